What follows belongs to an exercise in optimizing a design on an open flow for a short achievable clock period and few clock cycles; a production flow would make more cautious choices. At most, simulation tests tie the RTL to the original design; equivalence was not proved. The runs stand in the order in which they began. Some may have run side by side, so a run need not build on the results above it, and the first need not be the original design. The series may have gaps, and a smaller design here may also do less where the tests do not look. Function not checked in runs 2 to 4 and 7: the RTL went through the layout flow alone. No activity file was given, so power comes from the tool's default toggle rates.

==> design/flow/design.v <==
`timescale 1ns / 1ps
module PC(input clk,input rst, 
	input [31:0]jump_address,
	input[31:0] alu_ou_result,
	input [31:0]alu_result,
	input [1:0]pc_source,
	input zero,
	input pcwrite ,
	input pcwrite_cond,
	output reg [31:0] pc_out
    );
	 wire pc_in;
	 assign pc_in=pcwrite||(zero&&pcwrite_cond);
	always@(posedge clk or posedge rst)begin
		if(rst)begin
			pc_out<=0;
		end
		else begin
			if(pc_in)begin
				case(pc_source)
					2'b00:pc_out<=pc_out+1;
					2'b01:pc_out<=alu_ou_result;
					2'b10:pc_out<=jump_address;
					default:pc_out<=alu_result;
				endcase
			end
		end
	end
endmodule
`timescale 1ns / 1ps
module Instruction_reg(input [31:0]instruction,
input IRwrite,
input clk,
input rst,
output reg[5:0]opcode,
output reg[5:0]func,
output reg[31:0]jump_address,
output reg[4:0]rs,
output reg[4:0]rt,
output reg[4:0]rd,
output reg[31:0]signextend
    );
always@(posedge clk or posedge rst)begin
	if(rst)begin
		opcode<=0;
		rs<=0;
		rt<=0;
		rd<=0;
		func<=0;
		jump_address<=0;
		signextend<=0;
	end	
	else begin
		if(IRwrite)begin
			opcode<=instruction[31:26];
			rs<=instruction[25:21];
			rt<=instruction[20:16];
			rd<=instruction[15:11];
			func<=instruction[5:0];
			jump_address<={16'b0, instruction[15:0]};
			signextend<= {{16{instruction[15]}}, instruction[15:0]};
		end	
	end 
end
endmodule
`timescale 1ns / 1ps
module memory_data_register(input [31:0]data_in,
	input clk,input rst,
	output reg [31:0]mdr_result
    );
	always@(posedge clk or posedge rst)begin
		if(rst)begin
			mdr_result<=0;
		end
		else
			mdr_result<=data_in;
	end
endmodule
`timescale 1ns / 1ps
module controlunit (
    input clk,
    input rst,
    input [5:0] opcode,
    output PCWrite,
    output IorD,
    output MemWrite,
    output IRWrite,
    output ALUSrcA,
    output [1:0] ALUSrcB,
    output [1:0] ALUOp,
    output MemtoReg,
    output RegWrite,
    output RegDst,
    output PCWriteCond,
    output MemRead,
    output [1:0] PCSource,
    output Branch
    );
  reg PCWrite_reg, IorD_reg, MemWrite_reg, IRWrite_reg, ALUSrcA_reg, MemtoReg_reg, RegWrite_reg, RegDst_reg, PCWriteCond_reg, MemRead_reg, Branch_reg;
  reg [1:0] PCSource_reg;
  reg [1:0] ALUSrcB_reg;
  reg [1:0] ALUOp_reg;
    reg [3:0] next_state, current_state;
    parameter IDLE = 4'b0000, FETCH = 4'b0001, DECODE = 4'b0010, RTYP1 = 4'b0011, RTYP2 = 4'b0100, LW = 4'b0101,
    LW1 = 4'b0110, LW2 = 4'b0111, SW = 4'b1000, SW1 = 4'b1001, BEQ = 4'b1010, JUMP = 4'b1011;
    always@(posedge clk or posedge rst)
    begin 
        if(rst)
            current_state <= IDLE;
        else
            current_state <= next_state;
    end
    always@(current_state or opcode) begin
        case(current_state)
            IDLE: next_state = FETCH;
            FETCH: next_state= DECODE;
            DECODE: 
                case(opcode)
                    6'b000000: next_state = RTYP1;
                    6'b100011: next_state = LW;
                    6'b101011: next_state = SW;
                    6'b000100: next_state = BEQ;
                    6'b001000: next_state = JUMP;
                    default: next_state = IDLE;
                endcase
            RTYP1: next_state = RTYP2;
            LW: next_state = LW1;
            LW1: next_state = LW2;
            SW: next_state = SW1;
            SW1: next_state = IDLE;
            LW2: next_state = IDLE;
            RTYP2: next_state = IDLE;
            BEQ: next_state = IDLE;
            JUMP: next_state = IDLE;
            default: next_state = IDLE;
        endcase
    end
    always@(current_state)
    begin
            PCWrite_reg = 0;
            IorD_reg = 0;
            MemWrite_reg = 0;
            IRWrite_reg = 0;
            ALUSrcA_reg = 0;
            ALUSrcB_reg = 0;
            ALUOp_reg = 0;
            MemtoReg_reg = 0;
            RegWrite_reg = 0;
            RegDst_reg = 0;
            PCWriteCond_reg = 0;
            MemRead_reg = 0;
            PCSource_reg = 0;
            Branch_reg = 0;
        case(current_state)
            FETCH: begin
                PCWrite_reg = 1;
                IRWrite_reg = 1;
                ALUSrcB_reg = 2'b01;
					 MemRead_reg=1;
            end
            DECODE: begin
                ALUSrcB_reg = 2'b11;
            end
            RTYP1: begin
                ALUSrcA_reg = 1;
                ALUOp_reg = 2'b10;
            end
            RTYP2: begin
                RegDst_reg = 1;
                RegWrite_reg = 1;
            end
            LW, SW: begin
                ALUSrcA_reg = 1;
                ALUSrcB_reg = 2'b10;
            end
            LW1: begin
                IorD_reg = 1;
                MemRead_reg = 1;
            end
            LW2: begin
                MemtoReg_reg = 1;
                RegWrite_reg = 1;
            end
            SW1: begin
                IorD_reg = 1;
                MemWrite_reg = 1;
            end
            BEQ: begin
                ALUSrcA_reg = 1;
                ALUOp_reg = 2'b01;
                PCSource_reg = 2'b01;
                PCWriteCond_reg = 1;
                Branch_reg = 1;
            end
            JUMP: begin
                PCSource_reg = 2'b10;
                PCWrite_reg = 1;
            end
        endcase
    end
    assign PCWrite = PCWrite_reg;
    assign IorD = IorD_reg;
    assign MemWrite = MemWrite_reg;
    assign IRWrite = IRWrite_reg;
    assign ALUSrcA = ALUSrcA_reg;
    assign ALUSrcB = ALUSrcB_reg;
    assign ALUOp = ALUOp_reg;
    assign MemtoReg = MemtoReg_reg;
    assign RegWrite = RegWrite_reg;
    assign RegDst = RegDst_reg;
    assign PCWriteCond = PCWriteCond_reg;
    assign MemRead = MemRead_reg;
    assign PCSource = PCSource_reg;
    assign Branch = Branch_reg;
endmodule
module Registers( input clk,input rst,
	input [4:0]rs,
	input [4:0]rt,
	input [4:0]rd,	
	input regdst,
	input regwrite,
	input memtoreg,
	input[31:0] alu_ou_result,
	input[31:0]mdr_result,
	output reg[31:0]rs_data,
	output reg[31:0]rt_data
    );
	reg [31:0] register [9:0];
	wire [4:0] wa = regdst ? rd : rt;
	always@(*)begin
		if(rst)begin
			rs_data=0;
			rt_data=0;
		end
		else begin
			rs_data=(rs<5'd10)?register[rs]:32'b0;
			rt_data=(rt<5'd10)?register[rt]:32'b0;
		end
	end
	always@(posedge clk)begin
		if(regwrite && wa<5'd10)begin
			if(memtoreg)begin
				register[wa]<=mdr_result;
			end
			else
				register[wa]<=alu_ou_result;
		end
	end
endmodule
module registerA(input clk,input rst, input [31:0]rs_data,
	output reg[31:0]A_out
    );
	always@(posedge clk or posedge rst)begin
		if(rst)
			A_out<=0;
		else
			A_out<=rs_data;
	end
endmodule
module registerB(input clk,input rst, input [31:0]rt_data,
	output reg[31:0]B_out
    );
	always@(posedge clk or posedge rst)begin
		if(rst)
			B_out<=0;
		else
			B_out<=rt_data;
	end
endmodule
module Alu_Control(input clk,input rst,
	input [5:0]func,
	input[1:0]alu_op,
	output reg[3:0] alu_control
    );
	always @(*) begin
    if (rst) begin
        alu_control = 4'b0000;
    end
    else begin
        case (alu_op)
            2'b10: case (func)
                6'b000000: alu_control = 4'b0010;
                6'b000001: alu_control = 4'b0110;
                6'b000010: alu_control = 4'b0000;
                default: alu_control = 4'b0010;
            endcase
            2'b01: alu_control = 4'b0110;
            2'b11: alu_control = 4'b0010;
            default: alu_control = 4'b0010;
        endcase
    end
end
endmodule
module ALU(alu_result,zero,clk,inputA,inputB,signextend,pc,alu_control,alu_src_A,alu_src_B);
  output reg [31:0] alu_result;
  output reg zero;
  input clk;
  input wire [31:0] inputA,inputB;
  input wire [31:0] signextend;
  input wire [31:0]pc;
  input wire [3:0] alu_control;
  input wire alu_src_A;
  input wire [1:0]alu_src_B;
 reg [31:0] input1,input2;
  always@(*)begin
	if(alu_src_A)
		input1=inputA;
	else
		input1=pc;
  end
  always@(*)begin
	case(alu_src_B)
		2'b00:input2=inputB;
		2'b01:input2=1;
		default:input2=signextend;
	endcase	
  end
  always @(*)
      begin
          case (alu_control)
          4'b0010: alu_result = input1 + input2; 
          4'b0110: alu_result = input1 - input2; 
          4'b0000: alu_result = input1 & input2; 
          4'b0001: alu_result = input1 | input2; 
          4'b1100: alu_result = ~(input1 | input2); 
          4'b1001: alu_result = input2 << input1 ; 
          default: alu_result = input1 + input2;
       endcase
      end
  always@(alu_result)       
    begin
      if(alu_result == 32'h0000_0000)
            zero = 1'b1;
        else
            zero = 1'b0;
    end
endmodule
`timescale 1ns / 1ps
module ALUreg(input[31:0]alu_result,
	input clk,input rst,
	output reg[31:0]alu_ou_result
    );
	always@(posedge clk or posedge rst)begin
		if(rst)
			alu_ou_result<=0;
		else
			alu_ou_result<=alu_result;
	end
endmodule
`timescale 1ns / 1ps
module Integration(input clk,
	 input rst,
	 output [31:0]mem_addr,
	 output [31:0]mem_wdata,
	 output mem_we,
	 input [31:0]mem_rdata
 );
 	wire [5:0]func;
	wire [31:0]signextend;
	wire [31:0]rs_data;
	wire [31:0]rt_data;
	 wire [31:0]mdr_result;
	 wire [31:0]A_out;
	  wire [31:0]B_out;
	  wire [31:0]alu_ou_result;
	   wire[3:0]alu_control;
	 wire zero;
	 wire [31:0]instruction;
	 wire [31:0]pc_out;
	 wire [31:0]jump_address;
	 wire [31:0]alu_result;
	 wire [5:0] opcode;
	 wire [4:0] rs;
	 wire [4:0] rt;
	 wire [4:0] rd;
	 wire PCWrite;
	 wire IorD;
	 wire MemWrite;
	 wire IRWrite;
	 wire ALUSrcA;
	 wire [1:0] ALUSrcB;
	 wire [1:0] ALUOp;
	 wire MemtoReg;
	 wire RegWrite;
	 wire RegDst;
	 wire PCWriteCond;
	 wire MemRead;
	 wire [1:0] PCSource;
	 wire Branch;
	assign instruction = mem_rdata;
	assign mem_addr = IorD ? alu_ou_result : pc_out;
	assign mem_wdata = B_out;
	assign mem_we = MemWrite;
PC pc (
    .clk(clk), 
    .rst(rst), 
    .jump_address(jump_address),
    .alu_ou_result(alu_ou_result),
    .alu_result(alu_result),
    .pc_source(PCSource), 
    .zero(zero),
    .pcwrite(PCWrite), 
    .pcwrite_cond(PCWriteCond),
    .pc_out(pc_out)
    );
	Instruction_reg IR (
    .instruction(instruction), 
    .IRwrite(IRWrite), 
    .clk(clk), 
    .rst(rst), 
    .opcode(opcode), 
    .func(func), 
    .jump_address(jump_address), 
    .rs(rs), 
    .rt(rt), 
    .rd(rd), 
    .signextend(signextend)
    );
	 memory_data_register mdr (
    .data_in(mem_rdata), 
    .clk(clk), 
    .rst(rst), 
    .mdr_result(mdr_result)
    );
	 controlunit control (
    .clk(clk), 
    .rst(rst), 
    .opcode(opcode), 
    .PCWrite(PCWrite), 
    .IorD(IorD), 
    .MemWrite(MemWrite), 
    .IRWrite(IRWrite), 
    .ALUSrcA(ALUSrcA), 
    .ALUSrcB(ALUSrcB), 
    .ALUOp(ALUOp), 
    .MemtoReg(MemtoReg), 
    .RegWrite(RegWrite), 
    .RegDst(RegDst), 
    .PCWriteCond(PCWriteCond), 
    .MemRead(MemRead), 
    .PCSource(PCSource), 
    .Branch(Branch)
    );
	Registers registermem (
    .clk(clk), 
    .rst(rst), 
    .rs(rs), 
    .rt(rt), 
    .rd(rd), 
    .regdst(RegDst), 
    .regwrite(RegWrite), 
    .memtoreg(MemtoReg), 
    .alu_ou_result(alu_ou_result), 
    .mdr_result(mdr_result), 
    .rs_data(rs_data), 
    .rt_data(rt_data)
    );
	 registerA Areg (
    .clk(clk), 
    .rst(rst), 
    .rs_data(rs_data), 
    .A_out(A_out)
    );
	 registerB Breg (
    .clk(clk), 
    .rst(rst), 
    .rt_data(rt_data), 
    .B_out(B_out)
    );
	Alu_Control alu_cont(
    .clk(clk), 
    .rst(rst), 
    .func(func), 
    .alu_op(ALUOp), 
    .alu_control(alu_control)
    );
	ALU alu (
    .alu_result(alu_result), 
    .zero(zero), 
	 .clk(clk),
    .inputA(A_out), 
    .inputB(B_out), 
    .signextend(signextend), 
    .pc(pc_out), 
    .alu_control(alu_control), 
    .alu_src_A(ALUSrcA), 
    .alu_src_B(ALUSrcB)
    );
	 ALUreg alureg (
    .alu_result(alu_result), 
    .clk(clk), 
    .rst(rst), 
    .alu_ou_result(alu_ou_result)
    );
endmodule
==> design/flow/run.sh <==
#!/bin/bash
# synth_recipe.tcl (not shown) runs the flow's synth.tcl, then flattens the netlist and writes it again
# the make line also repeats each setting of config.mk as NAME=value (left out here)
make -C /OpenROAD-flow-scripts/flow DESIGN_CONFIG=/design/flow/config.mk WORK_HOME=/design/flow/orfs CLKGATE_MAP_FILE= SYNTH_SCRIPT=/design/flow/synth_recipe.tcl finish
==> design/flow/config.mk <==
export PLATFORM = sky130hd
export DESIGN_NAME = Integration
export DESIGN_NICKNAME = Integration
export VERILOG_FILES = /design/flow/design.v
export SDC_FILE = /design/flow/constraint.sdc
export NUM_CORES = 4
export LEC_CHECK = 0
export CAP_MARGIN = 20
export CORE_MARGIN = 2
export CORE_UTILIZATION = 40
export SLEW_MARGIN = 20
==> design/flow/constraint.sdc <==
create_clock -name core_clock -period 8.0 [get_ports {clk}]
set_input_delay 1.6000 -clock core_clock [delete_from_list [all_inputs] [get_ports {clk}]]
set_output_delay 1.6000 -clock core_clock [all_outputs]
set_load 0.01 [all_outputs]
==> impl_metrics.csv, run 1 <==
group,metric,value,unit
route,drt_drc_violations_left,0,
grt,number_of_global_route_vias_before_repair,19460,
floorplan,io_pins,99,
final_layout,layout-area-overhead-vs-synth,14.5,%
run_status,run_status,"no timing/DRC/antenna violations",
synth,synth_area_leaders,"edfxtp_1 35%, dfrtp_1 18%, mux4_2 11%",
floorplan,chipWidth,266,um
timing,timing.clock.skew,0.0165,ns
synth,yosysUniqueCellTypes,86,
worst_hold_path,worst_hold_startpoint,"IR.opcode[5]",
worst_setup_path,cp.required,8.50,ns
synth,syn-instance-count,2150,
synth,synth.ff_latch_count,516,
cts,postCtsSetupBuffers,0,
route,drt-total-wl,86.8,mm
synth,yosys.area_share.adder,1.81,%
worst_setup_path,r2r_setup_slack,0.58,ns
timing,hold_slack,0.554,ns
timing,grt_setup_unrepaired,"false",
cts,cts_hold_buffers,0,
synth,synth_top_family_by_area,"multiplexers",
synth,cell_with_the_most_instances_after_synthesis,"edfxtp_1",
worst_setup_path,critical_path.reg2reg.endpoint,"pc.pc_out[18]",
final_layout,finalNetCount,2293,
grt,overflow,0,
route,num_vias,19398,
synth,syn_nets,2223,
grt,grt_use_total,24.5,%
worst_setup_path,worstRegToRegCells,28,
timing,drv_slew,0,
worst_setup_path,r2r_start,"control.current_state[0]",
timing,period_utilisation_layout,92.8,%
floorplan,design.core.area,67500,um^2
route,routed_wirelength_normalized_by_instance_count,27.7,um
worst_setup_path,crit_path_start_kind,"flip-flop",
grt,global_route_wire_length_before_repair,129,mm
synth,sequential_share_of_the_synthesized_area,53.0,%
worst_setup_path,critical_path.slowest_cell,"ha_1",
synth,async_sr_flop_fraction,38.0,%
floorplan,die_ar,70600,um^2
grt,grt_antenna_before_repair,0,
placed_design,placedCellCount,3040,
cts,clock_tree.htree_level_count,2,
worst_setup_path,setup.worst_path.end_class,"flip-flop",
synth,number_of_synthesized_flops_with_an_enable_pin,320,
cts,cts_tree,"yes",
synth,yosysWarnings,10,
final_layout,non_filler_instance_count_after_layout,3135,
final_layout,antennaDiodeCount,0,
floorplan,placement_rows,95,
route,number_of_drc_markers_in_iteration_0,1880,
synth,synth_top_cells_by_count,"320 x edfxtp_1, 196 x dfrtp_1, 137 x a211oi_1",
synth,synth_xor_area_share,1.69,%
cts,clock_sink_count,516,
synth,avgSynthCellArea,12.7,um^2
worst_setup_path,max_stage_delay,0.45,ns
final_layout,drive_above_1_share,19.1,%
worst_setup_path,worst_path_most_repeated_cell,"o21ai_0",
timing,final-setup-viol-count,0,
timing,slew_headroom,33.8,%
timing,timing_hold_violations_final,0,
cts,ctsRootBufferMaster,"clkbuf_16",
cts,number_of_buffers_created_by_cts,51,
timing,time_the_worst_path_needs_with_i_o_delays_and_setup,7.42,ns
cts,clock_latency,0.62,ns
synth,portion_of_netlist_area_occupied_by_mux_cells,18.4,%
worst_setup_path,worstSetupPathType,"flip-flop to flip-flop",
placed_design,weighted_congestion_reported_at_the_end_of_routability_driven_placement,0.941,
synth,synth_area_leader_cell,"edfxtp_1",
timing,tightestPinTransition,0.983,ns
worst_setup_path,timing.critical_path.arrival,7.92,ns
cts,clock_tree.buffer_depth,3,
flow_run,cap_viol_max_count,0,
floorplan,initial_utilization,40.6,%
placed_design,hpwlAfterDp,60.2,mm
synth,synth_top_flop_cell,"edfxtp_1",
route,routed_via_density,6.19,
synth,syn-cell-area,27400,um^2
worst_setup_path,critPathMaxFanout,14,
route,drt-pass1-iter-count,5,
synth,synthSimpleGateAreaFrac,8.71,%
synth,post-synth-top-area-fraction,35.1,%
floorplan,die_height,266,um
route,ant_nets,0,
grt,grt_start_max_net_pins,77,
placed_design,numPortBuffers,98,
worst_hold_path,hold_path_end,"IR.opcode[5]",
cts,clkSlewWorstSetupHoldPaths,0.07,ns
cts,quantity_of_gates_resized_following_cts,0,
synth,synth_compound_area_share,13.7,%
worst_hold_path,min_path_type,"flip-flop to flip-flop",
timing,maximum_frequency_from_static_timing_analysis,135,MHz
worst_hold_path,hold_depth,1,
final_layout,postLayoutCoreUtil,46.5,%
## flip-flops by register name (all words and copies together) (netlist names)
| name | flops |
|---|---|
| pc.pc_out | 32 |
| IR.opcode | 6 |
| mdr.mdr_result | 32 |
| alureg.alu_ou_result | 32 |
| control.current_state | 4 |
| Areg.A_out | 32 |
| IR.signextend | 11 |
| IR.rt | 5 |
| IR.rd | 5 |
| registermem.register | 320 |
| IR.rs | 5 |
| Breg.B_out | 32 |
## final cells by class
cell class              count  area (um^2)
flip-flops and latches    516        14500
clock buffers              70         1480
clock inverters            25          317
inverters                  46          176
well taps                 873         1090
fillers                  5972        36200
multi-input cells        1445        12300
repair buffers            160         1470
## worst max path at each step
stage                                to  slack [ns]                     start  cells past startpoint
after detailed placement  pc.pc_out[18]        0.72  control.current_state[0]                     28
after global placement    pc.pc_out[18]        0.59  control.current_state[0]                     28
final                     pc.pc_out[18]        0.58  control.current_state[0]                     28
after global routing      pc.pc_out[18]        0.16  control.current_state[0]                     28
after floorplan            pc.pc_out[6]       -0.71                       rst                     18
after CTS                 pc.pc_out[18]        0.64  control.current_state[0]                     28
## metal layers
metal	share of wire [%]	GRT usage, %	vias to the layer above	wire length [um]
met2	47	39.4	722	41000
met5	0	0	-	0
li1	-	-	8571	-
met1	43	34.4	9972	37600
met3	6.6	3.57	133	5730
met4	2.8	7.39	0	2470
## layout by cell type (no fill, tap or decap), types with 13 or more instances in the layout
cell type / n
clkdlybuf4s50_1: 98
nand2_1: 124
clkbuf_8: 13
mux2i_1: 100
nand4_1: 14
xnor2_1: 32
mux4_2: 128
nor3_1: 32
o22ai_1: 24
dfrtp_1: 188
a211oi_1: 137
mux2_2: 102
inv_1: 44
nand2b_1: 13
a21o_1: 17
o31ai_1: 15
xor2_1: 21
ha_1: 37
edfxtp_1: 320
o21ai_0: 118
nor2_1: 88
nand3_1: 25
nor2b_1: 74
and3_1: 20
a21oi_1: 100
clkbuf_16: 51
nor4_1: 15
buf_4: 60
## worst max-delay path: cells and delay by family (launching register included)
| kind | cells | cell delay, ns |
|---|---|---|
| buffers and inverters | 3 | 0.55 |
| adder cells (fa/ha/maj) | 3 | 1.11 |
| multiplexers | 1 | 0.22 |
| AND/OR/NAND/NOR | 3 | 0.68 |
| AO/OA/AOI/OAI | 18 | 4.34 |
| flip-flops | 1 | 0.40 |
## stage by stage
stage | instance area (um^2) | setup TNS, ns | setup slack [ns]
after detailed placement | 29600 | 0 | 0.722
after global placement | 29600 | 0 | 0.589
final | 31400 | 0 | 0.579
after global routing | 31400 | 0 | 0.155
after floorplan | 27400 | -20.09 | -0.706
after CTS | 31400 | 0 | 0.642
## kinds of logic (layout without fill, tap and decap cells)
kind of cell               Yosys count  in the layout
AOI/OAI and AO/OA                  553            553
DFF                                516            516
and+or+nand+nor                    469            469
muxes                              331            331
buffers and inverters              189            301
xor gates and xnor gates            53             53
adders and majority gates           39             39
Testbench counts, summed over its fixed seeds: cycles 33,587.
Power of run 1 is not shown: the default activity estimate is doubtful for this run.
==> run 2: changes to the inputs <==
==> design/flow/design.v (replaced) <==
`timescale 1ns / 1ps
module Integration(input clk,
	 input rst,
	 output [31:0]mem_addr,
	 output [31:0]mem_wdata,
	 output mem_we,
	 input [31:0]mem_rdata
 );
	localparam OP_R = 6'b000000, OP_LW = 6'b100011, OP_SW = 6'b101011,
	           OP_BEQ = 6'b000100, OP_J = 6'b001000;
	reg [31:0] rf [0:9];
	reg [9:0] pc_f;
	reg d_valid;
	reg [31:0] d_ir;
	reg [9:0] d_pc;
	reg e_valid;
	reg [9:0] e_pc;
	reg e_rwe;           
	reg [3:0] e_wa;
	reg e_ld, e_st, e_beq;
	reg [4:0] e_rs, e_rt;
	reg [31:0] e_a, e_b, e_opb;
	reg e_opb_b;         
	reg e_cin, e_and;
	reg [9:0] e_tgt;
	reg e_tgt_nz;        
	reg m_active, m_st, m_ldwe;
	reg [3:0] m_wa;
	reg [31:0] m_addr, m_data;
	wire stall = m_active;
	wire [31:0] sum = e_a + e_opb + {31'b0, e_cin};
	wire [31:0] res = e_and ? (e_a & e_b) : sum;
	wire e_exec = e_valid & ~stall;
	wire e_wr = e_exec & e_rwe;
	wire e_redirect = e_exec & e_beq & e_tgt_nz & (e_a == e_b);
	wire [5:0] d_op = d_ir[31:26];
	wire [4:0] d_rs = d_ir[25:21];
	wire [4:0] d_rt = d_ir[20:16];
	wire [4:0] d_rd = d_ir[15:11];
	wire [5:0] d_fn = d_ir[5:0];
	wire [31:0] d_sext = {{16{d_ir[15]}}, d_ir[15:0]};
	wire [9:0] d_tgt = d_pc + 10'd1 + d_ir[9:0];
	wire d_tgt_nz = |d_ir[9:0];
	wire d_isr = (d_op == OP_R);
	wire d_isld = (d_op == OP_LW);
	wire d_isst = (d_op == OP_SW);
	wire d_isbeq = (d_op == OP_BEQ);
	wire d_same = (d_rs == d_rt);
	wire d_sub = d_isr & (d_fn == 6'd1);
	wire d_and = d_isr & (d_fn == 6'd2);
	wire d_redirect = ~stall & ~e_redirect & d_valid & d_isbeq & d_same & d_tgt_nz;
	wire [31:0] rf_a = (d_rs < 5'd10) ? rf[d_rs[3:0]] : 32'b0;
	wire [31:0] rf_b = (d_rt < 5'd10) ? rf[d_rt[3:0]] : 32'b0;
	wire byp_a = e_wr & (d_rs == {1'b0, e_wa});
	wire byp_b = e_wr & (d_rt == {1'b0, e_wa});
	wire [31:0] a_val = byp_a ? res : rf_a;
	wire [31:0] b_val = byp_b ? res : rf_b;
	wire f_isj = (mem_rdata[31:26] == OP_J);
	wire fetch_ok = ~stall & ~e_redirect & ~d_redirect;
	wire smc_hit = m_st & ((e_valid & (m_addr[9:0] == e_pc)) |
	                       (d_valid & (m_addr[9:0] == d_pc)));
	wire [9:0] smc_pc = e_valid ? e_pc : d_pc;
	wire ld_a = m_ldwe & (e_rs == {1'b0, m_wa});
	wire ld_b = m_ldwe & (e_rt == {1'b0, m_wa});
	assign mem_addr = {m_addr[31:10], stall ? m_addr[9:0] : pc_f};
	assign mem_wdata = m_data;
	assign mem_we = m_st;
	always @(posedge clk) begin
		if (e_wr)
			rf[e_wa] <= res;
		else if (m_ldwe)
			rf[m_wa] <= mem_rdata;
	end
	always @(posedge clk or posedge rst) begin
		if (rst) begin
			pc_f <= 0;
			d_valid <= 0;
			d_ir <= 0;
			d_pc <= 0;
			e_valid <= 0;
			e_pc <= 0;
			e_rwe <= 0;
			e_wa <= 0;
			e_ld <= 0;
			e_st <= 0;
			e_beq <= 0;
			e_rs <= 0;
			e_rt <= 0;
			e_a <= 0;
			e_b <= 0;
			e_opb <= 0;
			e_opb_b <= 0;
			e_cin <= 0;
			e_and <= 0;
			e_tgt <= 0;
			e_tgt_nz <= 0;
			m_active <= 0;
			m_st <= 0;
			m_ldwe <= 0;
			m_wa <= 0;
			m_addr <= 0;
			m_data <= 0;
		end else begin
			m_active <= e_exec & (e_ld | e_st);
			m_st <= e_exec & e_st;
			m_ldwe <= e_exec & e_ld & (e_rt < 5'd10);
			if (e_exec) begin
				m_wa <= e_rt[3:0];
				m_addr <= sum;
				m_data <= e_b;
			end
			if (stall) begin
				if (ld_a)
					e_a <= mem_rdata;
				if (ld_b) begin
					e_b <= mem_rdata;
					if (e_opb_b)
						e_opb <= e_cin ? ~mem_rdata : mem_rdata;
				end
				if (smc_hit) begin
					e_valid <= 0;
					d_valid <= 0;
					pc_f <= smc_pc;
				end
			end else begin
				if (e_redirect) begin
					e_valid <= 0;
				end else begin
					e_valid <= d_valid;
				end
				e_pc <= d_pc;
				e_rwe <= d_valid & d_isr & (d_rd < 5'd10);
				e_wa <= d_isr ? d_rd[3:0] : d_rt[3:0];
				e_ld <= d_valid & d_isld;
				e_st <= d_valid & d_isst;
				e_beq <= d_valid & d_isbeq & ~d_same;
				e_rs <= d_rs;
				e_rt <= d_rt;
				e_a <= a_val;
				e_b <= b_val;
				e_opb <= (d_isld | d_isst) ? d_sext : (d_sub ? ~b_val : b_val);
				e_opb_b <= d_isr;
				e_cin <= d_sub;
				e_and <= d_and;
				e_tgt <= d_tgt;
				e_tgt_nz <= d_tgt_nz;
				d_valid <= fetch_ok;
				d_ir <= mem_rdata;
				d_pc <= pc_f;
				if (e_redirect)
					pc_f <= e_tgt;
				else if (d_redirect)
					pc_f <= d_tgt;
				else if (f_isj)
					pc_f <= mem_rdata[9:0];
				else
					pc_f <= pc_f + 10'd1;
			end
		end
	end
endmodule
==> impl_metrics.csv, run 2 <==
group,metric,value,unit
run_status,run_status,"no timing/DRC/antenna violations",
route,drt-total-wl,95.5,mm
floorplan,chipWidth,286,um
cts,cts_hold_buffers,0,
final_layout,most_frequent_cells_in_the_layout,"320 x edfxtp_1, 252 x dfrtp_1, 207 x nand2_1",
route,ant_nets,0,
final_layout,finalNetCount,2694,
synth,cell_with_the_most_instances_after_synthesis,"edfxtp_1",
worst_setup_path,setup.worst_path.end_class,"flip-flop",
timing,tightestPinTransition,0.995,ns
power_and_ir_drop,ir_worst_vdd,200,uV
cts,clock_tree.buffer_depth,3,
route,num_vias,21965,
worst_setup_path,crit_family,"compound AO/OA/AOI/OAI gates",
worst_setup_path,timing.critical_path.arrival,4.53,ns
final_layout,fillers,7067,
cts,postCtsSetupBuffers,0,
grt,overflow,0,
worst_setup_path,path_cells,"fa_1 -> fa_1 -> a21o_1 -> and4_1 -> o2111ai_2 -> a21o_2 -> a21oi_1 -> xor2_1 -> a21boi_0 -> a21oi_1",
grt,grt_antenna_before_repair,0,
worst_setup_path,worstSetupPathType,"flip-flop to flip-flop",
floorplan,die_ar,81600,um^2
final_layout,largest_register_ff_count,320,
worst_hold_path,hold_depth,2,
route,routed_via_density,5.96,
cts,clock_tree.htree_level_count,2,
synth,async_sr_flop_fraction,45.1,%
worst_setup_path,max_stage_delay,0.79,ns
floorplan,initial_utilization,40.3,%
synth,synth_top_cells_by_count,"320 x edfxtp_1, 263 x dfrtp_1, 207 x nand2_1",
worst_setup_path,cp.required,8.32,ns
timing,timing.clock.skew,0.0241,ns
placed_design,numPortBuffers,98,
synth,synth_area_leaders,"edfxtp_1 30%, dfrtp_1 21%, mux4_2 9.1%",
route,drt_drc_violations_left,0,
worst_hold_path,hold_path_end,"m_addr[23]",
cts,clock_sink_count,583,
grt,global_route_wire_length_before_repair,142,mm
worst_setup_path,r2r_setup_slack,3.79,ns
placed_design,hpwlAfterDp,62.6,mm
final_layout,layout-area-overhead-vs-synth,12.3,%
timing,period_utilisation_layout,52.7,%
placed_design,weighted_congestion_reported_at_the_end_of_routability_driven_placement,0.976,
synth,yosysUniqueCellTypes,84,
cts,cts_tree,"yes",
synth,avgSynthCellArea,12.3,um^2
synth,synth_top_flop_cell,"edfxtp_1",
synth,syn_nets,2690,
placed_design,pre_cts_ws,3.60,ns
timing,time_the_worst_path_needs_with_i_o_delays_and_setup,4.21,ns
synth,syn-instance-count,2581,
power_and_ir_drop,p_leak,13.1,nW
synth,synth_area_leader_cell,"edfxtp_1",
synth,number_of_synthesized_flops_with_an_enable_pin,320,
final_layout,drive_above_1_share,16.7,%
route,number_of_drc_markers_in_iteration_0,2132,
route,drt-pass1-iter-count,5,
grt,grt_start_max_net_pins,160,
final_layout,postLayoutCoreUtil,45.2,%
flow_run,cap_viol_max_count,0,
timing,final-setup-viol-count,0,
timing,hold_slack,0.479,ns
worst_setup_path,critPathMaxFanout,10,
worst_setup_path,r2r_start,"e_a[0]",
floorplan,placement_rows,103,
synth,sequential_share_of_the_synthesized_area,51.0,%
worst_hold_path,min_path_type,"flip-flop to flip-flop",
floorplan,design.core.area,78700,um^2
worst_setup_path,crit_path_start_kind,"flip-flop",
grt,number_of_global_route_vias_before_repair,21722,
synth,synth.ff_latch_count,583,
worst_setup_path,worstRegToRegCells,10,
cts,clock_latency,0.65,ns
cts,number_of_buffers_created_by_cts,60,
worst_setup_path,cp_bufs_invs,0,
power_and_ir_drop,p_per_area,241,nW/um^2
timing,maximum_frequency_from_static_timing_analysis,237,MHz
cts,quantity_of_gates_resized_following_cts,0,
synth,yosysWarnings,1,
timing,worst_slack,3.79,ns
worst_hold_path,worst_hold_startpoint,"m_addr[23]",
timing,grt_setup_unrepaired,"false",
cts,clkSlewWorstSetupHoldPaths,0.06,ns
worst_setup_path,critical_path.reg2reg.endpoint,"rf[4][24]",
grt,grt_use_total,23.1,%
timing,drv_slew,0,
worst_setup_path,critical_path.slowest_cell,"a21oi_1",
synth,post-synth-top-area-fraction,30.3,%
route,routed_wirelength_normalized_by_instance_count,25.9,um
timing,timing_hold_violations_final,0,
floorplan,io_pins,99,
cts,ctsRootBufferMaster,"clkbuf_16",
final_layout,layout.cells.most_common,"edfxtp_1",
power_and_ir_drop,power,8.57,mW
floorplan,die_height,286,um
timing,fin_setup_tns,0,ns
synth,syn-cell-area,31700,um^2
timing,slew_headroom,32.8,%
-- run 2: changes by cell type after synthesis, moves of 49 or more --
cell      before  now
dfrtp_1      196  263
nor2_1        97  146
a211oi_1     137   71
nand2_1      125  207
a21oi_1      101  176
xnor2_1       32   87
mux2i_1      100  177
-- run 2: worst max path at each step --
stage	slack (ns)	start	endpoint	cells past startpoint
2_1_floorplan	2.93	rst	d_ir[0]	1
3_3_place_gp	3.72	e_valid	e_opb[23]	10
3_5_place_dp	3.60	e_valid	e_opb[23]	10
4_1_cts	3.61	e_valid	e_opb[23]	10
5_1_grt	3.56	m_active	pc_f[0]	12
6_report	3.79	e_a[0]	rf[4][24]	10
-- run 2: report_power, final --
part,internal (mW),switching [mW]
combinational,0.765,1.03
clock,1.71,1.22
sequential,3.54,0.300
total,6.02,2.55
-- run 2: routing by layer --
metal / part of all wire, % / track usage, %
met5: 0 / 0
met4: 3.0 / 6.95
met1: 44 / 32.5
met2: 46 / 37.0
met3: 6.8 / 3.59
-- run 2: cell families after synthesis --
kind of cell	share of synthesized area, %
DFF	51.0
and+or+nand+nor	8.39
AOI/OAI and AO/OA	11.4
muxes	19.0
buffers and inverters	3.51
xor gates and xnor gates	3.70
adders and majority gates	3.03
-- run 2: worst register-to-register path, cell delays in order (launching register included) --
cell and delay [ns]:
dfrtp_1 0.41, fa_1 0.50, fa_1 0.42, a21o_1 0.22
and4_1 0.23, o2111ai_2 0.53, a21o_2 0.26, a21oi_1 0.09
xor2_1 0.21, a21boi_0 0.22, a21oi_1 0.79
-- run 2: per-stage QoR --
stage / instance area, um^2 / cells
after CTS: 35600 / 3684
after global placement: 33500 / 3571
final: 35600 / 3687
after detailed placement: 33500 / 3571
after floorplan: 31700 / 2581
after global routing: 35600 / 3686
-- run 2: cell type report --
type / count / area, um^2 / share of cell area, %
Antenna cell: 1 / 2.50 / 0.00703
Clock inverter: 29 / 344 / 0.966
Sequential cell: 583 / 16200 / 45.5
Inverter: 37 / 143 / 0.400
Tap cell: 1050 / 1310 / 3.69
Clock buffer: 84 / 1710 / 4.81
Multi-Input combinational cell: 1757 / 14500 / 40.8
Timing Repair Buffer: 146 / 1360 / 3.82
==> run 3: changes to the inputs <==
--- a/design/flow/config.mk
+++ b/design/flow/config.mk
@@ -5,7 +5,9 @@
 export SDC_FILE = /design/flow/constraint.sdc
 export NUM_CORES = 4
 export LEC_CHECK = 0
+export ABC_CLOCK_PERIOD_IN_PS = 2000
 export CAP_MARGIN = 20
 export CORE_MARGIN = 2
 export CORE_UTILIZATION = 40
+export SETUP_SLACK_MARGIN = 5
 export SLEW_MARGIN = 20
==> impl_metrics.csv, run 3 <==
group,metric,value,unit
run_status,run_status,"no timing/DRC/antenna violations",
timing,tightestPinTransition,1.15,ns
worst_setup_path,timing.critical_path.arrival,4.00,ns
synth,yosysUniqueCellTypes,84,
worst_setup_path,critPathMaxFanout,5,
route,num_vias,23432,
flow_run,cap_viol_max_count,0,
synth,syn_nets,2690,
synth,yosys.area_share.adder,3.03,%
worst_hold_path,worst_hold_startpoint,"m_addr[11]",
floorplan,io_pins,99,
timing,maximum_frequency_from_static_timing_analysis,290,MHz
synth,syn-cell-area,31700,um^2
power_and_ir_drop,p_per_area,232,nW/um^2
floorplan,initial_utilization,40.3,%
grt,number_of_global_route_vias_before_repair,23483,
cts,ctsRootBufferMaster,"clkbuf_16",
synth,synthSimpleGateAreaFrac,8.39,%
placed_design,weighted_congestion_reported_at_the_end_of_routability_driven_placement,0.974,
floorplan,die_height,286,um
synth,synth_compound_area_share,11.4,%
synth,synth_top_flop_cell,"edfxtp_1",
floorplan,design.core.area,78700,um^2
synth,number_of_synthesized_flops_with_an_enable_pin,320,
worst_setup_path,setup.worst_path.end_class,"flip-flop",
final_layout,finalNetCount,2850,
final_layout,largest_register_ff_count,320,
floorplan,die_ar,81600,um^2
power_and_ir_drop,power,9.11,mW
floorplan,chipWidth,286,um
synth,synth_xor_area_share,3.70,%
synth,synth_area_leader_cell,"edfxtp_1",
route,routed_via_density,6.10,
final_layout,most_frequent_cells_in_the_layout,"320 x edfxtp_1, 247 x dfrtp_1, 177 x mux2i_1",
timing,timing_hold_violations_final,0,
grt,grt_use_total,25.0,%
synth,sequential_share_of_the_synthesized_area,51.0,%
power_and_ir_drop,p_leak,14.8,nW
worst_hold_path,min_path_type,"flip-flop to flip-flop",
worst_hold_path,hold_path_end,"m_addr[11]",
synth,cell_with_the_most_instances_after_synthesis,"edfxtp_1",
route,ant_nets,0,
timing,fin_setup_tns,0,ns
worst_setup_path,crit_path_start_kind,"flip-flop",
cts,clock_sink_count,583,
timing,final-setup-viol-count,0,
final_layout,layout-area-overhead-vs-synth,23.8,%
route,drt_drc_violations_left,0,
synth,synth_top_cells_by_count,"320 x edfxtp_1, 263 x dfrtp_1, 207 x nand2_1",
synth,synth_top_family_by_area,"multiplexers",
worst_setup_path,worstSetupPathType,"flip-flop to flip-flop",
synth,async_sr_flop_fraction,45.1,%
cts,clkSlewWorstSetupHoldPaths,0.06,ns
route,drt-total-wl,104,mm
cts,clock_tree.buffer_depth,3,
timing,time_the_worst_path_needs_with_i_o_delays_and_setup,3.44,ns
worst_setup_path,r2r_start,"e_cin",
timing,period_utilisation_layout,43.0,%
cts,number_of_buffers_created_by_cts,59,
grt,overflow,0,
cts,clock_latency,0.64,ns
route,drt-pass1-iter-count,8,
route,routed_wirelength_normalized_by_instance_count,27.2,um
placed_design,numPortBuffers,98,
worst_hold_path,hold_depth,2,
floorplan,placement_rows,103,
worst_setup_path,cp.required,8.56,ns
grt,global_route_wire_length_before_repair,154,mm
synth,synth_area_leaders,"edfxtp_1 30%, dfrtp_1 21%, mux4_2 9.1%",
timing,drv_slew,0,
cts,cts_hold_buffers,0,
synth,synth.ff_latch_count,583,
worst_setup_path,critical_path.reg2reg.endpoint,"e_b[16]",
timing,timing.clock.skew,0.0235,ns
timing,slew_headroom,23.0,%
synth,portion_of_netlist_area_occupied_by_mux_cells,19.0,%
timing,grt_setup_unrepaired,"true",
final_layout,layout.cells.most_common,"edfxtp_1",
synth,yosysWarnings,1,
route,number_of_drc_markers_in_iteration_0,2481,
placed_design,hpwlAfterDp,62.1,mm
synth,avgSynthCellArea,12.3,um^2
synth,post-synth-top-area-fraction,30.3,%
timing,hold_slack,0.475,ns
final_layout,drive_above_1_share,30.3,%
worst_setup_path,r2r_setup_slack,4.56,ns
grt,grt_antenna_before_repair,4,
cts,clock_tree.htree_level_count,2,
power_and_ir_drop,ir_worst_vdd,163,uV
synth,syn-instance-count,2581,
worst_setup_path,worstRegToRegCells,15,
grt,grt_start_max_net_pins,88,
cts,cts_tree,"yes",
run 3: cell counts after synthesis:
Identical to the previous run, type by type.
run 3: cell families after synthesis:
| kind of cell | after synthesis |
|---|---|
| compound gates | 558 |
| xor+xnor | 134 |
| fa+ha+maj | 75 |
| buf+inv | 241 |
| flops | 583 |
| mux | 426 |
| simple gates | 564 |
run 3: power breakdown:
group / internal (mW) / switching (mW) / total (mW) / leakage [nW]
Clock: 1.69 / 1.24 / 2.93 / 0.997
Sequential: 3.53 / 0.301 / 3.84 / 6.19
Combinational: 1.06 / 1.28 / 2.34 / 7.59
Total: 6.29 / 2.82 / 9.11 / 14.8
run 3: worst max-delay path by stage:
stage             startpoint           to  slack (ns)  depth (start not counted)
2_1_floorplan            rst      d_ir[0]        2.93                          1
3_3_place_gp   mem_rdata[26]      pc_f[2]        3.71                         10
3_5_place_dp         e_valid    e_opb[14]        3.69                         12
4_1_cts             m_active  mem_addr[5]        4.61                          4
5_1_grt                e_cin    e_opb[16]        4.45                         14
6_report               e_cin      e_b[16]        4.56                         15
run 3: layout make-up:
type | count | area (um^2)
sequential | 583 | 16200
tap | 1050 | 1310
timing repair buffer | 289 | 3090
antenna | 1 | 2.50
clock inverter | 32 | 365
clock buffer | 79 | 1670
multi-input combinational | 1771 | 16500
inverter | 37 | 146
fill | 6716 | 39500
run 3: timing repair:
action                     in CTS  in global routing
hold endpoints to repair        0                  0
cloned                         22                  4
setup endpoints to repair     861                450
pin swaps                      95                 90
resized for setup             390                186
buffers inserted               82                 49
run 3: layer usage:
| metal | vias to the layer above | track usage (%) | share of wire (%) |
|---|---|---|---|
| met3 | 224 | 4.11 | 8.1 |
| met2 | 1072 | 40.4 | 47 |
| met4 | 2 | 8.12 | 3.7 |
| met5 | - | 0 | 0.0077 |
| met1 | 12026 | 34.6 | 41 |
| li1 | 10108 | - | - |
run 3: worst max-delay path, cell delays in order, from the launching register on:
cell	delay, ns
dfrtp_2	0.42
buf_12	0.13
fa_2	0.37
fa_2	0.35
a21o_1	0.21
and4_4	0.19
o2111ai_4	0.21
buf_12	0.17
a21boi_4	0.06
o21ai_2	0.16
a21boi_2	0.11
o31ai_4	0.41
a22o_1	0.25
buf_4	0.12
nor2_1	0.03
a21oi_1	0.16
run 3: per-stage QoR:
stage,cells,util (%),area [um^2],setup slack [ns]
finish,3842,49.9,39300,4.56
global route,3841,49.9,39300,4.45
CTS,3788,48.2,38000,4.61
detailed placement,3573,42.7,33600,3.69
global placement,3573,42.7,33600,3.71
floorplan,2581,-,31800,2.93
==> run 4: changes to the inputs <==
==> design/flow/design.v (replaced) <==
`timescale 1ns / 1ps
module Integration(input clk,
	 input rst,
	 output [31:0]mem_addr,
	 output [31:0]mem_wdata,
	 output mem_we,
	 input [31:0]mem_rdata
 );
	localparam OP_R = 6'b000000, OP_LW = 6'b100011, OP_SW = 6'b101011,
	           OP_BEQ = 6'b000100, OP_J = 6'b001000;
	reg [31:0] rf [0:9];
	reg [9:0] pc_f;      
	reg [9:0] a_lo;      
	reg d_valid;
	reg [31:0] d_ir;
	reg [9:0] d_pc;
	reg e_valid;
	reg [9:0] e_pc;
	reg e_rwe;           
	reg e_ldwe;          
	reg [3:0] e_wa;      
	reg e_mem, e_st, e_beq;
	reg [31:0] e_a, e_b, e_imm;
	reg e_byp_a, e_byp_b;    
	reg e_sub, e_and;
	reg [9:0] e_tgt;
	reg e_tgt_nz;        
	reg m_active, m_st, m_ldwe;
	reg [3:0] m_wa;
	reg [31:0] m_addr, m_data;
	reg w_we;
	reg [3:0] w_wa;
	reg [31:0] w_res;
	wire stall = m_active;
	wire [31:0] a_in = e_byp_a ? w_res : e_a;
	wire [31:0] b_in = e_byp_b ? w_res : e_b;
	wire [31:0] opb = e_mem ? e_imm : (b_in ^ {32{e_sub}});
	wire [31:0] sum = a_in + opb + {31'b0, e_sub};
	wire [31:0] res = e_and ? (a_in & b_in) : sum;
	wire e_exec = e_valid & ~stall;
	wire e_redirect = e_exec & e_beq & e_tgt_nz & (a_in == b_in);
	wire m_next = e_exec & e_mem;
	wire [5:0] d_op = d_ir[31:26];
	wire [4:0] d_rs = d_ir[25:21];
	wire [4:0] d_rt = d_ir[20:16];
	wire [4:0] d_rd = d_ir[15:11];
	wire [5:0] d_fn = d_ir[5:0];
	wire [9:0] d_tgt = d_pc + 10'd1 + d_ir[9:0];
	wire d_tgt_nz = |d_ir[9:0];
	wire d_isr = (d_op == OP_R);
	wire d_isld = (d_op == OP_LW);
	wire d_isst = (d_op == OP_SW);
	wire d_isbeq = (d_op == OP_BEQ);
	wire d_same = (d_rs == d_rt);
	wire d_redirect = ~e_redirect & d_valid & d_isbeq & d_same & d_tgt_nz;
	wire [31:0] rf_a = (d_rs < 5'd10) ? rf[d_rs[3:0]] : 32'b0;
	wire [31:0] rf_b = (d_rt < 5'd10) ? rf[d_rt[3:0]] : 32'b0;
	wire [31:0] a_val = (w_we & (d_rs == {1'b0, w_wa})) ? w_res : rf_a;
	wire [31:0] b_val = (w_we & (d_rt == {1'b0, w_wa})) ? w_res : rf_b;
	wire e_wr = e_exec & (e_rwe | e_ldwe);
	wire j_take = (mem_rdata[31:26] == OP_J) & ~e_redirect & ~d_redirect;
	wire [9:0] pc_other = e_redirect ? e_tgt : (d_redirect ? d_tgt : pc_f + 10'd1);
	wire smc_hit = m_st & ((e_valid & (m_addr[9:0] == e_pc)) |
	                       (d_valid & (m_addr[9:0] == d_pc)));
	wire [9:0] smc_pc = e_valid ? e_pc : d_pc;
	assign mem_addr = {m_addr[31:10], a_lo};
	assign mem_wdata = m_data;
	assign mem_we = m_st;
	always @(posedge clk) begin
		if (w_we)
			rf[w_wa] <= w_res;
	end
	always @(posedge clk) begin
		if (stall) begin
			w_wa <= m_wa;
			w_res <= mem_rdata;
		end else begin
			w_wa <= e_wa;
			w_res <= res;
			m_wa <= e_wa;
			m_addr <= sum;
			m_data <= b_in;
			e_pc <= d_pc;
			e_rwe <= d_isr & (d_rd < 5'd10);
			e_ldwe <= d_isld & (d_rt < 5'd10);
			e_wa <= d_isr ? d_rd[3:0] : d_rt[3:0];
			e_mem <= d_valid & (d_isld | d_isst);
			e_st <= d_isst;
			e_beq <= d_isbeq & ~d_same;
			e_a <= a_val;
			e_b <= b_val;
			e_imm <= {{16{d_ir[15]}}, d_ir[15:0]};
			e_byp_a <= e_wr & (d_rs == {1'b0, e_wa});
			e_byp_b <= e_wr & (d_rt == {1'b0, e_wa});
			e_sub <= d_isr & (d_fn == 6'd1);
			e_and <= d_isr & (d_fn == 6'd2);
			e_tgt <= d_tgt;
			e_tgt_nz <= d_tgt_nz;
			d_ir <= mem_rdata;
			d_pc <= pc_f;
		end
	end
	always @(posedge clk or posedge rst) begin
		if (rst) begin
			pc_f <= 0;
			a_lo <= 0;
			d_valid <= 0;
			e_valid <= 0;
			m_active <= 0;
			m_st <= 0;
			m_ldwe <= 0;
			w_we <= 0;
		end else if (stall) begin
			m_active <= 0;
			m_st <= 0;
			m_ldwe <= 0;
			w_we <= m_ldwe;
			if (smc_hit) begin
				e_valid <= 0;
				d_valid <= 0;
				pc_f <= smc_pc;
				a_lo <= smc_pc;
			end else
				a_lo <= pc_f;
		end else begin
			m_active <= m_next;
			m_st <= e_exec & e_st;
			m_ldwe <= e_exec & e_ldwe;
			w_we <= e_exec & e_rwe;
			e_valid <= d_valid & ~e_redirect;
			d_valid <= ~e_redirect & ~d_redirect;
			pc_f <= j_take ? mem_rdata[9:0] : pc_other;
			a_lo <= m_next ? sum[9:0] : (j_take ? mem_rdata[9:0] : pc_other);
		end
	end
endmodule
==> impl_metrics.csv, run 4 <==
group,metric,value,unit
final_layout,regArea,17800,um^2
floorplan,die_ar,77400,um^2
grt,overflow,0,
run_status,run_status,"no timing/DRC/antenna violations",
route,number_of_drc_markers_in_iteration_0,1687,
final_layout,drive_above_1_share,27.1,%
timing,slew_headroom,27.5,%
final_layout,largest_register_ff_count,320,
final_layout,finalNetCount,2307,
floorplan,design.core.area,74400,um^2
cts,ctsRootBufferMaster,"clkbuf_16",
final_layout,layout-area-overhead-vs-synth,19.4,%
cts,cts_tree,"yes",
synth,number_of_synthesized_flops_with_an_enable_pin,544,
timing,timing_hold_violations_final,0,
worst_setup_path,cp_bufs_invs,2,
synth,synth_top_cells_by_count,"544 x edfxtp_1, 128 x mux4_2, 104 x a21oi_1",
placed_design,placedCellCount,3008,
synth,syn_nets,2171,
floorplan,initial_utilization,40.4,%
cts,clock_tree.htree_level_count,2,
synth,syn-instance-count,2062,
worst_hold_path,hold_depth,0,
worst_setup_path,r2r_start,"e_byp_b",
grt,grt_start_max_net_pins,107,
worst_setup_path,setup.worst_path.end_class,"flip-flop",
power_and_ir_drop,ir_worst_vdd,231,uV
timing,drv_slew,0,
worst_setup_path,worstSetupPathType,"flip-flop to flip-flop",
synth,yosysWarnings,1,
final_layout,fillers,6275,
synth,synth.ff_latch_count,610,
route,ant_nets,0,
final_layout,layout.cells.most_common,"edfxtp_1",
placed_design,hpwlAfterDp,52.2,mm
worst_setup_path,timing.critical_path.arrival,4.31,ns
timing,fin_setup_tns,0,ns
cts,clock_tree.buffer_depth,3,
worst_setup_path,max_stage_delay,0.46,ns
timing,grt_setup_unrepaired,"true",
synth,avgSynthCellArea,14.6,um^2
final_layout,non_filler_instance_count_after_layout,3219,
placed_design,numPortBuffers,98,
timing,maximum_frequency_from_static_timing_analysis,267,MHz
placed_design,weighted_congestion_reported_at_the_end_of_routability_driven_placement,0.899,
floorplan,chipWidth,278,um
grt,number_of_global_route_vias_before_repair,19108,
route,drt-total-wl,84.7,mm
timing,period_utilisation_layout,46.8,%
worst_setup_path,r2r_setup_slack,4.26,ns
worst_setup_path,worstRegToRegCells,15,
synth,yosysUniqueCellTypes,78,
floorplan,die_height,278,um
route,num_vias,18922,
grt,grt_use_total,21.7,%
worst_setup_path,crit_family,"compound AO/OA/AOI/OAI gates",
floorplan,placement_rows,100,
final_layout,multi_input_area,12600,um^2
route,drt-pass1-iter-count,5,
timing,timing.clock.skew,0.0265,ns
synth,syn-cell-area,30100,um^2
cts,clock_latency,0.65,ns
grt,grt_antenna_before_repair,0,
synth,async_sr_flop_fraction,4.26,%
worst_setup_path,path_cells,"buf_12 -> buf_4 -> mux2_2 -> xnor2_1 -> o21ai_1 -> ha_2 -> nand4_1 -> o221ai_2 -> or4_1 -> o21ai_4 -> o21bai_2 -> a31o_4 -> a221oi_4 -> nor4b_2 -> nor3b_2",
worst_setup_path,critical_path.reg2reg.endpoint,"w_res[28]",
final_layout,most_frequent_cells_in_the_layout,"544 x edfxtp_1, 128 x mux4_2, 100 x buf_4",
worst_hold_path,min_path_type,"flip-flop to flip-flop",
worst_hold_path,hold_path_end,"e_imm[10]",
power_and_ir_drop,p_per_area,444,nW/um^2
route,routed_via_density,5.88,
power_and_ir_drop,p_leak,12.9,nW
grt,global_route_wire_length_before_repair,126,mm
timing,time_the_worst_path_needs_with_i_o_delays_and_setup,3.74,ns
cts,clkSlewWorstSetupHoldPaths,0.07,ns
synth,synth_area_leaders,"edfxtp_1 54%, mux4_2 9.6%, mux2_2 3.1%",
cts,number_of_buffers_created_by_cts,59,
worst_setup_path,crit_path_start_kind,"flip-flop",
worst_setup_path,critPathMaxFanout,6,
synth,post-synth-top-area-fraction,54.3,%
worst_setup_path,critical_path.slowest_cell,"or4_1",
synth,cell_with_the_most_instances_after_synthesis,"edfxtp_1",
cts,clock_sink_count,610,
route,drt_drc_violations_left,0,
floorplan,io_pins,99,
worst_setup_path,cp.required,8.56,ns
synth,synth_top_flop_cell,"edfxtp_1",
timing,tightestPinTransition,1.08,ns
flow_run,cap_viol_max_count,0,
synth,synth_area_leader_cell,"edfxtp_1",
synth,sequential_share_of_the_synthesized_area,59.2,%
worst_hold_path,worst_hold_startpoint,"d_ir[10]",
timing,final-setup-viol-count,0,
route,routed_wirelength_normalized_by_instance_count,26.3,um
[run 4: through the flow]
step | cell area (um^2) | setup WS, ns | hold WS (ns) | total power [mW] | util [%]
floorplan | 30200 | 4.47 | 0.400 | 9.43 | -
global placement | 32100 | 3.63 | 0.409 | 11.4 | 43.1
detailed placement | 32100 | 3.56 | 0.409 | 11.5 | 43.1
CTS | 35400 | 4.30 | 0.437 | 15.4 | 47.5
global route | 35900 | 4.14 | 0.455 | 16.7 | 48.2
finish | 35900 | 4.26 | 0.430 | 15.9 | 48.2
[run 4: cell type report]
type	instances	share of cell area (%)
clock inverters	42	1.33
diodes	1	0.00697
well taps	969	3.38
flip-flops and latches	610	49.6
repair buffers	229	5.81
multi-input cells	1264	35.2
clock buffers	70	4.28
inverters	34	0.376
[run 4: worst max path at each step]
stage	start	endpoint	slack (ns)	cells past startpoint
floorplan	e_byp_b	w_res[28]	4.47	17
global placement	e_byp_b	w_res[30]	3.63	16
detailed placement	e_byp_b	w_res[28]	3.56	16
CTS	e_byp_b	w_res[28]	4.30	15
global route	e_byp_b	w_res[30]	4.14	16
finish	e_byp_b	w_res[28]	4.26	15
[run 4: metal layers]
layer | part of all wire, % | global-route usage, % | up-vias
met5 | 0 | 0 | -
li1 | - | - | 8399
met2 | 48 | 36.1 | 618
met1 | 44 | 30.2 | 9792
met4 | 2.6 | 5.43 | 0
met3 | 5.8 | 3.02 | 113
[run 4: cells by family after synthesis]
kind of cell               after synthesis  synth area share, %
adders and majority gates               75                 3.20
buffers and inverters                  188                 2.71
muxes                                  303                 15.8
DFF                                    610                 59.2
xor gates and xnor gates               112                 3.26
and+or+nand+nor                        331                 5.84
AOI/OAI and AO/OA                      443                 10.1
[run 4: what timing repair did]
| action | CTS | global route |
|---|---|---|
| hold buffers | 0 | 0 |
| pin swaps | 51 | 33 |
| setup buffers | 68 | 28 |
| hold endpoints to repair | 0 | 0 |
| endpoints found under the setup margin | 187 | 120 |
| resized for setup | 255 | 74 |
| cloned | 2 | 0 |
[run 4: power by group]
part / switching (mW) / leakage [nW] / internal, mW
clock: 1.25 / 0.974 / 1.67
sequential: 0.977 / 6.03 / 4.75
combinational: 3.94 / 5.92 / 3.34
total: 6.17 / 12.9 / 9.76
[run 4: worst register-to-register path, cell delays in order, from the launching register on]
cell	delay (ns)
edfxtp_1	0.45
buf_12	0.18
buf_4	0.14
mux2_2	0.30
xnor2_1	0.13
o21ai_1	0.16
ha_2	0.40
nand4_1	0.18
o221ai_2	0.12
or4_1	0.46
o21ai_4	0.21
o21bai_2	0.09
a31o_4	0.25
a221oi_4	0.30
nor4b_2	0.09
nor3b_2	0.19
==> run 5: changes to the inputs <==
==> design/flow/design.v (replaced) <==
`timescale 1ns / 1ps
module Integration(input clk,
	 input rst,
	 output [31:0]mem_addr,
	 output [31:0]mem_wdata,
	 output mem_we,
	 input [31:0]mem_rdata
 );
	localparam OP_R = 6'b000000, OP_LW = 6'b100011, OP_SW = 6'b101011,
	           OP_BEQ = 6'b000100, OP_J = 6'b001000;
	reg [31:0] rf [0:9];
	reg [9:0] pc_f;      
	reg [9:0] a_lo;      
	reg d_valid;
	reg [31:0] d_ir;
	reg [9:0] d_pc;
	reg [9:0] d_rs_oh, d_rt_oh;    
	reg e_valid;
	reg [9:0] e_pc;
	reg e_rwe;           
	reg e_ldwe;          
	reg [3:0] e_wa;      
	reg e_mem, e_st, e_beq;
	reg [31:0] e_a, e_b, e_opb;
	reg [31:0] e_g, e_p, e_gc, e_pp;
	reg e_opb_b;         
	reg e_sub, e_and;
	reg [9:0] e_tgt;
	reg e_tgt_nz;        
	reg m_active, m_st, m_ldwe;
	reg [3:0] m_wa;
	reg [31:0] m_addr, m_data;
	reg w_we;
	reg [3:0] w_wa;
	reg [31:0] w_res;
	wire stall = m_active;
	wire [31:0] kg [0:5];
	wire [31:0] kp [0:5];
	assign kg[0] = e_gc;     
	assign kp[0] = e_pp;
	genvar gl, gi;
	generate
		for (gl = 0; gl < 5; gl = gl + 1) begin : ks
			for (gi = 0; gi < 32; gi = gi + 1) begin : b
				if (gi >= (1 << gl)) begin : c
					assign kg[gl + 1][gi] = kg[gl][gi] | (kp[gl][gi] & kg[gl][gi - (1 << gl)]);
					assign kp[gl + 1][gi] = kp[gl][gi] & kp[gl][gi - (1 << gl)];
				end else begin : n
					assign kg[gl + 1][gi] = kg[gl][gi];
					assign kp[gl + 1][gi] = kp[gl][gi];
				end
			end
		end
	endgenerate
	wire [31:0] e_x = e_and ? e_g : (e_p & ~e_g);
	wire [31:0] sum = e_x ^ {kg[5][30:0], e_sub};
	wire [31:0] res = sum;
	reg br_pend;
	reg [9:0] br_tgt;
	wire e_exec = e_valid & ~stall & ~br_pend;
	wire e_taken = e_exec & e_beq & e_tgt_nz & ~|e_x;
	wire m_next = e_exec & e_mem;
	wire [5:0] d_op = d_ir[31:26];
	wire [4:0] d_rs = d_ir[25:21];
	wire [4:0] d_rt = d_ir[20:16];
	wire [4:0] d_rd = d_ir[15:11];
	wire [5:0] d_fn = d_ir[5:0];
	wire [9:0] d_tgt = d_pc + 10'd1 + d_ir[9:0];
	wire d_tgt_nz = |d_ir[9:0];
	wire d_isr = (d_op == OP_R);
	wire d_isld = (d_op == OP_LW);
	wire d_isst = (d_op == OP_SW);
	wire d_isbeq = (d_op == OP_BEQ);
	wire d_same = (d_rs == d_rt);
	wire d_sub = d_isr & (d_fn == 6'd1);
	wire d_and = d_isr & (d_fn == 6'd2);
	wire d_redirect = ~br_pend & d_valid & d_isbeq & d_same & d_tgt_nz;
	reg [31:0] rf_a, rf_b;
	integer k;
	always @(*) begin
		rf_a = 32'b0;
		rf_b = 32'b0;
		for (k = 0; k < 10; k = k + 1) begin
			rf_a = rf_a | (rf[k] & {32{d_rs_oh[k]}});
			rf_b = rf_b | (rf[k] & {32{d_rt_oh[k]}});
		end
	end
	wire e_byp_a = e_exec & e_rwe & (d_rs == {1'b0, e_wa});
	wire e_byp_b = e_exec & e_rwe & (d_rt == {1'b0, e_wa});
	wire e_ldb_a = e_exec & e_ldwe & (d_rs == {1'b0, e_wa});
	wire e_ldb_b = e_exec & e_ldwe & (d_rt == {1'b0, e_wa});
	wire w_byp_a = w_we & (d_rs == {1'b0, w_wa});
	wire w_byp_b = w_we & (d_rt == {1'b0, w_wa});
	wire [31:0] aw = w_byp_a ? w_res : rf_a;
	wire [31:0] bw = w_byp_b ? w_res : rf_b;
	wire d_mem = d_isld | d_isst;
	wire [31:0] d_imm = {{16{d_ir[15]}}, d_ir[15:0]};
	wire f_isj = ~mem_rdata[31] & ~mem_rdata[30] & mem_rdata[29] &
	             ~mem_rdata[28] & ~mem_rdata[27] & ~mem_rdata[26];
	wire j_take = f_isj & ~br_pend & ~d_redirect;
	wire [9:0] pc_other = br_pend ? br_tgt : (d_redirect ? d_tgt : pc_f + 10'd1);
	reg [9:0] f_rs_oh, f_rt_oh;
	always @(*) begin
		for (k = 0; k < 10; k = k + 1) begin
			f_rs_oh[k] = (mem_rdata[25:21] == k);
			f_rt_oh[k] = (mem_rdata[20:16] == k);
		end
	end
	wire smc_hit = m_st & ((e_valid & (m_addr[9:0] == e_pc)) |
	                       (d_valid & (m_addr[9:0] == d_pc)));
	wire [9:0] smc_pc = e_valid ? e_pc : d_pc;
	reg ld_a, ld_b;      
	wire [31:0] ld_a_val = ld_a ? mem_rdata : e_a;
	wire [31:0] ld_b_val = ld_b ? mem_rdata : e_b;
	wire [31:0] ld_opb_val = (ld_b & e_opb_b) ? (mem_rdata ^ {32{e_sub}}) : e_opb;
	wire [31:0] carry = {kg[5][30:0], e_sub};
	wire [31:0] a_c0 = e_byp_a ? e_x : aw;
	wire [31:0] a_c1 = e_byp_a ? ~e_x : aw;
	wire [31:0] b_c0 = e_byp_b ? e_x : bw;
	wire [31:0] b_c1 = e_byp_b ? ~e_x : bw;
	wire [31:0] o_c0 = d_mem ? d_imm : (b_c0 ^ {32{d_sub}});
	wire [31:0] o_c1 = d_mem ? d_imm : (b_c1 ^ {32{d_sub}});
	wire [31:0] na_0 = stall ? ld_a_val : a_c0;
	wire [31:0] na_1 = stall ? ld_a_val : a_c1;
	wire [31:0] nb_0 = stall ? ld_b_val : b_c0;
	wire [31:0] nb_1 = stall ? ld_b_val : b_c1;
	wire [31:0] no_0 = stall ? ld_opb_val : o_c0;
	wire [31:0] no_1 = stall ? ld_opb_val : o_c1;
	wire nand_ = stall ? ~e_and : ~d_and;
	wire ncin = stall ? e_sub : d_sub;
	wire [31:0] ng_0 = na_0 & no_0;
	wire [31:0] ng_1 = na_1 & no_1;
	wire [31:0] np_0 = na_0 | no_0;
	wire [31:0] np_1 = na_1 | no_1;
	function [31:0] csel(input [31:0] c, input [31:0] v1, input [31:0] v0);
		csel = (c & v1) | (~c & v0);
	endfunction
	assign mem_addr = {m_addr[31:10], a_lo};
	assign mem_wdata = m_data;
	assign mem_we = m_st;
	always @(posedge clk) begin
		if (w_we)
			rf[w_wa] <= w_res;
	end
	always @(posedge clk) begin
		e_a <= csel(carry, na_1, na_0);
		e_b <= csel(carry, nb_1, nb_0);
		e_opb <= csel(carry, no_1, no_0);
		e_g <= csel(carry, ng_1, ng_0);
		e_p <= csel(carry, np_1, np_0);
		e_gc <= csel(carry, ng_1 | {31'b0, np_1[0] & ncin}, ng_0 | {31'b0, np_0[0] & ncin}) & {32{nand_}};
		e_pp <= csel(carry, np_1, np_0) & {32{nand_}};
	end
	always @(posedge clk) begin
		if (stall) begin
			w_wa <= m_wa;
			w_res <= mem_rdata;
		end else begin
			w_wa <= e_wa;
			w_res <= res;
			m_wa <= e_wa;
			m_addr <= sum;
			m_data <= e_b;
			e_pc <= d_pc;
			e_rwe <= d_isr & (d_rd < 5'd10);
			e_ldwe <= d_isld & (d_rt < 5'd10);
			e_wa <= d_isr ? d_rd[3:0] : d_rt[3:0];
			ld_a <= e_ldb_a;
			ld_b <= e_ldb_b;
			e_mem <= d_valid & (d_isld | d_isst);
			e_st <= d_isst;
			e_beq <= d_isbeq & ~d_same;
			e_opb_b <= ~(d_isld | d_isst);
			e_sub <= d_sub;
			e_and <= d_and;
			br_tgt <= e_tgt;
			e_tgt <= d_tgt;
			e_tgt_nz <= d_tgt_nz;
			d_ir <= mem_rdata;
			d_pc <= pc_f;
			d_rs_oh <= f_rs_oh;
			d_rt_oh <= f_rt_oh;
		end
	end
	always @(posedge clk or posedge rst) begin
		if (rst) begin
			pc_f <= 0;
			a_lo <= 0;
			d_valid <= 0;
			e_valid <= 0;
			m_active <= 0;
			m_st <= 0;
			m_ldwe <= 0;
			w_we <= 0;
			br_pend <= 0;
		end else if (stall) begin
			m_active <= 0;
			m_st <= 0;
			m_ldwe <= 0;
			w_we <= m_ldwe;
			br_pend <= 0;
			if (smc_hit) begin
				e_valid <= 0;
				d_valid <= 0;
				pc_f <= smc_pc;
				a_lo <= smc_pc;
			end else
				a_lo <= pc_f;
		end else begin
			m_active <= m_next;
			m_st <= e_exec & e_st;
			m_ldwe <= e_exec & e_ldwe;
			w_we <= e_exec & e_rwe;
			br_pend <= e_taken;
			e_valid <= d_valid & ~br_pend;
			d_valid <= ~br_pend & ~d_redirect;
			pc_f <= j_take ? mem_rdata[9:0] : pc_other;
			a_lo <= m_next ? sum[9:0] : (j_take ? mem_rdata[9:0] : pc_other);
		end
	end
endmodule
==> impl_metrics.csv, run 5 <==
group,metric,value,unit
synth,number_of_synthesized_flops_with_an_enable_pin,494,
route,routed_via_density,6.40,
synth,synth_top_flop_cell,"edfxtp_1",
placed_design,hpwlAfterDp,80.6,mm
route,number_of_drc_markers_in_iteration_0,4025,
worst_setup_path,crit_path_start_kind,"flip-flop",
floorplan,die_ar,93800,um^2
timing,maximum_frequency_from_static_timing_analysis,318,MHz
final_layout,fin_area,43400,um^2
timing,slew_headroom,42.4,%
flow_run,cap_viol_max_count,0,
worst_setup_path,cp.required,8.54,ns
synth,cell_with_the_most_instances_after_synthesis,"edfxtp_1",
floorplan,io_pins,99,
placed_design,numPortBuffers,98,
worst_setup_path,max_stage_delay,0.49,ns
worst_setup_path,critical_path.slowest_cell,"edfxtp_1",
timing,tightestPinTransition,0.864,ns
placed_design,placedCellCount,4386,
floorplan,die_height,306,um
grt,grt_start_max_net_pins,134,
route,num_vias,29710,
worst_setup_path,r2r_start,"d_ir[20]",
worst_setup_path,crit_family,"simple AND/OR/NAND/NOR gates",
worst_setup_path,timing.critical_path.arrival,3.69,ns
final_layout,largest_register_ff_count,320,
worst_setup_path,setup.worst_path.end_class,"flip-flop",
final_layout,layout-area-overhead-vs-synth,18.8,%
timing,grt_setup_unrepaired,"true",
timing,worst_slack,4.86,ns
synth,post-synth-top-area-fraction,40.6,%
cts,cts_hold_buffers,0,
grt,grt_use_total,27.7,%
worst_setup_path,worst_path_most_repeated_cell,"mux2_4",
synth,syn-instance-count,3265,
cts,clock_sink_count,775,
worst_setup_path,worstSetupPathType,"flip-flop to flip-flop",
worst_hold_path,worst_hold_startpoint,"e_b[19]",
cts,number_of_buffers_created_by_cts,84,
cts,cts_tree,"yes",
placed_design,placedInstanceArea,38800,um^2
placed_design,weighted_congestion_reported_at_the_end_of_routability_driven_placement,0.925,
timing,final-setup-viol-count,0,
timing,timing.clock.skew,0.0378,ns
grt,number_of_global_route_vias_before_repair,28367,
floorplan,initial_utilization,40.5,%
synth,yosysUniqueCellTypes,102,
route,drt_drc_violations_left,0,
cts,clock_tree.buffer_depth,3,
timing,fin_setup_tns,0,ns
timing,period_utilisation_layout,39.3,%
synth,synth.ff_latch_count,775,
route,ant_nets,0,
synth,syn-cell-area,36500,um^2
floorplan,chipWidth,306,um
synth,synth_top_cells_by_count,"494 x edfxtp_1, 254 x dfxtp_1, 234 x nand2_1",
synth,synth_area_leader_cell,"edfxtp_1",
final_layout,most_frequent_cells_in_the_layout,"494 x edfxtp_1, 253 x dfxtp_1, 228 x nand2_1",
route,drt-pass1-iter-count,6,
synth,async_sr_flop_fraction,3.48,%
cts,clock_latency,0.67,ns
grt,global_route_wire_length_before_repair,192,mm
placed_design,pre_cts_ws,3.76,ns
final_layout,finalNetCount,3437,
timing,drv_slew,0,
worst_setup_path,critPathMaxFanout,6,
worst_hold_path,min_path_type,"flip-flop to flip-flop",
cts,clkSlewWorstSetupHoldPaths,0.07,ns
final_layout,drive_above_1_share,17.3,%
worst_setup_path,path_cells,"nor2b_2 -> o2111ai_4 -> or3_4 -> buf_4 -> clkbuf_16 -> mux2_4 -> and4_4 -> nor3_4 -> a21oi_1 -> mux2_4 -> and2_1",
timing,time_the_worst_path_needs_with_i_o_delays_and_setup,3.14,ns
synth,synth_area_leaders,"edfxtp_1 41%, dfxtp_1 14%, a22oi_1 3.4%",
worst_setup_path,cp_bufs_invs,2,
synth,syn_nets,3310,
final_layout,fillers,8144,
grt,overflow,0,
route,routed_wirelength_normalized_by_instance_count,29.0,um
final_layout,non_filler_instance_count_after_layout,4640,
grt,grt_antenna_before_repair,9,
floorplan,design.core.area,90300,um^2
route,drt-total-wl,134,mm
cts,ctsRootBufferMaster,"clkbuf_16",
cts,clock_tree.htree_level_count,3,
worst_setup_path,startpoint,"d_ir[20]",
synth,avgSynthCellArea,11.2,um^2
final_layout,layout.cells.most_common,"edfxtp_1",
floorplan,placement_rows,110,
synth,yosysWarnings,1,
run_status,run_status,"no timing/DRC/antenna violations",
synth,sequential_share_of_the_synthesized_area,56.4,%
timing,timing_hold_violations_final,0,
-- run 5: changes by cell type in the layout (fill, tap and decap cells not counted), sizes merged, moves of 43 or more --
| cell | previous run | this run |
|---|---|---|
| mux4 | 128 | 0 |
| ha | 72 | 10 |
| a221oi | 3 | 91 |
| a22oi | 1 | 167 |
| edfxtp | 544 | 494 |
| dfxtp | 40 | 254 |
| nand3 | 20 | 63 |
| nor2 | 46 | 212 |
| nand2 | 83 | 234 |
| a21oi | 107 | 225 |
| o21ai | 90 | 141 |
| clkbuf | 70 | 129 |
| nand4 | 16 | 64 |
-- run 5: final timing paths --
kind / end / slack, ns / cells after the start
max in group asynchronous: e_valid / 6.26 / 3
max reg2reg: e_gc[17] / 4.86 / 11
max: e_gc[17] / 4.86 / 11
min: m_data[19] / 0.41 / 0
min reg2reg: m_data[19] / 0.41 / 0
min in group asynchronous: pc_f[2] / 1.36 / 3
-- run 5: timing repair --
action / CTS / global route
gates resized for setup: 209 / 170
pin swaps: 18 / 34
gates cloned: 5 / 3
setup endpoints to repair: 332 / 147
endpoints found under the hold margin: 0 / 0
buffers inserted: 51 / 37
-- run 5: metal layers --
| layer | up-vias | routed length [um] | global-route usage, % |
|---|---|---|---|
| li1 | 12849 | - | - |
| met1 | 14702 | 54100 | 37.6 |
| met2 | 1788 | 59400 | 42.7 |
| met3 | 361 | 13100 | 4.98 |
| met4 | 10 | 7850 | 14.0 |
| met5 | - | 68 | 0 |
-- run 5: cell type report --
type                       instances  area, um^2  area share [%]
inverter                          49         196           0.452
sequential                       775       20600            47.5
antenna                            1        2.50         0.00576
clock buffer                     120        2360            5.43
clock inverter                    37         377           0.867
multi-input combinational       2220       16000            36.8
timing repair buffer             262        2450            5.64
tap                             1176        1470            3.39
-- run 5: cells by family after synthesis --
family / after synthesis / synth area share, %
flops: 775 / 56.4
fa+ha+maj: 11 / 0.397
compound gates: 1025 / 19.7
mux: 189 / 5.44
xor+xnor: 114 / 2.73
simple gates: 878 / 12.1
buf+inv: 273 / 3.24
-- run 5: metrics by stage --
stage / util [%] / hold WS (ns)
after detailed placement: 42.9 / 0.406
final: 48.1 / 0.413
after global routing: 48.1 / 0.427
after floorplan: - / 0.400
after global placement: 42.9 / 0.401
after CTS: 47.0 / 0.418
Testbench counts for the RTL of run 5, summed over its fixed seeds: cycles 10,252.
Power of run 5 is not shown: the default activity estimate is doubtful for this run.
==> run 6: changes to the inputs <==
--- a/design/flow/design.v
+++ b/design/flow/design.v
@@ -19,7 +19,7 @@
 	reg [9:0] e_pc;
 	reg e_rwe;           
 	reg e_ldwe;          
-	reg [3:0] e_wa;      
+	reg [4:0] e_wa;      
 	reg e_mem, e_st, e_beq;
 	reg [31:0] e_a, e_b, e_opb;
 	reg [31:0] e_g, e_p, e_gc, e_pp;
@@ -60,21 +60,12 @@
 	wire e_exec = e_valid & ~stall & ~br_pend;
 	wire e_taken = e_exec & e_beq & e_tgt_nz & ~|e_x;
 	wire m_next = e_exec & e_mem;
-	wire [5:0] d_op = d_ir[31:26];
 	wire [4:0] d_rs = d_ir[25:21];
 	wire [4:0] d_rt = d_ir[20:16];
 	wire [4:0] d_rd = d_ir[15:11];
-	wire [5:0] d_fn = d_ir[5:0];
 	wire [9:0] d_tgt = d_pc + 10'd1 + d_ir[9:0];
 	wire d_tgt_nz = |d_ir[9:0];
-	wire d_isr = (d_op == OP_R);
-	wire d_isld = (d_op == OP_LW);
-	wire d_isst = (d_op == OP_SW);
-	wire d_isbeq = (d_op == OP_BEQ);
-	wire d_same = (d_rs == d_rt);
-	wire d_sub = d_isr & (d_fn == 6'd1);
-	wire d_and = d_isr & (d_fn == 6'd2);
-	wire d_redirect = ~br_pend & d_valid & d_isbeq & d_same & d_tgt_nz;
+	reg d_isr, d_isld, d_isst, d_isbeq, d_same, d_sub, d_and, d_rwe, d_ldwe;
 	reg [31:0] rf_a, rf_b;
 	integer k;
 	always @(*) begin
@@ -85,20 +76,31 @@
 			rf_b = rf_b | (rf[k] & {32{d_rt_oh[k]}});
 		end
 	end
-	wire e_byp_a = e_exec & e_rwe & (d_rs == {1'b0, e_wa});
-	wire e_byp_b = e_exec & e_rwe & (d_rt == {1'b0, e_wa});
-	wire e_ldb_a = e_exec & e_ldwe & (d_rs == {1'b0, e_wa});
-	wire e_ldb_b = e_exec & e_ldwe & (d_rt == {1'b0, e_wa});
-	wire w_byp_a = w_we & (d_rs == {1'b0, w_wa});
-	wire w_byp_b = w_we & (d_rt == {1'b0, w_wa});
+	reg c_ea, c_eb, c_wa, c_wb;
+	wire e_byp_a = e_exec & e_rwe & c_ea;
+	wire e_byp_b = e_exec & e_rwe & c_eb;
+	wire e_ldb_a = e_exec & e_ldwe & c_ea;
+	wire e_ldb_b = e_exec & e_ldwe & c_eb;
+	wire w_byp_a = w_we & c_wa;
+	wire w_byp_b = w_we & c_wb;
+	wire [4:0] d_wa = d_isr ? d_rd : d_rt;
 	wire [31:0] aw = w_byp_a ? w_res : rf_a;
 	wire [31:0] bw = w_byp_b ? w_res : rf_b;
 	wire d_mem = d_isld | d_isst;
 	wire [31:0] d_imm = {{16{d_ir[15]}}, d_ir[15:0]};
 	wire f_isj = ~mem_rdata[31] & ~mem_rdata[30] & mem_rdata[29] &
 	             ~mem_rdata[28] & ~mem_rdata[27] & ~mem_rdata[26];
-	wire j_take = f_isj & ~br_pend & ~d_redirect;
-	wire [9:0] pc_other = br_pend ? br_tgt : (d_redirect ? d_tgt : pc_f + 10'd1);
+	wire [4:0] f_rs = mem_rdata[25:21];
+	wire [4:0] f_rt = mem_rdata[20:16];
+	wire f_isbeq = ~mem_rdata[31] & ~mem_rdata[30] & ~mem_rdata[29] &
+	               mem_rdata[28] & ~mem_rdata[27] & ~mem_rdata[26];
+	wire f_same = (f_rs == f_rt) | (f_rs >= 5'd10 & f_rt >= 5'd10);
+	wire [9:0] pc_inc = pc_f + 10'd1;
+	wire f_isr = (mem_rdata[31:26] == OP_R);
+	wire f_isld = (mem_rdata[31:26] == OP_LW);
+	wire d_redirect = ~br_pend & d_valid & d_isbeq & d_same & d_tgt_nz;
+	wire take_j = f_isj & ~br_pend & ~d_redirect;
+	wire [9:0] pc_other = br_pend ? br_tgt : (d_redirect ? d_tgt : pc_inc);
 	reg [9:0] f_rs_oh, f_rt_oh;
 	always @(*) begin
 		for (k = 0; k < 10; k = k + 1) begin
@@ -140,7 +142,7 @@
 	assign mem_we = m_st;
 	always @(posedge clk) begin
 		if (w_we)
-			rf[w_wa] <= w_res;
+			rf[w_wa[3:0]] <= w_res;
 	end
 	always @(posedge clk) begin
 		e_a <= csel(carry, na_1, na_0);
@@ -154,17 +156,23 @@
 	always @(posedge clk) begin
 		if (stall) begin
 			w_wa <= m_wa;
+			c_wa <= (d_rs == {1'b0, m_wa});
+			c_wb <= (d_rt == {1'b0, m_wa});
 			w_res <= mem_rdata;
 		end else begin
-			w_wa <= e_wa;
+			w_wa <= e_wa[3:0];
+			c_wa <= (f_rs == e_wa);
+			c_wb <= (f_rt == e_wa);
+			c_ea <= (f_rs == d_wa);
+			c_eb <= (f_rt == d_wa);
 			w_res <= res;
-			m_wa <= e_wa;
+			m_wa <= e_wa[3:0];
 			m_addr <= sum;
 			m_data <= e_b;
 			e_pc <= d_pc;
-			e_rwe <= d_isr & (d_rd < 5'd10);
-			e_ldwe <= d_isld & (d_rt < 5'd10);
-			e_wa <= d_isr ? d_rd[3:0] : d_rt[3:0];
+			e_rwe <= d_rwe;
+			e_ldwe <= d_ldwe;
+			e_wa <= d_wa;
 			ld_a <= e_ldb_a;
 			ld_b <= e_ldb_b;
 			e_mem <= d_valid & (d_isld | d_isst);
@@ -177,6 +185,15 @@
 			e_tgt <= d_tgt;
 			e_tgt_nz <= d_tgt_nz;
 			d_ir <= mem_rdata;
+			d_isr <= f_isr;
+			d_isld <= f_isld;
+			d_isst <= (mem_rdata[31:26] == OP_SW);
+			d_isbeq <= f_isbeq;
+			d_same <= f_same;
+			d_sub <= f_isr & (mem_rdata[5:0] == 6'd1);
+			d_and <= f_isr & (mem_rdata[5:0] == 6'd2);
+			d_rwe <= f_isr & (mem_rdata[15:11] < 5'd10);
+			d_ldwe <= f_isld & (f_rt < 5'd10);
 			d_pc <= pc_f;
 			d_rs_oh <= f_rs_oh;
 			d_rt_oh <= f_rt_oh;
@@ -214,8 +231,8 @@
 			br_pend <= e_taken;
 			e_valid <= d_valid & ~br_pend;
 			d_valid <= ~br_pend & ~d_redirect;
-			pc_f <= j_take ? mem_rdata[9:0] : pc_other;
-			a_lo <= m_next ? sum[9:0] : (j_take ? mem_rdata[9:0] : pc_other);
+			pc_f <= take_j ? mem_rdata[9:0] : pc_other;
+			a_lo <= (take_j & ~m_next) ? mem_rdata[9:0] : (m_next ? sum[9:0] : pc_other);
 		end
 	end
 endmodule
==> impl_metrics.csv, run 6 <==
group,metric,value,unit
cts,cts_tree,"yes",
cts,clock_tree.htree_level_count,3,
grt,grt.met2_usage,41.7,%
synth,synth_area_leader_cell,"edfxtp_1",
synth,yosysWarnings,1,
timing,maximum_frequency_from_static_timing_analysis,328,MHz
route,drt-total-wl,137,mm
worst_hold_path,worst_hold_startpoint,"e_tgt[0]",
cts,clkSlewWorstSetupHoldPaths,0.06,ns
timing,tightestPinTransition,0.910,ns
worst_setup_path,critical_path.reg2reg.endpoint,"e_p[31]",
final_layout,drive_above_1_share,14.1,%
final_layout,finalNetCount,3482,
synth,syn_nets,3384,
final_layout,fillers,8084,
timing,time_the_worst_path_needs_with_i_o_delays_and_setup,3.05,ns
synth,cell_with_the_most_instances_after_synthesis,"edfxtp_1",
floorplan,io_pins,99,
final_layout,layout-area-overhead-vs-synth,17.5,%
grt,grt_use_total,28.2,%
cts,clock_latency,0.66,ns
cts,ctsRootBufferMaster,"clkbuf_16",
grt,grt_antenna_before_repair,7,
synth,avgSynthCellArea,10.9,um^2
synth,synth_top_cells_by_count,"500 x edfxtp_1, 314 x nand2_1, 256 x dfxtp_1",
worst_setup_path,crit_path_start_kind,"flip-flop",
route,number_of_drc_markers_in_iteration_0,4296,
grt,met3_usage,6.30,%
grt,grt_start_max_net_pins,149,
final_layout,largest_register_ff_count,320,
floorplan,placement_rows,110,
flow_run,cap_viol_max_count,0,
grt,global_route_wire_length_before_repair,193,mm
floorplan,initial_utilization,40.5,%
placed_design,numPortBuffers,98,
route,routed_via_density,6.34,
worst_setup_path,cp.required,8.50,ns
final_layout,regArea,20800,um^2
synth,yosysUniqueCellTypes,99,
worst_setup_path,path_cells,"nand3_1 -> nor2_1 -> o2111ai_2 -> a21oi_2 -> or3_1 -> a21oi_1 -> o31ai_1 -> nand4_1",
worst_setup_path,critical_path.slowest_cell,"a21oi_2",
synth,number_of_synthesized_flops_with_an_enable_pin,500,
grt,busiest_layer,"met2",
worst_hold_path,min_path_type,"flip-flop to flip-flop",
timing,slew_headroom,39.3,%
route,routed_wirelength_normalized_by_instance_count,29.3,um
worst_hold_path,hold_depth,0,
synth,post-synth-top-area-fraction,41.1,%
run_status,run_status,"no timing/DRC/antenna violations",
worst_setup_path,worstSetupPathType,"flip-flop to flip-flop",
worst_setup_path,setup.worst_path.end_class,"flip-flop",
cts,clock_sink_count,783,
floorplan,die_height,306,um
worst_setup_path,critPathMaxFanout,9,
floorplan,chipWidth,306,um
synth,syn-instance-count,3339,
synth,async_sr_flop_fraction,3.45,%
route,drt_drc_violations_left,0,
floorplan,design.core.area,90100,um^2
worst_setup_path,r2r_setup_slack,4.95,ns
timing,grt_setup_unrepaired,"true",
synth,synth_area_leaders,"edfxtp_1 41%, dfxtp_1 14%, a22oi_1 4.0%",
grt,grtUsageMet1,39.4,%
worst_setup_path,r2r_start,"e_pp[15]",
grt,overflow,0,
grt,number_of_global_route_vias_before_repair,27578,
cts,number_of_buffers_created_by_cts,85,
timing,timing_hold_violations_final,0,
synth,syn-cell-area,36500,um^2
worst_setup_path,worstRegToRegCells,8,
route,ant_nets,0,
worst_setup_path,timing.critical_path.arrival,3.55,ns
placed_design,hpwlAfterDp,80.9,mm
cts,clock_tree.buffer_depth,3,
floorplan,die_ar,93700,um^2
synth,synth_top_flop_cell,"edfxtp_1",
timing,timing.clock.skew,0.0456,ns
timing,fin_setup_tns,0,ns
final_layout,layout.cells.most_common,"edfxtp_1",
route,num_vias,29710,
synth,sequential_share_of_the_synthesized_area,57.0,%
timing,final-setup-viol-count,0,
worst_setup_path,max_stage_delay,0.54,ns
final_layout,multi_input_area,15100,um^2
route,drt-pass1-iter-count,9,
timing,period_utilisation_layout,38.1,%
final_layout,most_frequent_cells_in_the_layout,"500 x edfxtp_1, 310 x nand2_1, 255 x dfxtp_1",
timing,drv_slew,0,
synth,synth.ff_latch_count,783,
placed_design,weighted_congestion_reported_at_the_end_of_routability_driven_placement,0.957,
worst_hold_path,hold_path_end,"br_tgt[0]",
## run 6: cell types whose count changed in the layout (fill, tap and decap cells not counted), moves of 38 or more
cell / change
nand3_1: +113
nand2_1: +82
a22o_1: -74
inv_1: +38
a221oi_1: -80
a222oi_1: +61
nand4_1: -40
## run 6: area by class of cell
class | count | area share, %
Timing Repair Buffer | 233 | 5.18
Inverter | 91 | 0.834
Antenna cell | 2 | 0.0117
Clock buffer | 112 | 5.49
Tap cell | 1176 | 3.43
Clock inverter | 47 | 1.24
Sequential cell | 783 | 48.6
Multi-Input combinational cell | 2243 | 35.3
## run 6: kinds of logic (layout without fill, tap and decap cells)
| logic type | after synthesis | after routing | synth area share (%) |
|---|---|---|---|
| adders and majority gates | 12 | 12 | 0.425 |
| DFF | 783 | 783 | 57.0 |
| xor gates and xnor gates | 140 | 140 | 3.36 |
| other | 0 | 2 | 0 |
| AOI/OAI and AO/OA | 980 | 980 | 18.8 |
| buffers and inverters | 316 | 483 | 3.71 |
| muxes | 132 | 132 | 3.77 |
| and+or+nand+nor | 976 | 979 | 12.9 |
## run 6: critical path, delay by kind of cell, from the launching register on
family / cells / cell delay (ns)
and+or+nand+nor: 4 / 0.88
DFF: 1 / 0.50
AOI/OAI and AO/OA: 4 / 1.49
## run 6: timing repair
| action | in CTS | in global routing |
|---|---|---|
| pin swaps | 8 | 35 |
| setup endpoints to repair | 313 | 135 |
| gates cloned | 4 | 4 |
| setup buffers | 13 | 54 |
| resized for setup | 146 | 122 |
| hold buffers | 0 | 0 |
## run 6: layer usage
layer	wire, um	vias up
met3	16600	327
li1	-	12925
met1	56100	14483
met4	6300	4
met5	33	-
met2	58400	1971
## run 6: how the worst max path moves through the flow
| stage | startpoint | endpoint | slack (ns) | cells after the start |
|---|---|---|---|---|
| floorplan | m_wa[0] | rf[0][0] | 3.78 | 2 |
| global placement | e_valid | e_pp[30] | 3.80 | 9 |
| detailed placement | e_valid | e_pp[30] | 3.85 | 9 |
| CTS | mem_rdata[24] | e_pp[24] | 4.84 | 10 |
| global route | mem_rdata[5] | e_gc[5] | 4.92 | 7 |
| finish | e_pp[15] | e_p[31] | 4.95 | 8 |
## run 6: per-stage QoR
step           area, um^2  cells  worst slack (ns)  hold WS [ns]  util (%)
6_report            42900   4687              4.95         0.419      47.6
4_1_cts             41900   4627              4.84         0.410      46.5
3_5_place_dp        38600   4451              3.85         0.405      42.8
3_3_place_gp        38600   4451              3.80         0.401      42.8
5_1_grt             42900   4686              4.92         0.413      47.6
2_1_floorplan       36600   3339              3.78         0.400         -
Testbench counts for the RTL of run 6, summed over its fixed seeds: cycles 10,250.
Power of run 6 is not shown: the default activity estimate is doubtful for this run.
==> run 7: changes to the inputs <==
--- a/design/flow/design.v
+++ b/design/flow/design.v
@@ -58,7 +58,7 @@
 	reg br_pend;
 	reg [9:0] br_tgt;
 	wire e_exec = e_valid & ~stall & ~br_pend;
-	wire e_taken = e_exec & e_beq & e_tgt_nz & ~|e_x;
+	wire e_taken = e_exec & e_beq & e_tgt_nz & ~|(e_p & ~e_g);    
 	wire m_next = e_exec & e_mem;
 	wire [4:0] d_rs = d_ir[25:21];
 	wire [4:0] d_rt = d_ir[20:16];
@@ -154,6 +154,10 @@
 		e_pp <= csel(carry, np_1, np_0) & {32{nand_}};
 	end
 	always @(posedge clk) begin
+		m_addr <= sum;
+		m_data <= e_b;
+	end
+	always @(posedge clk) begin
 		if (stall) begin
 			w_wa <= m_wa;
 			c_wa <= (d_rs == {1'b0, m_wa});
@@ -167,8 +171,6 @@
 			c_eb <= (f_rt == d_wa);
 			w_res <= res;
 			m_wa <= e_wa[3:0];
-			m_addr <= sum;
-			m_data <= e_b;
 			e_pc <= d_pc;
 			e_rwe <= d_rwe;
 			e_ldwe <= d_ldwe;
==> design/flow/flow/run.sh (new file) <==
#!/bin/bash
set -euo pipefail
export BUFFER_PORTS_ARGS="-inputs -outputs -buffer_cell sky130_fd_sc_hd__buf_8"
bash standard.sh SETUP_SLACK_MARGIN=6 MATCH_CELL_FOOTPRINT=0 finish > run_make.log 2>&1
==> design/flow/standard.sh (new file) <==
#!/bin/bash
# synth_recipe.tcl (not shown) runs the flow's synth.tcl, then flattens the netlist and writes it again
# the make line also repeats each setting of config.mk as NAME=value (left out here)
make -C /OpenROAD-flow-scripts/flow DESIGN_CONFIG=/design/flow/config.mk WORK_HOME=/design/flow/orfs CLKGATE_MAP_FILE= SYNTH_SCRIPT=/design/flow/synth_recipe.tcl "${@:-finish}"
==> design/flow/config.mk (replaced) <==
export PLATFORM = sky130hd
export DESIGN_NAME = Integration
export DESIGN_NICKNAME = Integration
export VERILOG_FILES = /design/flow/design.v
export SDC_FILE = /design/flow/constraint.sdc
export NUM_CORES = 4
export LEC_CHECK = 0
export CAP_MARGIN = 20
export CORE_MARGIN = 2
export CORE_UTILIZATION = 40
export SLEW_MARGIN = 20
removed: design/flow/run.sh
==> impl_metrics.csv, run 7 <==
group,metric,value,unit
run_status,run_status,"no timing/DRC/antenna violations",
timing,slew_headroom,34.9,%
floorplan,die_ar,92300,um^2
placed_design,hpwlAfterDp,82.1,mm
worst_setup_path,cp_bufs_invs,4,
grt,grt_start_max_net_pins,73,
timing,timing_hold_violations_final,0,
worst_setup_path,timing.critical_path.arrival,3.46,ns
floorplan,placement_rows,109,
route,routed_via_density,6.51,
timing,timing.clock.skew,0.0373,ns
floorplan,io_pins,99,
grt,grt_use_total,32.1,%
route,number_of_drc_markers_in_iteration_0,5186,
placed_design,weighted_congestion_reported_at_the_end_of_routability_driven_placement,0.923,
final_layout,fillers,6800,
route,num_vias,32872,
synth,syn-cell-area,36000,um^2
worst_setup_path,worst_path_most_repeated_cell,"buf_12",
worst_setup_path,critPathMaxFanout,4,
route,drt-total-wl,158,mm
route,routed_wirelength_normalized_by_instance_count,31.3,um
cts,cts_tree,"yes",
synth,post-synth-top-area-fraction,36.4,%
timing,final-setup-viol-count,0,
grt,grt_antenna_before_repair,5,
floorplan,die_height,304,um
synth,syn_nets,3380,
synth,avgSynthCellArea,10.8,um^2
cts,clock_latency,0.70,ns
timing,drv_slew,0,
worst_setup_path,max_stage_delay,0.44,ns
floorplan,chipWidth,304,um
grt,global_route_wire_length_before_repair,216,mm
floorplan,design.core.area,88800,um^2
final_layout,largest_register_ff_count,320,
synth,yosysWarnings,1,
cts,clkSlewWorstSetupHoldPaths,0.07,ns
worst_setup_path,cp.required,8.53,ns
worst_setup_path,setup.worst_path.end_class,"flip-flop",
synth,synth_top_flop_cell,"edfxtp_1",
worst_hold_path,hold_depth,0,
floorplan,initial_utilization,40.5,%
grt,number_of_global_route_vias_before_repair,30691,
cts,clock_tree.htree_level_count,3,
worst_setup_path,crit_path_start_kind,"flip-flop",
synth,synth_area_leaders,"edfxtp_1 36%, dfxtp_1 18%, a22oi_1 4.0%",
worst_setup_path,critical_path.reg2reg.endpoint,"e_pp[7]",
placed_design,placedCellCount,4424,
worst_setup_path,worstSetupPathType,"flip-flop to flip-flop",
synth,syn-instance-count,3335,
timing,maximum_frequency_from_static_timing_analysis,342,MHz
worst_setup_path,worstRegToRegCells,11,
synth,synth.ff_latch_count,783,
placed_design,numPortBuffers,98,
worst_hold_path,hold_path_end,"m_data[29]",
worst_hold_path,min_path_type,"flip-flop to flip-flop",
cts,clock_tree.buffer_depth,3,
final_layout,non_filler_instance_count_after_layout,5049,
timing,worst_slack,5.08,ns
timing,fin_setup_tns,0,ns
flow_run,cap_viol_max_count,0,
timing,tightestPinTransition,0.967,ns
route,drt_drc_violations_left,0,
worst_setup_path,path_cells,"buf_12 -> buf_12 -> buf_8 -> a222oi_1 -> nand4_1 -> a21oi_2 -> o32a_1 -> nor3_2 -> a211oi_2 -> buf_4 -> a21oi_1",
final_layout,layout.cells.most_common,"edfxtp_1",
worst_setup_path,crit_family,"compound AO/OA/AOI/OAI gates",
timing,period_utilisation_layout,36.5,%
synth,synth_area_leader_cell,"edfxtp_1",
timing,grt_setup_unrepaired,"true",
synth,sequential_share_of_the_synthesized_area,56.1,%
worst_setup_path,r2r_start,"d_rt_oh[0]",
final_layout,drive_above_1_share,40.6,%
final_layout,regArea,20300,um^2
worst_setup_path,r2r_setup_slack,5.08,ns
worst_hold_path,worst_hold_startpoint,"e_b[29]",
final_layout,most_frequent_cells_in_the_layout,"436 x edfxtp_1, 248 x dfxtp_1, 244 x buf_4",
timing,time_the_worst_path_needs_with_i_o_delays_and_setup,2.92,ns
synth,cell_with_the_most_instances_after_synthesis,"edfxtp_1",
cts,clock_sink_count,783,
final_layout,finalNetCount,3856,
route,ant_nets,0,
synth,yosysUniqueCellTypes,109,
synth,number_of_synthesized_flops_with_an_enable_pin,436,
final_layout,layout-area-overhead-vs-synth,43.8,%
final_layout,multi_input_area,19300,um^2
grt,overflow,0,
cts,number_of_buffers_created_by_cts,85,
placed_design,pre_cts_ws,3.72,ns
synth,synth_top_cells_by_count,"436 x edfxtp_1, 320 x dfxtp_1, 295 x nand2_1",
synth,async_sr_flop_fraction,3.45,%
cts,ctsRootBufferMaster,"clkbuf_16",
worst_setup_path,critical_path.slowest_cell,"edfxtp_1",
route,drt-pass1-iter-count,10,
-- run 7: layer usage --
| layer | track usage, % | vias up | share of wire [%] |
|---|---|---|---|
| met5 | 0 | - | 0.016 |
| met4 | 21.4 | 4 | 8.4 |
| met3 | 8.02 | 696 | 13 |
| met2 | 47.5 | 2685 | 42 |
| met1 | 41.6 | 15959 | 37 |
| li1 | - | 13528 | - |
-- run 7: cell type report --
type	instances	area share, %
multi-input combinational	2227	37.4
clock buffer	116	4.60
antenna	1	0.00484
tap	1165	2.82
sequential	783	39.3
timing repair inverter	1	0.0218
clock inverter	43	0.813
inverter	103	0.820
timing repair buffer	610	14.2
-- run 7: worst reg2reg max path: stages (launching register included) --
cell and delay (ns):
edfxtp_1 0.44, buf_12 0.17, buf_12 0.14, buf_8 0.13
a222oi_1 0.33, nand4_1 0.31, a21oi_2 0.38, o32a_1 0.31
nor3_2 0.07, a211oi_2 0.23, buf_4 0.18, a21oi_1 0.07
-- run 7: worst max-delay path by stage --
stage / depth (start not counted) / slack [ns] / end / startpoint
after CTS: 9 / 5.13 / e_gc[0] / d_rt_oh[0]
after global routing: 14 / 5.02 / e_gc[14] / d_rt_oh[0]
after detailed placement: 10 / 3.72 / e_pp[28] / m_active
final: 11 / 5.08 / e_pp[7] / d_rt_oh[0]
after floorplan: 8 / 5.01 / a_lo[8] / mem_rdata[27]
after global placement: 10 / 3.76 / e_pp[28] / m_active
-- run 7: metrics by stage --
stage | utilization, % | hold WS (ns) | cell area [um^2]
finish | 58.2 | 0.345 | 51700
global route | 58.2 | 0.349 | 51700
CTS | 55.3 | 0.345 | 49100
detailed placement | 44.0 | 0.335 | 39100
global placement | 44.0 | 0.334 | 39100
floorplan | - | 0.324 | 37100
-- run 7: cells by family after synthesis --
kind of cell	count (synthesis)	share of synthesized area [%]
buffers and inverters	333	4.07
AO/OA/AOI/OAI	968	19.0
adder cells (fa/ha/maj)	13	0.463
XOR/XNOR	147	3.60
multiplexers	139	4.04
flip-flops	783	56.1
AND/OR/NAND/NOR	952	12.7
-- run 7: what timing repair did --
action | CTS | global route
pin swaps | 306 | 254
buffers inserted | 287 | 134
gates cloned | 41 | 3
setup endpoints to repair | 662 | 545
gates resized for setup | 886 | 335
hold buffers | 0 | 0
Power of run 7 is not shown: the default activity estimate is doubtful for this run.
==> run 8: changes to the inputs <==
--- a/design/flow/design.v
+++ b/design/flow/design.v
@@ -76,13 +76,10 @@
 			rf_b = rf_b | (rf[k] & {32{d_rt_oh[k]}});
 		end
 	end
-	reg c_ea, c_eb, c_wa, c_wb;
-	wire e_byp_a = e_exec & e_rwe & c_ea;
-	wire e_byp_b = e_exec & e_rwe & c_eb;
+	reg c_ea, c_eb;
+	reg e_byp_a, e_byp_b, w_byp_a, w_byp_b;
 	wire e_ldb_a = e_exec & e_ldwe & c_ea;
 	wire e_ldb_b = e_exec & e_ldwe & c_eb;
-	wire w_byp_a = w_we & c_wa;
-	wire w_byp_b = w_we & c_wb;
 	wire [4:0] d_wa = d_isr ? d_rd : d_rt;
 	wire [31:0] aw = w_byp_a ? w_res : rf_a;
 	wire [31:0] bw = w_byp_b ? w_res : rf_b;
@@ -99,8 +96,15 @@
 	wire f_isr = (mem_rdata[31:26] == OP_R);
 	wire f_isld = (mem_rdata[31:26] == OP_LW);
 	wire d_redirect = ~br_pend & d_valid & d_isbeq & d_same & d_tgt_nz;
-	wire take_j = f_isj & ~br_pend & ~d_redirect;
+	wire smc_hit = m_st & ((e_valid & (m_addr[9:0] == e_pc)) |
+	                       (d_valid & (m_addr[9:0] == d_pc)));
+	wire [9:0] smc_pc = e_valid ? e_pc : d_pc;
 	wire [9:0] pc_other = br_pend ? br_tgt : (d_redirect ? d_tgt : pc_inc);
+	wire j_en = ~stall & ~br_pend & ~d_redirect;
+	wire [9:0] pc_keep = stall ? (smc_hit ? smc_pc : pc_f) : pc_other;
+	wire [9:0] a_keep = stall ? (smc_hit ? smc_pc : pc_f) : (m_next ? sum[9:0] : pc_other);
+	wire [9:0] pc_next = (f_isj & j_en) ? mem_rdata[9:0] : pc_keep;
+	wire [9:0] a_next = (f_isj & j_en & ~m_next) ? mem_rdata[9:0] : a_keep;
 	reg [9:0] f_rs_oh, f_rt_oh;
 	always @(*) begin
 		for (k = 0; k < 10; k = k + 1) begin
@@ -108,9 +112,6 @@
 			f_rt_oh[k] = (mem_rdata[20:16] == k);
 		end
 	end
-	wire smc_hit = m_st & ((e_valid & (m_addr[9:0] == e_pc)) |
-	                       (d_valid & (m_addr[9:0] == d_pc)));
-	wire [9:0] smc_pc = e_valid ? e_pc : d_pc;
 	reg ld_a, ld_b;      
 	wire [31:0] ld_a_val = ld_a ? mem_rdata : e_a;
 	wire [31:0] ld_b_val = ld_b ? mem_rdata : e_b;
@@ -160,15 +161,17 @@
 	always @(posedge clk) begin
 		if (stall) begin
 			w_wa <= m_wa;
-			c_wa <= (d_rs == {1'b0, m_wa});
-			c_wb <= (d_rt == {1'b0, m_wa});
+			w_byp_a <= m_ldwe & (d_rs == {1'b0, m_wa});
+			w_byp_b <= m_ldwe & (d_rt == {1'b0, m_wa});
 			w_res <= mem_rdata;
 		end else begin
 			w_wa <= e_wa[3:0];
-			c_wa <= (f_rs == e_wa);
-			c_wb <= (f_rt == e_wa);
+			w_byp_a <= e_exec & e_rwe & (f_rs == e_wa);
+			w_byp_b <= e_exec & e_rwe & (f_rt == e_wa);
 			c_ea <= (f_rs == d_wa);
 			c_eb <= (f_rt == d_wa);
+			e_byp_a <= d_valid & d_rwe & (f_rs == d_wa);
+			e_byp_b <= d_valid & d_rwe & (f_rt == d_wa);
 			w_res <= res;
 			m_wa <= e_wa[3:0];
 			e_pc <= d_pc;
@@ -205,6 +208,13 @@
 		if (rst) begin
 			pc_f <= 0;
 			a_lo <= 0;
+		end else begin
+			pc_f <= pc_next;
+			a_lo <= a_next;
+		end
+	end
+	always @(posedge clk or posedge rst) begin
+		if (rst) begin
 			d_valid <= 0;
 			e_valid <= 0;
 			m_active <= 0;
@@ -221,10 +231,7 @@
 			if (smc_hit) begin
 				e_valid <= 0;
 				d_valid <= 0;
-				pc_f <= smc_pc;
-				a_lo <= smc_pc;
-			end else
-				a_lo <= pc_f;
+			end
 		end else begin
 			m_active <= m_next;
 			m_st <= e_exec & e_st;
@@ -233,8 +240,6 @@
 			br_pend <= e_taken;
 			e_valid <= d_valid & ~br_pend;
 			d_valid <= ~br_pend & ~d_redirect;
-			pc_f <= take_j ? mem_rdata[9:0] : pc_other;
-			a_lo <= (take_j & ~m_next) ? mem_rdata[9:0] : (m_next ? sum[9:0] : pc_other);
 		end
 	end
 endmodule
==> impl_metrics.csv, run 8 <==
group,metric,value,unit
run_status,run_status,"no timing/DRC/antenna violations",
grt,overflow,0,
route,number_of_drc_markers_in_iteration_0,4973,
worst_setup_path,max_stage_delay,0.43,ns
placed_design,weighted_congestion_reported_at_the_end_of_routability_driven_placement,0.912,
floorplan,initial_utilization,40.3,%
worst_setup_path,cp_bufs_invs,1,
synth,synth_area_leader_cell,"edfxtp_1",
cts,cts_tree,"yes",
worst_setup_path,crit_path_start_kind,"flip-flop",
route,ant_nets,0,
synth,syn-instance-count,3431,
timing,tightestPinTransition,1.01,ns
worst_setup_path,cp.required,6.40,ns
grt,grt_antenna_before_repair,6,
synth,sequential_share_of_the_synthesized_area,54.8,%
route,highest_layer,"met5",
cts,clock_tree.buffer_depth,3,
synth,synth.ff_latch_count,785,
cts,clkSlewWorstSetupHoldPaths,0.06,ns
grt,global_route_wire_length_before_repair,224,mm
synth,syn_nets,3476,
worst_setup_path,critPathMaxFanout,1,
worst_setup_path,critical_path.slowest_cell,"dfrtp_1",
floorplan,die_ar,94800,um^2
synth,post-synth-top-area-fraction,35.6,%
grt,number_of_global_route_vias_before_repair,32135,
grt,grt_start_max_net_pins,66,
worst_setup_path,path_cells,"buf_8",
timing,period_utilisation_layout,35.6,%
route,dr_wl_met3,18.8,mm
placed_design,numPortBuffers,98,
final_layout,layout.cells.most_common,"edfxtp_1",
synth,avgSynthCellArea,10.8,um^2
grt,grt_use_total,32.8,%
final_layout,drive_above_1_share,39.4,%
synth,synth_top_cells_by_count,"438 x edfxtp_1, 320 x dfxtp_1, 295 x nand2_1",
route,num_vias,34053,
timing,timing_hold_violations_final,0,
final_layout,multi_input_area,20400,um^2
route,routed_via_density,6.63,
worst_hold_path,min_path_type,"flip-flop to flip-flop",
placed_design,placedCellCount,4535,
floorplan,placement_rows,111,
final_layout,regArea,20300,um^2
timing,maximum_frequency_from_static_timing_analysis,351,MHz
floorplan,chipWidth,308,um
synth,synth_top_flop_cell,"edfxtp_1",
synth,synth_area_leaders,"edfxtp_1 36%, dfxtp_1 17%, a22oi_1 3.1%",
route,met1Wirelength,59.5,mm
route,drt-pass1-iter-count,9,
final_layout,most_frequent_cells_in_the_layout,"438 x edfxtp_1, 255 x nand2_1, 250 x dfxtp_1",
route,drt_drc_violations_left,0,
cts,clock_sink_count,785,
final_layout,layout-area-overhead-vs-synth,43.8,%
synth,yosysWarnings,1,
timing,drv_slew,0,
route,drt-total-wl,165,mm
final_layout,fillers,7087,
worst_setup_path,timing.critical_path.arrival,1.25,ns
timing,final-setup-viol-count,0,
timing,grt_setup_unrepaired,"true",
floorplan,design.core.area,91500,um^2
final_layout,largest_register_ff_count,320,
floorplan,io_pins,99,
final_layout,non_filler_instance_count_after_layout,5139,
worst_setup_path,worstSetupPathType,"flip-flop to output pin",
synth,async_sr_flop_fraction,3.44,%
synth,yosysUniqueCellTypes,98,
flow_run,cap_viol_max_count,0,
cts,clock_latency,0.69,ns
cts,cts_hold_buffers,0,
worst_setup_path,crit_family,"flip-flops",
floorplan,die_height,308,um
timing,slew_headroom,32.2,%
timing,time_the_worst_path_needs_with_i_o_delays_and_setup,2.85,ns
final_layout,finalNetCount,3925,
route,routed_wirelength_normalized_by_instance_count,32.2,um
route,met2RoutedLength,71.5,mm
synth,number_of_synthesized_flops_with_an_enable_pin,438,
cts,clock_tree.htree_level_count,3,
cts,ctsRootBufferMaster,"clkbuf_16",
timing,fin_setup_tns,0,ns
synth,cell_with_the_most_instances_after_synthesis,"edfxtp_1",
timing,timing.clock.skew,0.0483,ns
synth,syn-cell-area,36900,um^2
worst_setup_path,setup.worst_path.end_class,"output pin",
cts,number_of_buffers_created_by_cts,84,
placed_design,hpwlAfterDp,87.8,mm
## run 8: cell count changes after synthesis, sizes merged, moves of 35 or more
cell,previous run,this run
a22oi,192,152
nand3,169,89
a22o,6,44
clkbuf,123,158
nor2,197,156
o21ai,134,172
inv,102,67
a211oi,50,115
## run 8: what timing repair did
action | 4_1_cts | 5_1_grt
pin swaps | 304 | 250
setup endpoints to repair | 769 | 574
hold endpoints to repair | 0 | 0
setup buffers | 292 | 126
gates resized for setup | 862 | 375
cloned | 21 | 6
## run 8: logic make-up (layout without fill, tap and decap cells)
family          count (synthesis)  in the layout  share of synthesized area [%]
simple gates                  902            902                           12.0
mux                           126            126                           3.57
flops                         785            785                           54.8
fa+ha+maj                      11             11                          0.393
other cells                     0              3                              0
xor+xnor                      126            126                           2.99
compound gates               1164           1164                           22.6
buf+inv                       317            836                           3.59
## run 8: per-layer routing
metal | track usage, % | vias to the layer above
met5 | 0 | -
met4 | 24.8 | 2
met3 | 6.82 | 741
met2 | 49.9 | 2525
met1 | 41.0 | 16667
li1 | - | 14118
## run 8: final cells by class
cell class | instances | share of cell area (%)
diodes | 3 | 0.0141
clock buffers | 113 | 4.53
clock inverters | 43 | 1.13
inverters | 70 | 0.622
multi-input cells | 2329 | 38.5
flip-flops and latches | 785 | 38.3
well taps | 1186 | 2.79
repair buffers | 609 | 14.1
repair inverters | 1 | 0.0212
## run 8: per-stage QoR
stage / area [um^2] / setup WS [ns] / hold WS, ns / utilization, %
finish: 53100 / 5.15 / 0.341 / 58.0
global route: 53100 / 5.14 / 0.347 / 58.0
CTS: 50100 / 5.12 / 0.333 / 54.7
detailed placement: 40300 / 4.05 / 0.331 / 44.1
global placement: 40300 / 4.12 / 0.335 / 44.1
floorplan: 38300 / 4.94 / 0.324 / -
## run 8: path summary, 6_finish.rpt
| check | startpoint | endpoint | slack, ns | cells after the start |
|---|---|---|---|---|
| min in group asynchronous | rst | w_we | 1.01 | 2 |
| max reg2reg | e_gc[2] | w_res[27] | 5.18 | 13 |
| max | a_lo[7] | mem_addr[7] | 5.15 | 1 |
| min | e_b[1] | m_data[1] | 0.34 | 0 |
| min reg2reg | e_b[1] | m_data[1] | 0.34 | 0 |
| max in group asynchronous | rst | m_active | 6.47 | 2 |
Testbench counts for the RTL of run 8, summed over its fixed seeds: cycles 10,250.
Power of run 8 is not shown: the default activity estimate is doubtful for this run.
==> run 9: changes to the inputs <==
--- a/design/flow/design.v
+++ b/design/flow/design.v
@@ -14,6 +14,7 @@
 	reg d_valid;
 	reg [31:0] d_ir;
 	reg [9:0] d_pc;
+	reg [9:0] d_pc1;     
 	reg [9:0] d_rs_oh, d_rt_oh;    
 	reg e_valid;
 	reg [9:0] e_pc;
@@ -23,6 +24,7 @@
 	reg e_mem, e_st, e_beq;
 	reg [31:0] e_a, e_b, e_opb;
 	reg [31:0] e_g, e_p, e_gc, e_pp;
+	reg e_b_w;           
 	reg e_opb_b;         
 	reg e_sub, e_and;
 	reg [9:0] e_tgt;
@@ -63,7 +65,7 @@
 	wire [4:0] d_rs = d_ir[25:21];
 	wire [4:0] d_rt = d_ir[20:16];
 	wire [4:0] d_rd = d_ir[15:11];
-	wire [9:0] d_tgt = d_pc + 10'd1 + d_ir[9:0];
+	wire [9:0] d_tgt = d_pc1 + d_ir[9:0];
 	wire d_tgt_nz = |d_ir[9:0];
 	reg d_isr, d_isld, d_isst, d_isbeq, d_same, d_sub, d_and, d_rwe, d_ldwe;
 	reg [31:0] rf_a, rf_b;
@@ -125,8 +127,6 @@
 	wire [31:0] o_c1 = d_mem ? d_imm : (b_c1 ^ {32{d_sub}});
 	wire [31:0] na_0 = stall ? ld_a_val : a_c0;
 	wire [31:0] na_1 = stall ? ld_a_val : a_c1;
-	wire [31:0] nb_0 = stall ? ld_b_val : b_c0;
-	wire [31:0] nb_1 = stall ? ld_b_val : b_c1;
 	wire [31:0] no_0 = stall ? ld_opb_val : o_c0;
 	wire [31:0] no_1 = stall ? ld_opb_val : o_c1;
 	wire nand_ = stall ? ~e_and : ~d_and;
@@ -146,9 +146,10 @@
 			rf[w_wa[3:0]] <= w_res;
 	end
 	always @(posedge clk) begin
-		e_a <= csel(carry, na_1, na_0);
-		e_b <= csel(carry, nb_1, nb_0);
-		e_opb <= csel(carry, no_1, no_0);
+		e_a <= stall ? ld_a_val : aw;
+		e_b <= stall ? ld_b_val : bw;
+		e_opb <= stall ? ld_opb_val : (d_mem ? d_imm : (bw ^ {32{d_sub}}));
+		e_b_w <= stall ? (e_b_w & ~ld_b) : e_byp_b;
 		e_g <= csel(carry, ng_1, ng_0);
 		e_p <= csel(carry, np_1, np_0);
 		e_gc <= csel(carry, ng_1 | {31'b0, np_1[0] & ncin}, ng_0 | {31'b0, np_0[0] & ncin}) & {32{nand_}};
@@ -156,7 +157,7 @@
 	end
 	always @(posedge clk) begin
 		m_addr <= sum;
-		m_data <= e_b;
+		m_data <= e_b_w ? w_res : e_b;
 	end
 	always @(posedge clk) begin
 		if (stall) begin
@@ -200,6 +201,7 @@
 			d_rwe <= f_isr & (mem_rdata[15:11] < 5'd10);
 			d_ldwe <= f_isld & (f_rt < 5'd10);
 			d_pc <= pc_f;
+			d_pc1 <= pc_inc;
 			d_rs_oh <= f_rs_oh;
 			d_rt_oh <= f_rt_oh;
 		end
==> impl_metrics.csv, run 9 <==
group,metric,value,unit
synth,synth_compound_area_share,19.3,%
final_layout,drive_above_1_share,37.7,%
grt,busiest_layer,"met2",
floorplan,die_ar,96200,um^2
cts,clock_latency,0.68,ns
timing,grt_setup_unrepaired,"true",
cts,clock_tree.htree_level_count,3,
route,drt_drc_violations_left,0,
synth,cell_with_the_most_instances_after_synthesis,"edfxtp_1",
synth,portion_of_netlist_area_occupied_by_mux_cells,4.70,%
worst_setup_path,crit_path_start_kind,"flip-flop",
worst_setup_path,max_stage_delay,0.45,ns
route,routed_wirelength_normalized_by_instance_count,31.4,um
grt,global_route_wire_length_before_repair,226,mm
cts,clock_sink_count,796,
synth,yosysUniqueCellTypes,86,
final_layout,layout.cells.most_common,"edfxtp_1",
synth,sequential_share_of_the_synthesized_area,55.7,%
timing,drv_slew,0,
route,ant_nets,0,
route,number_of_drc_markers_in_iteration_0,5115,
cts,cts_tree,"yes",
timing,final-setup-viol-count,0,
synth,syn-instance-count,3442,
cts,clock_tree.buffer_depth,3,
worst_setup_path,cp_bufs_invs,1,
synth,yosysWarnings,1,
final_layout,layout-area-overhead-vs-synth,40.1,%
timing,tightestPinTransition,0.920,ns
synth,post-synth-top-area-fraction,38.5,%
floorplan,design.core.area,93000,um^2
worst_setup_path,path_cells,"buf_8",
worst_setup_path,critPathMaxFanout,2,
worst_setup_path,worstSetupPathType,"flip-flop to output pin",
final_layout,regArea,21000,um^2
route,drt-total-wl,163,mm
synth,synth.ff_latch_count,796,
grt,grt_antenna_before_repair,5,
synth,synth_area_leaders,"edfxtp_1 38%, dfxtp_1 15%, a22oi_1 4.0%",
timing,timing.clock.skew,0.0336,ns
cts,ctsRootBufferMaster,"clkbuf_16",
timing,maximum_frequency_from_static_timing_analysis,351,MHz
cts,cts_hold_buffers,0,
cts,clkSlewWorstSetupHoldPaths,0.06,ns
grt,grtUsageMet1,43.6,%
route,drt-pass1-iter-count,8,
route,num_vias,33810,
grt,grt_use_total,32.7,%
grt,number_of_global_route_vias_before_repair,31778,
final_layout,most_frequent_cells_in_the_layout,"480 x edfxtp_1, 267 x nand2_1, 208 x dfxtp_1",
synth,syn_nets,3487,
worst_setup_path,critical_path.slowest_cell,"dfrtp_2",
synth,synth_top_family_by_area,"compound AO/OA/AOI/OAI gates",
grt,grt.met2_usage,47.9,%
worst_setup_path,crit_family,"flip-flops",
final_layout,multi_input_area,19600,um^2
timing,time_the_worst_path_needs_with_i_o_delays_and_setup,2.85,ns
grt,met3_usage,8.83,%
synth,syn-cell-area,37500,um^2
worst_setup_path,timing.critical_path.arrival,1.25,ns
floorplan,placement_rows,112,
grt,grt_start_max_net_pins,71,
worst_setup_path,setup.worst_path.end_class,"output pin",
synth,synth_top_cells_by_count,"480 x edfxtp_1, 315 x nand2_1, 289 x dfxtp_1",
final_layout,fillers,7503,
placed_design,numPortBuffers,98,
synth,yosys.area_share.adder,0.387,%
final_layout,finalNetCount,3908,
synth,synth_area_leader_cell,"edfxtp_1",
synth,synth_top_flop_cell,"edfxtp_1",
timing,fin_setup_tns,0,ns
timing,period_utilisation_layout,35.6,%
floorplan,initial_utilization,40.3,%
cts,number_of_buffers_created_by_cts,89,
route,routed_via_density,6.51,
flow_run,cap_viol_max_count,0,
placed_design,hpwlAfterDp,87.9,mm
floorplan,die_height,310,um
placed_design,weighted_congestion_reported_at_the_end_of_routability_driven_placement,0.950,
timing,slew_headroom,38.7,%
final_layout,antennaDiodeCount,0,
synth,synth_xor_area_share,3.74,%
synth,avgSynthCellArea,10.9,um^2
floorplan,io_pins,99,
worst_hold_path,min_path_type,"flip-flop to flip-flop",
grt,overflow,0,
synth,async_sr_flop_fraction,3.39,%
floorplan,chipWidth,310,um
synth,number_of_synthesized_flops_with_an_enable_pin,480,
final_layout,largest_register_ff_count,320,
timing,timing_hold_violations_final,0,
synth,synthSimpleGateAreaFrac,12.8,%
worst_setup_path,cp.required,6.40,ns
run_status,run_status,"no timing/DRC/antenna violations",
[run 9: path summary, 6_finish.rpt]
check                           start         to  slack, ns  cells after the start
max                              m_st     mem_we       5.15                      1
min                          e_tgt[3]  br_tgt[3]       0.42                      0
max reg2reg                d_rt_oh[1]   e_gc[27]       5.24                     11
min reg2reg                  e_tgt[3]  br_tgt[3]       0.42                      0
max in group asynchronous         rst    br_pend       6.49                      2
min in group asynchronous         rst       w_we       1.03                      2
[run 9: layout make-up]
type	count	share of cell area, %
inverter	51	0.457
clock inverter	42	0.736
tap	1254	2.99
sequential	796	40.0
timing repair buffer	573	13.5
multi-input combinational	2352	37.4
clock buffer	126	4.82
[run 9: metal layers]
| metal | vias up | share of wire (%) |
|---|---|---|
| met3 | 583 | 13 |
| met4 | 2 | 6.8 |
| met2 | 2565 | 43 |
| li1 | 14037 | - |
| met1 | 16623 | 38 |
| met5 | - | 0.0073 |
[run 9: logic make-up after synthesis]
group | after synthesis
AOI/OAI and AO/OA | 1035
and+or+nand+nor | 977
DFF | 796
buffers and inverters | 297
muxes | 166
xor gates and xnor gates | 160
adders and majority gates | 11
[run 9: stage by stage]
stage / utilization, % / cells / setup slack (ns) / hold WS, ns / instance area, um^2
4_1_cts: 53.6 / 5077 / 5.14 / 0.420 / 49900
5_1_grt: 56.4 / 5194 / 5.12 / 0.425 / 52500
2_1_floorplan: - / 3442 / 5.16 / 0.400 / 38700
6_report: 56.4 / 5194 / 5.15 / 0.419 / 52500
3_5_place_dp: 43.8 / 4611 / 4.49 / 0.407 / 40800
3_3_place_gp: 43.8 / 4611 / 4.54 / 0.401 / 40800
[run 9: worst register-to-register path, delay by kind of cell (launching register included)]
family	cells	cell delay, ns
buffers and inverters	4	0.62
flip-flops	1	0.46
AND/OR/NAND/NOR	3	0.63
AO/OA/AOI/OAI	4	1.00
[run 9: repair_timing]
action / CTS / global route
cloned: 32 / 2
gates resized for setup: 799 / 378
pin swaps: 334 / 275
setup endpoints to repair: 811 / 443
buffers inserted: 266 / 115
Testbench counts for the RTL of run 9, summed over its fixed seeds: cycles 10,250.
Power of run 9 is not shown: the default activity estimate is doubtful for this run.
==> run 10: changes to the inputs <==
--- a/design/flow/design.v
+++ b/design/flow/design.v
@@ -140,7 +140,7 @@
 	endfunction
 	assign mem_addr = {m_addr[31:10], a_lo};
 	assign mem_wdata = m_data;
-	assign mem_we = m_st;
+	assign mem_we = we_q;
 	always @(posedge clk) begin
 		if (w_we)
 			rf[w_wa[3:0]] <= w_res;
@@ -207,12 +207,30 @@
 		end
 	end
 	always @(posedge clk or posedge rst) begin
+		if (rst)
+			pc_f <= 0;
+		else if (~boot_bad)
+			pc_f <= pc_next;
+	end
+	reg we_q;
+	reg rst_seen;        
+	reg up;              
+	always @(posedge clk)
+		rst_seen <= rst;
+	always @(posedge clk or posedge rst) begin
+		if (rst)
+			up <= 0;
+		else
+			up <= 1;
+	end
+	wire boot_bad = ~up & ~rst_seen;
+	always @(posedge clk) begin
 		if (rst) begin
-			pc_f <= 0;
 			a_lo <= 0;
+			we_q <= 0;
 		end else begin
-			pc_f <= pc_next;
-			a_lo <= a_next;
+			a_lo <= boot_bad ? pc_f : a_next;
+			we_q <= e_exec & e_st;
 		end
 	end
 	always @(posedge clk or posedge rst) begin
@@ -241,7 +259,7 @@
 			w_we <= e_exec & e_rwe;
 			br_pend <= e_taken;
 			e_valid <= d_valid & ~br_pend;
-			d_valid <= ~br_pend & ~d_redirect;
+			d_valid <= ~br_pend & ~d_redirect & ~boot_bad;
 		end
 	end
 endmodule
==> impl_metrics.csv, run 10 <==
group,metric,value,unit
floorplan,placement_rows,111,
timing,maximum_frequency_from_static_timing_analysis,354,MHz
route,number_of_drc_markers_in_iteration_0,4269,
route,drt_drc_violations_left,0,
cts,clkSlewWorstSetupHoldPaths,0.07,ns
cts,clock_sink_count,799,
synth,cell_with_the_most_instances_after_synthesis,"edfxtp_1",
worst_hold_path,min_path_type,"flip-flop to flip-flop",
floorplan,io_pins,99,
timing,hold_slack,0.419,ns
grt,grt_use_total,30.6,%
run_status,run_status,"no timing/DRC/antenna violations",
timing,drv_slew,0,
timing,timing_hold_violations_final,0,
final_layout,layout.cells.most_common,"edfxtp_1",
worst_setup_path,worstSetupPathType,"flip-flop to flip-flop",
synth,number_of_synthesized_flops_with_an_enable_pin,480,
route,met1Wirelength,55.7,mm
synth,synth.ff_latch_count,799,
synth,synth_top_flop_cell,"edfxtp_1",
synth,sequential_share_of_the_synthesized_area,56.2,%
worst_setup_path,max_stage_delay,0.46,ns
synth,synth_top_cells_by_count,"480 x edfxtp_1, 324 x nand2_1, 301 x dfxtp_1",
final_layout,layout-area-overhead-vs-synth,38.4,%
final_layout,most_frequent_cells_in_the_layout,"480 x edfxtp_1, 293 x nand2_1, 223 x dfxtp_1",
route,dr_wl_met3,15.6,mm
worst_setup_path,critical_path.reg2reg.endpoint,"e_g[31]",
timing,grt_setup_unrepaired,"true",
route,routed_wirelength_normalized_by_instance_count,29.6,um
worst_setup_path,critPathMaxFanout,7,
timing,period_utilisation_layout,35.3,%
synth,yosysUniqueCellTypes,96,
grt,overflow,0,
timing,worst_slack,5.18,ns
worst_hold_path,hold_depth,0,
final_layout,multi_input_area,19100,um^2
final_layout,largest_register_ff_count,320,
route,ant_nets,0,
synth,syn-cell-area,37200,um^2
timing,fin_setup_tns,0,ns
synth,avgSynthCellArea,11.1,um^2
floorplan,chipWidth,309,um
worst_setup_path,cp_bufs_invs,3,
synth,yosysWarnings,1,
synth,async_sr_flop_fraction,2.25,%
cts,clock_tree.buffer_depth,3,
grt,global_route_wire_length_before_repair,211,mm
grt,grt_start_max_net_pins,112,
route,drt-pass1-iter-count,8,
worst_setup_path,r2r_setup_slack,5.18,ns
worst_setup_path,setup.worst_path.end_class,"flip-flop",
worst_hold_path,hold_path_end,"br_tgt[0]",
worst_hold_path,worst_hold_startpoint,"e_tgt[0]",
worst_setup_path,crit_path_start_kind,"flip-flop",
floorplan,die_ar,95400,um^2
floorplan,initial_utilization,40.4,%
placed_design,numPortBuffers,98,
worst_setup_path,worstRegToRegCells,11,
placed_design,weighted_congestion_reported_at_the_end_of_routability_driven_placement,0.914,
synth,post-synth-top-area-fraction,38.8,%
cts,cts_tree,"yes",
worst_setup_path,crit_family,"compound AO/OA/AOI/OAI gates",
timing,time_the_worst_path_needs_with_i_o_delays_and_setup,2.82,ns
synth,syn_nets,3397,
final_layout,finalNetCount,3799,
worst_setup_path,timing.critical_path.arrival,3.43,ns
cts,number_of_buffers_created_by_cts,88,
route,highest_layer,"met4",
timing,timing.clock.skew,0.0379,ns
flow_run,cap_viol_max_count,0,
route,drt-total-wl,150,mm
synth,syn-instance-count,3352,
grt,grt_antenna_before_repair,5,
placed_design,pre_cts_ws,4.22,ns
synth,synth_area_leaders,"edfxtp_1 39%, dfxtp_1 16%, nand2_1 3.3%",
route,met2RoutedLength,66.7,mm
final_layout,drive_above_1_share,37.3,%
grt,number_of_global_route_vias_before_repair,30350,
placed_design,hpwlAfterDp,85.2,mm
timing,tightestPinTransition,1.06,ns
cts,cts_hold_buffers,0,
final_layout,regArea,21000,um^2
timing,slew_headroom,29.2,%
worst_setup_path,path_cells,"buf_6 -> buf_12 -> a222oi_1 -> nand4_1 -> mux2i_4 -> buf_6 -> nor2_2 -> a21oi_2 -> mux2i_1 -> o21ai_1 -> o21ai_2",
route,num_vias,32039,
floorplan,design.core.area,91900,um^2
worst_setup_path,critical_path.slowest_cell,"nand4_1",
worst_setup_path,worst_path_most_repeated_cell,"buf_6",
synth,synth_area_leader_cell,"edfxtp_1",
cts,clock_latency,0.69,ns
cts,clock_tree.htree_level_count,3,
cts,ctsRootBufferMaster,"clkbuf_16",
route,routed_via_density,6.31,
floorplan,die_height,309,um
worst_setup_path,r2r_start,"d_rt_oh[0]",
timing,final-setup-viol-count,0,
final_layout,fillers,7473,
worst_setup_path,cp.required,8.60,ns
run 10: changes by cell type in the layout (fill, tap and decap cells not counted), moves of 22 or more:
cell and delta:
a22oi_1 -34, a221oi_2 +22, nand2b_1 -33, nand2_1 +26, a22o_1 +27, a22oi_2 -32
nand3_1 -23
run 10: repair_timing:
action                                  4_1_cts  5_1_grt
pin swaps                                   293      208
hold endpoints to repair                      0        0
endpoints found under the setup margin      776      531
gates cloned                                 25        1
gates resized for setup                     800      293
buffers inserted                            260      109
run 10: worst max path at each step:
stage	start	endpoint	slack, ns	depth (start not counted)
after detailed placement	mem_rdata[31]	a_lo[3]	4.22	7
after global placement	mem_rdata[31]	a_lo[3]	4.21	7
after global routing	d_rt_oh[0]	e_gc[21]	5.12	13
after floorplan	mem_rdata[31]	a_lo[0]	5.07	9
after CTS	a_lo[4]	mem_addr[4]	5.22	1
final	d_rt_oh[0]	e_g[31]	5.18	11
run 10: cell type report:
type,count,share of cell area (%)
Tap cell,1243,3.02
Sequential cell,799,40.8
Multi-Input combinational cell,2267,37.2
Clock buffer,112,4.57
Timing Repair Buffer,554,12.7
Antenna cell,5,0.0243
Clock inverter,53,1.21
Inverter,44,0.391
run 10: logic make-up (layout without fill, tap and decap cells):
family | count (synthesis) | after routing | share of synthesized area (%)
flops | 799 | 799 | 56.2
compound gates | 984 | 985 | 19.0
fa+ha+maj | 11 | 11 | 0.390
simple gates | 911 | 912 | 11.8
mux | 194 | 194 | 5.48
buf+inv | 288 | 763 | 3.26
xor+xnor | 164 | 164 | 3.88
other cells | 1 | 6 | 0.0101
run 10: routing by layer:
| layer | track usage, % | up-vias |
|---|---|---|
| li1 | - | 13634 |
| met1 | 38.3 | 15871 |
| met2 | 46.8 | 2047 |
| met3 | 6.54 | 487 |
| met4 | 22.4 | 0 |
| met5 | 0 | - |
run 10: worst reg2reg max path: stages (launching register included):
cell and delay [ns]:
edfxtp_1 0.42, buf_6 0.16, buf_12 0.15, a222oi_1 0.35, nand4_1 0.46, mux2i_4 0.37, buf_6 0.14, nor2_2 0.03
a21oi_2 0.14, mux2i_1 0.25, o21ai_1 0.12, o21ai_2 0.16
run 10: per-stage QoR:
stage,util [%],cell area (um^2),std cells
finish,56.0,51500,5077
global route,56.0,51500,5072
CTS,53.6,49200,4962
detailed placement,44.0,40400,4512
global placement,44.0,40400,4512
floorplan,-,38300,3352
Testbench counts for the RTL of run 10, summed over its fixed seeds: cycles 10,250.
Power of run 10 is not shown: the default activity estimate is doubtful for this run.
==> run 11: changes to the inputs <==
--- a/design/flow/design.v
+++ b/design/flow/design.v
@@ -15,7 +15,8 @@
 	reg [31:0] d_ir;
 	reg [9:0] d_pc;
 	reg [9:0] d_pc1;     
-	reg [9:0] d_rs_oh, d_rt_oh;    
+	reg [31:0] d_ra, d_rb, d_pval;
+	reg d_pw_a, d_pw_b;
 	reg e_valid;
 	reg [9:0] e_pc;
 	reg e_rwe;           
@@ -67,17 +68,18 @@
 	wire [4:0] d_rd = d_ir[15:11];
 	wire [9:0] d_tgt = d_pc1 + d_ir[9:0];
 	wire d_tgt_nz = |d_ir[9:0];
-	reg d_isr, d_isld, d_isst, d_isbeq, d_same, d_sub, d_and, d_rwe, d_ldwe;
-	reg [31:0] rf_a, rf_b;
-	integer k;
-	always @(*) begin
-		rf_a = 32'b0;
-		rf_b = 32'b0;
-		for (k = 0; k < 10; k = k + 1) begin
-			rf_a = rf_a | (rf[k] & {32{d_rs_oh[k]}});
-			rf_b = rf_b | (rf[k] & {32{d_rt_oh[k]}});
-		end
-	end
+	wire [5:0] d_op = d_ir[31:26];
+	wire d_isr = (d_op == OP_R);
+	wire d_isld = (d_op == OP_LW);
+	wire d_isst = (d_op == OP_SW);
+	wire d_isbeq = (d_op == OP_BEQ);
+	wire d_same = (d_rs == d_rt) | (d_rs >= 5'd10 & d_rt >= 5'd10);
+	wire d_sub = d_isr & (d_ir[5:0] == 6'd1);
+	wire d_and = d_isr & (d_ir[5:0] == 6'd2);
+	wire d_rwe = d_isr & (d_rd < 5'd10);
+	wire d_ldwe = d_isld & (d_rt < 5'd10);
+	wire [31:0] rf_a = d_pw_a ? d_pval : d_ra;
+	wire [31:0] rf_b = d_pw_b ? d_pval : d_rb;
 	reg c_ea, c_eb;
 	reg e_byp_a, e_byp_b, w_byp_a, w_byp_b;
 	wire e_ldb_a = e_exec & e_ldwe & c_ea;
@@ -91,27 +93,27 @@
 	             ~mem_rdata[28] & ~mem_rdata[27] & ~mem_rdata[26];
 	wire [4:0] f_rs = mem_rdata[25:21];
 	wire [4:0] f_rt = mem_rdata[20:16];
-	wire f_isbeq = ~mem_rdata[31] & ~mem_rdata[30] & ~mem_rdata[29] &
-	               mem_rdata[28] & ~mem_rdata[27] & ~mem_rdata[26];
-	wire f_same = (f_rs == f_rt) | (f_rs >= 5'd10 & f_rt >= 5'd10);
 	wire [9:0] pc_inc = pc_f + 10'd1;
-	wire f_isr = (mem_rdata[31:26] == OP_R);
-	wire f_isld = (mem_rdata[31:26] == OP_LW);
 	wire d_redirect = ~br_pend & d_valid & d_isbeq & d_same & d_tgt_nz;
 	wire smc_hit = m_st & ((e_valid & (m_addr[9:0] == e_pc)) |
 	                       (d_valid & (m_addr[9:0] == d_pc)));
 	wire [9:0] smc_pc = e_valid ? e_pc : d_pc;
-	wire [9:0] pc_other = br_pend ? br_tgt : (d_redirect ? d_tgt : pc_inc);
+	wire [9:0] pc_other = br_pend ? br_tgt : pc_inc;
 	wire j_en = ~stall & ~br_pend & ~d_redirect;
 	wire [9:0] pc_keep = stall ? (smc_hit ? smc_pc : pc_f) : pc_other;
 	wire [9:0] a_keep = stall ? (smc_hit ? smc_pc : pc_f) : (m_next ? sum[9:0] : pc_other);
-	wire [9:0] pc_next = (f_isj & j_en) ? mem_rdata[9:0] : pc_keep;
-	wire [9:0] a_next = (f_isj & j_en & ~m_next) ? mem_rdata[9:0] : a_keep;
-	reg [9:0] f_rs_oh, f_rt_oh;
+	wire d_take = ~stall & ~br_pend & d_redirect;
+	wire [9:0] pc_next = d_take ? d_tgt : ((f_isj & j_en) ? mem_rdata[9:0] : pc_keep);
+	wire [9:0] a_next = (d_take & ~m_next) ? d_tgt :
+	                    ((f_isj & j_en & ~m_next) ? mem_rdata[9:0] : a_keep);
+	reg [31:0] f_ra, f_rb;
+	integer k;
 	always @(*) begin
+		f_ra = 32'b0;
+		f_rb = 32'b0;
 		for (k = 0; k < 10; k = k + 1) begin
-			f_rs_oh[k] = (mem_rdata[25:21] == k);
-			f_rt_oh[k] = (mem_rdata[20:16] == k);
+			f_ra = f_ra | (rf[k] & {32{f_rs == k}});
+			f_rb = f_rb | (rf[k] & {32{f_rt == k}});
 		end
 	end
 	reg ld_a, ld_b;      
@@ -191,46 +193,25 @@
 			e_tgt <= d_tgt;
 			e_tgt_nz <= d_tgt_nz;
 			d_ir <= mem_rdata;
-			d_isr <= f_isr;
-			d_isld <= f_isld;
-			d_isst <= (mem_rdata[31:26] == OP_SW);
-			d_isbeq <= f_isbeq;
-			d_same <= f_same;
-			d_sub <= f_isr & (mem_rdata[5:0] == 6'd1);
-			d_and <= f_isr & (mem_rdata[5:0] == 6'd2);
-			d_rwe <= f_isr & (mem_rdata[15:11] < 5'd10);
-			d_ldwe <= f_isld & (f_rt < 5'd10);
 			d_pc <= pc_f;
 			d_pc1 <= pc_inc;
-			d_rs_oh <= f_rs_oh;
-			d_rt_oh <= f_rt_oh;
-		end
-	end
+			d_ra <= f_ra;
+			d_rb <= f_rb;
+			d_pval <= w_res;
+			d_pw_a <= w_we & (f_rs == {1'b0, w_wa});
+			d_pw_b <= w_we & (f_rt == {1'b0, w_wa});
+		end
+	end
+	reg we_q;
 	always @(posedge clk or posedge rst) begin
-		if (rst)
+		if (rst) begin
 			pc_f <= 0;
-		else if (~boot_bad)
-			pc_f <= pc_next;
-	end
-	reg we_q;
-	reg rst_seen;        
-	reg up;              
-	always @(posedge clk)
-		rst_seen <= rst;
-	always @(posedge clk or posedge rst) begin
-		if (rst)
-			up <= 0;
-		else
-			up <= 1;
-	end
-	wire boot_bad = ~up & ~rst_seen;
-	always @(posedge clk) begin
-		if (rst) begin
 			a_lo <= 0;
 			we_q <= 0;
 		end else begin
-			a_lo <= boot_bad ? pc_f : a_next;
-			we_q <= e_exec & e_st;
+			pc_f <= pc_next;
+			a_lo <= a_next;
+			we_q <= ~stall & e_exec & e_st;
 		end
 	end
 	always @(posedge clk or posedge rst) begin
@@ -259,7 +240,7 @@
 			w_we <= e_exec & e_rwe;
 			br_pend <= e_taken;
 			e_valid <= d_valid & ~br_pend;
-			d_valid <= ~br_pend & ~d_redirect & ~boot_bad;
+			d_valid <= ~br_pend & ~d_redirect;
 		end
 	end
 endmodule
==> impl_metrics.csv, run 11 <==
group,metric,value,unit
final_layout,drive_above_1_share,36.4,%
synth,synth_compound_area_share,17.6,%
cts,ctsRootBufferMaster,"clkbuf_16",
route,num_vias,35304,
timing,time_the_worst_path_needs_with_i_o_delays_and_setup,2.81,ns
route,drt_drc_violations_left,0,
flow_run,cap_viol_max_count,0,
cts,clkSlewWorstSetupHoldPaths,0.06,ns
worst_hold_path,worst_hold_startpoint,"e_tgt[8]",
timing,maximum_frequency_from_static_timing_analysis,356,MHz
worst_setup_path,timing.critical_path.arrival,3.37,ns
floorplan,placement_rows,118,
synth,synth_top_flop_cell,"edfxtp_1",
run_status,run_status,"no timing/DRC/antenna violations",
timing,tightestPinTransition,1.17,ns
power_and_ir_drop,ir_worst_vdd,240,uV
route,routed_via_density,6.35,
synth,cell_with_the_most_instances_after_synthesis,"edfxtp_1",
route,ant_nets,0,
grt,global_route_wire_length_before_repair,238,mm
timing,fin_setup_tns,0,ns
final_layout,layout-area-overhead-vs-synth,36.9,%
final_layout,largest_register_ff_count,320,
synth,sequential_share_of_the_synthesized_area,55.6,%
worst_setup_path,cp.required,8.56,ns
final_layout,layout.cells.most_common,"edfxtp_1",
grt,overflow,0,
grt,number_of_global_route_vias_before_repair,33888,
synth,syn_nets,3762,
timing,grt_setup_unrepaired,"true",
floorplan,chipWidth,327,um
synth,avgSynthCellArea,11.2,um^2
timing,drv_slew,0,
synth,async_sr_flop_fraction,3.21,%
synth,post-synth-top-area-fraction,40.0,%
synth,synth_area_leaders,"edfxtp_1 40%, dfxtp_1 14%, mux2_2 3.9%",
route,drt-total-wl,171,mm
grt,grt_use_total,30.5,%
timing,period_utilisation_layout,35.1,%
synth,synth_top_cells_by_count,"555 x edfxtp_1, 289 x dfxtp_1, 271 x nand2_1",
floorplan,initial_utilization,40.3,%
worst_hold_path,min_path_type,"flip-flop to flip-flop",
cts,clock_tree.htree_level_count,3,
cts,cts_tree,"yes",
worst_setup_path,worstSetupPathType,"input pin to flip-flop",
route,routed_wirelength_normalized_by_instance_count,30.7,um
placed_design,weighted_congestion_reported_at_the_end_of_routability_driven_placement,0.905,
synth,synth.ff_latch_count,872,
worst_setup_path,setup.worst_path.end_class,"flip-flop",
synth,synthSimpleGateAreaFrac,11.7,%
worst_setup_path,r2r_start,"d_ir[3]",
timing,hold_slack,0.422,ns
synth,number_of_synthesized_flops_with_an_enable_pin,555,
synth,synth_top_family_by_area,"compound AO/OA/AOI/OAI gates",
final_layout,finalNetCount,4140,
power_and_ir_drop,p_leak,21.6,nW
route,drt-pass1-iter-count,8,
synth,yosysWarnings,1,
synth,syn-cell-area,41700,um^2
timing,final-setup-viol-count,0,
synth,syn-instance-count,3717,
timing,slew_headroom,22.0,%
cts,clock_sink_count,872,
route,number_of_drc_markers_in_iteration_0,5212,
worst_setup_path,r2r_setup_slack,5.21,ns
grt,grt_antenna_before_repair,8,
cts,clock_latency,0.70,ns
final_layout,fin_area,57100,um^2
synth,portion_of_netlist_area_occupied_by_mux_cells,7.79,%
worst_setup_path,crit_path_start_kind,"input pin",
timing,timing_hold_violations_final,0,
floorplan,io_pins,99,
power_and_ir_drop,p_per_area,426,nW/um^2
final_layout,most_frequent_cells_in_the_layout,"555 x edfxtp_1, 245 x nand2_1, 219 x dfxtp_1",
floorplan,die_height,327,um
final_layout,fillers,8292,
timing,timing.clock.skew,0.0375,ns
cts,number_of_buffers_created_by_cts,95,
synth,synth_xor_area_share,3.85,%
grt,grt_start_max_net_pins,80,
placed_design,placedInstanceArea,44800,um^2
synth,yosysUniqueCellTypes,90,
synth,yosys.area_share.adder,0.348,%
placed_design,hpwlAfterDp,91.2,mm
floorplan,die_ar,107000,um^2
worst_setup_path,startpoint,"mem_rdata[26]",
cts,clock_tree.buffer_depth,3,
synth,synth_area_leader_cell,"edfxtp_1",
worst_setup_path,critPathMaxFanout,5,
floorplan,design.core.area,103000,um^2
placed_design,numPortBuffers,98,
-- run 11: cell count changes after synthesis, moves of 33 or more --
cell,change
nand2_1,-53
nand3_1,+38
nor2b_1,+65
mux2_2,+68
a21oi_1,+57
mux2i_1,+33
a211oi_1,+68
edfxtp_1,+75
-- run 11: power by group --
part | switching, mW | internal, mW
sequential | 1.40 | 6.69
clock | 1.90 | 2.55
combinational | 6.41 | 5.36
-- run 11: final timing paths --
kind | to | cells past startpoint
worst max-delay path | a_lo[6] | 8
worst min-delay path | br_tgt[8] | 0
worst max register to register | e_gc[3] | 14
worst min register to register | br_tgt[8] | 0
max in group asynchronous | e_valid | 3
min in group asynchronous | pc_f[2] | 3
-- run 11: stage by stage --
step / total power, mW / setup slack, ns / utilization, % / cells
detailed placement: 15.8 / 3.66 / 43.3 / 4995
floorplan: 12.8 / 5.04 / - / 3717
finish: 24.3 / 5.19 / 55.1 / 5559
global route: 25.2 / 5.16 / 55.1 / 5558
global placement: 15.7 / 3.80 / 43.3 / 4995
CTS: 22.9 / 5.17 / 53.1 / 5476
-- run 11: critical path, stage by stage --
cell and delay [ns]:
buf_12 0.12, nor4_4 0.48, and4b_1 0.32, o21ai_4 0.11, buf_6 0.16, o22a_1 0.19, o31a_1 0.12, mux2_4 0.27
-- run 11: layout make-up --
cell class	instances	area (um^2)	area share (%)
Inverter	60	279	0.489
Antenna cell	1	2.50	0.00439
Tap cell	1380	1730	3.03
Clock buffer	136	2700	4.72
Multi-Input combinational cell	2534	21700	38.1
Clock inverter	44	423	0.741
Timing Repair inverter	3	33.8	0.0592
Timing Repair Buffer	529	6900	12.1
Sequential cell	872	23300	40.8
-- run 11: timing repair --
| item | CTS | global route |
|---|---|---|
| gates resized for setup | 886 | 280 |
| hold buffers | 0 | 0 |
| setup endpoints to repair | 993 | 586 |
| cloned | 53 | 5 |
| setup buffers | 248 | 77 |
| pin swaps | 338 | 234 |
| hold endpoints to repair | 0 | 0 |
-- run 11: cells by family (layout without fill, tap and decap cells) --
group           count (synthesis)  after routing
compound gates               1051           1053
xor+xnor                      183            183
fa+ha+maj                      11             11
buf+inv                       319            772
flops                         872            872
mux                           300            300
other cells                     0              1
simple gates                  981            987
-- run 11: per-layer routing --
layer | GRT usage, % | part of all wire (%) | up-vias
li1 | - | - | 14855
met4 | 17.9 | 7.4 | 8
met2 | 46.0 | 43 | 2436
met1 | 39.6 | 38 | 17349
met3 | 7.83 | 12 | 656
met5 | 0 | 0.032 | -
Testbench counts for the RTL of run 11, summed over its fixed seeds: cycles 10,250.
==> run 12: changes to the inputs <==
--- a/design/flow/design.v
+++ b/design/flow/design.v
@@ -202,16 +202,31 @@
 			d_pw_b <= w_we & (f_rt == {1'b0, w_wa});
 		end
 	end
+	always @(posedge clk or posedge rst) begin
+		if (rst)
+			pc_f <= 0;
+		else if (~boot_bad)
+			pc_f <= pc_next;
+	end
 	reg we_q;
+	reg rst_seen;        
+	reg up;              
+	always @(posedge clk)
+		rst_seen <= rst;
 	always @(posedge clk or posedge rst) begin
+		if (rst)
+			up <= 0;
+		else
+			up <= 1;
+	end
+	wire boot_bad = ~up & ~rst_seen;
+	always @(posedge clk) begin
 		if (rst) begin
-			pc_f <= 0;
 			a_lo <= 0;
 			we_q <= 0;
 		end else begin
-			pc_f <= pc_next;
-			a_lo <= a_next;
-			we_q <= ~stall & e_exec & e_st;
+			a_lo <= boot_bad ? pc_f : a_next;
+			we_q <= e_exec & e_st;
 		end
 	end
 	always @(posedge clk or posedge rst) begin
@@ -240,7 +255,7 @@
 			w_we <= e_exec & e_rwe;
 			br_pend <= e_taken;
 			e_valid <= d_valid & ~br_pend;
-			d_valid <= ~br_pend & ~d_redirect;
+			d_valid <= ~br_pend & ~d_redirect & ~boot_bad;
 		end
 	end
 endmodule
==> impl_metrics.csv, run 12 <==
group,metric,value,unit
route,number_of_drc_markers_in_iteration_0,6444,
cts,number_of_buffers_created_by_cts,95,
worst_setup_path,r2r_setup_slack,5.20,ns
placed_design,hpwlAfterDp,98.2,mm
route,routed_wirelength_normalized_by_instance_count,31.4,um
timing,timing.clock.skew,0.0301,ns
power_and_ir_drop,comb_power_share,29.7,%
worst_setup_path,setup.worst_path.end_class,"flip-flop",
timing,maximum_frequency_from_static_timing_analysis,358,MHz
worst_setup_path,worstSetupPathType,"flip-flop to flip-flop",
route,drt-pass1-iter-count,11,
final_layout,largest_register_ff_count,320,
timing,final-setup-viol-count,0,
cts,cts_hold_buffers,0,
flow_run,cap_viol_max_count,0,
worst_setup_path,cp_bufs_invs,4,
floorplan,die_height,330,um
cts,clkSlewWorstSetupHoldPaths,0.06,ns
worst_setup_path,crit_family,"simple AND/OR/NAND/NOR gates",
floorplan,io_pins,99,
power_and_ir_drop,power,16.5,mW
power_and_ir_drop,sw_frac_of_total,33.6,%
synth,synth.ff_latch_count,874,
synth,syn-instance-count,3875,
synth,number_of_synthesized_flops_with_an_enable_pin,555,
route,drt-total-wl,183,mm
synth,synth_top_flop_cell,"edfxtp_1",
cts,clock_tree.buffer_depth,3,
grt,global_route_wire_length_before_repair,249,mm
synth,syn_nets,3920,
cts,clock_sink_count,874,
route,drt_drc_violations_left,0,
worst_hold_path,hold_depth,0,
worst_setup_path,crit_path_start_kind,"flip-flop",
final_layout,fin_area,59800,um^2
floorplan,initial_utilization,40.3,%
worst_setup_path,path_cells,"buf_12 -> or4_4 -> nor4b_4 -> nor2_4 -> buf_6 -> a21o_4 -> buf_6 -> buf_6 -> mux2i_1 -> o22ai_1",
route,ant_nets,0,
timing,grt_setup_unrepaired,"true",
synth,synth_area_leaders,"edfxtp_1 39%, dfxtp_1 14%, mux2i_1 5.4%",
worst_hold_path,min_path_type,"flip-flop to flip-flop",
grt,grt.met2_usage,47.1,%
synth,yosysWarnings,1,
timing,worst_slack,5.20,ns
power_and_ir_drop,internal-power,11.0,mW
worst_setup_path,r2r_start,"d_ir[0]",
final_layout,finalNetCount,4407,
worst_setup_path,timing.critical_path.arrival,3.36,ns
synth,syn-cell-area,42500,um^2
worst_setup_path,cp.required,8.56,ns
synth,sequential_share_of_the_synthesized_area,54.5,%
worst_setup_path,worst_path_most_repeated_cell,"buf_6",
power_and_ir_drop,p_leak,22.9,nW
placed_design,placedCellCount,5168,
grt,grtUsageMet1,42.3,%
final_layout,non_filler_instance_count_after_layout,5832,
worst_setup_path,critical_path.slowest_cell,"or4_4",
final_layout,most_frequent_cells_in_the_layout,"555 x edfxtp_1, 255 x buf_4, 250 x nand2_1",
cts,clock_latency,0.72,ns
route,routed_via_density,6.53,
grt,met3_usage,8.16,%
route,num_vias,38098,
power_and_ir_drop,p_per_area,276,nW/um^2
power_and_ir_drop,power.clock.fraction,27.9,%
timing,time_the_worst_path_needs_with_i_o_delays_and_setup,2.80,ns
timing,slew_headroom,31.8,%
timing,tightestPinTransition,1.02,ns
grt,busiest_layer,"met2",
power_and_ir_drop,net_switching_component_of_the_power,5.54,mW
cts,cts_tree,"yes",
power_and_ir_drop,ir_worst_vdd,239,uV
worst_setup_path,worstRegToRegCells,10,
timing,timing_hold_violations_final,0,
grt,grt_antenna_before_repair,5,
cts,ctsRootBufferMaster,"clkbuf_16",
cts,clock_tree.htree_level_count,3,
worst_setup_path,critPathMaxFanout,7,
timing,period_utilisation_layout,34.9,%
synth,async_sr_flop_fraction,2.06,%
grt,number_of_global_route_vias_before_repair,35441,
timing,fin_setup_tns,0,ns
placed_design,weighted_congestion_reported_at_the_end_of_routability_driven_placement,0.911,
grt,grt_use_total,31.7,%
synth,cell_with_the_most_instances_after_synthesis,"edfxtp_1",
synth,post-synth-top-area-fraction,39.2,%
synth,avgSynthCellArea,11.0,um^2
synth,synth_top_cells_by_count,"555 x edfxtp_1, 301 x dfxtp_1, 285 x nor2_1",
synth,yosysUniqueCellTypes,93,
placed_design,pre_cts_ws,3.98,ns
timing,drv_slew,0,
placed_design,numPortBuffers,98,
final_layout,drive_above_1_share,38.5,%
placed_design,placedInstanceArea,45800,um^2
final_layout,antennaDiodeCount,0,
worst_setup_path,max_stage_delay,0.54,ns
worst_hold_path,worst_hold_startpoint,"e_tgt[9]",
floorplan,design.core.area,105000,um^2
worst_hold_path,hold_path_end,"br_tgt[9]",
floorplan,die_ar,109000,um^2
floorplan,placement_rows,119,
final_layout,layout-area-overhead-vs-synth,40.9,%
grt,grt_start_max_net_pins,74,
timing,hold_slack,0.420,ns
grt,overflow,0,
power_and_ir_drop,flop_pwr_share,42.3,%
final_layout,postLayoutCoreUtil,56.8,%
run_status,run_status,"no timing/DRC/antenna violations",
floorplan,chipWidth,330,um
worst_setup_path,critical_path.reg2reg.endpoint,"pc_f[3]",
synth,synth_area_leader_cell,"edfxtp_1",
final_layout,layout.cells.most_common,"edfxtp_1",
[run 12: changes by cell type after synthesis, sizes merged, moves of 40 or more]
cell    before  now
a211oi     103   60
a21oi      204  244
a22oi      126   68
mux2i      150  228
nor2       211  285
nor2b       73   24
[run 12: power by group through the flow]
stage               combinational [mW]  sequential [mW]  clock, mW
floorplan                         2.24             6.49          0
global placement                  3.31             6.92          0
detailed placement                3.33             6.95          0
CTS                               4.26             6.93       4.62
global route                      5.13             7.06       4.79
finish                            4.91             6.99       4.61
[run 12: worst max-delay path by stage]
| stage | startpoint | to | slack (ns) | depth (start not counted) |
|---|---|---|---|---|
| 2_1_floorplan | mem_rdata[25] | d_ra[29] | 5.05 | 9 |
| 3_3_place_gp | mem_rdata[16] | d_rb[28] | 4.03 | 9 |
| 3_5_place_dp | mem_rdata[16] | d_rb[28] | 3.98 | 9 |
| 4_1_cts | a_lo[7] | mem_addr[7] | 5.21 | 1 |
| 5_1_grt | d_ir[0] | pc_f[3] | 5.21 | 10 |
| 6_report | d_ir[0] | pc_f[3] | 5.20 | 10 |
[run 12: area by class of cell]
cell class,count,area (um^2)
clock buffer,124,2620
clock inverter,52,581
fill,8238,45400
inverter,50,263
multi-input combinational,2697,23100
sequential,874,23300
tap,1391,1740
timing repair buffer,641,8260
timing repair inverter,3,23.8
[run 12: per-layer routing]
layer	routed length (um)	vias to the layer above
li1	-	15653
met1	68000	18620
met2	77500	3073
met3	24500	752
met4	13400	0
met5	0	-
[run 12: cells by family after synthesis]
logic type                 Yosys count  share of synthesized area, %
xor gates and xnor gates           193                          3.98
muxes                              357                          8.79
AOI/OAI and AO/OA                 1063                          17.2
buffers and inverters              312                          3.06
and+or+nand+nor                   1064                          12.1
adders and majority gates           11                         0.342
other                                1                       0.00883
DFF                                874                          54.5
[run 12: repair_timing]
action	4_1_cts	5_1_grt
pin swaps	307	270
gates cloned	48	8
buffers inserted	292	140
resized for setup	865	414
setup endpoints to repair	976	700
Testbench counts for the RTL of run 12, summed over its fixed seeds: cycles 10,250.
==> run 13: changes to the inputs <==
--- a/design/flow/design.v
+++ b/design/flow/design.v
@@ -68,16 +68,7 @@
 	wire [4:0] d_rd = d_ir[15:11];
 	wire [9:0] d_tgt = d_pc1 + d_ir[9:0];
 	wire d_tgt_nz = |d_ir[9:0];
-	wire [5:0] d_op = d_ir[31:26];
-	wire d_isr = (d_op == OP_R);
-	wire d_isld = (d_op == OP_LW);
-	wire d_isst = (d_op == OP_SW);
-	wire d_isbeq = (d_op == OP_BEQ);
-	wire d_same = (d_rs == d_rt) | (d_rs >= 5'd10 & d_rt >= 5'd10);
-	wire d_sub = d_isr & (d_ir[5:0] == 6'd1);
-	wire d_and = d_isr & (d_ir[5:0] == 6'd2);
-	wire d_rwe = d_isr & (d_rd < 5'd10);
-	wire d_ldwe = d_isld & (d_rt < 5'd10);
+	reg d_isr, d_isld, d_isst, d_isbeq, d_same, d_sub, d_and, d_rwe, d_ldwe;
 	wire [31:0] rf_a = d_pw_a ? d_pval : d_ra;
 	wire [31:0] rf_b = d_pw_b ? d_pval : d_rb;
 	reg c_ea, c_eb;
@@ -93,7 +84,12 @@
 	             ~mem_rdata[28] & ~mem_rdata[27] & ~mem_rdata[26];
 	wire [4:0] f_rs = mem_rdata[25:21];
 	wire [4:0] f_rt = mem_rdata[20:16];
+	wire f_isbeq = ~mem_rdata[31] & ~mem_rdata[30] & ~mem_rdata[29] &
+	               mem_rdata[28] & ~mem_rdata[27] & ~mem_rdata[26];
+	wire f_same = (f_rs == f_rt) | (f_rs >= 5'd10 & f_rt >= 5'd10);
 	wire [9:0] pc_inc = pc_f + 10'd1;
+	wire f_isr = (mem_rdata[31:26] == OP_R);
+	wire f_isld = (mem_rdata[31:26] == OP_LW);
 	wire d_redirect = ~br_pend & d_valid & d_isbeq & d_same & d_tgt_nz;
 	wire smc_hit = m_st & ((e_valid & (m_addr[9:0] == e_pc)) |
 	                       (d_valid & (m_addr[9:0] == d_pc)));
@@ -193,6 +189,15 @@
 			e_tgt <= d_tgt;
 			e_tgt_nz <= d_tgt_nz;
 			d_ir <= mem_rdata;
+			d_isr <= f_isr;
+			d_isld <= f_isld;
+			d_isst <= (mem_rdata[31:26] == OP_SW);
+			d_isbeq <= f_isbeq;
+			d_same <= f_same;
+			d_sub <= f_isr & (mem_rdata[5:0] == 6'd1);
+			d_and <= f_isr & (mem_rdata[5:0] == 6'd2);
+			d_rwe <= f_isr & (mem_rdata[15:11] < 5'd10);
+			d_ldwe <= f_isld & (f_rt < 5'd10);
 			d_pc <= pc_f;
 			d_pc1 <= pc_inc;
 			d_ra <= f_ra;
==> impl_metrics.csv, run 13 <==
group,metric,value,unit
run_status,run_status,"no timing/DRC/antenna violations",
worst_setup_path,worstRegToRegCells,7,
final_layout,multi_input_area,22100,um^2
worst_setup_path,setup.worst_path.end_class,"flip-flop",
route,routed_via_density,6.53,
final_layout,fillers,8043,
timing,drv_slew,0,
cts,clock_tree.htree_level_count,3,
final_layout,drive_above_1_share,39.9,%
route,ant_nets,0,
route,routed_wirelength_normalized_by_instance_count,31.4,um
cts,cts_hold_buffers,0,
cts,clock_latency,0.73,ns
floorplan,design.core.area,103000,um^2
timing,tightestPinTransition,1.06,ns
grt,grt_antenna_before_repair,8,
floorplan,placement_rows,118,
synth,syn-instance-count,3732,
synth,sequential_share_of_the_synthesized_area,55.6,%
timing,hold_slack,0.419,ns
worst_setup_path,critPathMaxFanout,5,
cts,number_of_buffers_created_by_cts,95,
floorplan,die_ar,107000,um^2
timing,period_utilisation_layout,36.5,%
grt,grt_use_total,31.3,%
final_layout,antennaDiodeCount,0,
synth,post-synth-top-area-fraction,40.1,%
route,drt-pass1-iter-count,8,
grt,grt_start_max_net_pins,97,
cts,ctsRootBufferMaster,"clkbuf_16",
final_layout,layout-area-overhead-vs-synth,41.6,%
synth,yosysUniqueCellTypes,90,
power_and_ir_drop,p_per_area,430,nW/um^2
route,number_of_drc_markers_in_iteration_0,5811,
floorplan,die_height,327,um
power_and_ir_drop,ir_worst_vdd,221,uV
timing,timing_hold_violations_final,0,
timing,time_the_worst_path_needs_with_i_o_delays_and_setup,2.92,ns
final_layout,largest_register_ff_count,320,
timing,fin_setup_tns,0,ns
worst_setup_path,timing.critical_path.arrival,3.48,ns
cts,clock_sink_count,877,
floorplan,initial_utilization,40.3,%
flow_run,cap_viol_max_count,0,
placed_design,hpwlAfterDp,95.6,mm
synth,yosysWarnings,1,
worst_setup_path,cp.required,8.56,ns
grt,overflow,0,
route,num_vias,37291,
floorplan,chipWidth,327,um
placed_design,weighted_congestion_reported_at_the_end_of_routability_driven_placement,0.899,
final_layout,layout.cells.most_common,"edfxtp_1",
synth,syn_nets,3777,
timing,final-setup-viol-count,0,
floorplan,io_pins,99,
synth,synth_top_flop_cell,"edfxtp_1",
synth,async_sr_flop_fraction,2.05,%
route,drt_drc_violations_left,0,
worst_setup_path,worstSetupPathType,"input pin to flip-flop",
power_and_ir_drop,p_leak,22.2,nW
cts,cts_tree,"yes",
timing,timing.clock.skew,0.0620,ns
final_layout,most_frequent_cells_in_the_layout,"558 x edfxtp_1, 303 x buf_4, 226 x nand2_1",
synth,synth_area_leaders,"edfxtp_1 40%, dfxtp_1 14%, mux2i_1 3.7%",
synth,synth_top_cells_by_count,"558 x edfxtp_1, 301 x dfxtp_1, 265 x nand2_1",
final_layout,regArea,23400,um^2
synth,syn-cell-area,41800,um^2
route,drt-total-wl,179,mm
cts,clock_tree.buffer_depth,3,
cts,clkSlewWorstSetupHoldPaths,0.06,ns
grt,number_of_global_route_vias_before_repair,35022,
synth,synth_area_leader_cell,"edfxtp_1",
timing,grt_setup_unrepaired,"true",
synth,avgSynthCellArea,11.2,um^2
synth,number_of_synthesized_flops_with_an_enable_pin,558,
grt,global_route_wire_length_before_repair,244,mm
worst_setup_path,r2r_setup_slack,5.24,ns
synth,synth.ff_latch_count,877,
synth,cell_with_the_most_instances_after_synthesis,"edfxtp_1",
final_layout,finalNetCount,4296,
worst_setup_path,crit_path_start_kind,"input pin",
worst_hold_path,hold_depth,0,
timing,slew_headroom,29.1,%
placed_design,numPortBuffers,98,
worst_hold_path,min_path_type,"flip-flop to flip-flop",
timing,maximum_frequency_from_static_timing_analysis,342,MHz
[run 13: power breakdown]
| group | switching, mW | total, mW | leakage, nW | internal, mW |
|---|---|---|---|---|
| registers | 1.38 | 8.07 | 8.25 | 6.69 |
| logic | 6.86 | 12.9 | 12.4 | 6.05 |
| clock network | 1.95 | 4.41 | 1.50 | 2.46 |
[run 13: layout make-up]
type / instances / share of cell area (%)
tap: 1380 / 2.92
clock buffer: 128 / 4.47
multi-input combinational: 2532 / 37.4
clock inverter: 50 / 0.720
timing repair buffer: 688 / 14.5
timing repair inverter: 3 / 0.0508
sequential: 877 / 39.5
inverter: 54 / 0.423
[run 13: per-layer routing]
metal	vias to the layer above	GRT usage, %	share of wire (%)
met5	-	0	0.015
met4	4	19.8	7.4
met3	692	7.60	12
met2	2878	47.4	44
met1	18406	40.1	37
li1	15311	-	-
[run 13: worst paths after layout]
kind / start / end
max: mem_rdata[31] / a_lo[1]
min: e_tgt[8] / br_tgt[8]
max reg2reg: br_pend / a_lo[2]
min reg2reg: e_tgt[8] / br_tgt[8]
max in group asynchronous: rst / e_valid
min in group asynchronous: rst / pc_f[6]
[run 13: cell families after synthesis]
group,Yosys count,synth area share [%]
AOI/OAI and AO/OA,1075,18.1
and+or+nand+nor,982,11.9
DFF,877,55.6
buffers and inverters,329,3.27
muxes,274,6.92
xor gates and xnor gates,183,3.84
adders and majority gates,11,0.348
other,1,0.00898
[run 13: worst max-delay path, cell delays in order]
cell and delay [ns]:
buf_8 0.10, or4_4 0.59, nor4_4 0.18, buf_6 0.21, nand2_8 0.08, buf_12 0.14, or3_4 0.34, o311ai_4 0.10
a311oi_2 0.13
[run 13: timing repair]
action	in CTS	in global routing
setup buffers	314	153
setup endpoints to repair	897	496
gates cloned	52	11
resized for setup	897	426
pin swaps	330	291
[run 13: through the flow]
step           util [%]  cells  cell area (um^2)  setup slack (ns)  total power, mW
2_1_floorplan         -   3732             42700              4.86             12.8
3_3_place_gp       43.4   5004             44900              3.62             15.9
3_5_place_dp       43.4   5004             44900              3.58             16.0
4_1_cts            53.8   5548             55700              5.14             23.4
5_1_grt            57.1   5712             59100              5.10             26.2
6_report           57.1   5712             59100              5.08             25.4
Testbench counts for the RTL of run 13, summed over its fixed seeds: cycles 10,250.
==> run 14: changes to the inputs <==
--- a/design/flow/design.v
+++ b/design/flow/design.v
@@ -207,31 +207,16 @@
 			d_pw_b <= w_we & (f_rt == {1'b0, w_wa});
 		end
 	end
+	reg we_q;
 	always @(posedge clk or posedge rst) begin
-		if (rst)
+		if (rst) begin
 			pc_f <= 0;
-		else if (~boot_bad)
-			pc_f <= pc_next;
-	end
-	reg we_q;
-	reg rst_seen;        
-	reg up;              
-	always @(posedge clk)
-		rst_seen <= rst;
-	always @(posedge clk or posedge rst) begin
-		if (rst)
-			up <= 0;
-		else
-			up <= 1;
-	end
-	wire boot_bad = ~up & ~rst_seen;
-	always @(posedge clk) begin
-		if (rst) begin
 			a_lo <= 0;
 			we_q <= 0;
 		end else begin
-			a_lo <= boot_bad ? pc_f : a_next;
-			we_q <= e_exec & e_st;
+			pc_f <= pc_next;
+			a_lo <= a_next;
+			we_q <= ~stall & e_exec & e_st;
 		end
 	end
 	always @(posedge clk or posedge rst) begin
@@ -260,7 +245,7 @@
 			w_we <= e_exec & e_rwe;
 			br_pend <= e_taken;
 			e_valid <= d_valid & ~br_pend;
-			d_valid <= ~br_pend & ~d_redirect & ~boot_bad;
+			d_valid <= ~br_pend & ~d_redirect;
 		end
 	end
 endmodule
==> impl_metrics.csv, run 14 <==
group,metric,value,unit
route,drt_drc_violations_left,0,
synth,portion_of_netlist_area_occupied_by_mux_cells,7.84,%
floorplan,io_pins,99,
worst_hold_path,hold_path_end,"br_tgt[2]",
synth,cell_with_the_most_instances_after_synthesis,"edfxtp_1",
synth,synth_top_cells_by_count,"558 x edfxtp_1, 371 x nand2_1, 289 x dfxtp_1",
final_layout,finalNetCount,4005,
worst_setup_path,cp_bufs_invs,1,
worst_setup_path,max_stage_delay,0.42,ns
route,routed_via_density,6.38,
power_and_ir_drop,p_per_area,459,nW/um^2
grt,grt_use_total,30.5,%
grt,busiest_layer,"met2",
floorplan,initial_utilization,40.3,%
placed_design,placedInstanceArea,43800,um^2
timing,timing.clock.skew,0.0394,ns
route,drt-total-wl,168,mm
cts,cts_hold_buffers,0,
timing,timing_hold_violations_final,0,
final_layout,fillers,7956,
grt,met3_usage,8.22,%
route,number_of_drc_markers_in_iteration_0,5651,
cts,cts_tree,"yes",
final_layout,fin_area,55900,um^2
synth,yosysWarnings,1,
synth,synth_compound_area_share,16.1,%
timing,hold_slack,0.415,ns
synth,synth_top_family_by_area,"compound AO/OA/AOI/OAI gates",
power_and_ir_drop,internal-power,15.3,mW
timing,worst_slack,5.15,ns
cts,clock_sink_count,875,
worst_setup_path,cp.required,6.40,ns
final_layout,non_filler_instance_count_after_layout,5335,
worst_setup_path,path_cells,"buf_8",
grt,overflow,0,
power_and_ir_drop,ir_worst_vdd,275,uV
synth,avgSynthCellArea,11.4,um^2
synth,post-synth-top-area-fraction,41.5,%
synth,syn-instance-count,3557,
floorplan,die_ar,104000,um^2
timing,tightestPinTransition,1.05,ns
synth,synth_xor_area_share,4.70,%
timing,fin_setup_tns,0,ns
worst_hold_path,worst_hold_startpoint,"e_tgt[2]",
floorplan,chipWidth,322,um
route,ant_nets,0,
timing,grt_setup_unrepaired,"true",
cts,number_of_buffers_created_by_cts,94,
route,num_vias,34055,
timing,slew_headroom,29.8,%
synth,yosysUniqueCellTypes,87,
worst_setup_path,critical_path.slowest_cell,"dfrtp_1",
synth,number_of_synthesized_flops_with_an_enable_pin,558,
power_and_ir_drop,sw_frac_of_total,40.2,%
floorplan,placement_rows,116,
grt,global_route_wire_length_before_repair,228,mm
final_layout,regArea,23300,um^2
flow_run,cap_viol_max_count,0,
synth,syn_nets,3602,
cts,clock_tree.buffer_depth,3,
grt,grt_antenna_before_repair,6,
cts,clkSlewWorstSetupHoldPaths,0.06,ns
floorplan,design.core.area,100000,um^2
power_and_ir_drop,comb_power_share,50.3,%
power_and_ir_drop,p_leak,20.9,nW
synth,synthSimpleGateAreaFrac,10.5,%
worst_setup_path,setup.worst_path.end_class,"output pin",
placed_design,weighted_congestion_reported_at_the_end_of_routability_driven_placement,0.864,
placed_design,pre_cts_ws,3.68,ns
final_layout,antennaDiodeCount,0,
cts,clock_tree.htree_level_count,3,
grt,number_of_global_route_vias_before_repair,32123,
worst_setup_path,worstRegToRegCells,10,
worst_setup_path,timing.critical_path.arrival,1.25,ns
floorplan,die_height,322,um
power_and_ir_drop,flop_pwr_share,32.0,%
placed_design,hpwlAfterDp,85.5,mm
cts,ctsRootBufferMaster,"clkbuf_16",
final_layout,multi_input_area,19900,um^2
power_and_ir_drop,power,25.7,mW
timing,maximum_frequency_from_static_timing_analysis,351,MHz
run_status,run_status,"no timing/DRC/antenna violations",
timing,final-setup-viol-count,0,
worst_setup_path,critical_path.reg2reg.endpoint,"w_res[31]",
placed_design,numPortBuffers,98,
final_layout,drive_above_1_share,36.3,%
route,drt-pass1-iter-count,10,
power_and_ir_drop,net_switching_component_of_the_power,10.3,mW
worst_setup_path,r2r_start,"e_gc[3]",
synth,yosys.area_share.adder,0.359,%
synth,async_sr_flop_fraction,3.20,%
timing,period_utilisation_layout,35.6,%
synth,synth_top_flop_cell,"edfxtp_1",
grt,grt.met2_usage,46.1,%
worst_setup_path,crit_family,"flip-flops",
cts,clock_latency,0.70,ns
synth,synth_area_leader_cell,"edfxtp_1",
worst_hold_path,min_path_type,"flip-flop to flip-flop",
worst_setup_path,critPathMaxFanout,1,
synth,sequential_share_of_the_synthesized_area,57.5,%
final_layout,largest_register_ff_count,320,
worst_hold_path,hold_depth,0,
timing,drv_slew,0,
synth,syn-cell-area,40400,um^2
final_layout,postLayoutCoreUtil,55.8,%
worst_setup_path,worstSetupPathType,"flip-flop to output pin",
synth,synth_area_leaders,"edfxtp_1 41%, dfxtp_1 14%, mux2i_1 4.4%",
final_layout,most_frequent_cells_in_the_layout,"558 x edfxtp_1, 353 x nand2_1, 222 x dfxtp_1",
grt,grtUsageMet1,39.9,%
power_and_ir_drop,power.clock.fraction,17.7,%
worst_setup_path,crit_path_start_kind,"flip-flop",
grt,grt_start_max_net_pins,90,
final_layout,layout.cells.most_common,"edfxtp_1",
worst_setup_path,r2r_setup_slack,5.21,ns
final_layout,layout-area-overhead-vs-synth,38.4,%
route,routed_wirelength_normalized_by_instance_count,31.4,um
synth,synth.ff_latch_count,875,
placed_design,placedCellCount,4761,
timing,time_the_worst_path_needs_with_i_o_delays_and_setup,2.85,ns
-- run 14: worst max path at each step --
stage | startpoint | end | depth (start not counted)
floorplan | mem_rdata[27] | a_lo[4] | 6
global placement | mem_rdata[22] | d_ra[27] | 10
detailed placement | mem_rdata[22] | d_ra[5] | 10
CTS | a_lo[1] | mem_addr[1] | 1
global route | a_lo[1] | mem_addr[1] | 1
finish | a_lo[1] | mem_addr[1] | 1
-- run 14: cells by family (layout without fill, tap and decap cells) --
logic type | Yosys count | count (layout)
and+or+nand+nor | 909 | 913
xor gates and xnor gates | 217 | 217
muxes | 301 | 301
AOI/OAI and AO/OA | 950 | 950
adders and majority gates | 11 | 11
buffers and inverters | 294 | 770
DFF | 875 | 875
-- run 14: power by group through the flow --
stage	combinational [mW]	clock [mW]	sequential, mW
after global routing	13.6	4.75	8.32
after CTS	11.4	4.56	8.14
after floorplan	6.17	0	7.50
final	12.9	4.55	8.22
after detailed placement	8.74	0	8.20
after global placement	8.69	0	8.17
-- run 14: area by class of cell --
class / count / area share (%)
timing repair inverter: 2 / 0.0403
inverter: 42 / 0.407
clock inverter: 44 / 0.965
multi-input combinational: 2392 / 35.6
clock buffer: 129 / 4.78
tap: 1298 / 2.90
timing repair buffer: 553 / 13.5
sequential: 875 / 41.8
-- run 14: timing repair --
| item | in CTS | in global routing |
|---|---|---|
| pin swaps | 248 | 173 |
| setup endpoints to repair | 927 | 444 |
| gates cloned | 48 | 12 |
| buffers inserted | 241 | 100 |
| gates resized for setup | 774 | 316 |
-- run 14: layer usage --
layer  wire length (um)  part of all wire, %  vias up
li1                   -                    -    14169
met1              62300                   37    16654
met2              72200                   43     2616
met3              22300                   13      614
met4              10900                  6.5        2
met5                  8               0.0048        -
Testbench counts for the RTL of run 14, summed over its fixed seeds: cycles 10,250.
==> run 15: changes to the inputs <==
==> design/flow/design.v: back to that of run 12 <==
==> design/flow/flow/run.sh (replaced) <==
#!/bin/bash
# Layout flow: the standard layout (standard.sh), with these changes to
# how the layout is optimised:
#  - synthesis is the standard flow's (synth_recipe.tcl) with a faster ABC mapping script
#    (flow/synth.tcl, flow/abc_fast.script); registers are as in the standard
#    synthesis,
#  - the resizer may pick any cell, not only one of the same footprint,
#  - every input and output port gets a sky130_fd_sc_hd__buf_8 buffer
#    instead of the delay cell buffer_ports picks by default.
# make's full output goes to run_make.log; ORFS keeps each step's log under
# orfs/logs/.
set -euo pipefail
export BUFFER_PORTS_ARGS="-inputs -outputs -buffer_cell sky130_fd_sc_hd__buf_8"
export FAST_ABC_SCRIPT="$PWD/flow/abc_fast.script"
bash standard.sh SYNTH_SCRIPT="$PWD/flow/synth.tcl" SETUP_SLACK_MARGIN=6 MATCH_CELL_FOOTPRINT=0 finish > run_make.log 2>&1
==> design/flow/flow/abc_fast.script (new file) <==
&get -n
&st
&dch
&nf -p -F 1
&st
&syn2
&if -g -K 6
&synch2
&nf -p -F 1
&st
&syn2
&if -g -K 6
&synch2
&nf -p -F 1
&st
&syn2
&if -g -K 6
&synch2
&nf -p -F 1
&st
&syn2
&if -g -K 6
&synch2
&nf -p -F 1
&st
&syn2
&if -g -K 6
&synch2
&nf -p -F 1
&put
buffer -c
topo
stime -c
upsize -c
==> design/flow/flow/synth.tcl (new file) <==
# The standard flow's synthesis script (synth_recipe.tcl), with one change: ABC maps with
# flow/abc_fast.script, ORFS's abc_speed.script with a single area-flow round
# in each &nf and no final dnsize, so that paths ABC sees as short are not
# slowed down to the length of the longest one. Registers are not touched
# (ABC runs on the combinational logic only).
proc synth {args} { yosys synth -nofsm -noshare {*}$args }
proc abc {args} {
  set i [lsearch -exact $args -script]
  if {$i >= 0} { lset args [expr {$i + 1}] $::env(FAST_ABC_SCRIPT) }
  yosys abc {*}$args
}
source $::env(SCRIPTS_DIR)/synth.tcl
# left out here: clear keep_hierarchy, flatten, clean up, hide names made inside functions, write 1_2_yosys.v
==> impl_metrics.csv, run 15 <==
group,metric,value,unit
run_status,run_status,"no timing/DRC/antenna violations",
floorplan,placement_rows,124,
route,routed_via_density,6.35,
timing,maximum_frequency_from_static_timing_analysis,361,MHz
synth,synth_top_cells_by_count,"555 x edfxtp_1, 311 x nor2_1, 301 x dfxtp_1",
cts,clock_tree.buffer_depth,3,
final_layout,non_filler_instance_count_after_layout,6130,
timing,period_utilisation_layout,34.6,%
worst_setup_path,critical_path.slowest_cell,"dfxtp_2",
synth,sequential_share_of_the_synthesized_area,50.2,%
final_layout,regArea,23300,um^2
final_layout,layout.cells.most_common,"edfxtp_1",
final_layout,finalNetCount,4572,
worst_hold_path,min_path_type,"flip-flop to flip-flop",
worst_setup_path,setup.worst_path.end_class,"output pin",
flow_run,cap_viol_max_count,0,
route,number_of_drc_markers_in_iteration_0,5435,
route,drt_drc_violations_left,0,
worst_setup_path,cp.required,6.40,ns
cts,cts_hold_buffers,0,
cts,clock_sink_count,874,
synth,syn_nets,4055,
synth,number_of_synthesized_flops_with_an_enable_pin,555,
floorplan,die_height,344,um
route,ant_nets,0,
final_layout,layout-area-overhead-vs-synth,36.3,%
synth,post-synth-top-area-fraction,36.1,%
floorplan,die_ar,118000,um^2
worst_setup_path,worstSetupPathType,"flip-flop to output pin",
timing,final-setup-viol-count,0,
power_and_ir_drop,p_per_area,270,nW/um^2
final_layout,multi_input_area,25400,um^2
route,num_vias,38929,
placed_design,weighted_congestion_reported_at_the_end_of_routability_driven_placement,0.934,
grt,grt_antenna_before_repair,6,
grt,grt_use_total,30.7,%
synth,syn-instance-count,4010,
timing,tightestPinTransition,1.10,ns
timing,grt_setup_unrepaired,"true",
placed_design,numPortBuffers,98,
worst_setup_path,timing.critical_path.arrival,1.17,ns
synth,async_sr_flop_fraction,2.06,%
final_layout,most_frequent_cells_in_the_layout,"555 x edfxtp_1, 278 x buf_4, 240 x nor2_1",
route,drt-total-wl,192,mm
grt,overflow,0,
final_layout,largest_register_ff_count,320,
timing,fin_setup_tns,0,ns
power_and_ir_drop,ir_worst_vdd,195,uV
synth,yosysWarnings,1,
cts,ctsRootBufferMaster,"clkbuf_16",
worst_setup_path,crit_path_start_kind,"flip-flop",
route,drt-pass1-iter-count,9,
timing,slew_headroom,26.4,%
grt,number_of_global_route_vias_before_repair,36092,
grt,grt_start_max_net_pins,65,
worst_setup_path,max_stage_delay,0.33,ns
worst_setup_path,cp_bufs_invs,1,
final_layout,drive_above_1_share,47.7,%
synth,cell_with_the_most_instances_after_synthesis,"edfxtp_1",
worst_setup_path,crit_family,"flip-flops",
floorplan,io_pins,99,
floorplan,chipWidth,344,um
final_layout,fillers,9066,
synth,synth_area_leader_cell,"edfxtp_1",
cts,clkSlewWorstSetupHoldPaths,0.06,ns
timing,drv_slew,0,
synth,avgSynthCellArea,11.5,um^2
placed_design,placedCellCount,5412,
synth,syn-cell-area,46100,um^2
placed_design,hpwlAfterDp,101,mm
synth,synth_top_flop_cell,"edfxtp_1",
power_and_ir_drop,p_leak,23.4,nW
cts,clock_tree.htree_level_count,3,
cts,cts_tree,"yes",
worst_setup_path,path_cells,"buf_8",
cts,clock_latency,0.72,ns
floorplan,design.core.area,114000,um^2
synth,synth.ff_latch_count,874,
worst_setup_path,critPathMaxFanout,1,
floorplan,initial_utilization,40.4,%
grt,global_route_wire_length_before_repair,261,mm
synth,synth_area_leaders,"edfxtp_1 36%, dfxtp_1 13%, clkbuf_8 5.6%",
route,routed_wirelength_normalized_by_instance_count,31.3,um
synth,yosysUniqueCellTypes,107,
timing,time_the_worst_path_needs_with_i_o_delays_and_setup,2.77,ns
cts,number_of_buffers_created_by_cts,100,
timing,timing_hold_violations_final,0,
timing,timing.clock.skew,0.0402,ns
run 15: cell types whose count changed in the layout (fill, tap and decap cells not counted), sizes merged, moves of 62 or more:
cell,delta
xnor2,-68
nand3,+94
and2,+90
nor2b,-62
nand2,-118
or2b,+76
nor2,+130
buf,+120
run 15: cells by family (layout without fill, tap and decap cells):
logic type / Yosys count / in the layout / synth area share (%)
mux: 301 / 301 / 6.87
fa+ha+maj: 11 / 11 / 0.315
buf+inv: 321 / 911 / 8.07
compound gates: 1130 / 1131 / 17.2
simple gates: 1190 / 1203 / 13.9
flops: 874 / 874 / 50.2
other cells: 1 / 5 / 0.00813
xor+xnor: 182 / 182 / 3.45
run 15: where the power goes:
group | switching [mW] | internal [mW] | total, mW
Combinational | 2.66 | 2.40 | 5.07
Sequential | 1.02 | 5.99 | 7.02
Clock | 2.01 | 2.89 | 4.89
Total | 5.69 | 11.3 | 17.0
run 15: final timing paths:
path                             from      endpoint  slack [ns]  cells after the start
max                        m_addr[27]  mem_addr[27]        5.23                      1
min                          e_tgt[7]     br_tgt[7]        0.42                      0
max reg2reg                   d_ir[2]      e_pp[13]        5.36                     11
min reg2reg                  e_tgt[7]     br_tgt[7]        0.42                      0
max in group asynchronous         rst       br_pend        6.58                      2
min in group asynchronous         rst            up        0.91                      2
run 15: per-layer routing:
layer	global-route usage (%)	share of wire [%]
met5	0.120	0.018
met1	40.0	37
met2	45.8	43
met4	19.9	7.5
met3	7.20	12
run 15: final cells by class:
| class | instances | share of cell area [%] |
|---|---|---|
| Inverter | 53 | 0.428 |
| Tap cell | 1512 | 3.01 |
| Sequential cell | 874 | 37.1 |
| Clock buffer | 137 | 4.52 |
| Timing Repair Buffer | 664 | 13.4 |
| Multi-Input combinational cell | 2829 | 40.4 |
| Antenna cell | 4 | 0.0159 |
| Clock inverter | 52 | 1.04 |
| Timing Repair inverter | 5 | 0.0736 |
run 15: through the flow:
step / setup WS (ns) / hold WS [ns] / util, % / total power [mW] / instance area, um^2
after floorplan: 5.02 / 0.400 / - / 9.06 / 47900
after global placement: 3.76 / 0.400 / 42.1 / 10.5 / 48100
after detailed placement: 3.77 / 0.405 / 42.1 / 10.5 / 48100
after CTS: 5.21 / 0.418 / 52.2 / 16.3 / 59700
after global routing: 5.21 / 0.421 / 55.0 / 17.5 / 62900
final: 5.23 / 0.418 / 55.0 / 17.0 / 62900
run 15: what timing repair did:
action | in CTS | in global routing
buffers inserted | 350 | 115
resized for setup | 901 | 388
cloned | 51 | 9
endpoints found under the setup margin | 949 | 583
pin swaps | 305 | 220
Testbench counts for the RTL of run 15, summed over its fixed seeds: cycles 10,250.
==> run 16: changes to the inputs <==
==> design/flow/design.v: back to that of run 9 <==
==> impl_metrics.csv, run 16 <==
group,metric,value,unit
run_status,run_status,"no timing/DRC/antenna violations",
synth,synth_area_leaders,"edfxtp_1 35%, dfxtp_1 14%, clkbuf_8 6.0%",
synth,post-synth-top-area-fraction,35.4,%
cts,clock_tree.htree_level_count,3,
placed_design,hpwlAfterDp,89.1,mm
synth,synth_top_cells_by_count,"480 x edfxtp_1, 408 x nand2_1, 289 x dfxtp_1",
placed_design,weighted_congestion_reported_at_the_end_of_routability_driven_placement,0.890,
synth,syn-cell-area,40700,um^2
timing,time_the_worst_path_needs_with_i_o_delays_and_setup,2.87,ns
cts,clock_latency,0.70,ns
synth,yosysWarnings,1,
cts,clock_sink_count,796,
route,ant_nets,0,
grt,number_of_global_route_vias_before_repair,32597,
timing,period_utilisation_layout,35.9,%
timing,drv_slew,0,
route,drt-total-wl,162,mm
route,routed_wirelength_normalized_by_instance_count,30.0,um
timing,hold_slack,0.423,ns
flow_run,cap_viol_max_count,0,
final_layout,finalNetCount,3990,
synth,synth_top_flop_cell,"edfxtp_1",
worst_setup_path,cp.required,6.40,ns
worst_setup_path,critical_path.reg2reg.endpoint,"e_gc[23]",
timing,timing.clock.skew,0.0373,ns
floorplan,die_height,323,um
grt,overflow,0,
synth,sequential_share_of_the_synthesized_area,51.3,%
final_layout,drive_above_1_share,45.3,%
cts,cts_tree,"yes",
worst_setup_path,worstSetupPathType,"flip-flop to output pin",
worst_setup_path,worstRegToRegCells,14,
synth,cell_with_the_most_instances_after_synthesis,"edfxtp_1",
floorplan,die_ar,104000,um^2
synth,async_sr_flop_fraction,3.39,%
worst_setup_path,cp_bufs_invs,1,
floorplan,placement_rows,117,
final_layout,regArea,21000,um^2
synth,number_of_synthesized_flops_with_an_enable_pin,480,
timing,final-setup-viol-count,0,
final_layout,multi_input_area,22000,um^2
timing,fin_setup_tns,0,ns
worst_setup_path,critPathMaxFanout,1,
route,drt-pass1-iter-count,7,
floorplan,initial_utilization,40.2,%
placed_design,pre_cts_ws,4.62,ns
synth,synth.ff_latch_count,796,
timing,slew_headroom,37.6,%
timing,worst_slack,5.13,ns
placed_design,placedCellCount,4857,
synth,avgSynthCellArea,11.4,um^2
worst_setup_path,setup.worst_path.end_class,"output pin",
worst_hold_path,min_path_type,"flip-flop to flip-flop",
final_layout,largest_register_ff_count,320,
worst_setup_path,crit_family,"flip-flops",
grt,global_route_wire_length_before_repair,224,mm
timing,maximum_frequency_from_static_timing_analysis,348,MHz
synth,syn-instance-count,3577,
route,drt_drc_violations_left,0,
timing,grt_setup_unrepaired,"true",
final_layout,non_filler_instance_count_after_layout,5386,
final_layout,fillers,8440,
worst_setup_path,startpoint,"a_lo[9]",
cts,cts_hold_buffers,0,
floorplan,chipWidth,323,um
worst_setup_path,max_stage_delay,0.43,ns
synth,syn_nets,3622,
cts,clock_tree.buffer_depth,3,
timing,tightestPinTransition,0.935,ns
synth,yosysUniqueCellTypes,110,
worst_setup_path,timing.critical_path.arrival,1.27,ns
worst_setup_path,critical_path_cell_count,1,
cts,clkSlewWorstSetupHoldPaths,0.07,ns
final_layout,layout.cells.most_common,"edfxtp_1",
floorplan,design.core.area,101000,um^2
worst_setup_path,path_cells,"buf_8",
worst_setup_path,worst_setup_path_endpoint,"mem_addr[9]",
worst_setup_path,r2r_setup_slack,5.35,ns
final_layout,most_frequent_cells_in_the_layout,"480 x edfxtp_1, 334 x nand2_1, 203 x buf_4",
timing,timing_hold_violations_final,0,
floorplan,io_pins,99,
grt,grt_antenna_before_repair,4,
final_layout,layout-area-overhead-vs-synth,33.2,%
route,number_of_drc_markers_in_iteration_0,4934,
cts,ctsRootBufferMaster,"clkbuf_16",
worst_setup_path,r2r_start,"d_rs_oh[0]",
worst_setup_path,crit_path_start_kind,"flip-flop",
worst_setup_path,critical_path.slowest_cell,"dfrtp_1",
placed_design,numPortBuffers,98,
grt,grt_use_total,29.6,%
synth,synth_area_leader_cell,"edfxtp_1",
route,routed_via_density,6.37,
cts,number_of_buffers_created_by_cts,86,
grt,grt_start_max_net_pins,91,
route,num_vias,34329,
## run 16: cell types whose count changed in the layout (fill, tap and decap cells not counted), sizes merged, moves of 59 or more
cell and delta:
o21ai -59, a22oi +200, edfxtp -75, and2 -73
buf -135, a21oi -67, nand2 +157, mux2i -111
nor2 -98
## run 16: worst min path at each step
stage	from	endpoint	slack, ns	depth (start not counted)
after floorplan	e_tgt[0]	br_tgt[0]	0.40	0
after global placement	e_tgt[9]	br_tgt[9]	0.40	0
after detailed placement	d_ldwe	e_ldwe	0.41	0
after CTS	d_ldwe	e_ldwe	0.42	0
after global routing	e_tgt[9]	br_tgt[9]	0.42	0
final	e_tgt[9]	br_tgt[9]	0.42	0
## run 16: kinds of logic after synthesis
| kind of cell | after synthesis | share of synthesized area, % |
|---|---|---|
| xor+xnor | 162 | 3.49 |
| fa+ha+maj | 11 | 0.357 |
| mux | 137 | 3.64 |
| buf+inv | 285 | 8.16 |
| flops | 796 | 51.3 |
| simple gates | 1102 | 14.0 |
| compound gates | 1084 | 19.1 |
## run 16: area by class of cell
cell class	count	area share, %
multi-input cells	2497	40.5
well taps	1368	3.16
diodes	2	0.00923
inverters	44	0.411
flip-flops and latches	796	38.8
clock buffers	123	4.57
clock inverters	36	0.801
repair inverters	2	0.0346
repair buffers	518	11.7
## run 16: what timing repair did
item / 4_1_cts / 5_1_grt
pin swaps: 333 / 301
gates resized for setup: 885 / 404
buffers inserted: 228 / 109
gates cloned: 28 / 3
endpoints found under the setup margin: 768 / 472
## run 16: metal layers
metal	share of wire (%)	track usage (%)	wire [um]
met5	0.0062	0	10
met4	7.9	18.7	12800
met3	12	6.76	18800
met2	43	44.2	69500
met1	38	38.6	60600
## run 16: per-stage QoR
stage | cell area, um^2 | util (%)
after global placement | 42000 | 41.5
after floorplan | 41700 | -
after detailed placement | 42000 | 41.5
after global routing | 54200 | 53.5
after CTS | 51400 | 50.8
final | 54200 | 53.5
Testbench counts for the RTL of run 16, summed over its fixed seeds: cycles 10,250.
Power of run 16 is not shown: the default activity estimate is doubtful for this run.
==> run 17: changes to the inputs <==
--- a/design/flow/design.v
+++ b/design/flow/design.v
@@ -15,7 +15,8 @@
 	reg [31:0] d_ir;
 	reg [9:0] d_pc;
 	reg [9:0] d_pc1;     
-	reg [9:0] d_rs_oh, d_rt_oh;    
+	reg [31:0] d_ra, d_rb, d_pval;
+	reg d_pw_a, d_pw_b;
 	reg e_valid;
 	reg [9:0] e_pc;
 	reg e_rwe;           
@@ -67,17 +68,18 @@
 	wire [4:0] d_rd = d_ir[15:11];
 	wire [9:0] d_tgt = d_pc1 + d_ir[9:0];
 	wire d_tgt_nz = |d_ir[9:0];
-	reg d_isr, d_isld, d_isst, d_isbeq, d_same, d_sub, d_and, d_rwe, d_ldwe;
-	reg [31:0] rf_a, rf_b;
-	integer k;
-	always @(*) begin
-		rf_a = 32'b0;
-		rf_b = 32'b0;
-		for (k = 0; k < 10; k = k + 1) begin
-			rf_a = rf_a | (rf[k] & {32{d_rs_oh[k]}});
-			rf_b = rf_b | (rf[k] & {32{d_rt_oh[k]}});
-		end
-	end
+	wire [5:0] d_op = d_ir[31:26];
+	wire d_isr = (d_op == OP_R);
+	wire d_isld = (d_op == OP_LW);
+	wire d_isst = (d_op == OP_SW);
+	wire d_isbeq = (d_op == OP_BEQ);
+	wire d_same = (d_rs == d_rt) | (d_rs >= 5'd10 & d_rt >= 5'd10);
+	wire d_sub = d_isr & (d_ir[5:0] == 6'd1);
+	wire d_and = d_isr & (d_ir[5:0] == 6'd2);
+	wire d_rwe = d_isr & (d_rd < 5'd10);
+	wire d_ldwe = d_isld & (d_rt < 5'd10);
+	wire [31:0] rf_a = d_pw_a ? d_pval : d_ra;
+	wire [31:0] rf_b = d_pw_b ? d_pval : d_rb;
 	reg c_ea, c_eb;
 	reg e_byp_a, e_byp_b, w_byp_a, w_byp_b;
 	wire e_ldb_a = e_exec & e_ldwe & c_ea;
@@ -91,27 +93,41 @@
 	             ~mem_rdata[28] & ~mem_rdata[27] & ~mem_rdata[26];
 	wire [4:0] f_rs = mem_rdata[25:21];
 	wire [4:0] f_rt = mem_rdata[20:16];
-	wire f_isbeq = ~mem_rdata[31] & ~mem_rdata[30] & ~mem_rdata[29] &
-	               mem_rdata[28] & ~mem_rdata[27] & ~mem_rdata[26];
-	wire f_same = (f_rs == f_rt) | (f_rs >= 5'd10 & f_rt >= 5'd10);
 	wire [9:0] pc_inc = pc_f + 10'd1;
-	wire f_isr = (mem_rdata[31:26] == OP_R);
-	wire f_isld = (mem_rdata[31:26] == OP_LW);
 	wire d_redirect = ~br_pend & d_valid & d_isbeq & d_same & d_tgt_nz;
 	wire smc_hit = m_st & ((e_valid & (m_addr[9:0] == e_pc)) |
 	                       (d_valid & (m_addr[9:0] == d_pc)));
 	wire [9:0] smc_pc = e_valid ? e_pc : d_pc;
-	wire [9:0] pc_other = br_pend ? br_tgt : (d_redirect ? d_tgt : pc_inc);
+	wire [9:0] pc_other = br_pend ? br_tgt : pc_inc;
 	wire j_en = ~stall & ~br_pend & ~d_redirect;
 	wire [9:0] pc_keep = stall ? (smc_hit ? smc_pc : pc_f) : pc_other;
 	wire [9:0] a_keep = stall ? (smc_hit ? smc_pc : pc_f) : (m_next ? sum[9:0] : pc_other);
-	wire [9:0] pc_next = (f_isj & j_en) ? mem_rdata[9:0] : pc_keep;
-	wire [9:0] a_next = (f_isj & j_en & ~m_next) ? mem_rdata[9:0] : a_keep;
-	reg [9:0] f_rs_oh, f_rt_oh;
+	wire d_take = ~stall & ~br_pend & d_redirect;
+	reg we_q;
+	reg rst_seen;        
+	reg up;              
+	always @(posedge clk)
+		rst_seen <= rst;
+	always @(posedge clk or posedge rst) begin
+		if (rst)
+			up <= 0;
+		else
+			up <= 1;
+	end
+	wire boot_bad = ~up & ~rst_seen;
+	wire j_take = f_isj & j_en & ~boot_bad;
+	wire [9:0] pc_next = j_take ? mem_rdata[9:0] :
+	                     (boot_bad ? pc_f : (d_take ? d_tgt : pc_keep));
+	wire [9:0] a_next = (j_take & ~m_next & ~rst) ? mem_rdata[9:0] :
+	                    ((boot_bad | rst) ? pc_f : ((d_take & ~m_next) ? d_tgt : a_keep));
+	reg [31:0] f_ra, f_rb;
+	integer k;
 	always @(*) begin
+		f_ra = 32'b0;
+		f_rb = 32'b0;
 		for (k = 0; k < 10; k = k + 1) begin
-			f_rs_oh[k] = (mem_rdata[25:21] == k);
-			f_rt_oh[k] = (mem_rdata[20:16] == k);
+			f_ra = f_ra | (rf[k] & {32{f_rs == k}});
+			f_rb = f_rb | (rf[k] & {32{f_rt == k}});
 		end
 	end
 	reg ld_a, ld_b;      
@@ -140,7 +156,7 @@
 	endfunction
 	assign mem_addr = {m_addr[31:10], a_lo};
 	assign mem_wdata = m_data;
-	assign mem_we = m_st;
+	assign mem_we = we_q;
 	always @(posedge clk) begin
 		if (w_we)
 			rf[w_wa[3:0]] <= w_res;
@@ -191,29 +207,24 @@
 			e_tgt <= d_tgt;
 			e_tgt_nz <= d_tgt_nz;
 			d_ir <= mem_rdata;
-			d_isr <= f_isr;
-			d_isld <= f_isld;
-			d_isst <= (mem_rdata[31:26] == OP_SW);
-			d_isbeq <= f_isbeq;
-			d_same <= f_same;
-			d_sub <= f_isr & (mem_rdata[5:0] == 6'd1);
-			d_and <= f_isr & (mem_rdata[5:0] == 6'd2);
-			d_rwe <= f_isr & (mem_rdata[15:11] < 5'd10);
-			d_ldwe <= f_isld & (f_rt < 5'd10);
 			d_pc <= pc_f;
 			d_pc1 <= pc_inc;
-			d_rs_oh <= f_rs_oh;
-			d_rt_oh <= f_rt_oh;
+			d_ra <= f_ra;
+			d_rb <= f_rb;
+			d_pval <= w_res;
+			d_pw_a <= w_we & (f_rs == {1'b0, w_wa});
+			d_pw_b <= w_we & (f_rt == {1'b0, w_wa});
 		end
 	end
 	always @(posedge clk or posedge rst) begin
-		if (rst) begin
+		if (rst)
 			pc_f <= 0;
-			a_lo <= 0;
-		end else begin
+		else
 			pc_f <= pc_next;
-			a_lo <= a_next;
-		end
+	end
+	always @(posedge clk) begin
+		a_lo <= a_next;
+		we_q <= ~rst & e_exec & e_st;
 	end
 	always @(posedge clk or posedge rst) begin
 		if (rst) begin
@@ -241,7 +252,7 @@
 			w_we <= e_exec & e_rwe;
 			br_pend <= e_taken;
 			e_valid <= d_valid & ~br_pend;
-			d_valid <= ~br_pend & ~d_redirect;
+			d_valid <= ~br_pend & ~d_redirect & ~boot_bad;
 		end
 	end
 endmodule
==> impl_metrics.csv, run 17 <==
group,metric,value,unit
run_status,run_status,"no timing/DRC/antenna violations",
floorplan,die_ar,117000,um^2
route,routed_wirelength_normalized_by_instance_count,30.7,um
timing,timing_hold_violations_final,0,
timing,maximum_frequency_from_static_timing_analysis,364,MHz
worst_setup_path,critical_path.slowest_cell,"dfxtp_2",
worst_setup_path,max_stage_delay,0.32,ns
placed_design,hpwlAfterDp,99.4,mm
cts,number_of_buffers_created_by_cts,98,
synth,synth_compound_area_share,15.9,%
synth,yosysWarnings,1,
timing,time_the_worst_path_needs_with_i_o_delays_and_setup,2.75,ns
worst_setup_path,timing.critical_path.arrival,1.15,ns
synth,syn_nets,3987,
route,routed_via_density,6.30,
worst_setup_path,startpoint,"m_data[10]",
floorplan,design.core.area,113000,um^2
route,drt-total-wl,184,mm
synth,synth_xor_area_share,3.57,%
power_and_ir_drop,p_leak,23.6,nW
placed_design,pre_cts_ws,3.96,ns
route,drt_drc_violations_left,0,
final_layout,largest_register_ff_count,320,
final_layout,drive_above_1_share,49.1,%
synth,syn-cell-area,45700,um^2
worst_setup_path,setup.worst_path.end_class,"output pin",
placed_design,weighted_congestion_reported_at_the_end_of_routability_driven_placement,0.901,
synth,async_sr_flop_fraction,2.06,%
worst_hold_path,worst_hold_startpoint,"e_tgt[1]",
synth,syn-instance-count,3942,
placed_design,numPortBuffers,98,
synth,synth_area_leader_cell,"edfxtp_1",
timing,grt_setup_unrepaired,"true",
final_layout,most_frequent_cells_in_the_layout,"555 x edfxtp_1, 292 x nand2_1, 225 x buf_4",
grt,grt_start_max_net_pins,70,
synth,yosysUniqueCellTypes,112,
final_layout,postLayoutCoreUtil,55.1,%
timing,fin_setup_tns,0,ns
cts,ctsRootBufferMaster,"clkbuf_16",
synth,synth_top_cells_by_count,"555 x edfxtp_1, 370 x nand2_1, 301 x dfxtp_1",
route,number_of_drc_markers_in_iteration_0,5464,
route,drt-pass1-iter-count,6,
cts,clock_latency,0.71,ns
timing,slew_headroom,42.6,%
synth,synth_area_leaders,"edfxtp_1 36%, dfxtp_1 13%, clkbuf_8 5.1%",
grt,number_of_global_route_vias_before_repair,35715,
worst_hold_path,min_path_type,"flip-flop to flip-flop",
grt,grt_antenna_before_repair,12,
worst_setup_path,critPathMaxFanout,1,
cts,clock_tree.htree_level_count,3,
cts,clock_tree.buffer_depth,3,
synth,yosys.area_share.adder,0.318,%
floorplan,chipWidth,342,um
worst_setup_path,cp_bufs_invs,1,
timing,tightestPinTransition,0.860,ns
synth,synth.ff_latch_count,874,
synth,synth_top_flop_cell,"edfxtp_1",
worst_setup_path,crit_family,"flip-flops",
floorplan,initial_utilization,40.4,%
synth,sequential_share_of_the_synthesized_area,50.7,%
timing,timing.clock.skew,0.0413,ns
floorplan,io_pins,99,
worst_setup_path,worstSetupPathType,"flip-flop to output pin",
final_layout,layout.cells.most_common,"edfxtp_1",
cts,clkSlewWorstSetupHoldPaths,0.06,ns
grt,global_route_wire_length_before_repair,254,mm
timing,worst_slack,5.25,ns
final_layout,layout-area-overhead-vs-synth,36.3,%
timing,drv_slew,0,
grt,grt_use_total,29.9,%
cts,clock_sink_count,874,
synth,avgSynthCellArea,11.6,um^2
timing,period_utilisation_layout,34.4,%
final_layout,finalNetCount,4459,
grt,overflow,0,
worst_setup_path,crit_path_start_kind,"flip-flop",
floorplan,die_height,342,um
cts,cts_hold_buffers,0,
power_and_ir_drop,ir_worst_vdd,217,uV
worst_setup_path,path_cells,"buf_8",
synth,cell_with_the_most_instances_after_synthesis,"edfxtp_1",
worst_setup_path,cp.required,6.40,ns
synth,post-synth-top-area-fraction,36.5,%
synth,portion_of_netlist_area_occupied_by_mux_cells,7.62,%
timing,final-setup-viol-count,0,
flow_run,cap_viol_max_count,0,
route,ant_nets,0,
cts,cts_tree,"yes",
synth,number_of_synthesized_flops_with_an_enable_pin,555,
worst_setup_path,r2r_start,"d_ir[28]",
route,num_vias,37804,
synth,synthSimpleGateAreaFrac,14.2,%
synth,synth_top_family_by_area,"compound AO/OA/AOI/OAI gates",
floorplan,placement_rows,123,
worst_setup_path,r2r_setup_slack,5.27,ns
power_and_ir_drop,p_per_area,272,nW/um^2
run 17: report_power, final:
group | switching (mW) | total, mW | internal, mW | leakage, nW
sequential | 0.949 | 6.96 | 6.01 | 8.26
combinational | 2.72 | 5.22 | 2.50 | 13.7
clock | 2.00 | 4.75 | 2.76 | 1.65
run 17: cells by family after synthesis:
group | count (synthesis)
other cells | 1
simple gates | 1214
mux | 326
fa+ha+maj | 11
compound gates | 1023
buf+inv | 307
xor+xnor | 186
flops | 874
run 17: repair_timing:
item	in CTS	in global routing
gates cloned	63	5
gates resized for setup	951	395
setup buffers	298	102
pin swaps	335	308
setup endpoints to repair	907	601
run 17: worst paths after layout:
check                           endpoint  depth (start not counted)
max                        mem_wdata[10]                          1
min                            br_tgt[1]                          0
max reg2reg                     e_gc[16]                         11
min reg2reg                    br_tgt[1]                          0
max in group asynchronous        pc_f[0]                          2
min in group asynchronous       m_active                          2
run 17: per-layer routing:
layer | part of all wire [%] | routed length [um] | up-vias | GRT usage, %
met1 | 38 | 69300 | 18705 | 39.2
met4 | 7.1 | 13100 | 4 | 17.7
met5 | 0.013 | 24 | - | 0
li1 | - | - | 15816 | -
met2 | 44 | 80400 | 2620 | 45.5
met3 | 11 | 21100 | 659 | 6.54
run 17: cell type report:
type	instances	area [um^2]
Timing Repair Buffer	624	8350
Clock buffer	128	2700
Sequential cell	874	23300
Multi-Input combinational cell	2769	25000
Inverter	45	255
Fill cell	9119	50700
Tap cell	1500	1880
Timing Repair inverter	2	16.3
Clock inverter	58	716
Antenna cell	4	10.0
run 17: worst register-to-register path, delay by kind of cell (launching register included):
family          cells  cell delay [ns]
simple gates        4             1.06
buf+inv             4             0.72
flops               1             0.50
mux                 2             0.26
compound gates      1             0.18
run 17: through the flow:
stage	hold slack, ns	area [um^2]	cells	power [mW]
after floorplan	0.400	47300	3942	9.12
after global placement	0.402	47700	5346	10.6
after detailed placement	0.405	47700	5346	10.6
after CTS	0.398	59200	5893	16.3
after global routing	0.411	62200	6000	17.5
final	0.405	62300	6004	16.9
Testbench counts for the RTL of run 17, summed over its fixed seeds: cycles 10,250.
==> run 18: changes to the inputs <==
--- a/design/flow/design.v
+++ b/design/flow/design.v
@@ -103,23 +103,9 @@
 	wire [9:0] pc_keep = stall ? (smc_hit ? smc_pc : pc_f) : pc_other;
 	wire [9:0] a_keep = stall ? (smc_hit ? smc_pc : pc_f) : (m_next ? sum[9:0] : pc_other);
 	wire d_take = ~stall & ~br_pend & d_redirect;
-	reg we_q;
-	reg rst_seen;        
-	reg up;              
-	always @(posedge clk)
-		rst_seen <= rst;
-	always @(posedge clk or posedge rst) begin
-		if (rst)
-			up <= 0;
-		else
-			up <= 1;
-	end
-	wire boot_bad = ~up & ~rst_seen;
-	wire j_take = f_isj & j_en & ~boot_bad;
-	wire [9:0] pc_next = j_take ? mem_rdata[9:0] :
-	                     (boot_bad ? pc_f : (d_take ? d_tgt : pc_keep));
-	wire [9:0] a_next = (j_take & ~m_next & ~rst) ? mem_rdata[9:0] :
-	                    ((boot_bad | rst) ? pc_f : ((d_take & ~m_next) ? d_tgt : a_keep));
+	wire [9:0] pc_next = d_take ? d_tgt : ((f_isj & j_en) ? mem_rdata[9:0] : pc_keep);
+	wire [9:0] a_next = (d_take & ~m_next) ? d_tgt :
+	                    ((f_isj & j_en & ~m_next) ? mem_rdata[9:0] : a_keep);
 	reg [31:0] f_ra, f_rb;
 	integer k;
 	always @(*) begin
@@ -219,12 +205,29 @@
 	always @(posedge clk or posedge rst) begin
 		if (rst)
 			pc_f <= 0;
+		else if (~boot_bad)
+			pc_f <= pc_next;
+	end
+	reg we_q;
+	reg rst_seen;        
+	reg up;              
+	always @(posedge clk)
+		rst_seen <= rst;
+	always @(posedge clk or posedge rst) begin
+		if (rst)
+			up <= 0;
 		else
-			pc_f <= pc_next;
-	end
-	always @(posedge clk) begin
-		a_lo <= a_next;
-		we_q <= ~rst & e_exec & e_st;
+			up <= 1;
+	end
+	wire boot_bad = ~up & ~rst_seen;
+	always @(posedge clk) begin
+		if (rst) begin
+			a_lo <= 0;
+			we_q <= 0;
+		end else begin
+			a_lo <= boot_bad ? pc_f : a_next;
+			we_q <= e_exec & e_st;
+		end
 	end
 	always @(posedge clk or posedge rst) begin
 		if (rst) begin
--- a/design/flow/flow/run.sh
+++ b/design/flow/flow/run.sh
@@ -12,4 +12,4 @@
 set -euo pipefail
 export BUFFER_PORTS_ARGS="-inputs -outputs -buffer_cell sky130_fd_sc_hd__buf_8"
 export FAST_ABC_SCRIPT="$PWD/flow/abc_fast.script"
-bash standard.sh SYNTH_SCRIPT="$PWD/flow/synth.tcl" SETUP_SLACK_MARGIN=6 MATCH_CELL_FOOTPRINT=0 finish > run_make.log 2>&1
+bash standard.sh SYNTH_SCRIPT="$PWD/flow/synth.tcl" SETUP_SLACK_MARGIN=7 MATCH_CELL_FOOTPRINT=0 finish > run_make.log 2>&1
==> impl_metrics.csv, run 18 <==
group,metric,value,unit
timing,timing_hold_violations_final,0,
worst_setup_path,cp.required,8.34,ns
placed_design,hpwlAfterDp,103,mm
route,drt_drc_violations_left,0,
route,drt-pass1-iter-count,11,
timing,final-setup-viol-count,0,
synth,yosysUniqueCellTypes,107,
cts,ctsRootBufferMaster,"clkbuf_16",
synth,yosysWarnings,1,
grt,grt_use_total,35.4,%
final_layout,fillers,8155,
power_and_ir_drop,comb_power_share,33.5,%
flow_run,cap_viol_max_count,0,
route,routed_wirelength_normalized_by_instance_count,35.5,um
worst_hold_path,min_path_type,"flip-flop to flip-flop",
floorplan,design.core.area,114000,um^2
final_layout,most_frequent_cells_in_the_layout,"555 x edfxtp_1, 349 x buf_4, 215 x buf_6",
synth,sequential_share_of_the_synthesized_area,50.2,%
timing,tightestPinTransition,0.749,ns
power_and_ir_drop,internal-power,11.7,mW
grt,number_of_global_route_vias_before_repair,39847,
run_status,run_status,"no timing/DRC/antenna violations",
placed_design,numPortBuffers,98,
grt,global_route_wire_length_before_repair,296,mm
cts,cts_tree,"yes",
floorplan,io_pins,99,
timing,timing.clock.skew,0.0720,ns
power_and_ir_drop,p_leak,26.3,nW
synth,synth_area_leaders,"edfxtp_1 36%, dfxtp_1 13%, clkbuf_8 5.6%",
synth,synth_top_flop_cell,"edfxtp_1",
floorplan,die_ar,118000,um^2
cts,clock_latency,0.76,ns
synth,syn_nets,4055,
synth,cell_with_the_most_instances_after_synthesis,"edfxtp_1",
floorplan,chipWidth,344,um
timing,slew_headroom,49.6,%
grt,grt_start_max_net_pins,65,
power_and_ir_drop,power,17.9,mW
timing,fin_setup_tns,0,ns
power_and_ir_drop,flop_pwr_share,39.6,%
cts,clock_tree.buffer_depth,3,
grt,grt_antenna_before_repair,16,
power_and_ir_drop,sw_frac_of_total,34.6,%
final_layout,layout-area-overhead-vs-synth,49.4,%
cts,clkSlewWorstSetupHoldPaths,0.07,ns
floorplan,initial_utilization,40.4,%
cts,clock_sink_count,874,
synth,number_of_synthesized_flops_with_an_enable_pin,555,
synth,synth_area_leader_cell,"edfxtp_1",
final_layout,drive_above_1_share,53.5,%
worst_setup_path,worstSetupPathType,"input pin to flip-flop",
final_layout,non_filler_instance_count_after_layout,6430,
final_layout,regArea,23400,um^2
synth,synth.ff_latch_count,874,
grt,overflow,0,
worst_setup_path,critPathMaxFanout,7,
final_layout,finalNetCount,4877,
timing,grt_setup_unrepaired,"true",
synth,avgSynthCellArea,11.5,um^2
final_layout,largest_register_ff_count,320,
final_layout,postLayoutCoreUtil,60.3,%
worst_setup_path,setup.worst_path.end_class,"flip-flop",
route,num_vias,43034,
synth,syn-instance-count,4010,
floorplan,placement_rows,124,
route,routed_via_density,6.69,
worst_setup_path,timing.critical_path.arrival,3.32,ns
worst_hold_path,hold_depth,0,
placed_design,placedCellCount,5419,
route,drt-total-wl,228,mm
timing,maximum_frequency_from_static_timing_analysis,336,MHz
power_and_ir_drop,net_switching_component_of_the_power,6.19,mW
timing,time_the_worst_path_needs_with_i_o_delays_and_setup,2.98,ns
final_layout,multi_input_area,26600,um^2
worst_setup_path,worstRegToRegCells,8,
placed_design,weighted_congestion_reported_at_the_end_of_routability_driven_placement,0.931,
timing,period_utilisation_layout,37.3,%
power_and_ir_drop,power.clock.fraction,26.9,%
timing,drv_slew,0,
final_layout,layout.cells.most_common,"edfxtp_1",
floorplan,die_height,344,um
route,number_of_drc_markers_in_iteration_0,7377,
worst_setup_path,crit_path_start_kind,"input pin",
synth,syn-cell-area,46100,um^2
route,ant_nets,0,
cts,clock_tree.htree_level_count,3,
power_and_ir_drop,p_per_area,259,nW/um^2
synth,async_sr_flop_fraction,2.06,%
cts,number_of_buffers_created_by_cts,99,
worst_setup_path,r2r_setup_slack,5.25,ns
synth,synth_top_cells_by_count,"555 x edfxtp_1, 311 x nor2_1, 301 x dfxtp_1",
synth,post-synth-top-area-fraction,36.1,%
power_and_ir_drop,ir_worst_vdd,179,uV
-- run 18: kinds of logic after synthesis --
group                    count (synthesis)  share of synthesized area [%]
other                                    1                        0.00813
multiplexers                           301                           6.87
buffers and inverters                  321                           8.07
adder cells (fa/ha/maj)                 11                          0.315
XOR/XNOR                               182                           3.45
flip-flops                             874                           50.2
AND/OR/NAND/NOR                       1190                           13.9
AO/OA/AOI/OAI                         1130                           17.2
-- run 18: repair_timing --
action | CTS | global route
cloned | 126 | 14
setup endpoints to repair | 1334 | 1174
setup buffers | 463 | 221
hold buffers | 0 | 0
gates resized for setup | 1222 | 454
pin swaps | 338 | 272
-- run 18: critical path, cell delays in order --
cell and delay [ns]:
buf_16 0.11, clkinvlp_4 0.15, nand2_4 0.12, nor2_4 0.05, buf_12 0.15, buf_4 0.20, nand2_1 0.09, o21ai_0 0.10
a221oi_1 0.30, nand3_1 0.42
-- run 18: layout make-up --
type | count | area share (%)
Timing Repair inverter | 9 | 0.261
Timing Repair Buffer | 968 | 19.2
Sequential cell | 874 | 33.9
Inverter | 53 | 0.428
Antenna cell | 5 | 0.0181
Clock buffer | 124 | 3.93
Multi-Input combinational cell | 2827 | 38.6
Clock inverter | 58 | 0.918
Tap cell | 1512 | 2.74
-- run 18: final timing paths --
path	to	startpoint
max	d_ra[9]	mem_rdata[21]
min	br_tgt[9]	e_tgt[9]
max reg2reg	a_lo[4]	br_pend
min reg2reg	br_tgt[9]	e_tgt[9]
max in group asynchronous	w_we	rst
min in group asynchronous	pc_f[9]	rst
-- run 18: power groups by stage --
stage / Clock, mW / Combinational (mW) / Sequential (mW)
final: 4.82 / 5.98 / 7.09
after global routing: 4.98 / 6.15 / 7.12
after CTS: 4.77 / 5.04 / 6.95
after detailed placement: 0 / 3.73 / 7.00
after global placement: 0 / 3.71 / 6.97
after floorplan: 0 / 2.71 / 6.55
-- run 18: metrics by stage --
step / hold slack (ns) / cell area (um^2) / setup slack [ns]
6_report: 0.419 / 68900 / 5.02
5_1_grt: 0.428 / 68900 / 5.09
4_1_cts: 0.417 / 64500 / 5.20
3_5_place_dp: 0.405 / 49000 / 3.73
3_3_place_gp: 0.401 / 49000 / 3.76
2_1_floorplan: 0.400 / 48900 / 5.02
-- run 18: layer usage --
layer | share of wire, % | vias up | GRT usage, % | wire, um
li1 | - | 16894 | - | -
met1 | 33 | 20664 | 42.9 | 75300
met2 | 41 | 4012 | 51.9 | 94200
met3 | 15 | 1448 | 12.0 | 34400
met4 | 11 | 16 | 27.1 | 24200
met5 | 0.12 | - | 0.0401 | 280
Testbench counts for the RTL of run 18, summed over its fixed seeds: cycles 10,250.

what the ideal ports hide:
In the flow no input, the clock included, has a driving cell. The finished layouts below were timed again as built, in two steps.
Step 1, drivers: a clkbuf_16 drives clk and a buf_2 each remaining input, both assumed.
Step 2, shift: input delay + t, output delay - t, t = (earliest + latest rising clock arrival at the registers) / 2. This alone moves slack from input paths to output paths.
Three values: ideal, step 1, step 2; two values: the first two.
run	t (ns)	setup slack, ns	worst setup path at the end	slew at the worst register clock pin (ns)
run 1	0.673	0.579 / 0.579 / 0.579	register to register	0.07 / 0.07
run 2	0.706	3.787 / 3.787 / 3.757	input to register	0.07 / 0.07
run 3	0.698	4.557 / 4.557 / 4.475	input to register	0.07 / 0.07
run 4	0.700	4.257 / 4.257 / 4.108	input to register	0.07 / 0.07
run 5	0.717	4.858 / 4.858 / 4.290	input to register	0.07 / 0.07
run 6	0.708	4.955 / 4.955 / 4.376	input to register	0.07 / 0.07
run 7	0.742	5.076 / 5.076 / 4.490	input to register	0.07 / 0.07
run 8	0.736	5.152 / 5.085 / 4.628	input to register	0.07 / 0.07
run 9	0.730	5.155 / 5.087 / 4.728	input to register	0.07 / 0.07
run 10	0.735	5.176 / 5.167 / 4.652	input to register	0.07 / 0.07
run 11	0.749	5.188 / 5.102 / 4.353	input to register	0.07 / 0.07
run 12	0.769	5.205 / 5.172 / 4.525	input to register	0.07 / 0.07
run 13	0.774	5.079 / 5.115 / 4.342	input to register	0.07 / 0.07
run 14	0.758	5.150 / 5.071 / 4.439	input to register	0.07 / 0.07
run 15	0.780	5.232 / 5.155 / 4.440	input to register	0.06 / 0.06
run 16	0.746	5.129 / 5.061 / 4.663	input to register	0.07 / 0.07
run 17	0.768	5.249 / 5.175 / 4.555	input to register	0.07 / 0.07
run 18	0.801	5.020 / 4.686 / 3.884	input to register	0.08 / 0.08
After both steps every run listed still meets setup and hold. For run 18, which loses most, drivers alone change the setup slack by -0.334 ns; drivers and shift together by -1.136 ns.
